Source: an optimization exercise on an open RTL-to-GDS flow (aim: small area, a short achievable clock period and few clock cycles per item). Production flows keep margins and buffers that such runs may drop. RTL that was checked went through simulation tests only; none was proved equivalent to the original. Runs are listed by start time; runs that overlapped did not see each other's results, and the first one shown may already differ from the original design. Not every run is shown, and edits may drop behaviour that the tests do not exercise. For runs 1 and 2, only the layout was checked, not whether the RTL still works. Power and IR drop assume default switching activity.

File: design.v
module compare #(
	parameter dir       = 1,
	parameter PT_WIDTH  = 4,
	parameter IDX_WIDTH = 9
) (
	input      [PT_WIDTH+IDX_WIDTH-1:0] a, b,
	output reg [PT_WIDTH+IDX_WIDTH-1:0] s0, s1
);
	always @(*) begin
		if ((a[PT_WIDTH-1:0] > b[PT_WIDTH-1:0]) == dir) begin
			s0 = a;
			s1 = b;
		end
		else begin
			s0 = b;
			s1 = a;
		end
	end
endmodule
module bitonic_merge #(
	parameter WIDTH     = 4,
	parameter DIR       = 1,
	parameter PT_WIDTH  = 4,
	parameter IDX_WIDTH = 9
) (
	input  [WIDTH*(PT_WIDTH+IDX_WIDTH)-1:0] m,
	output [WIDTH*(PT_WIDTH+IDX_WIDTH)-1:0] q
);
	localparam MW = PT_WIDTH + IDX_WIDTH;
	localparam k  = WIDTH/2;
	wire [WIDTH*MW-1:0] cmp;
	genvar i;
	generate
		if (WIDTH == 1) begin : leaf
			assign q = m;
		end
		else begin : node
			for (i = 0; i < k; i = i + 1) begin : cmp_g
				compare #(
					.dir(DIR),
					.PT_WIDTH(PT_WIDTH),
					.IDX_WIDTH(IDX_WIDTH)
				) compare_i (
					.a(m[i*MW +: MW]),
					.b(m[(i+k)*MW +: MW]),
					.s0(cmp[i*MW +: MW]),
					.s1(cmp[(i+k)*MW +: MW])
				);
			end
			bitonic_merge #(
				.WIDTH(WIDTH/2),
				.DIR(DIR),
				.PT_WIDTH(PT_WIDTH),
				.IDX_WIDTH(IDX_WIDTH)
			) bitonic_merge_low (
				.m(cmp[0 +: k*MW]),
				.q(q[0 +: k*MW])
			);
			bitonic_merge #(
				.WIDTH(WIDTH/2),
				.DIR(DIR),
				.PT_WIDTH(PT_WIDTH),
				.IDX_WIDTH(IDX_WIDTH)
			) bitonic_merge_high (
				.m(cmp[k*MW +: k*MW]),
				.q(q[k*MW +: k*MW])
			);
		end
	endgenerate
endmodule
module bitonic_sort #(
	parameter WIDTH     = 4,
	parameter DIR       = 1,
	parameter PT_WIDTH  = 4,
	parameter IDX_WIDTH = 9
) (
	input  [WIDTH*(PT_WIDTH+IDX_WIDTH)-1:0] m,
	output [WIDTH*(PT_WIDTH+IDX_WIDTH)-1:0] q
);
	localparam MW = PT_WIDTH + IDX_WIDTH;
	localparam k  = WIDTH/2;
	wire [WIDTH*MW-1:0] sort;
	generate
		if (WIDTH == 1) begin : leaf
			assign q = m;
		end
		else begin : node
			bitonic_sort #(
				.WIDTH(WIDTH/2),
				.DIR(1),
				.PT_WIDTH(PT_WIDTH),
				.IDX_WIDTH(IDX_WIDTH)
			) bitonic_sort_low (
				.m(m[0 +: k*MW]),
				.q(sort[0 +: k*MW])
			);
			bitonic_sort #(
				.WIDTH(WIDTH/2),
				.DIR(0),
				.PT_WIDTH(PT_WIDTH),
				.IDX_WIDTH(IDX_WIDTH)
			) bitonic_sort_high (
				.m(m[k*MW +: k*MW]),
				.q(sort[k*MW +: k*MW])
			);
			bitonic_merge #(
				.WIDTH(WIDTH),
				.DIR(DIR),
				.PT_WIDTH(PT_WIDTH),
				.IDX_WIDTH(IDX_WIDTH)
			) bitonic_merge_i (
				.m(sort),
				.q(q)
			);
		end
	endgenerate
endmodule
module retiming_bitonic #(
	parameter W         = 16,
	parameter DIR       = 1,
	parameter delay     = 0,
	parameter PT_WIDTH  = 4,
	parameter IDX_WIDTH = 9) (
	input clk,
	input  [W*(PT_WIDTH+IDX_WIDTH)-1:0] m,
	output [W*(PT_WIDTH+IDX_WIDTH)-1:0] q);
localparam MW = PT_WIDTH + IDX_WIDTH;
wire [W*MW-1:0] qcomb;
generate
	if (delay == 0) begin : nodelay
		assign q = qcomb;
	end
	else begin : withdelay
		reg [W*MW-1:0] qdelay [1:delay];
		integer i;
		always @(posedge clk) begin
			qdelay[1] <= qcomb;
			for (i = 2; i <= delay; i = i + 1)
				qdelay[i] <= qdelay[i-1];
		end
		assign q = qdelay[delay];
	end
endgenerate
	bitonic_sort #(
		.WIDTH(W),
		.DIR(DIR),
		.PT_WIDTH(PT_WIDTH),
		.IDX_WIDTH(IDX_WIDTH)
	) sorter_inst (
		.m(m),
		.q(qcomb)
	);
endmodule
module bitonic_sorter_top (
	input              clk,
	input              rst,
	input              in_valid,
	input      [415:0] in_data,
	output reg         out_valid,
	output reg [415:0] out_data
);
	localparam CAND_NUM  = 32;
	localparam PT_WIDTH  = 4;
	localparam IDX_WIDTH = 9;    
	reg  [415:0] unsorted_muons;
	reg          unsorted_valid;
	wire [415:0] sorter_out;
	always @(posedge clk) begin
		unsorted_muons <= in_data;
		out_data       <= sorter_out;
	end
	always @(posedge clk) begin
		if (rst) begin
			unsorted_valid <= 1'b0;
			out_valid      <= 1'b0;
		end
		else begin
			unsorted_valid <= in_valid;
			out_valid      <= unsorted_valid;
		end
	end
	retiming_bitonic #(
		.W(CAND_NUM),
		.DIR(1),
		.delay(0),
		.PT_WIDTH(PT_WIDTH),
		.IDX_WIDTH(IDX_WIDTH)
	) dut_inst (
		.clk(clk),
		.m(unsorted_muons),
		.q(sorter_out)
	);
endmodule
File: run.sh
#!/bin/bash
# synth_recipe.tcl (not shown) runs the flow's synth.tcl, then flattens the netlist and writes it again
# the make line also repeats each setting of config.mk as NAME=value (left out here)
make -C /OpenROAD-flow-scripts/flow DESIGN_CONFIG=/design/flow/config.mk WORK_HOME=/design/flow/orfs CLKGATE_MAP_FILE= SYNTH_SCRIPT=/design/flow/synth_recipe.tcl finish
File: config.mk
export PLATFORM = sky130hd
export DESIGN_NAME = bitonic_sorter_top
export DESIGN_NICKNAME = bitonic_sorter_top
export VERILOG_FILES = /design/flow/design.v
export SDC_FILE = /design/flow/constraint.sdc
export NUM_CORES = 4
export LEC_CHECK = 0
export CAP_MARGIN = 20
export CORE_MARGIN = 2
export CORE_UTILIZATION = 40
export SLEW_MARGIN = 20
File: constraint.sdc
create_clock -name core_clock -period 24.0 [get_ports {clk}]
set_input_delay 4.8000 -clock core_clock [delete_from_list [all_inputs] [get_ports {clk}]]
set_output_delay 4.8000 -clock core_clock [all_outputs]
set_load 0.01 [all_outputs]
==> results of run 1 <==
[cell type report]
type                    instances  area [um2]
flip-flops and latches        834       16700
multi-input cells           11600      104000
diodes                         25        62.6
clock buffers                 127        2670
well taps                    3919        4900
fillers                     27300      132000
inverters                     799        3000
clock inverters                37         459
repair buffers               3608       30700
[flip-flops by register name, indices dropped and copies added (netlist names)]
name and flops:
unsorted_valid 1, out_valid 1, unsorted_muons 416, out_data 416
[timing repair]
action,4_1_cts,5_1_grt
pin swaps,38,221
endpoints found under the setup margin,416,416
cloned,2,19
endpoints found under the hold margin,0,0
resized for setup,298,1293
buffers inserted,65,329
[layout by cell type (no fill, tap or decap), types with 510 or more instances in the layout]
cell	Yosys	final
inv_1	796	791
buf_4	32	2595
mux2_2	1559	1536
ha_1	656	584
a21oi_1	716	510
nand2_1	849	814
clkdlybuf4s50_1	0	835
mux2i_1	3364	3001
nor2_1	768	729
dfxtp_1	834	824
[through the flow]
stage	setup WS [ps]	std cells
6_report	558	20900
5_1_grt	-433	20900
4_1_cts	1.50	20500
3_5_place_dp	-1630	20300
3_3_place_gp	-1530	20300
2_1_floorplan	1.44	13900
[cell families (layout without fill, tap and decap cells)]
group	count (synthesis)	count (layout)	synth area share (%)
muxes	4964	4964	43.7
AOI/OAI and AO/OA	3184	3187	18.9
and+or+nand+nor	2672	2672	10.6
buffers and inverters	1511	4571	5.13
DFF	834	834	14.1
adders and majority gates	682	682	7.16
xor gates and xnor gates	45	45	0.333
other	0	25	0
[final timing paths]
| path | to | slack, ps |
|---|---|---|
| max | out_data[10]$_DFF_P_ | 560 |
| max reg2reg | out_data[10]$_DFF_P_ | 560 |
| min reg2reg | out_valid$_SDFF_PP0_ | 440 |
| min | out_valid$_SDFF_PP0_ | 440 |
[layer usage]
layer / track usage [%] / part of all wire [%] / wire (um) / up-vias
li1: - / - / - / 58700
met1: 52.3 / 44 / 273000 / 61900
met2: 59.9 / 43 / 268000 / 4981
met3: 4.46 / 6.8 / 42300 / 963
met4: 18.5 / 5.9 / 36300 / 6
met5: 0 / 0.0082 / 51 / -
==> flow_metrics.env, run 1 <==
export IMPL_dr_pass1_iters=9
export IMPL_startpoint="unsorted_muons[300]$_DFF_P_"
export IMPL_grt_pass1_vias=115000
export IMPL_hold_depth=1
export IMPL_hpwl_mm=529
export IMPL_numCtsBuffers=93
export IMPL_io_buffers=835
export IMPL_grt_max_degree=38
export IMPL_dieHeight_um=548
export IMPL_dpl_instance_area_mm2=0.148
export IMPL_clockRootBuffer="clkbuf_16"
export IMPL_cts_tree="yes"
export IMPL_crit_cells=121
export IMPL_cp_end_kind="register"
export IMPL_synth_most_common_cell="mux2i_1"
export IMPL_htreeDepth=3
export IMPL_drt_iter0_drc=12600
export IMPL_grt_overflow=0
export IMPL_yosys_warnings=3
export IMPL_netlist_area_mm2=0.118
export IMPL_fin_area_mm2=0.162
export IMPL_core_area_mm2=0.294
export IMPL_fin_skew_ps=86.2
export IMPL_drt_antenna_violating_nets=0
export IMPL_cpPeakStageDelay_ps=440
export IMPL_drcViolationCount=0
export IMPL_fin_setup_tns_ps=0
export IMPL_async_reset_ff_share_pct=0
export IMPL_start_kind="register"
export IMPL_crit_fanout=19
export IMPL_path_delay_family="compound AO/OA/AOI/OAI gates"
export IMPL_report_final_hold_viol_count=0
export IMPL_crit_type="reg2reg"
export IMPL_postCtsHoldBufs=0
export IMPL_ys_ff_latch=834
export IMPL_routed_via_count=127000
export IMPL_post_route_util_pct=55.2
export IMPL_holdWs_ps=440
export IMPL_synth_nets=15000
export IMPL_cp_common_cell="buf_4"
export IMPL_synth_distinct_cells=147
export IMPL_grt_usage_pct=38.4
export IMPL_max_freq_mhz=42.7
export IMPL_post_drt_wl_per_cell_um=29.6
export IMPL_antenna_found_initial=41
export IMPL_grt_pass1_wl_mm=838
export IMPL_clk_path_buf_depth=4
export IMPL_critical_path_buf_inv_count=26
export IMPL_synth_edf_count=0
export IMPL_synth_top_area_share_pct=28.4
export IMPL_die_area_mm2=0.300
export IMPL_synthTopCellsByArea="mux2i_1 28%, mux2_2 15%, dfxtp_1 14%"
export IMPL_relSlewSlack_pct=14.9
export IMPL_critPathSlowestCell="or3_4"
export IMPL_synthFlopType="dfxtp_1"
export IMPL_netlist_instances=13900
export IMPL_syn2layout_area_growth_pct=37.2
export IMPL_start_util_pct=40.2
export IMPL_cts_sinks=834
export IMPL_worstRegToRegCells=121
export IMPL_rows=199
export IMPL_yosys_area_top_type="mux2i_1"
export IMPL_tightest_slew_ps=1240
export IMPL_fin_crit_ps=23440
export IMPL_drv_cap=0
export IMPL_routed_wl_mm=619
export IMPL_min_path_type="reg2reg"
export IMPL_nets=18000
export IMPL_crit_arrival_ps=24190
export IMPL_post_route_period_util_pct=97.7
export IMPL_ys_top_cells_by_count="3364 x mux2i_1, 1559 x mux2_2, 849 x nand2_1"
export IMPL_final_max_slew_viol_count=0
export IMPL_crit_required_ps=24750
export IMPL_die_w_um=548
export IMPL_rr_startpoint="unsorted_muons[300]$_DFF_P_"
export IMPL_drive_gt1_share_pct=34.8
export IMPL_path_clk_slew_ps=60
export IMPL_ioPinCount=836
export IMPL_avgSynthCellArea_um2=8.52
export IMPL_hold_start="unsorted_valid$_SDFF_PP0_"
export IMPL_place_gp_congestion=1.11
export IMPL_insertion_delay_ps=880
export IMPL_seq_area_frac_synth_pct=14.1
export IMPL_via_per_inst=6.05
export IMPL_status="timing/DRC/antenna clean"
export IMPL_finalSetupViolations=0
Power of run 1 is not shown: default switching activity piles up to over one toggle a cycle in this logic, so the estimate is an artifact.
==> run 2, diff against run 1 <==
==> design.v (replaced) <==
module compare (
	input  [12:0] a, b,
	output [12:0] s0, s1
);
	wire [3:0] x = a[3:0], y = b[3:0];
	wire swap = (~x[3] & y[3]) | ((~x[3] | y[3]) & ((~x[2] & y[2]) |
	            ((~x[2] | y[2]) & ((~x[1] & y[1]) | ((~x[1] | y[1]) & ~x[0] & y[0])))));
	assign s0 = swap ? b : a;
	assign s1 = swap ? a : b;
endmodule
module bitonic_sorter_top (
	input              clk,
	input              rst,
	input              in_valid,
	input      [415:0] in_data,
	output             out_valid,
	output     [415:0] out_data
);
	localparam MW = 13;
	reg [2:0] vld;
	always @(posedge clk) begin
		if (rst) vld <= 3'd0;
		else     vld <= {vld[1:0], in_valid};
	end
	assign out_valid = vld[2];
	wire [415:0] l1;
	compare ce_1_0_13 (.a(in_data[0*MW +: MW]), .b(in_data[13*MW +: MW]), .s0(l1[0*MW +: MW]), .s1(l1[13*MW +: MW]));
	compare ce_1_1_12 (.a(in_data[1*MW +: MW]), .b(in_data[12*MW +: MW]), .s0(l1[1*MW +: MW]), .s1(l1[12*MW +: MW]));
	compare ce_1_2_15 (.a(in_data[2*MW +: MW]), .b(in_data[15*MW +: MW]), .s0(l1[2*MW +: MW]), .s1(l1[15*MW +: MW]));
	compare ce_1_3_14 (.a(in_data[3*MW +: MW]), .b(in_data[14*MW +: MW]), .s0(l1[3*MW +: MW]), .s1(l1[14*MW +: MW]));
	compare ce_1_4_8 (.a(in_data[4*MW +: MW]), .b(in_data[8*MW +: MW]), .s0(l1[4*MW +: MW]), .s1(l1[8*MW +: MW]));
	compare ce_1_5_6 (.a(in_data[5*MW +: MW]), .b(in_data[6*MW +: MW]), .s0(l1[5*MW +: MW]), .s1(l1[6*MW +: MW]));
	compare ce_1_7_11 (.a(in_data[7*MW +: MW]), .b(in_data[11*MW +: MW]), .s0(l1[7*MW +: MW]), .s1(l1[11*MW +: MW]));
	compare ce_1_9_10 (.a(in_data[9*MW +: MW]), .b(in_data[10*MW +: MW]), .s0(l1[9*MW +: MW]), .s1(l1[10*MW +: MW]));
	compare ce_1_16_29 (.a(in_data[16*MW +: MW]), .b(in_data[29*MW +: MW]), .s0(l1[16*MW +: MW]), .s1(l1[29*MW +: MW]));
	compare ce_1_17_28 (.a(in_data[17*MW +: MW]), .b(in_data[28*MW +: MW]), .s0(l1[17*MW +: MW]), .s1(l1[28*MW +: MW]));
	compare ce_1_18_31 (.a(in_data[18*MW +: MW]), .b(in_data[31*MW +: MW]), .s0(l1[18*MW +: MW]), .s1(l1[31*MW +: MW]));
	compare ce_1_19_30 (.a(in_data[19*MW +: MW]), .b(in_data[30*MW +: MW]), .s0(l1[19*MW +: MW]), .s1(l1[30*MW +: MW]));
	compare ce_1_20_24 (.a(in_data[20*MW +: MW]), .b(in_data[24*MW +: MW]), .s0(l1[20*MW +: MW]), .s1(l1[24*MW +: MW]));
	compare ce_1_21_22 (.a(in_data[21*MW +: MW]), .b(in_data[22*MW +: MW]), .s0(l1[21*MW +: MW]), .s1(l1[22*MW +: MW]));
	compare ce_1_23_27 (.a(in_data[23*MW +: MW]), .b(in_data[27*MW +: MW]), .s0(l1[23*MW +: MW]), .s1(l1[27*MW +: MW]));
	compare ce_1_25_26 (.a(in_data[25*MW +: MW]), .b(in_data[26*MW +: MW]), .s0(l1[25*MW +: MW]), .s1(l1[26*MW +: MW]));
	wire [415:0] l2;
	compare ce_2_0_5 (.a(l1[0*MW +: MW]), .b(l1[5*MW +: MW]), .s0(l2[0*MW +: MW]), .s1(l2[5*MW +: MW]));
	compare ce_2_1_7 (.a(l1[1*MW +: MW]), .b(l1[7*MW +: MW]), .s0(l2[1*MW +: MW]), .s1(l2[7*MW +: MW]));
	compare ce_2_2_9 (.a(l1[2*MW +: MW]), .b(l1[9*MW +: MW]), .s0(l2[2*MW +: MW]), .s1(l2[9*MW +: MW]));
	compare ce_2_3_4 (.a(l1[3*MW +: MW]), .b(l1[4*MW +: MW]), .s0(l2[3*MW +: MW]), .s1(l2[4*MW +: MW]));
	compare ce_2_6_13 (.a(l1[6*MW +: MW]), .b(l1[13*MW +: MW]), .s0(l2[6*MW +: MW]), .s1(l2[13*MW +: MW]));
	compare ce_2_8_14 (.a(l1[8*MW +: MW]), .b(l1[14*MW +: MW]), .s0(l2[8*MW +: MW]), .s1(l2[14*MW +: MW]));
	compare ce_2_10_15 (.a(l1[10*MW +: MW]), .b(l1[15*MW +: MW]), .s0(l2[10*MW +: MW]), .s1(l2[15*MW +: MW]));
	compare ce_2_11_12 (.a(l1[11*MW +: MW]), .b(l1[12*MW +: MW]), .s0(l2[11*MW +: MW]), .s1(l2[12*MW +: MW]));
	compare ce_2_16_21 (.a(l1[16*MW +: MW]), .b(l1[21*MW +: MW]), .s0(l2[16*MW +: MW]), .s1(l2[21*MW +: MW]));
	compare ce_2_17_23 (.a(l1[17*MW +: MW]), .b(l1[23*MW +: MW]), .s0(l2[17*MW +: MW]), .s1(l2[23*MW +: MW]));
	compare ce_2_18_25 (.a(l1[18*MW +: MW]), .b(l1[25*MW +: MW]), .s0(l2[18*MW +: MW]), .s1(l2[25*MW +: MW]));
	compare ce_2_19_20 (.a(l1[19*MW +: MW]), .b(l1[20*MW +: MW]), .s0(l2[19*MW +: MW]), .s1(l2[20*MW +: MW]));
	compare ce_2_22_29 (.a(l1[22*MW +: MW]), .b(l1[29*MW +: MW]), .s0(l2[22*MW +: MW]), .s1(l2[29*MW +: MW]));
	compare ce_2_24_30 (.a(l1[24*MW +: MW]), .b(l1[30*MW +: MW]), .s0(l2[24*MW +: MW]), .s1(l2[30*MW +: MW]));
	compare ce_2_26_31 (.a(l1[26*MW +: MW]), .b(l1[31*MW +: MW]), .s0(l2[26*MW +: MW]), .s1(l2[31*MW +: MW]));
	compare ce_2_27_28 (.a(l1[27*MW +: MW]), .b(l1[28*MW +: MW]), .s0(l2[27*MW +: MW]), .s1(l2[28*MW +: MW]));
	wire [415:0] l3;
	compare ce_3_0_1 (.a(l2[0*MW +: MW]), .b(l2[1*MW +: MW]), .s0(l3[0*MW +: MW]), .s1(l3[1*MW +: MW]));
	compare ce_3_2_3 (.a(l2[2*MW +: MW]), .b(l2[3*MW +: MW]), .s0(l3[2*MW +: MW]), .s1(l3[3*MW +: MW]));
	compare ce_3_4_5 (.a(l2[4*MW +: MW]), .b(l2[5*MW +: MW]), .s0(l3[4*MW +: MW]), .s1(l3[5*MW +: MW]));
	compare ce_3_6_8 (.a(l2[6*MW +: MW]), .b(l2[8*MW +: MW]), .s0(l3[6*MW +: MW]), .s1(l3[8*MW +: MW]));
	compare ce_3_7_9 (.a(l2[7*MW +: MW]), .b(l2[9*MW +: MW]), .s0(l3[7*MW +: MW]), .s1(l3[9*MW +: MW]));
	compare ce_3_10_11 (.a(l2[10*MW +: MW]), .b(l2[11*MW +: MW]), .s0(l3[10*MW +: MW]), .s1(l3[11*MW +: MW]));
	compare ce_3_12_13 (.a(l2[12*MW +: MW]), .b(l2[13*MW +: MW]), .s0(l3[12*MW +: MW]), .s1(l3[13*MW +: MW]));
	compare ce_3_14_15 (.a(l2[14*MW +: MW]), .b(l2[15*MW +: MW]), .s0(l3[14*MW +: MW]), .s1(l3[15*MW +: MW]));
	compare ce_3_16_17 (.a(l2[16*MW +: MW]), .b(l2[17*MW +: MW]), .s0(l3[16*MW +: MW]), .s1(l3[17*MW +: MW]));
	compare ce_3_18_19 (.a(l2[18*MW +: MW]), .b(l2[19*MW +: MW]), .s0(l3[18*MW +: MW]), .s1(l3[19*MW +: MW]));
	compare ce_3_20_21 (.a(l2[20*MW +: MW]), .b(l2[21*MW +: MW]), .s0(l3[20*MW +: MW]), .s1(l3[21*MW +: MW]));
	compare ce_3_22_24 (.a(l2[22*MW +: MW]), .b(l2[24*MW +: MW]), .s0(l3[22*MW +: MW]), .s1(l3[24*MW +: MW]));
	compare ce_3_23_25 (.a(l2[23*MW +: MW]), .b(l2[25*MW +: MW]), .s0(l3[23*MW +: MW]), .s1(l3[25*MW +: MW]));
	compare ce_3_26_27 (.a(l2[26*MW +: MW]), .b(l2[27*MW +: MW]), .s0(l3[26*MW +: MW]), .s1(l3[27*MW +: MW]));
	compare ce_3_28_29 (.a(l2[28*MW +: MW]), .b(l2[29*MW +: MW]), .s0(l3[28*MW +: MW]), .s1(l3[29*MW +: MW]));
	compare ce_3_30_31 (.a(l2[30*MW +: MW]), .b(l2[31*MW +: MW]), .s0(l3[30*MW +: MW]), .s1(l3[31*MW +: MW]));
	reg [415:0] r3;
	always @(posedge clk) r3 <= l3;
	wire [415:0] l4;
	compare ce_4_0_2 (.a(r3[0*MW +: MW]), .b(r3[2*MW +: MW]), .s0(l4[0*MW +: MW]), .s1(l4[2*MW +: MW]));
	compare ce_4_1_3 (.a(r3[1*MW +: MW]), .b(r3[3*MW +: MW]), .s0(l4[1*MW +: MW]), .s1(l4[3*MW +: MW]));
	compare ce_4_4_10 (.a(r3[4*MW +: MW]), .b(r3[10*MW +: MW]), .s0(l4[4*MW +: MW]), .s1(l4[10*MW +: MW]));
	compare ce_4_5_11 (.a(r3[5*MW +: MW]), .b(r3[11*MW +: MW]), .s0(l4[5*MW +: MW]), .s1(l4[11*MW +: MW]));
	compare ce_4_6_7 (.a(r3[6*MW +: MW]), .b(r3[7*MW +: MW]), .s0(l4[6*MW +: MW]), .s1(l4[7*MW +: MW]));
	compare ce_4_8_9 (.a(r3[8*MW +: MW]), .b(r3[9*MW +: MW]), .s0(l4[8*MW +: MW]), .s1(l4[9*MW +: MW]));
	compare ce_4_12_14 (.a(r3[12*MW +: MW]), .b(r3[14*MW +: MW]), .s0(l4[12*MW +: MW]), .s1(l4[14*MW +: MW]));
	compare ce_4_13_15 (.a(r3[13*MW +: MW]), .b(r3[15*MW +: MW]), .s0(l4[13*MW +: MW]), .s1(l4[15*MW +: MW]));
	compare ce_4_16_18 (.a(r3[16*MW +: MW]), .b(r3[18*MW +: MW]), .s0(l4[16*MW +: MW]), .s1(l4[18*MW +: MW]));
	compare ce_4_17_19 (.a(r3[17*MW +: MW]), .b(r3[19*MW +: MW]), .s0(l4[17*MW +: MW]), .s1(l4[19*MW +: MW]));
	compare ce_4_20_26 (.a(r3[20*MW +: MW]), .b(r3[26*MW +: MW]), .s0(l4[20*MW +: MW]), .s1(l4[26*MW +: MW]));
	compare ce_4_21_27 (.a(r3[21*MW +: MW]), .b(r3[27*MW +: MW]), .s0(l4[21*MW +: MW]), .s1(l4[27*MW +: MW]));
	compare ce_4_22_23 (.a(r3[22*MW +: MW]), .b(r3[23*MW +: MW]), .s0(l4[22*MW +: MW]), .s1(l4[23*MW +: MW]));
	compare ce_4_24_25 (.a(r3[24*MW +: MW]), .b(r3[25*MW +: MW]), .s0(l4[24*MW +: MW]), .s1(l4[25*MW +: MW]));
	compare ce_4_28_30 (.a(r3[28*MW +: MW]), .b(r3[30*MW +: MW]), .s0(l4[28*MW +: MW]), .s1(l4[30*MW +: MW]));
	compare ce_4_29_31 (.a(r3[29*MW +: MW]), .b(r3[31*MW +: MW]), .s0(l4[29*MW +: MW]), .s1(l4[31*MW +: MW]));
	wire [415:0] l5;
	compare ce_5_1_2 (.a(l4[1*MW +: MW]), .b(l4[2*MW +: MW]), .s0(l5[1*MW +: MW]), .s1(l5[2*MW +: MW]));
	compare ce_5_3_12 (.a(l4[3*MW +: MW]), .b(l4[12*MW +: MW]), .s0(l5[3*MW +: MW]), .s1(l5[12*MW +: MW]));
	compare ce_5_4_6 (.a(l4[4*MW +: MW]), .b(l4[6*MW +: MW]), .s0(l5[4*MW +: MW]), .s1(l5[6*MW +: MW]));
	compare ce_5_5_7 (.a(l4[5*MW +: MW]), .b(l4[7*MW +: MW]), .s0(l5[5*MW +: MW]), .s1(l5[7*MW +: MW]));
	compare ce_5_8_10 (.a(l4[8*MW +: MW]), .b(l4[10*MW +: MW]), .s0(l5[8*MW +: MW]), .s1(l5[10*MW +: MW]));
	compare ce_5_9_11 (.a(l4[9*MW +: MW]), .b(l4[11*MW +: MW]), .s0(l5[9*MW +: MW]), .s1(l5[11*MW +: MW]));
	compare ce_5_13_14 (.a(l4[13*MW +: MW]), .b(l4[14*MW +: MW]), .s0(l5[13*MW +: MW]), .s1(l5[14*MW +: MW]));
	compare ce_5_17_18 (.a(l4[17*MW +: MW]), .b(l4[18*MW +: MW]), .s0(l5[17*MW +: MW]), .s1(l5[18*MW +: MW]));
	compare ce_5_19_28 (.a(l4[19*MW +: MW]), .b(l4[28*MW +: MW]), .s0(l5[19*MW +: MW]), .s1(l5[28*MW +: MW]));
	compare ce_5_20_22 (.a(l4[20*MW +: MW]), .b(l4[22*MW +: MW]), .s0(l5[20*MW +: MW]), .s1(l5[22*MW +: MW]));
	compare ce_5_21_23 (.a(l4[21*MW +: MW]), .b(l4[23*MW +: MW]), .s0(l5[21*MW +: MW]), .s1(l5[23*MW +: MW]));
	compare ce_5_24_26 (.a(l4[24*MW +: MW]), .b(l4[26*MW +: MW]), .s0(l5[24*MW +: MW]), .s1(l5[26*MW +: MW]));
	compare ce_5_25_27 (.a(l4[25*MW +: MW]), .b(l4[27*MW +: MW]), .s0(l5[25*MW +: MW]), .s1(l5[27*MW +: MW]));
	compare ce_5_29_30 (.a(l4[29*MW +: MW]), .b(l4[30*MW +: MW]), .s0(l5[29*MW +: MW]), .s1(l5[30*MW +: MW]));
	compare ce_5_0_16 (.a(l4[0*MW +: MW]), .b(l4[16*MW +: MW]), .s0(l5[0*MW +: MW]), .s1(l5[16*MW +: MW]));
	compare ce_5_15_31 (.a(l4[15*MW +: MW]), .b(l4[31*MW +: MW]), .s0(l5[15*MW +: MW]), .s1(l5[31*MW +: MW]));
	wire [415:0] l6;
	compare ce_6_1_4 (.a(l5[1*MW +: MW]), .b(l5[4*MW +: MW]), .s0(l6[1*MW +: MW]), .s1(l6[4*MW +: MW]));
	compare ce_6_2_6 (.a(l5[2*MW +: MW]), .b(l5[6*MW +: MW]), .s0(l6[2*MW +: MW]), .s1(l6[6*MW +: MW]));
	compare ce_6_5_8 (.a(l5[5*MW +: MW]), .b(l5[8*MW +: MW]), .s0(l6[5*MW +: MW]), .s1(l6[8*MW +: MW]));
	compare ce_6_7_10 (.a(l5[7*MW +: MW]), .b(l5[10*MW +: MW]), .s0(l6[7*MW +: MW]), .s1(l6[10*MW +: MW]));
	compare ce_6_9_13 (.a(l5[9*MW +: MW]), .b(l5[13*MW +: MW]), .s0(l6[9*MW +: MW]), .s1(l6[13*MW +: MW]));
	compare ce_6_11_14 (.a(l5[11*MW +: MW]), .b(l5[14*MW +: MW]), .s0(l6[11*MW +: MW]), .s1(l6[14*MW +: MW]));
	compare ce_6_17_20 (.a(l5[17*MW +: MW]), .b(l5[20*MW +: MW]), .s0(l6[17*MW +: MW]), .s1(l6[20*MW +: MW]));
	compare ce_6_18_22 (.a(l5[18*MW +: MW]), .b(l5[22*MW +: MW]), .s0(l6[18*MW +: MW]), .s1(l6[22*MW +: MW]));
	compare ce_6_21_24 (.a(l5[21*MW +: MW]), .b(l5[24*MW +: MW]), .s0(l6[21*MW +: MW]), .s1(l6[24*MW +: MW]));
	compare ce_6_23_26 (.a(l5[23*MW +: MW]), .b(l5[26*MW +: MW]), .s0(l6[23*MW +: MW]), .s1(l6[26*MW +: MW]));
	compare ce_6_25_29 (.a(l5[25*MW +: MW]), .b(l5[29*MW +: MW]), .s0(l6[25*MW +: MW]), .s1(l6[29*MW +: MW]));
	compare ce_6_27_30 (.a(l5[27*MW +: MW]), .b(l5[30*MW +: MW]), .s0(l6[27*MW +: MW]), .s1(l6[30*MW +: MW]));
	assign l6[0*MW +: MW] = l5[0*MW +: MW];
	assign l6[3*MW +: MW] = l5[3*MW +: MW];
	assign l6[12*MW +: MW] = l5[12*MW +: MW];
	assign l6[15*MW +: MW] = l5[15*MW +: MW];
	assign l6[16*MW +: MW] = l5[16*MW +: MW];
	assign l6[19*MW +: MW] = l5[19*MW +: MW];
	assign l6[28*MW +: MW] = l5[28*MW +: MW];
	assign l6[31*MW +: MW] = l5[31*MW +: MW];
	wire [415:0] l7;
	compare ce_7_2_4 (.a(l6[2*MW +: MW]), .b(l6[4*MW +: MW]), .s0(l7[2*MW +: MW]), .s1(l7[4*MW +: MW]));
	compare ce_7_3_6 (.a(l6[3*MW +: MW]), .b(l6[6*MW +: MW]), .s0(l7[3*MW +: MW]), .s1(l7[6*MW +: MW]));
	compare ce_7_9_12 (.a(l6[9*MW +: MW]), .b(l6[12*MW +: MW]), .s0(l7[9*MW +: MW]), .s1(l7[12*MW +: MW]));
	compare ce_7_11_13 (.a(l6[11*MW +: MW]), .b(l6[13*MW +: MW]), .s0(l7[11*MW +: MW]), .s1(l7[13*MW +: MW]));
	compare ce_7_18_20 (.a(l6[18*MW +: MW]), .b(l6[20*MW +: MW]), .s0(l7[18*MW +: MW]), .s1(l7[20*MW +: MW]));
	compare ce_7_19_22 (.a(l6[19*MW +: MW]), .b(l6[22*MW +: MW]), .s0(l7[19*MW +: MW]), .s1(l7[22*MW +: MW]));
	compare ce_7_25_28 (.a(l6[25*MW +: MW]), .b(l6[28*MW +: MW]), .s0(l7[25*MW +: MW]), .s1(l7[28*MW +: MW]));
	compare ce_7_27_29 (.a(l6[27*MW +: MW]), .b(l6[29*MW +: MW]), .s0(l7[27*MW +: MW]), .s1(l7[29*MW +: MW]));
	compare ce_7_14_30 (.a(l6[14*MW +: MW]), .b(l6[30*MW +: MW]), .s0(l7[14*MW +: MW]), .s1(l7[30*MW +: MW]));
	compare ce_7_1_17 (.a(l6[1*MW +: MW]), .b(l6[17*MW +: MW]), .s0(l7[1*MW +: MW]), .s1(l7[17*MW +: MW]));
	assign l7[0*MW +: MW] = l6[0*MW +: MW];
	assign l7[5*MW +: MW] = l6[5*MW +: MW];
	assign l7[7*MW +: MW] = l6[7*MW +: MW];
	assign l7[8*MW +: MW] = l6[8*MW +: MW];
	assign l7[10*MW +: MW] = l6[10*MW +: MW];
	assign l7[15*MW +: MW] = l6[15*MW +: MW];
	assign l7[16*MW +: MW] = l6[16*MW +: MW];
	assign l7[21*MW +: MW] = l6[21*MW +: MW];
	assign l7[23*MW +: MW] = l6[23*MW +: MW];
	assign l7[24*MW +: MW] = l6[24*MW +: MW];
	assign l7[26*MW +: MW] = l6[26*MW +: MW];
	assign l7[31*MW +: MW] = l6[31*MW +: MW];
	wire [415:0] l8;
	compare ce_8_3_5 (.a(l7[3*MW +: MW]), .b(l7[5*MW +: MW]), .s0(l8[3*MW +: MW]), .s1(l8[5*MW +: MW]));
	compare ce_8_6_8 (.a(l7[6*MW +: MW]), .b(l7[8*MW +: MW]), .s0(l8[6*MW +: MW]), .s1(l8[8*MW +: MW]));
	compare ce_8_7_9 (.a(l7[7*MW +: MW]), .b(l7[9*MW +: MW]), .s0(l8[7*MW +: MW]), .s1(l8[9*MW +: MW]));
	compare ce_8_10_12 (.a(l7[10*MW +: MW]), .b(l7[12*MW +: MW]), .s0(l8[10*MW +: MW]), .s1(l8[12*MW +: MW]));
	compare ce_8_19_21 (.a(l7[19*MW +: MW]), .b(l7[21*MW +: MW]), .s0(l8[19*MW +: MW]), .s1(l8[21*MW +: MW]));
	compare ce_8_22_24 (.a(l7[22*MW +: MW]), .b(l7[24*MW +: MW]), .s0(l8[22*MW +: MW]), .s1(l8[24*MW +: MW]));
	compare ce_8_23_25 (.a(l7[23*MW +: MW]), .b(l7[25*MW +: MW]), .s0(l8[23*MW +: MW]), .s1(l8[25*MW +: MW]));
	compare ce_8_26_28 (.a(l7[26*MW +: MW]), .b(l7[28*MW +: MW]), .s0(l8[26*MW +: MW]), .s1(l8[28*MW +: MW]));
	compare ce_8_2_18 (.a(l7[2*MW +: MW]), .b(l7[18*MW +: MW]), .s0(l8[2*MW +: MW]), .s1(l8[18*MW +: MW]));
	compare ce_8_13_29 (.a(l7[13*MW +: MW]), .b(l7[29*MW +: MW]), .s0(l8[13*MW +: MW]), .s1(l8[29*MW +: MW]));
	assign l8[0*MW +: MW] = l7[0*MW +: MW];
	assign l8[1*MW +: MW] = l7[1*MW +: MW];
	assign l8[4*MW +: MW] = l7[4*MW +: MW];
	assign l8[11*MW +: MW] = l7[11*MW +: MW];
	assign l8[14*MW +: MW] = l7[14*MW +: MW];
	assign l8[15*MW +: MW] = l7[15*MW +: MW];
	assign l8[16*MW +: MW] = l7[16*MW +: MW];
	assign l8[17*MW +: MW] = l7[17*MW +: MW];
	assign l8[20*MW +: MW] = l7[20*MW +: MW];
	assign l8[27*MW +: MW] = l7[27*MW +: MW];
	assign l8[30*MW +: MW] = l7[30*MW +: MW];
	assign l8[31*MW +: MW] = l7[31*MW +: MW];
	wire [415:0] l9;
	compare ce_9_3_4 (.a(l8[3*MW +: MW]), .b(l8[4*MW +: MW]), .s0(l9[3*MW +: MW]), .s1(l9[4*MW +: MW]));
	compare ce_9_5_6 (.a(l8[5*MW +: MW]), .b(l8[6*MW +: MW]), .s0(l9[5*MW +: MW]), .s1(l9[6*MW +: MW]));
	compare ce_9_7_8 (.a(l8[7*MW +: MW]), .b(l8[8*MW +: MW]), .s0(l9[7*MW +: MW]), .s1(l9[8*MW +: MW]));
	compare ce_9_9_10 (.a(l8[9*MW +: MW]), .b(l8[10*MW +: MW]), .s0(l9[9*MW +: MW]), .s1(l9[10*MW +: MW]));
	compare ce_9_11_12 (.a(l8[11*MW +: MW]), .b(l8[12*MW +: MW]), .s0(l9[11*MW +: MW]), .s1(l9[12*MW +: MW]));
	compare ce_9_19_20 (.a(l8[19*MW +: MW]), .b(l8[20*MW +: MW]), .s0(l9[19*MW +: MW]), .s1(l9[20*MW +: MW]));
	compare ce_9_21_22 (.a(l8[21*MW +: MW]), .b(l8[22*MW +: MW]), .s0(l9[21*MW +: MW]), .s1(l9[22*MW +: MW]));
	compare ce_9_23_24 (.a(l8[23*MW +: MW]), .b(l8[24*MW +: MW]), .s0(l9[23*MW +: MW]), .s1(l9[24*MW +: MW]));
	compare ce_9_25_26 (.a(l8[25*MW +: MW]), .b(l8[26*MW +: MW]), .s0(l9[25*MW +: MW]), .s1(l9[26*MW +: MW]));
	compare ce_9_27_28 (.a(l8[27*MW +: MW]), .b(l8[28*MW +: MW]), .s0(l9[27*MW +: MW]), .s1(l9[28*MW +: MW]));
	assign l9[0*MW +: MW] = l8[0*MW +: MW];
	assign l9[1*MW +: MW] = l8[1*MW +: MW];
	assign l9[2*MW +: MW] = l8[2*MW +: MW];
	assign l9[13*MW +: MW] = l8[13*MW +: MW];
	assign l9[14*MW +: MW] = l8[14*MW +: MW];
	assign l9[15*MW +: MW] = l8[15*MW +: MW];
	assign l9[16*MW +: MW] = l8[16*MW +: MW];
	assign l9[17*MW +: MW] = l8[17*MW +: MW];
	assign l9[18*MW +: MW] = l8[18*MW +: MW];
	assign l9[29*MW +: MW] = l8[29*MW +: MW];
	assign l9[30*MW +: MW] = l8[30*MW +: MW];
	assign l9[31*MW +: MW] = l8[31*MW +: MW];
	reg [415:0] r9;
	always @(posedge clk) r9 <= l9;
	wire [415:0] l10;
	compare ce_10_6_7 (.a(r9[6*MW +: MW]), .b(r9[7*MW +: MW]), .s0(l10[6*MW +: MW]), .s1(l10[7*MW +: MW]));
	compare ce_10_8_9 (.a(r9[8*MW +: MW]), .b(r9[9*MW +: MW]), .s0(l10[8*MW +: MW]), .s1(l10[9*MW +: MW]));
	compare ce_10_22_23 (.a(r9[22*MW +: MW]), .b(r9[23*MW +: MW]), .s0(l10[22*MW +: MW]), .s1(l10[23*MW +: MW]));
	compare ce_10_24_25 (.a(r9[24*MW +: MW]), .b(r9[25*MW +: MW]), .s0(l10[24*MW +: MW]), .s1(l10[25*MW +: MW]));
	compare ce_10_4_20 (.a(r9[4*MW +: MW]), .b(r9[20*MW +: MW]), .s0(l10[4*MW +: MW]), .s1(l10[20*MW +: MW]));
	compare ce_10_12_28 (.a(r9[12*MW +: MW]), .b(r9[28*MW +: MW]), .s0(l10[12*MW +: MW]), .s1(l10[28*MW +: MW]));
	compare ce_10_10_26 (.a(r9[10*MW +: MW]), .b(r9[26*MW +: MW]), .s0(l10[10*MW +: MW]), .s1(l10[26*MW +: MW]));
	compare ce_10_5_21 (.a(r9[5*MW +: MW]), .b(r9[21*MW +: MW]), .s0(l10[5*MW +: MW]), .s1(l10[21*MW +: MW]));
	compare ce_10_3_19 (.a(r9[3*MW +: MW]), .b(r9[19*MW +: MW]), .s0(l10[3*MW +: MW]), .s1(l10[19*MW +: MW]));
	compare ce_10_11_27 (.a(r9[11*MW +: MW]), .b(r9[27*MW +: MW]), .s0(l10[11*MW +: MW]), .s1(l10[27*MW +: MW]));
	assign l10[0*MW +: MW] = r9[0*MW +: MW];
	assign l10[1*MW +: MW] = r9[1*MW +: MW];
	assign l10[2*MW +: MW] = r9[2*MW +: MW];
	assign l10[13*MW +: MW] = r9[13*MW +: MW];
	assign l10[14*MW +: MW] = r9[14*MW +: MW];
	assign l10[15*MW +: MW] = r9[15*MW +: MW];
	assign l10[16*MW +: MW] = r9[16*MW +: MW];
	assign l10[17*MW +: MW] = r9[17*MW +: MW];
	assign l10[18*MW +: MW] = r9[18*MW +: MW];
	assign l10[29*MW +: MW] = r9[29*MW +: MW];
	assign l10[30*MW +: MW] = r9[30*MW +: MW];
	assign l10[31*MW +: MW] = r9[31*MW +: MW];
	wire [415:0] l11;
	compare ce_11_8_24 (.a(l10[8*MW +: MW]), .b(l10[24*MW +: MW]), .s0(l11[8*MW +: MW]), .s1(l11[24*MW +: MW]));
	compare ce_11_12_20 (.a(l10[12*MW +: MW]), .b(l10[20*MW +: MW]), .s0(l11[12*MW +: MW]), .s1(l11[20*MW +: MW]));
	compare ce_11_10_18 (.a(l10[10*MW +: MW]), .b(l10[18*MW +: MW]), .s0(l11[10*MW +: MW]), .s1(l11[18*MW +: MW]));
	compare ce_11_6_22 (.a(l10[6*MW +: MW]), .b(l10[22*MW +: MW]), .s0(l11[6*MW +: MW]), .s1(l11[22*MW +: MW]));
	compare ce_11_9_25 (.a(l10[9*MW +: MW]), .b(l10[25*MW +: MW]), .s0(l11[9*MW +: MW]), .s1(l11[25*MW +: MW]));
	compare ce_11_13_21 (.a(l10[13*MW +: MW]), .b(l10[21*MW +: MW]), .s0(l11[13*MW +: MW]), .s1(l11[21*MW +: MW]));
	compare ce_11_11_19 (.a(l10[11*MW +: MW]), .b(l10[19*MW +: MW]), .s0(l11[11*MW +: MW]), .s1(l11[19*MW +: MW]));
	compare ce_11_7_23 (.a(l10[7*MW +: MW]), .b(l10[23*MW +: MW]), .s0(l11[7*MW +: MW]), .s1(l11[23*MW +: MW]));
	assign l11[0*MW +: MW] = l10[0*MW +: MW];
	assign l11[1*MW +: MW] = l10[1*MW +: MW];
	assign l11[2*MW +: MW] = l10[2*MW +: MW];
	assign l11[3*MW +: MW] = l10[3*MW +: MW];
	assign l11[4*MW +: MW] = l10[4*MW +: MW];
	assign l11[5*MW +: MW] = l10[5*MW +: MW];
	assign l11[14*MW +: MW] = l10[14*MW +: MW];
	assign l11[15*MW +: MW] = l10[15*MW +: MW];
	assign l11[16*MW +: MW] = l10[16*MW +: MW];
	assign l11[17*MW +: MW] = l10[17*MW +: MW];
	assign l11[26*MW +: MW] = l10[26*MW +: MW];
	assign l11[27*MW +: MW] = l10[27*MW +: MW];
	assign l11[28*MW +: MW] = l10[28*MW +: MW];
	assign l11[29*MW +: MW] = l10[29*MW +: MW];
	assign l11[30*MW +: MW] = l10[30*MW +: MW];
	assign l11[31*MW +: MW] = l10[31*MW +: MW];
	wire [415:0] l12;
	compare ce_12_8_16 (.a(l11[8*MW +: MW]), .b(l11[16*MW +: MW]), .s0(l12[8*MW +: MW]), .s1(l12[16*MW +: MW]));
	compare ce_12_20_24 (.a(l11[20*MW +: MW]), .b(l11[24*MW +: MW]), .s0(l12[20*MW +: MW]), .s1(l12[24*MW +: MW]));
	compare ce_12_14_22 (.a(l11[14*MW +: MW]), .b(l11[22*MW +: MW]), .s0(l12[14*MW +: MW]), .s1(l12[22*MW +: MW]));
	compare ce_12_6_10 (.a(l11[6*MW +: MW]), .b(l11[10*MW +: MW]), .s0(l12[6*MW +: MW]), .s1(l12[10*MW +: MW]));
	compare ce_12_9_17 (.a(l11[9*MW +: MW]), .b(l11[17*MW +: MW]), .s0(l12[9*MW +: MW]), .s1(l12[17*MW +: MW]));
	compare ce_12_21_25 (.a(l11[21*MW +: MW]), .b(l11[25*MW +: MW]), .s0(l12[21*MW +: MW]), .s1(l12[25*MW +: MW]));
	compare ce_12_15_23 (.a(l11[15*MW +: MW]), .b(l11[23*MW +: MW]), .s0(l12[15*MW +: MW]), .s1(l12[23*MW +: MW]));
	compare ce_12_7_11 (.a(l11[7*MW +: MW]), .b(l11[11*MW +: MW]), .s0(l12[7*MW +: MW]), .s1(l12[11*MW +: MW]));
	assign l12[0*MW +: MW] = l11[0*MW +: MW];
	assign l12[1*MW +: MW] = l11[1*MW +: MW];
	assign l12[2*MW +: MW] = l11[2*MW +: MW];
	assign l12[3*MW +: MW] = l11[3*MW +: MW];
	assign l12[4*MW +: MW] = l11[4*MW +: MW];
	assign l12[5*MW +: MW] = l11[5*MW +: MW];
	assign l12[12*MW +: MW] = l11[12*MW +: MW];
	assign l12[13*MW +: MW] = l11[13*MW +: MW];
	assign l12[18*MW +: MW] = l11[18*MW +: MW];
	assign l12[19*MW +: MW] = l11[19*MW +: MW];
	assign l12[26*MW +: MW] = l11[26*MW +: MW];
	assign l12[27*MW +: MW] = l11[27*MW +: MW];
	assign l12[28*MW +: MW] = l11[28*MW +: MW];
	assign l12[29*MW +: MW] = l11[29*MW +: MW];
	assign l12[30*MW +: MW] = l11[30*MW +: MW];
	assign l12[31*MW +: MW] = l11[31*MW +: MW];
	wire [415:0] l13;
	compare ce_13_4_8 (.a(l12[4*MW +: MW]), .b(l12[8*MW +: MW]), .s0(l13[4*MW +: MW]), .s1(l13[8*MW +: MW]));
	compare ce_13_12_16 (.a(l12[12*MW +: MW]), .b(l12[16*MW +: MW]), .s0(l13[12*MW +: MW]), .s1(l13[16*MW +: MW]));
	compare ce_13_14_18 (.a(l12[14*MW +: MW]), .b(l12[18*MW +: MW]), .s0(l13[14*MW +: MW]), .s1(l13[18*MW +: MW]));
	compare ce_13_22_26 (.a(l12[22*MW +: MW]), .b(l12[26*MW +: MW]), .s0(l13[22*MW +: MW]), .s1(l13[26*MW +: MW]));
	compare ce_13_5_9 (.a(l12[5*MW +: MW]), .b(l12[9*MW +: MW]), .s0(l13[5*MW +: MW]), .s1(l13[9*MW +: MW]));
	compare ce_13_13_17 (.a(l12[13*MW +: MW]), .b(l12[17*MW +: MW]), .s0(l13[13*MW +: MW]), .s1(l13[17*MW +: MW]));
	compare ce_13_15_19 (.a(l12[15*MW +: MW]), .b(l12[19*MW +: MW]), .s0(l13[15*MW +: MW]), .s1(l13[19*MW +: MW]));
	compare ce_13_23_27 (.a(l12[23*MW +: MW]), .b(l12[27*MW +: MW]), .s0(l13[23*MW +: MW]), .s1(l13[27*MW +: MW]));
	assign l13[0*MW +: MW] = l12[0*MW +: MW];
	assign l13[1*MW +: MW] = l12[1*MW +: MW];
	assign l13[2*MW +: MW] = l12[2*MW +: MW];
	assign l13[3*MW +: MW] = l12[3*MW +: MW];
	assign l13[6*MW +: MW] = l12[6*MW +: MW];
	assign l13[7*MW +: MW] = l12[7*MW +: MW];
	assign l13[10*MW +: MW] = l12[10*MW +: MW];
	assign l13[11*MW +: MW] = l12[11*MW +: MW];
	assign l13[20*MW +: MW] = l12[20*MW +: MW];
	assign l13[21*MW +: MW] = l12[21*MW +: MW];
	assign l13[24*MW +: MW] = l12[24*MW +: MW];
	assign l13[25*MW +: MW] = l12[25*MW +: MW];
	assign l13[28*MW +: MW] = l12[28*MW +: MW];
	assign l13[29*MW +: MW] = l12[29*MW +: MW];
	assign l13[30*MW +: MW] = l12[30*MW +: MW];
	assign l13[31*MW +: MW] = l12[31*MW +: MW];
	wire [415:0] l14;
	compare ce_14_2_4 (.a(l13[2*MW +: MW]), .b(l13[4*MW +: MW]), .s0(l14[2*MW +: MW]), .s1(l14[4*MW +: MW]));
	compare ce_14_6_8 (.a(l13[6*MW +: MW]), .b(l13[8*MW +: MW]), .s0(l14[6*MW +: MW]), .s1(l14[8*MW +: MW]));
	compare ce_14_10_12 (.a(l13[10*MW +: MW]), .b(l13[12*MW +: MW]), .s0(l14[10*MW +: MW]), .s1(l14[12*MW +: MW]));
	compare ce_14_14_16 (.a(l13[14*MW +: MW]), .b(l13[16*MW +: MW]), .s0(l14[14*MW +: MW]), .s1(l14[16*MW +: MW]));
	compare ce_14_18_20 (.a(l13[18*MW +: MW]), .b(l13[20*MW +: MW]), .s0(l14[18*MW +: MW]), .s1(l14[20*MW +: MW]));
	compare ce_14_22_24 (.a(l13[22*MW +: MW]), .b(l13[24*MW +: MW]), .s0(l14[22*MW +: MW]), .s1(l14[24*MW +: MW]));
	compare ce_14_26_28 (.a(l13[26*MW +: MW]), .b(l13[28*MW +: MW]), .s0(l14[26*MW +: MW]), .s1(l14[28*MW +: MW]));
	compare ce_14_3_5 (.a(l13[3*MW +: MW]), .b(l13[5*MW +: MW]), .s0(l14[3*MW +: MW]), .s1(l14[5*MW +: MW]));
	compare ce_14_7_9 (.a(l13[7*MW +: MW]), .b(l13[9*MW +: MW]), .s0(l14[7*MW +: MW]), .s1(l14[9*MW +: MW]));
	compare ce_14_11_13 (.a(l13[11*MW +: MW]), .b(l13[13*MW +: MW]), .s0(l14[11*MW +: MW]), .s1(l14[13*MW +: MW]));
	compare ce_14_15_17 (.a(l13[15*MW +: MW]), .b(l13[17*MW +: MW]), .s0(l14[15*MW +: MW]), .s1(l14[17*MW +: MW]));
	compare ce_14_19_21 (.a(l13[19*MW +: MW]), .b(l13[21*MW +: MW]), .s0(l14[19*MW +: MW]), .s1(l14[21*MW +: MW]));
	compare ce_14_23_25 (.a(l13[23*MW +: MW]), .b(l13[25*MW +: MW]), .s0(l14[23*MW +: MW]), .s1(l14[25*MW +: MW]));
	compare ce_14_27_29 (.a(l13[27*MW +: MW]), .b(l13[29*MW +: MW]), .s0(l14[27*MW +: MW]), .s1(l14[29*MW +: MW]));
	assign l14[0*MW +: MW] = l13[0*MW +: MW];
	assign l14[1*MW +: MW] = l13[1*MW +: MW];
	assign l14[30*MW +: MW] = l13[30*MW +: MW];
	assign l14[31*MW +: MW] = l13[31*MW +: MW];
	wire [415:0] l15;
	compare ce_15_1_2 (.a(l14[1*MW +: MW]), .b(l14[2*MW +: MW]), .s0(l15[1*MW +: MW]), .s1(l15[2*MW +: MW]));
	compare ce_15_3_4 (.a(l14[3*MW +: MW]), .b(l14[4*MW +: MW]), .s0(l15[3*MW +: MW]), .s1(l15[4*MW +: MW]));
	compare ce_15_5_6 (.a(l14[5*MW +: MW]), .b(l14[6*MW +: MW]), .s0(l15[5*MW +: MW]), .s1(l15[6*MW +: MW]));
	compare ce_15_7_8 (.a(l14[7*MW +: MW]), .b(l14[8*MW +: MW]), .s0(l15[7*MW +: MW]), .s1(l15[8*MW +: MW]));
	compare ce_15_9_10 (.a(l14[9*MW +: MW]), .b(l14[10*MW +: MW]), .s0(l15[9*MW +: MW]), .s1(l15[10*MW +: MW]));
	compare ce_15_11_12 (.a(l14[11*MW +: MW]), .b(l14[12*MW +: MW]), .s0(l15[11*MW +: MW]), .s1(l15[12*MW +: MW]));
	compare ce_15_13_14 (.a(l14[13*MW +: MW]), .b(l14[14*MW +: MW]), .s0(l15[13*MW +: MW]), .s1(l15[14*MW +: MW]));
	compare ce_15_15_16 (.a(l14[15*MW +: MW]), .b(l14[16*MW +: MW]), .s0(l15[15*MW +: MW]), .s1(l15[16*MW +: MW]));
	compare ce_15_17_18 (.a(l14[17*MW +: MW]), .b(l14[18*MW +: MW]), .s0(l15[17*MW +: MW]), .s1(l15[18*MW +: MW]));
	compare ce_15_19_20 (.a(l14[19*MW +: MW]), .b(l14[20*MW +: MW]), .s0(l15[19*MW +: MW]), .s1(l15[20*MW +: MW]));
	compare ce_15_21_22 (.a(l14[21*MW +: MW]), .b(l14[22*MW +: MW]), .s0(l15[21*MW +: MW]), .s1(l15[22*MW +: MW]));
	compare ce_15_23_24 (.a(l14[23*MW +: MW]), .b(l14[24*MW +: MW]), .s0(l15[23*MW +: MW]), .s1(l15[24*MW +: MW]));
	compare ce_15_25_26 (.a(l14[25*MW +: MW]), .b(l14[26*MW +: MW]), .s0(l15[25*MW +: MW]), .s1(l15[26*MW +: MW]));
	compare ce_15_27_28 (.a(l14[27*MW +: MW]), .b(l14[28*MW +: MW]), .s0(l15[27*MW +: MW]), .s1(l15[28*MW +: MW]));
	compare ce_15_29_30 (.a(l14[29*MW +: MW]), .b(l14[30*MW +: MW]), .s0(l15[29*MW +: MW]), .s1(l15[30*MW +: MW]));
	assign l15[0*MW +: MW] = l14[0*MW +: MW];
	assign l15[31*MW +: MW] = l14[31*MW +: MW];
	reg [415:0] r15;
	always @(posedge clk) r15 <= l15;
	assign out_data = r15;
endmodule
==> flow_metrics.env, run 2 <==
export IMPL_async_reset_ff_share_pct=0
export IMPL_drv_cap=0
export IMPL_dieHeight_um=487
export IMPL_min_path_type="reg2reg"
export IMPL_start_util_pct=40.2
export IMPL_post_cts_buffers=0
export IMPL_fin_setup_tns_ps=0
export IMPL_rsz0062_at_grt="no"
export IMPL_antenna_found_initial=38
export IMPL_tightest_slew_ps=1340
export IMPL_numCtsBuffers=145
export IMPL_ys_top_cells_by_count="2883 x mux2i_1, 1251 x dfxtp_1, 815 x mux2_2"
export IMPL_fin_crit_ps=10360
export IMPL_htreeDepth=4
export IMPL_layout_common_cells="2878 x mux2i_1, 1251 x dfxtp_1, 835 x clkdlybuf4s50_1"
export IMPL_clk_path_buf_depth=3
export IMPL_path_clk_slew_ps=60
export IMPL_nets=11400
export IMPL_routed_wl_mm=475
export IMPL_clockRootBuffer="clkbuf_16"
export IMPL_drcViolationCount=0
export IMPL_max_freq_mhz=96.5
export IMPL_finalSetupViolations=0
export IMPL_synth_top_family_by_area="multiplexers"
export IMPL_synth_xor_area_share_pct=0
export IMPL_cp_end_kind="register"
export IMPL_die_area_mm2=0.237
export IMPL_io_buffers=835
export IMPL_report_final_hold_viol_count=0
export IMPL_yosys_area_top_type="mux2i_1"
export IMPL_synth_distinct_cells=125
export IMPL_crit_type="in2reg"
export IMPL_grt_max_degree=50
export IMPL_die_w_um=487
export IMPL_core_area_mm2=0.233
export IMPL_crit_fanout=26
export IMPL_seq_area_frac_synth_pct=26.8
export IMPL_start_kind="input port"
export IMPL_cts_sinks=1251
export IMPL_synth_edf_count=0
export IMPL_drive_gt1_share_pct=13.5
export IMPL_synth_compound_area_share_pct=14.6
export IMPL_drt_antenna_violating_nets=0
export IMPL_worstRegToRegCells=23
export IMPL_synthAdderAreaFrac_pct=2.64
export IMPL_hold_depth=0
export IMPL_synth_most_common_cell="mux2i_1"
export IMPL_netlist_area_mm2=0.0934
export IMPL_final_max_slew_viol_count=0
export IMPL_top_regs="r15 x416, r3 x416, r9 x416"
export IMPL_cts_tree="yes"
export IMPL_fin_skew_ps=34.3
export IMPL_synth_nets=10800
export IMPL_netlist_instances=10400
export IMPL_insertion_delay_ps=830
export IMPL_drt_iter0_drc=10400
export IMPL_muxShareOfSynthArea_pct=41.1
export IMPL_post_route_period_util_pct=43.2
export IMPL_place_gp_congestion=1.09
export IMPL_ys_ff_latch=1251
export IMPL_ioPinCount=836
export IMPL_routed_via_count=88400
export IMPL_final_common_cell="mux2i_1"
export IMPL_via_per_inst=6.23
export IMPL_grt_pass1_vias=80500
export IMPL_synthTopCellsByArea="mux2i_1 31%, dfxtp_1 27%, mux2_2 9.8%"
export IMPL_grt_usage_pct=38.0
export IMPL_syn2layout_area_growth_pct=17.8
export IMPL_synth_top_area_share_pct=30.9
export IMPL_grt_pass1_wl_mm=636
export IMPL_postCtsHoldBufs=0
export IMPL_yosys_warnings=1
export IMPL_relSlewSlack_pct=10.1
export IMPL_grt_overflow=0
export IMPL_post_drt_wl_per_cell_um=33.4
export IMPL_status="timing/DRC/antenna clean"
export IMPL_hpwl_mm=409
export IMPL_crit_required_ps=24690
export IMPL_dr_pass1_iters=6
export IMPL_synthSimpleGateAreaFrac_pct=11.1
export IMPL_avgSynthCellArea_um2=8.98
export IMPL_rows=177
export IMPL_synthFlopType="dfxtp_1"
export IMPL_post_cts_resized=0
export IMPL_crit_arrival_ps=11050
[run 2: changes by cell type after synthesis, sizes merged, moves of 103 or more]
cell,before,now
dfxtp,834,1251
o31ai,216,42
inv,798,302
a21oi,729,512
nand3,205,102
mux2,1585,847
mux2i,3379,2883
maj3,26,245
nand2,851,748
ha,656,0
o211ai,203,46
[run 2: final cells by class]
cell class	count	area, um2
clock buffers	184	4010
fillers	22000	122000
well taps	3043	3810
repair buffers	1000	9600
multi-input cells	8314	65400
inverters	302	1130
diodes	17	42.5
flip-flops and latches	1251	25000
clock inverters	81	990
[run 2: path summary, 6_finish.rpt]
path	startpoint	to	slack, ps
hold reg to reg	r9[12]$_DFF_P_	r15[12]$_DFF_P_	320
hold / removal	r9[12]$_DFF_P_	r15[12]$_DFF_P_	320
setup / recovery	in_data[169]	r3[177]$_DFF_P_	13640
setup reg to reg	r3[250]$_DFF_P_	r9[300]$_DFF_P_	14700
[run 2: logic make-up after synthesis]
group	Yosys count
AND/OR/NAND/NOR	2277
flip-flops	1251
AO/OA/AOI/OAI	2062
adder cells (fa/ha/maj)	245
buffers and inverters	846
multiplexers	3730
[run 2: per-stage QoR]
| stage | area, um2 | setup slack (ps) | hold slack [ps] | cells | util, % |
|---|---|---|---|---|---|
| after detailed placement | 105000 | 12740 | 312 | 13900 | 45.1 |
| after CTS | 110000 | 13550 | 325 | 14200 | 47.3 |
| final | 110000 | 13640 | 323 | 14200 | 47.3 |
| after floorplan | 93400 | 14430 | 310 | 10400 | - |
| after global placement | 105000 | 12730 | 314 | 13900 | 45.1 |
| after global routing | 110000 | 13380 | 332 | 14200 | 47.3 |
[run 2: critical path: stages]
cell	delay [ps]
clkdlybuf4s50_1	450
nor2b_1	160
nand2_1	60
nand2_1	50
o21ai_0	80
maj3_1	230
nand2_1	100
a21oi_4	930
mux2i_1	260
nand2b_1	210
maj3_1	330
maj3_1	380
maj3_1	370
buf_4	280
mux2i_1	540
nand2b_1	110
maj3_1	350
maj3_1	360
maj3_1	350
buf_4	260
mux2_2	340
[run 2: per-layer routing]
| layer | GRT usage (%) | share of wire (%) | vias to the layer above |
|---|---|---|---|
| met5 | 0 | 0.0095 | - |
| met3 | 6.84 | 8.0 | 790 |
| met2 | 58.5 | 43 | 4419 |
| met1 | 49.8 | 42 | 43500 |
| met4 | 21.9 | 6.8 | 6 |
| li1 | - | - | 39700 |
Power of run 2 is left out for the same reason.
--- run 3: outline of the changes from run 2 ---
design.v: 343 -> 1260 lines; modules unchanged: 0
  th_dec: new, 11 lines
  th_enc: new, 13 lines
  cmpt: new, 11 lines
  maxmin: new, 13 lines
  sel: new, 10 lines
  bitonic_sorter_top: edited, 333 -> 1202 lines, shown in part
  removed: compare
==> module th_dec as of run 3 <==
module th_dec (
	input  [3:0]  p,
	output [14:0] t
);
	genvar k;
	generate
		for (k = 0; k < 15; k = k + 1) begin : g
			assign t[k] = p > k;
		end
	endgenerate
endmodule
==> module th_enc as of run 3 <==
module th_enc #(
	parameter P = 0
) (
	input  [14:0] t,
	output [3:0]  p
);
	wire [14:0] u = P ? ~t : t;
	assign p[3] = u[7];
	assign p[2] = u[11] | (u[3] & ~u[7]);
	assign p[1] = u[13] | (u[9] & ~u[11]) | (u[5] & ~u[7]) | (u[1] & ~u[3]);
	assign p[0] = u[14] | (u[12] & ~u[13]) | (u[10] & ~u[11]) | (u[8] & ~u[9]) |
	              (u[6] & ~u[7]) | (u[4] & ~u[5]) | (u[2] & ~u[3]) | (u[0] & ~u[1]);
endmodule
==> module cmpt as of run 3 <==
module cmpt #(
	parameter P = 0
) (
	input  [14:0] x, y,
	output        s, sn
);
	wire [14:0] u = P ? ~x : x;
	wire [14:0] v = P ? ~y : y;
	assign s  = |(~u & v);
	assign sn = ~s;
endmodule
==> module maxmin as of run 3 <==
module maxmin #(
	parameter P  = 0,
	parameter Q0 = 1,
	parameter Q1 = 1
) (
	input  [14:0] a, b,
	output [14:0] hi, lo
);
	wire [14:0] u = P ? ~a : a;
	wire [14:0] v = P ? ~b : b;
	assign hi = Q0 ? ~(u | v) : (u | v);
	assign lo = Q1 ? ~(u & v) : (u & v);
endmodule
==> module sel as of run 3 <==
module sel #(
	parameter INV = 0
) (
	input        s, sn,
	input  [8:0] a, b,
	output [8:0] y
);
	wire [8:0] m = ({9{s}} | a) & ({9{sn}} | b);
	assign y = INV ? ~m : m;
endmodule
==> module bitonic_sorter_top, changes in run 3, first 25 of 1513 lines <==
@@ -9,324 +9,1193 @@
 	localparam MW = 13;
-	reg [2:0] vld;
+	localparam TW = 24;   
+	reg [1:0] vld;
 	always @(posedge clk) begin
-		if (rst) vld <= 3'd0;
-		else     vld <= {vld[1:0], in_valid};
+		if (rst) vld <= 2'd0;
+		else     vld <= {vld[0:0], in_valid};
 	end
-	assign out_valid = vld[2];
-	wire [415:0] l1;
-	compare ce_1_0_13 (.a(in_data[0*MW +: MW]), .b(in_data[13*MW +: MW]), .s0(l1[0*MW +: MW]), .s1(l1[13*MW +: MW]));
-	compare ce_1_1_12 (.a(in_data[1*MW +: MW]), .b(in_data[12*MW +: MW]), .s0(l1[1*MW +: MW]), .s1(l1[12*MW +: MW]));
-	compare ce_1_2_15 (.a(in_data[2*MW +: MW]), .b(in_data[15*MW +: MW]), .s0(l1[2*MW +: MW]), .s1(l1[15*MW +: MW]));
-	compare ce_1_3_14 (.a(in_data[3*MW +: MW]), .b(in_data[14*MW +: MW]), .s0(l1[3*MW +: MW]), .s1(l1[14*MW +: MW]));
-	compare ce_1_4_8 (.a(in_data[4*MW +: MW]), .b(in_data[8*MW +: MW]), .s0(l1[4*MW +: MW]), .s1(l1[8*MW +: MW]));
-	compare ce_1_5_6 (.a(in_data[5*MW +: MW]), .b(in_data[6*MW +: MW]), .s0(l1[5*MW +: MW]), .s1(l1[6*MW +: MW]));
-	compare ce_1_7_11 (.a(in_data[7*MW +: MW]), .b(in_data[11*MW +: MW]), .s0(l1[7*MW +: MW]), .s1(l1[11*MW +: MW]));
-	compare ce_1_9_10 (.a(in_data[9*MW +: MW]), .b(in_data[10*MW +: MW]), .s0(l1[9*MW +: MW]), .s1(l1[10*MW +: MW]));
-	compare ce_1_16_29 (.a(in_data[16*MW +: MW]), .b(in_data[29*MW +: MW]), .s0(l1[16*MW +: MW]), .s1(l1[29*MW +: MW]));
-	compare ce_1_17_28 (.a(in_data[17*MW +: MW]), .b(in_data[28*MW +: MW]), .s0(l1[17*MW +: MW]), .s1(l1[28*MW +: MW]));
-	compare ce_1_18_31 (.a(in_data[18*MW +: MW]), .b(in_data[31*MW +: MW]), .s0(l1[18*MW +: MW]), .s1(l1[31*MW +: MW]));
-	compare ce_1_19_30 (.a(in_data[19*MW +: MW]), .b(in_data[30*MW +: MW]), .s0(l1[19*MW +: MW]), .s1(l1[30*MW +: MW]));
--- a/config.mk
+++ b/config.mk
@@ -11 +11,3 @@
 export SLEW_MARGIN = 20
+export SYNTH_HIERARCHICAL = 1
+export SYNTH_MINIMUM_KEEP_SIZE = 0
==> flow_metrics.env, run 3 <==
export IMPL_antenna_found_initial=84
export IMPL_wl_met3_mm=113
export IMPL_met1_length_mm=259
export IMPL_post_drt_wl_per_cell_um=37.9
export IMPL_p_sw_mw=8.51
export IMPL_postCtsHoldBufs=0
export IMPL_dieHeight_um=502
export IMPL_muxShareOfSynthArea_pct=0
export IMPL_post_route_period_util_pct=38.0
export IMPL_seq_area_frac_synth_pct=16.8
export IMPL_grt_pass1_vias=113000
export IMPL_met2_length_mm=284
export IMPL_relSlewSlack_pct=-0.355
export IMPL_place_gp_congestion=1.23
export IMPL_synthFlopType="dfxtp_1"
export IMPL_layout_common_cells="3651 x o22ai_1, 2723 x nand2_1, 2723 x nor2_1"
export IMPL_dr_pass1_iters=13
export IMPL_leakage_nw=48.1
export IMPL_post_cts_buffers=0
export IMPL_routed_top_layer="met5"
export IMPL_pwr_share_comb_pct=75.3
export IMPL_die_w_um=502
export IMPL_start_kind="register"
export IMPL_crit_arrival_ps=9860
export IMPL_grt_usage_pct=57.1
export IMPL_nets=16800
export IMPL_synth_most_common_cell="o22ai_1"
export IMPL_fin_skew_ps=63.5
export IMPL_start_util_pct=40.3
export IMPL_synth_edf_count=0
export IMPL_cp_common_cell="o22ai_1"
export IMPL_max_freq_mhz=110
export IMPL_rsz0062_at_grt="no"
export IMPL_final_max_slew_viol_count=2
export IMPL_dpl_instance_area_mm2=0.106
export IMPL_synth_distinct_cells=30
export IMPL_powerDensity_mw_per_mm2=129
export IMPL_drt_antenna_violating_nets=0
export IMPL_synthAdderAreaFrac_pct=0
export IMPL_fin_area_mm2=0.109
export IMPL_netlist_instances=16200
export IMPL_clk_path_buf_depth=3
export IMPL_htreeDepth=3
export IMPL_fin_crit_ps=9120
export IMPL_cts_tree="yes"
export IMPL_clockRootBuffer="clkbuf_16"
export IMPL_netlist_area_mm2=0.0993
export IMPL_avgSynthCellArea_um2=6.11
export IMPL_synth_nets=16700
export IMPL_grt_pass1_wl_mm=980
export IMPL_insertion_delay_ps=840
export IMPL_routed_wl_mm=755
export IMPL_top_regs="r0 x416, r15 x416, vld x2"
export IMPL_power_frac_clock_pct=10.5
export IMPL_critical_path_buf_inv_count=1
export IMPL_drcViolationCount=0
export IMPL_via_per_inst=6.69
export IMPL_crit_required_ps=24740
export IMPL_synthSimpleGateAreaFrac_pct=36.0
export IMPL_final_common_cell="o22ai_1"
export IMPL_yosys_warnings=7
export IMPL_cpPeakStageDelay_ps=1060
export IMPL_routed_via_count=133000
export IMPL_post_cts_resized=0
export IMPL_rows=182
export IMPL_yosys_area_top_type="o22ai_1"
export IMPL_path_delay_family="compound AO/OA/AOI/OAI gates"
export IMPL_peakVddDrop_mv=0.0819
export IMPL_swShare_pct=60.5
export IMPL_crit_cells=20
export IMPL_synthTopCellsByArea="o22ai_1 23%, dfxtp_1 17%, nor2_1 10%"
export IMPL_failed_checks="capacitance limit, slew limit"
export IMPL_cts_sinks=834
export IMPL_p_int_mw=5.56
export IMPL_grt_overflow=0
export IMPL_fin_setup_tns_ps=0
export IMPL_post_route_util_pct=44.4
export IMPL_synth_compound_area_share_pct=32.1
export IMPL_cp_end_kind="register"
export IMPL_synth_top_area_share_pct=23.2
export IMPL_ys_ff_latch=834
export IMPL_finalSetupViolations=0
export IMPL_crit_type="reg2reg"
export IMPL_core_area_mm2=0.246
export IMPL_syn2layout_area_growth_pct=10.2
export IMPL_worstRegToRegCells=20
export IMPL_crit_chain="nand2_1 > inv_1 > nor2_1 > nor2_1 > nor2_1 > nand2b_1 > o2111ai_1 > nor3_2 > nand4_1 > o22ai_1 > o22ai_1 > o22ai_1 > o22ai_1 > o22ai_1 > o22ai_1 > o22ai_1 > o22ai_1 > o22ai_1 > o22ai_1 > o22ai_1"
export IMPL_ioPinCount=836
export IMPL_hold_depth=1
export IMPL_ys_top_cells_by_count="3678 x o22ai_1, 2738 x nor2_1, 2723 x nand2_1"
export IMPL_drt_iter0_drc=24300
export IMPL_critPathSlowestCell="nand4_1"
export IMPL_holdWs_ps=446
export IMPL_tightest_slew_ps=1510
export IMPL_drive_gt1_share_pct=4.18
export IMPL_path_clk_slew_ps=60
export IMPL_die_area_mm2=0.252
export IMPL_synth_top_family_by_area="simple AND/OR/NAND/NOR gates"
export IMPL_status="finished with violations"
export IMPL_report_final_hold_viol_count=0
export IMPL_grt_max_degree=19
export IMPL_numCtsBuffers=86
export IMPL_min_path_type="reg2reg"
export IMPL_seqPwrFrac_pct=14.2
export IMPL_hpwl_mm=650
export IMPL_synth_xor_area_share_pct=0
export IMPL_drv_cap=1
export IMPL_crit_fanout=18
export IMPL_async_reset_ff_share_pct=0
export IMPL_io_buffers=835
## run 3: cell types whose count changed in the layout (fill, tap and decap cells not counted), moves of 205 or more
cell and delta:
o21ai_0 -405, o22ai_1 +3545, mux2i_1 -2878, dfxtp_1 -417, nand2b_1 +768, nand2_1 +1982
maj3_1 -216, nor2_1 +1968, mux2_2 -815, nand4_1 +205, inv_1 +1753
## run 3: per-layer routing
metal / track usage (%) / vias up
met2: 78.5 / 11700
met3: 26.4 / 3358
li1: - / 57400
met4: 56.6 / 40
met1: 63.3 / 60600
met5: 1.08 / -
## run 3: modules after synthesis (local to each module, per instance), a selection
module / flip-flops and latches / times used / cells inside / cell area [um2]
th_dec: 0 / 32 / 24 / 140
bitonic_sorter_top: 834 / 1 / 908 / 17000
## run 3: worst reg2reg max path: cells and delay by family, from the launching register on
family | cells | cell delay [ps]
flip-flops | 1 | 560
AO/OA/AOI/OAI | 12 | 4820
buffers and inverters | 1 | 120
AND/OR/NAND/NOR | 7 | 3540
## run 3: worst paths after layout
kind | from | end | slack, ps
setup / recovery | r0[172]$_DFF_P_ | r15[191]$_DFF_P_ | 14880
hold / removal | vld[0]$_SDFF_PP0_ | vld[1]$_SDFF_PP0_ | 450
setup reg to reg | r0[172]$_DFF_P_ | r15[191]$_DFF_P_ | 14880
hold reg to reg | vld[0]$_SDFF_PP0_ | vld[1]$_SDFF_PP0_ | 450
## run 3: kinds of logic (layout without fill, tap and decap cells)
| kind of cell | count (synthesis) | count (layout) |
|---|---|---|
| and+or+nand+nor | 7704 | 7704 |
| buffers and inverters | 2950 | 3197 |
| AOI/OAI and AO/OA | 4760 | 4760 |
| other | 0 | 86 |
| DFF | 834 | 834 |
## run 3: area by class of cell
class,instances,area (um2)
Inverter,2050,7690
Fill cell,26600,137000
Tap cell,3312,4140
Timing Repair Buffer,989,9660
Clock inverter,38,618
Clock buffer,120,2480
Antenna cell,86,215
Multi-Input combinational cell,12500,67800
Sequential cell,834,16700
## run 3: per-stage QoR
stage	cells	total power [mW]	setup WS (ps)
after floorplan	16200	7.31	18870
after global placement	19600	11.4	16420
after detailed placement	19600	11.5	16420
after CTS	19800	13.0	16410
after global routing	19800	13.9	15290
final	19900	14.1	14880
## run 3: power by group through the flow
stage | registers, mW | logic (mW) | clock network, mW
3_5_place_dp | 2.02 | 9.46 | 0
3_3_place_gp | 2.02 | 9.42 | 0
4_1_cts | 1.99 | 9.50 | 1.48
6_report | 2.00 | 10.6 | 1.48
5_1_grt | 2.01 | 10.4 | 1.53
2_1_floorplan | 2.07 | 5.24 | 0
Testbench counts for the RTL of run 3, summed over its fixed seeds: cycles 8,016, items 8,000.
==> run 4, diff against run 3 <==
--- a/design.v
+++ b/design.v
@@ -1,2 +1,4 @@
-module th_dec (
+module th_dec #(
+	parameter P = 0
+) (
 	input  [3:0]  p,
@@ -4,2 +6,3 @@
 );
+	wire [3:0] q = P ? ~p : p;
 	genvar k;
@@ -7,3 +10,3 @@
 		for (k = 0; k < 15; k = k + 1) begin : g
-			assign t[k] = p > k;
+			assign t[k] = P ? ~(q > k) : (q > k);
 		end
@@ -11,2 +14,24 @@
 endmodule
+module cmpb #(
+	parameter P = 0
+) (
+	input  [3:0] x, y,
+	output       s, sn
+);
+	wire [3:0] u = P ? y : x;
+	wire [3:0] v = P ? x : y;
+	assign s = (~u[3] & v[3]) | ((~u[3] | v[3]) & ((~u[2] & v[2]) |
+	           ((~u[2] | v[2]) & ((~u[1] & v[1]) | ((~u[1] | v[1]) & ~u[0] & v[0])))));
+	assign sn = ~s;
+endmodule
+module selb #(
+	parameter INV = 0
+) (
+	input         s, sn,
+	input  [12:0] a, b,
+	output [12:0] y
+);
+	wire [12:0] m = ({13{s}} | a) & ({13{sn}} | b);
+	assign y = INV ? ~m : m;
+endmodule
 module th_enc #(
@@ -74,231 +99,215 @@
 	assign out_valid = vld[1];
-	reg [415:0] r0;
-	always @(posedge clk) r0 <= in_data;
-	wire [32*TW-1:0] l0;
-	assign l0[0*TW+15 +: 9] = r0[0*MW+4 +: 9];
-	th_dec dec_l0_0 (.p(r0[0*MW +: 4]), .t(l0[0*TW +: 15]));
-	assign l0[1*TW+15 +: 9] = r0[1*MW+4 +: 9];
-	th_dec dec_l0_1 (.p(r0[1*MW +: 4]), .t(l0[1*TW +: 15]));
-	assign l0[2*TW+15 +: 9] = r0[2*MW+4 +: 9];
-	th_dec dec_l0_2 (.p(r0[2*MW +: 4]), .t(l0[2*TW +: 15]));
-	assign l0[3*TW+15 +: 9] = r0[3*MW+4 +: 9];
-	th_dec dec_l0_3 (.p(r0[3*MW +: 4]), .t(l0[3*TW +: 15]));
-	assign l0[4*TW+15 +: 9] = r0[4*MW+4 +: 9];
-	th_dec dec_l0_4 (.p(r0[4*MW +: 4]), .t(l0[4*TW +: 15]));
-	assign l0[5*TW+15 +: 9] = r0[5*MW+4 +: 9];
-	th_dec dec_l0_5 (.p(r0[5*MW +: 4]), .t(l0[5*TW +: 15]));
-	assign l0[6*TW+15 +: 9] = r0[6*MW+4 +: 9];
-	th_dec dec_l0_6 (.p(r0[6*MW +: 4]), .t(l0[6*TW +: 15]));
-	assign l0[7*TW+15 +: 9] = r0[7*MW+4 +: 9];
-	th_dec dec_l0_7 (.p(r0[7*MW +: 4]), .t(l0[7*TW +: 15]));
-	assign l0[8*TW+15 +: 9] = r0[8*MW+4 +: 9];
-	th_dec dec_l0_8 (.p(r0[8*MW +: 4]), .t(l0[8*TW +: 15]));
-	assign l0[9*TW+15 +: 9] = r0[9*MW+4 +: 9];
-	th_dec dec_l0_9 (.p(r0[9*MW +: 4]), .t(l0[9*TW +: 15]));
-	assign l0[10*TW+15 +: 9] = r0[10*MW+4 +: 9];
-	th_dec dec_l0_10 (.p(r0[10*MW +: 4]), .t(l0[10*TW +: 15]));
-	assign l0[11*TW+15 +: 9] = r0[11*MW+4 +: 9];
-	th_dec dec_l0_11 (.p(r0[11*MW +: 4]), .t(l0[11*TW +: 15]));
-	assign l0[12*TW+15 +: 9] = r0[12*MW+4 +: 9];
-	th_dec dec_l0_12 (.p(r0[12*MW +: 4]), .t(l0[12*TW +: 15]));
-	assign l0[13*TW+15 +: 9] = r0[13*MW+4 +: 9];
-	th_dec dec_l0_13 (.p(r0[13*MW +: 4]), .t(l0[13*TW +: 15]));
-	assign l0[14*TW+15 +: 9] = r0[14*MW+4 +: 9];
-	th_dec dec_l0_14 (.p(r0[14*MW +: 4]), .t(l0[14*TW +: 15]));
-	assign l0[15*TW+15 +: 9] = r0[15*MW+4 +: 9];
-	th_dec dec_l0_15 (.p(r0[15*MW +: 4]), .t(l0[15*TW +: 15]));
-	assign l0[16*TW+15 +: 9] = r0[16*MW+4 +: 9];
-	th_dec dec_l0_16 (.p(r0[16*MW +: 4]), .t(l0[16*TW +: 15]));
-	assign l0[17*TW+15 +: 9] = r0[17*MW+4 +: 9];
-	th_dec dec_l0_17 (.p(r0[17*MW +: 4]), .t(l0[17*TW +: 15]));
-	assign l0[18*TW+15 +: 9] = r0[18*MW+4 +: 9];
-	th_dec dec_l0_18 (.p(r0[18*MW +: 4]), .t(l0[18*TW +: 15]));
-	assign l0[19*TW+15 +: 9] = r0[19*MW+4 +: 9];
-	th_dec dec_l0_19 (.p(r0[19*MW +: 4]), .t(l0[19*TW +: 15]));
-	assign l0[20*TW+15 +: 9] = r0[20*MW+4 +: 9];
-	th_dec dec_l0_20 (.p(r0[20*MW +: 4]), .t(l0[20*TW +: 15]));
-	assign l0[21*TW+15 +: 9] = r0[21*MW+4 +: 9];
-	th_dec dec_l0_21 (.p(r0[21*MW +: 4]), .t(l0[21*TW +: 15]));
-	assign l0[22*TW+15 +: 9] = r0[22*MW+4 +: 9];
-	th_dec dec_l0_22 (.p(r0[22*MW +: 4]), .t(l0[22*TW +: 15]));
-	assign l0[23*TW+15 +: 9] = r0[23*MW+4 +: 9];
-	th_dec dec_l0_23 (.p(r0[23*MW +: 4]), .t(l0[23*TW +: 15]));
-	assign l0[24*TW+15 +: 9] = r0[24*MW+4 +: 9];
-	th_dec dec_l0_24 (.p(r0[24*MW +: 4]), .t(l0[24*TW +: 15]));
-	assign l0[25*TW+15 +: 9] = r0[25*MW+4 +: 9];
-	th_dec dec_l0_25 (.p(r0[25*MW +: 4]), .t(l0[25*TW +: 15]));
-	assign l0[26*TW+15 +: 9] = r0[26*MW+4 +: 9];
-	th_dec dec_l0_26 (.p(r0[26*MW +: 4]), .t(l0[26*TW +: 15]));
-	assign l0[27*TW+15 +: 9] = r0[27*MW+4 +: 9];
-	th_dec dec_l0_27 (.p(r0[27*MW +: 4]), .t(l0[27*TW +: 15]));
-	assign l0[28*TW+15 +: 9] = r0[28*MW+4 +: 9];
-	th_dec dec_l0_28 (.p(r0[28*MW +: 4]), .t(l0[28*TW +: 15]));
-	assign l0[29*TW+15 +: 9] = r0[29*MW+4 +: 9];
-	th_dec dec_l0_29 (.p(r0[29*MW +: 4]), .t(l0[29*TW +: 15]));
-	assign l0[30*TW+15 +: 9] = r0[30*MW+4 +: 9];
-	th_dec dec_l0_30 (.p(r0[30*MW +: 4]), .t(l0[30*TW +: 15]));
-	assign l0[31*TW+15 +: 9] = r0[31*MW+4 +: 9];
-	th_dec dec_l0_31 (.p(r0[31*MW +: 4]), .t(l0[31*TW +: 15]));
-	wire [32*TW-1:0] l1;
-	wire c1_0_s, c1_0_n;
-	cmpt #(.P(0)) c1_0 (.x(l0[0*TW +: 15]), .y(l0[13*TW +: 15]), .s(c1_0_s), .sn(c1_0_n));
-	maxmin #(.P(0), .Q0(1), .Q1(1)) c1_0_m (.a(l0[0*TW +: 15]), .b(l0[13*TW +: 15]), .hi(l1[0*TW +: 15]), .lo(l1[13*TW +: 15]));
-	sel #(.INV(1)) c1_0_0 (.s(c1_0_s), .sn(c1_0_n), .a(l0[0*TW+15 +: 9]), .b(l0[13*TW+15 +: 9]), .y(l1[0*TW+15 +: 9]));
-	sel #(.INV(1)) c1_0_1 (.s(c1_0_s), .sn(c1_0_n), .a(l0[13*TW+15 +: 9]), .b(l0[0*TW+15 +: 9]), .y(l1[13*TW+15 +: 9]));
-	wire c1_1_s, c1_1_n;
-	cmpt #(.P(0)) c1_1 (.x(l0[1*TW +: 15]), .y(l0[12*TW +: 15]), .s(c1_1_s), .sn(c1_1_n));
-	maxmin #(.P(0), .Q0(1), .Q1(1)) c1_1_m (.a(l0[1*TW +: 15]), .b(l0[12*TW +: 15]), .hi(l1[1*TW +: 15]), .lo(l1[12*TW +: 15]));
-	sel #(.INV(1)) c1_1_0 (.s(c1_1_s), .sn(c1_1_n), .a(l0[1*TW+15 +: 9]), .b(l0[12*TW+15 +: 9]), .y(l1[1*TW+15 +: 9]));
-	sel #(.INV(1)) c1_1_1 (.s(c1_1_s), .sn(c1_1_n), .a(l0[12*TW+15 +: 9]), .b(l0[1*TW+15 +: 9]), .y(l1[12*TW+15 +: 9]));
-	wire c1_2_s, c1_2_n;
-	cmpt #(.P(0)) c1_2 (.x(l0[2*TW +: 15]), .y(l0[15*TW +: 15]), .s(c1_2_s), .sn(c1_2_n));
-	maxmin #(.P(0), .Q0(1), .Q1(1)) c1_2_m (.a(l0[2*TW +: 15]), .b(l0[15*TW +: 15]), .hi(l1[2*TW +: 15]), .lo(l1[15*TW +: 15]));
-	sel #(.INV(1)) c1_2_0 (.s(c1_2_s), .sn(c1_2_n), .a(l0[2*TW+15 +: 9]), .b(l0[15*TW+15 +: 9]), .y(l1[2*TW+15 +: 9]));
-	sel #(.INV(1)) c1_2_1 (.s(c1_2_s), .sn(c1_2_n), .a(l0[15*TW+15 +: 9]), .b(l0[2*TW+15 +: 9]), .y(l1[15*TW+15 +: 9]));
-	wire c1_3_s, c1_3_n;
-	cmpt #(.P(0)) c1_3 (.x(l0[3*TW +: 15]), .y(l0[14*TW +: 15]), .s(c1_3_s), .sn(c1_3_n));
-	maxmin #(.P(0), .Q0(1), .Q1(1)) c1_3_m (.a(l0[3*TW +: 15]), .b(l0[14*TW +: 15]), .hi(l1[3*TW +: 15]), .lo(l1[14*TW +: 15]));
-	sel #(.INV(1)) c1_3_0 (.s(c1_3_s), .sn(c1_3_n), .a(l0[3*TW+15 +: 9]), .b(l0[14*TW+15 +: 9]), .y(l1[3*TW+15 +: 9]));
-	sel #(.INV(1)) c1_3_1 (.s(c1_3_s), .sn(c1_3_n), .a(l0[14*TW+15 +: 9]), .b(l0[3*TW+15 +: 9]), .y(l1[14*TW+15 +: 9]));
-	wire c1_4_s, c1_4_n;
-	cmpt #(.P(0)) c1_4 (.x(l0[4*TW +: 15]), .y(l0[8*TW +: 15]), .s(c1_4_s), .sn(c1_4_n));
-	maxmin #(.P(0), .Q0(1), .Q1(1)) c1_4_m (.a(l0[4*TW +: 15]), .b(l0[8*TW +: 15]), .hi(l1[4*TW +: 15]), .lo(l1[8*TW +: 15]));
-	sel #(.INV(1)) c1_4_0 (.s(c1_4_s), .sn(c1_4_n), .a(l0[4*TW+15 +: 9]), .b(l0[8*TW+15 +: 9]), .y(l1[4*TW+15 +: 9]));
-	sel #(.INV(1)) c1_4_1 (.s(c1_4_s), .sn(c1_4_n), .a(l0[8*TW+15 +: 9]), .b(l0[4*TW+15 +: 9]), .y(l1[8*TW+15 +: 9]));
-	wire c1_5_s, c1_5_n;
-	cmpt #(.P(0)) c1_5 (.x(l0[5*TW +: 15]), .y(l0[6*TW +: 15]), .s(c1_5_s), .sn(c1_5_n));
-	maxmin #(.P(0), .Q0(1), .Q1(1)) c1_5_m (.a(l0[5*TW +: 15]), .b(l0[6*TW +: 15]), .hi(l1[5*TW +: 15]), .lo(l1[6*TW +: 15]));
-	sel #(.INV(1)) c1_5_0 (.s(c1_5_s), .sn(c1_5_n), .a(l0[5*TW+15 +: 9]), .b(l0[6*TW+15 +: 9]), .y(l1[5*TW+15 +: 9]));
-	sel #(.INV(1)) c1_5_1 (.s(c1_5_s), .sn(c1_5_n), .a(l0[6*TW+15 +: 9]), .b(l0[5*TW+15 +: 9]), .y(l1[6*TW+15 +: 9]));
-	wire c1_7_s, c1_7_n;
-	cmpt #(.P(0)) c1_7 (.x(l0[7*TW +: 15]), .y(l0[11*TW +: 15]), .s(c1_7_s), .sn(c1_7_n));
-	maxmin #(.P(0), .Q0(1), .Q1(1)) c1_7_m (.a(l0[7*TW +: 15]), .b(l0[11*TW +: 15]), .hi(l1[7*TW +: 15]), .lo(l1[11*TW +: 15]));
-	sel #(.INV(1)) c1_7_0 (.s(c1_7_s), .sn(c1_7_n), .a(l0[7*TW+15 +: 9]), .b(l0[11*TW+15 +: 9]), .y(l1[7*TW+15 +: 9]));
-	sel #(.INV(1)) c1_7_1 (.s(c1_7_s), .sn(c1_7_n), .a(l0[11*TW+15 +: 9]), .b(l0[7*TW+15 +: 9]), .y(l1[11*TW+15 +: 9]));
-	wire c1_9_s, c1_9_n;
-	cmpt #(.P(0)) c1_9 (.x(l0[9*TW +: 15]), .y(l0[10*TW +: 15]), .s(c1_9_s), .sn(c1_9_n));
-	maxmin #(.P(0), .Q0(1), .Q1(1)) c1_9_m (.a(l0[9*TW +: 15]), .b(l0[10*TW +: 15]), .hi(l1[9*TW +: 15]), .lo(l1[10*TW +: 15]));
-	sel #(.INV(1)) c1_9_0 (.s(c1_9_s), .sn(c1_9_n), .a(l0[9*TW+15 +: 9]), .b(l0[10*TW+15 +: 9]), .y(l1[9*TW+15 +: 9]));
-	sel #(.INV(1)) c1_9_1 (.s(c1_9_s), .sn(c1_9_n), .a(l0[10*TW+15 +: 9]), .b(l0[9*TW+15 +: 9]), .y(l1[10*TW+15 +: 9]));
-	wire c1_16_s, c1_16_n;
-	cmpt #(.P(0)) c1_16 (.x(l0[16*TW +: 15]), .y(l0[29*TW +: 15]), .s(c1_16_s), .sn(c1_16_n));
-	maxmin #(.P(0), .Q0(1), .Q1(1)) c1_16_m (.a(l0[16*TW +: 15]), .b(l0[29*TW +: 15]), .hi(l1[16*TW +: 15]), .lo(l1[29*TW +: 15]));
-	sel #(.INV(1)) c1_16_0 (.s(c1_16_s), .sn(c1_16_n), .a(l0[16*TW+15 +: 9]), .b(l0[29*TW+15 +: 9]), .y(l1[16*TW+15 +: 9]));
-	sel #(.INV(1)) c1_16_1 (.s(c1_16_s), .sn(c1_16_n), .a(l0[29*TW+15 +: 9]), .b(l0[16*TW+15 +: 9]), .y(l1[29*TW+15 +: 9]));
-	wire c1_17_s, c1_17_n;
-	cmpt #(.P(0)) c1_17 (.x(l0[17*TW +: 15]), .y(l0[28*TW +: 15]), .s(c1_17_s), .sn(c1_17_n));
-	maxmin #(.P(0), .Q0(1), .Q1(1)) c1_17_m (.a(l0[17*TW +: 15]), .b(l0[28*TW +: 15]), .hi(l1[17*TW +: 15]), .lo(l1[28*TW +: 15]));
-	sel #(.INV(1)) c1_17_0 (.s(c1_17_s), .sn(c1_17_n), .a(l0[17*TW+15 +: 9]), .b(l0[28*TW+15 +: 9]), .y(l1[17*TW+15 +: 9]));
-	sel #(.INV(1)) c1_17_1 (.s(c1_17_s), .sn(c1_17_n), .a(l0[28*TW+15 +: 9]), .b(l0[17*TW+15 +: 9]), .y(l1[28*TW+15 +: 9]));
-	wire c1_18_s, c1_18_n;
-	cmpt #(.P(0)) c1_18 (.x(l0[18*TW +: 15]), .y(l0[31*TW +: 15]), .s(c1_18_s), .sn(c1_18_n));
-	maxmin #(.P(0), .Q0(1), .Q1(1)) c1_18_m (.a(l0[18*TW +: 15]), .b(l0[31*TW +: 15]), .hi(l1[18*TW +: 15]), .lo(l1[31*TW +: 15]));
-	sel #(.INV(1)) c1_18_0 (.s(c1_18_s), .sn(c1_18_n), .a(l0[18*TW+15 +: 9]), .b(l0[31*TW+15 +: 9]), .y(l1[18*TW+15 +: 9]));
-	sel #(.INV(1)) c1_18_1 (.s(c1_18_s), .sn(c1_18_n), .a(l0[31*TW+15 +: 9]), .b(l0[18*TW+15 +: 9]), .y(l1[31*TW+15 +: 9]));
-	wire c1_19_s, c1_19_n;
-	cmpt #(.P(0)) c1_19 (.x(l0[19*TW +: 15]), .y(l0[30*TW +: 15]), .s(c1_19_s), .sn(c1_19_n));
-	maxmin #(.P(0), .Q0(1), .Q1(1)) c1_19_m (.a(l0[19*TW +: 15]), .b(l0[30*TW +: 15]), .hi(l1[19*TW +: 15]), .lo(l1[30*TW +: 15]));
-	sel #(.INV(1)) c1_19_0 (.s(c1_19_s), .sn(c1_19_n), .a(l0[19*TW+15 +: 9]), .b(l0[30*TW+15 +: 9]), .y(l1[19*TW+15 +: 9]));
-	sel #(.INV(1)) c1_19_1 (.s(c1_19_s), .sn(c1_19_n), .a(l0[30*TW+15 +: 9]), .b(l0[19*TW+15 +: 9]), .y(l1[30*TW+15 +: 9]));
-	wire c1_20_s, c1_20_n;
-	cmpt #(.P(0)) c1_20 (.x(l0[20*TW +: 15]), .y(l0[24*TW +: 15]), .s(c1_20_s), .sn(c1_20_n));
-	maxmin #(.P(0), .Q0(1), .Q1(1)) c1_20_m (.a(l0[20*TW +: 15]), .b(l0[24*TW +: 15]), .hi(l1[20*TW +: 15]), .lo(l1[24*TW +: 15]));
-	sel #(.INV(1)) c1_20_0 (.s(c1_20_s), .sn(c1_20_n), .a(l0[20*TW+15 +: 9]), .b(l0[24*TW+15 +: 9]), .y(l1[20*TW+15 +: 9]));
-	sel #(.INV(1)) c1_20_1 (.s(c1_20_s), .sn(c1_20_n), .a(l0[24*TW+15 +: 9]), .b(l0[20*TW+15 +: 9]), .y(l1[24*TW+15 +: 9]));
-	wire c1_21_s, c1_21_n;
-	cmpt #(.P(0)) c1_21 (.x(l0[21*TW +: 15]), .y(l0[22*TW +: 15]), .s(c1_21_s), .sn(c1_21_n));
-	maxmin #(.P(0), .Q0(1), .Q1(1)) c1_21_m (.a(l0[21*TW +: 15]), .b(l0[22*TW +: 15]), .hi(l1[21*TW +: 15]), .lo(l1[22*TW +: 15]));
-	sel #(.INV(1)) c1_21_0 (.s(c1_21_s), .sn(c1_21_n), .a(l0[21*TW+15 +: 9]), .b(l0[22*TW+15 +: 9]), .y(l1[21*TW+15 +: 9]));
-	sel #(.INV(1)) c1_21_1 (.s(c1_21_s), .sn(c1_21_n), .a(l0[22*TW+15 +: 9]), .b(l0[21*TW+15 +: 9]), .y(l1[22*TW+15 +: 9]));
-	wire c1_23_s, c1_23_n;
-	cmpt #(.P(0)) c1_23 (.x(l0[23*TW +: 15]), .y(l0[27*TW +: 15]), .s(c1_23_s), .sn(c1_23_n));
-	maxmin #(.P(0), .Q0(1), .Q1(1)) c1_23_m (.a(l0[23*TW +: 15]), .b(l0[27*TW +: 15]), .hi(l1[23*TW +: 15]), .lo(l1[27*TW +: 15]));
-	sel #(.INV(1)) c1_23_0 (.s(c1_23_s), .sn(c1_23_n), .a(l0[23*TW+15 +: 9]), .b(l0[27*TW+15 +: 9]), .y(l1[23*TW+15 +: 9]));
-	sel #(.INV(1)) c1_23_1 (.s(c1_23_s), .sn(c1_23_n), .a(l0[27*TW+15 +: 9]), .b(l0[23*TW+15 +: 9]), .y(l1[27*TW+15 +: 9]));
-	wire c1_25_s, c1_25_n;
-	cmpt #(.P(0)) c1_25 (.x(l0[25*TW +: 15]), .y(l0[26*TW +: 15]), .s(c1_25_s), .sn(c1_25_n));
-	maxmin #(.P(0), .Q0(1), .Q1(1)) c1_25_m (.a(l0[25*TW +: 15]), .b(l0[26*TW +: 15]), .hi(l1[25*TW +: 15]), .lo(l1[26*TW +: 15]));
-	sel #(.INV(1)) c1_25_0 (.s(c1_25_s), .sn(c1_25_n), .a(l0[25*TW+15 +: 9]), .b(l0[26*TW+15 +: 9]), .y(l1[25*TW+15 +: 9]));
-	sel #(.INV(1)) c1_25_1 (.s(c1_25_s), .sn(c1_25_n), .a(l0[26*TW+15 +: 9]), .b(l0[25*TW+15 +: 9]), .y(l1[26*TW+15 +: 9]));
+	wire [415:0] bl1;
+	wire b1_0_s, b1_0_n;
+	cmpb #(.P(0)) b1_0 (.x(in_data[0*MW +: 4]), .y(in_data[13*MW +: 4]), .s(b1_0_s), .sn(b1_0_n));
+	selb #(.INV(1)) b1_0_0 (.s(b1_0_s), .sn(b1_0_n), .a(in_data[0*MW +: MW]), .b(in_data[13*MW +: MW]), .y(bl1[0*MW +: MW]));
+	selb #(.INV(1)) b1_0_1 (.s(b1_0_s), .sn(b1_0_n), .a(in_data[13*MW +: MW]), .b(in_data[0*MW +: MW]), .y(bl1[13*MW +: MW]));
+	wire b1_1_s, b1_1_n;
+	cmpb #(.P(0)) b1_1 (.x(in_data[1*MW +: 4]), .y(in_data[12*MW +: 4]), .s(b1_1_s), .sn(b1_1_n));
+	selb #(.INV(1)) b1_1_0 (.s(b1_1_s), .sn(b1_1_n), .a(in_data[1*MW +: MW]), .b(in_data[12*MW +: MW]), .y(bl1[1*MW +: MW]));
+	selb #(.INV(1)) b1_1_1 (.s(b1_1_s), .sn(b1_1_n), .a(in_data[12*MW +: MW]), .b(in_data[1*MW +: MW]), .y(bl1[12*MW +: MW]));
+	wire b1_2_s, b1_2_n;
+	cmpb #(.P(0)) b1_2 (.x(in_data[2*MW +: 4]), .y(in_data[15*MW +: 4]), .s(b1_2_s), .sn(b1_2_n));
+	selb #(.INV(1)) b1_2_0 (.s(b1_2_s), .sn(b1_2_n), .a(in_data[2*MW +: MW]), .b(in_data[15*MW +: MW]), .y(bl1[2*MW +: MW]));
+	selb #(.INV(1)) b1_2_1 (.s(b1_2_s), .sn(b1_2_n), .a(in_data[15*MW +: MW]), .b(in_data[2*MW +: MW]), .y(bl1[15*MW +: MW]));
+	wire b1_3_s, b1_3_n;
+	cmpb #(.P(0)) b1_3 (.x(in_data[3*MW +: 4]), .y(in_data[14*MW +: 4]), .s(b1_3_s), .sn(b1_3_n));
+	selb #(.INV(1)) b1_3_0 (.s(b1_3_s), .sn(b1_3_n), .a(in_data[3*MW +: MW]), .b(in_data[14*MW +: MW]), .y(bl1[3*MW +: MW]));
+	selb #(.INV(1)) b1_3_1 (.s(b1_3_s), .sn(b1_3_n), .a(in_data[14*MW +: MW]), .b(in_data[3*MW +: MW]), .y(bl1[14*MW +: MW]));
+	wire b1_4_s, b1_4_n;
+	cmpb #(.P(0)) b1_4 (.x(in_data[4*MW +: 4]), .y(in_data[8*MW +: 4]), .s(b1_4_s), .sn(b1_4_n));
+	selb #(.INV(1)) b1_4_0 (.s(b1_4_s), .sn(b1_4_n), .a(in_data[4*MW +: MW]), .b(in_data[8*MW +: MW]), .y(bl1[4*MW +: MW]));
+	selb #(.INV(1)) b1_4_1 (.s(b1_4_s), .sn(b1_4_n), .a(in_data[8*MW +: MW]), .b(in_data[4*MW +: MW]), .y(bl1[8*MW +: MW]));
+	wire b1_5_s, b1_5_n;
+	cmpb #(.P(0)) b1_5 (.x(in_data[5*MW +: 4]), .y(in_data[6*MW +: 4]), .s(b1_5_s), .sn(b1_5_n));
+	selb #(.INV(1)) b1_5_0 (.s(b1_5_s), .sn(b1_5_n), .a(in_data[5*MW +: MW]), .b(in_data[6*MW +: MW]), .y(bl1[5*MW +: MW]));
+	selb #(.INV(1)) b1_5_1 (.s(b1_5_s), .sn(b1_5_n), .a(in_data[6*MW +: MW]), .b(in_data[5*MW +: MW]), .y(bl1[6*MW +: MW]));
+	wire b1_7_s, b1_7_n;
+	cmpb #(.P(0)) b1_7 (.x(in_data[7*MW +: 4]), .y(in_data[11*MW +: 4]), .s(b1_7_s), .sn(b1_7_n));
+	selb #(.INV(1)) b1_7_0 (.s(b1_7_s), .sn(b1_7_n), .a(in_data[7*MW +: MW]), .b(in_data[11*MW +: MW]), .y(bl1[7*MW +: MW]));
+	selb #(.INV(1)) b1_7_1 (.s(b1_7_s), .sn(b1_7_n), .a(in_data[11*MW +: MW]), .b(in_data[7*MW +: MW]), .y(bl1[11*MW +: MW]));
+	wire b1_9_s, b1_9_n;
+	cmpb #(.P(0)) b1_9 (.x(in_data[9*MW +: 4]), .y(in_data[10*MW +: 4]), .s(b1_9_s), .sn(b1_9_n));
+	selb #(.INV(1)) b1_9_0 (.s(b1_9_s), .sn(b1_9_n), .a(in_data[9*MW +: MW]), .b(in_data[10*MW +: MW]), .y(bl1[9*MW +: MW]));
+	selb #(.INV(1)) b1_9_1 (.s(b1_9_s), .sn(b1_9_n), .a(in_data[10*MW +: MW]), .b(in_data[9*MW +: MW]), .y(bl1[10*MW +: MW]));
+	wire b1_16_s, b1_16_n;
+	cmpb #(.P(0)) b1_16 (.x(in_data[16*MW +: 4]), .y(in_data[29*MW +: 4]), .s(b1_16_s), .sn(b1_16_n));
+	selb #(.INV(1)) b1_16_0 (.s(b1_16_s), .sn(b1_16_n), .a(in_data[16*MW +: MW]), .b(in_data[29*MW +: MW]), .y(bl1[16*MW +: MW]));
+	selb #(.INV(1)) b1_16_1 (.s(b1_16_s), .sn(b1_16_n), .a(in_data[29*MW +: MW]), .b(in_data[16*MW +: MW]), .y(bl1[29*MW +: MW]));
+	wire b1_17_s, b1_17_n;
+	cmpb #(.P(0)) b1_17 (.x(in_data[17*MW +: 4]), .y(in_data[28*MW +: 4]), .s(b1_17_s), .sn(b1_17_n));
+	selb #(.INV(1)) b1_17_0 (.s(b1_17_s), .sn(b1_17_n), .a(in_data[17*MW +: MW]), .b(in_data[28*MW +: MW]), .y(bl1[17*MW +: MW]));
+	selb #(.INV(1)) b1_17_1 (.s(b1_17_s), .sn(b1_17_n), .a(in_data[28*MW +: MW]), .b(in_data[17*MW +: MW]), .y(bl1[28*MW +: MW]));
+	wire b1_18_s, b1_18_n;
+	cmpb #(.P(0)) b1_18 (.x(in_data[18*MW +: 4]), .y(in_data[31*MW +: 4]), .s(b1_18_s), .sn(b1_18_n));
+	selb #(.INV(1)) b1_18_0 (.s(b1_18_s), .sn(b1_18_n), .a(in_data[18*MW +: MW]), .b(in_data[31*MW +: MW]), .y(bl1[18*MW +: MW]));
+	selb #(.INV(1)) b1_18_1 (.s(b1_18_s), .sn(b1_18_n), .a(in_data[31*MW +: MW]), .b(in_data[18*MW +: MW]), .y(bl1[31*MW +: MW]));
+	wire b1_19_s, b1_19_n;
+	cmpb #(.P(0)) b1_19 (.x(in_data[19*MW +: 4]), .y(in_data[30*MW +: 4]), .s(b1_19_s), .sn(b1_19_n));
+	selb #(.INV(1)) b1_19_0 (.s(b1_19_s), .sn(b1_19_n), .a(in_data[19*MW +: MW]), .b(in_data[30*MW +: MW]), .y(bl1[19*MW +: MW]));
+	selb #(.INV(1)) b1_19_1 (.s(b1_19_s), .sn(b1_19_n), .a(in_data[30*MW +: MW]), .b(in_data[19*MW +: MW]), .y(bl1[30*MW +: MW]));
+	wire b1_20_s, b1_20_n;
+	cmpb #(.P(0)) b1_20 (.x(in_data[20*MW +: 4]), .y(in_data[24*MW +: 4]), .s(b1_20_s), .sn(b1_20_n));
+	selb #(.INV(1)) b1_20_0 (.s(b1_20_s), .sn(b1_20_n), .a(in_data[20*MW +: MW]), .b(in_data[24*MW +: MW]), .y(bl1[20*MW +: MW]));
+	selb #(.INV(1)) b1_20_1 (.s(b1_20_s), .sn(b1_20_n), .a(in_data[24*MW +: MW]), .b(in_data[20*MW +: MW]), .y(bl1[24*MW +: MW]));
+	wire b1_21_s, b1_21_n;
+	cmpb #(.P(0)) b1_21 (.x(in_data[21*MW +: 4]), .y(in_data[22*MW +: 4]), .s(b1_21_s), .sn(b1_21_n));
+	selb #(.INV(1)) b1_21_0 (.s(b1_21_s), .sn(b1_21_n), .a(in_data[21*MW +: MW]), .b(in_data[22*MW +: MW]), .y(bl1[21*MW +: MW]));
+	selb #(.INV(1)) b1_21_1 (.s(b1_21_s), .sn(b1_21_n), .a(in_data[22*MW +: MW]), .b(in_data[21*MW +: MW]), .y(bl1[22*MW +: MW]));
+	wire b1_23_s, b1_23_n;
+	cmpb #(.P(0)) b1_23 (.x(in_data[23*MW +: 4]), .y(in_data[27*MW +: 4]), .s(b1_23_s), .sn(b1_23_n));
+	selb #(.INV(1)) b1_23_0 (.s(b1_23_s), .sn(b1_23_n), .a(in_data[23*MW +: MW]), .b(in_data[27*MW +: MW]), .y(bl1[23*MW +: MW]));
+	selb #(.INV(1)) b1_23_1 (.s(b1_23_s), .sn(b1_23_n), .a(in_data[27*MW +: MW]), .b(in_data[23*MW +: MW]), .y(bl1[27*MW +: MW]));
+	wire b1_25_s, b1_25_n;
+	cmpb #(.P(0)) b1_25 (.x(in_data[25*MW +: 4]), .y(in_data[26*MW +: 4]), .s(b1_25_s), .sn(b1_25_n));
+	selb #(.INV(1)) b1_25_0 (.s(b1_25_s), .sn(b1_25_n), .a(in_data[25*MW +: MW]), .b(in_data[26*MW +: MW]), .y(bl1[25*MW +: MW]));
+	selb #(.INV(1)) b1_25_1 (.s(b1_25_s), .sn(b1_25_n), .a(in_data[26*MW +: MW]), .b(in_data[25*MW +: MW]), .y(bl1[26*MW +: MW]));
+	reg [415:0] r1;
+	always @(posedge clk) r1 <= bl1;
+	wire [32*TW-1:0] l1_t;
+	assign l1_t[0*TW+15 +: 9] = r1[0*MW+4 +: 9];
+	th_dec #(.P(1)) dec_l1_t_0 (.p(r1[0*MW +: 4]), .t(l1_t[0*TW +: 15]));
+	assign l1_t[1*TW+15 +: 9] = r1[1*MW+4 +: 9];
+	th_dec #(.P(1)) dec_l1_t_1 (.p(r1[1*MW +: 4]), .t(l1_t[1*TW +: 15]));
+	assign l1_t[2*TW+15 +: 9] = r1[2*MW+4 +: 9];
+	th_dec #(.P(1)) dec_l1_t_2 (.p(r1[2*MW +: 4]), .t(l1_t[2*TW +: 15]));
+	assign l1_t[3*TW+15 +: 9] = r1[3*MW+4 +: 9];
+	th_dec #(.P(1)) dec_l1_t_3 (.p(r1[3*MW +: 4]), .t(l1_t[3*TW +: 15]));
+	assign l1_t[4*TW+15 +: 9] = r1[4*MW+4 +: 9];
+	th_dec #(.P(1)) dec_l1_t_4 (.p(r1[4*MW +: 4]), .t(l1_t[4*TW +: 15]));
+	assign l1_t[5*TW+15 +: 9] = r1[5*MW+4 +: 9];
+	th_dec #(.P(1)) dec_l1_t_5 (.p(r1[5*MW +: 4]), .t(l1_t[5*TW +: 15]));
+	assign l1_t[6*TW+15 +: 9] = r1[6*MW+4 +: 9];
+	th_dec #(.P(1)) dec_l1_t_6 (.p(r1[6*MW +: 4]), .t(l1_t[6*TW +: 15]));
+	assign l1_t[7*TW+15 +: 9] = r1[7*MW+4 +: 9];
+	th_dec #(.P(1)) dec_l1_t_7 (.p(r1[7*MW +: 4]), .t(l1_t[7*TW +: 15]));
+	assign l1_t[8*TW+15 +: 9] = r1[8*MW+4 +: 9];
+	th_dec #(.P(1)) dec_l1_t_8 (.p(r1[8*MW +: 4]), .t(l1_t[8*TW +: 15]));
+	assign l1_t[9*TW+15 +: 9] = r1[9*MW+4 +: 9];
+	th_dec #(.P(1)) dec_l1_t_9 (.p(r1[9*MW +: 4]), .t(l1_t[9*TW +: 15]));
+	assign l1_t[10*TW+15 +: 9] = r1[10*MW+4 +: 9];
+	th_dec #(.P(1)) dec_l1_t_10 (.p(r1[10*MW +: 4]), .t(l1_t[10*TW +: 15]));
+	assign l1_t[11*TW+15 +: 9] = r1[11*MW+4 +: 9];
+	th_dec #(.P(1)) dec_l1_t_11 (.p(r1[11*MW +: 4]), .t(l1_t[11*TW +: 15]));
+	assign l1_t[12*TW+15 +: 9] = r1[12*MW+4 +: 9];
+	th_dec #(.P(1)) dec_l1_t_12 (.p(r1[12*MW +: 4]), .t(l1_t[12*TW +: 15]));
+	assign l1_t[13*TW+15 +: 9] = r1[13*MW+4 +: 9];
+	th_dec #(.P(1)) dec_l1_t_13 (.p(r1[13*MW +: 4]), .t(l1_t[13*TW +: 15]));
+	assign l1_t[14*TW+15 +: 9] = r1[14*MW+4 +: 9];
+	th_dec #(.P(1)) dec_l1_t_14 (.p(r1[14*MW +: 4]), .t(l1_t[14*TW +: 15]));
+	assign l1_t[15*TW+15 +: 9] = r1[15*MW+4 +: 9];
+	th_dec #(.P(1)) dec_l1_t_15 (.p(r1[15*MW +: 4]), .t(l1_t[15*TW +: 15]));
+	assign l1_t[16*TW+15 +: 9] = r1[16*MW+4 +: 9];
+	th_dec #(.P(1)) dec_l1_t_16 (.p(r1[16*MW +: 4]), .t(l1_t[16*TW +: 15]));
+	assign l1_t[17*TW+15 +: 9] = r1[17*MW+4 +: 9];
+	th_dec #(.P(1)) dec_l1_t_17 (.p(r1[17*MW +: 4]), .t(l1_t[17*TW +: 15]));
+	assign l1_t[18*TW+15 +: 9] = r1[18*MW+4 +: 9];
+	th_dec #(.P(1)) dec_l1_t_18 (.p(r1[18*MW +: 4]), .t(l1_t[18*TW +: 15]));
+	assign l1_t[19*TW+15 +: 9] = r1[19*MW+4 +: 9];
+	th_dec #(.P(1)) dec_l1_t_19 (.p(r1[19*MW +: 4]), .t(l1_t[19*TW +: 15]));
+	assign l1_t[20*TW+15 +: 9] = r1[20*MW+4 +: 9];
+	th_dec #(.P(1)) dec_l1_t_20 (.p(r1[20*MW +: 4]), .t(l1_t[20*TW +: 15]));
+	assign l1_t[21*TW+15 +: 9] = r1[21*MW+4 +: 9];
+	th_dec #(.P(1)) dec_l1_t_21 (.p(r1[21*MW +: 4]), .t(l1_t[21*TW +: 15]));
+	assign l1_t[22*TW+15 +: 9] = r1[22*MW+4 +: 9];
+	th_dec #(.P(1)) dec_l1_t_22 (.p(r1[22*MW +: 4]), .t(l1_t[22*TW +: 15]));
+	assign l1_t[23*TW+15 +: 9] = r1[23*MW+4 +: 9];
+	th_dec #(.P(1)) dec_l1_t_23 (.p(r1[23*MW +: 4]), .t(l1_t[23*TW +: 15]));
+	assign l1_t[24*TW+15 +: 9] = r1[24*MW+4 +: 9];
+	th_dec #(.P(1)) dec_l1_t_24 (.p(r1[24*MW +: 4]), .t(l1_t[24*TW +: 15]));
+	assign l1_t[25*TW+15 +: 9] = r1[25*MW+4 +: 9];
+	th_dec #(.P(1)) dec_l1_t_25 (.p(r1[25*MW +: 4]), .t(l1_t[25*TW +: 15]));
+	assign l1_t[26*TW+15 +: 9] = r1[26*MW+4 +: 9];
+	th_dec #(.P(1)) dec_l1_t_26 (.p(r1[26*MW +: 4]), .t(l1_t[26*TW +: 15]));
+	assign l1_t[27*TW+15 +: 9] = r1[27*MW+4 +: 9];
+	th_dec #(.P(1)) dec_l1_t_27 (.p(r1[27*MW +: 4]), .t(l1_t[27*TW +: 15]));
+	assign l1_t[28*TW+15 +: 9] = r1[28*MW+4 +: 9];
+	th_dec #(.P(1)) dec_l1_t_28 (.p(r1[28*MW +: 4]), .t(l1_t[28*TW +: 15]));
+	assign l1_t[29*TW+15 +: 9] = r1[29*MW+4 +: 9];
+	th_dec #(.P(1)) dec_l1_t_29 (.p(r1[29*MW +: 4]), .t(l1_t[29*TW +: 15]));
+	assign l1_t[30*TW+15 +: 9] = r1[30*MW+4 +: 9];
+	th_dec #(.P(1)) dec_l1_t_30 (.p(r1[30*MW +: 4]), .t(l1_t[30*TW +: 15]));
+	assign l1_t[31*TW+15 +: 9] = r1[31*MW+4 +: 9];
+	th_dec #(.P(1)) dec_l1_t_31 (.p(r1[31*MW +: 4]), .t(l1_t[31*TW +: 15]));
 	wire [32*TW-1:0] l2;
 	wire c2_0_s, c2_0_n;
-	cmpt #(.P(1)) c2_0 (.x(l1[0*TW +: 15]), .y(l1[5*TW +: 15]), .s(c2_0_s), .sn(c2_0_n));
-	maxmin #(.P(1), .Q0(0), .Q1(0)) c2_0_m (.a(l1[0*TW +: 15]), .b(l1[5*TW +: 15]), .hi(l2[0*TW +: 15]), .lo(l2[5*TW +: 15]));
-	sel #(.INV(1)) c2_0_0 (.s(c2_0_s), .sn(c2_0_n), .a(l1[0*TW+15 +: 9]), .b(l1[5*TW+15 +: 9]), .y(l2[0*TW+15 +: 9]));
-	sel #(.INV(1)) c2_0_1 (.s(c2_0_s), .sn(c2_0_n), .a(l1[5*TW+15 +: 9]), .b(l1[0*TW+15 +: 9]), .y(l2[5*TW+15 +: 9]));
+	cmpb #(.P(1)) c2_0 (.x(r1[0*MW +: 4]), .y(r1[5*MW +: 4]), .s(c2_0_s), .sn(c2_0_n));
+	maxmin #(.P(1), .Q0(0), .Q1(0)) c2_0_m (.a(l1_t[0*TW +: 15]), .b(l1_t[5*TW +: 15]), .hi(l2[0*TW +: 15]), .lo(l2[5*TW +: 15]));
+	sel #(.INV(1)) c2_0_0 (.s(c2_0_s), .sn(c2_0_n), .a(l1_t[0*TW+15 +: 9]), .b(l1_t[5*TW+15 +: 9]), .y(l2[0*TW+15 +: 9]));
+	sel #(.INV(1)) c2_0_1 (.s(c2_0_s), .sn(c2_0_n), .a(l1_t[5*TW+15 +: 9]), .b(l1_t[0*TW+15 +: 9]), .y(l2[5*TW+15 +: 9]));
 	wire c2_1_s, c2_1_n;
-	cmpt #(.P(1)) c2_1 (.x(l1[1*TW +: 15]), .y(l1[7*TW +: 15]), .s(c2_1_s), .sn(c2_1_n));
-	maxmin #(.P(1), .Q0(0), .Q1(0)) c2_1_m (.a(l1[1*TW +: 15]), .b(l1[7*TW +: 15]), .hi(l2[1*TW +: 15]), .lo(l2[7*TW +: 15]));
-	sel #(.INV(1)) c2_1_0 (.s(c2_1_s), .sn(c2_1_n), .a(l1[1*TW+15 +: 9]), .b(l1[7*TW+15 +: 9]), .y(l2[1*TW+15 +: 9]));
-	sel #(.INV(1)) c2_1_1 (.s(c2_1_s), .sn(c2_1_n), .a(l1[7*TW+15 +: 9]), .b(l1[1*TW+15 +: 9]), .y(l2[7*TW+15 +: 9]));
+	cmpb #(.P(1)) c2_1 (.x(r1[1*MW +: 4]), .y(r1[7*MW +: 4]), .s(c2_1_s), .sn(c2_1_n));
+	maxmin #(.P(1), .Q0(0), .Q1(0)) c2_1_m (.a(l1_t[1*TW +: 15]), .b(l1_t[7*TW +: 15]), .hi(l2[1*TW +: 15]), .lo(l2[7*TW +: 15]));
+	sel #(.INV(1)) c2_1_0 (.s(c2_1_s), .sn(c2_1_n), .a(l1_t[1*TW+15 +: 9]), .b(l1_t[7*TW+15 +: 9]), .y(l2[1*TW+15 +: 9]));
+	sel #(.INV(1)) c2_1_1 (.s(c2_1_s), .sn(c2_1_n), .a(l1_t[7*TW+15 +: 9]), .b(l1_t[1*TW+15 +: 9]), .y(l2[7*TW+15 +: 9]));
 	wire c2_2_s, c2_2_n;
-	cmpt #(.P(1)) c2_2 (.x(l1[2*TW +: 15]), .y(l1[9*TW +: 15]), .s(c2_2_s), .sn(c2_2_n));
-	maxmin #(.P(1), .Q0(0), .Q1(0)) c2_2_m (.a(l1[2*TW +: 15]), .b(l1[9*TW +: 15]), .hi(l2[2*TW +: 15]), .lo(l2[9*TW +: 15]));
-	sel #(.INV(1)) c2_2_0 (.s(c2_2_s), .sn(c2_2_n), .a(l1[2*TW+15 +: 9]), .b(l1[9*TW+15 +: 9]), .y(l2[2*TW+15 +: 9]));
-	sel #(.INV(1)) c2_2_1 (.s(c2_2_s), .sn(c2_2_n), .a(l1[9*TW+15 +: 9]), .b(l1[2*TW+15 +: 9]), .y(l2[9*TW+15 +: 9]));
+	cmpb #(.P(1)) c2_2 (.x(r1[2*MW +: 4]), .y(r1[9*MW +: 4]), .s(c2_2_s), .sn(c2_2_n));
+	maxmin #(.P(1), .Q0(0), .Q1(0)) c2_2_m (.a(l1_t[2*TW +: 15]), .b(l1_t[9*TW +: 15]), .hi(l2[2*TW +: 15]), .lo(l2[9*TW +: 15]));
+	sel #(.INV(1)) c2_2_0 (.s(c2_2_s), .sn(c2_2_n), .a(l1_t[2*TW+15 +: 9]), .b(l1_t[9*TW+15 +: 9]), .y(l2[2*TW+15 +: 9]));
+	sel #(.INV(1)) c2_2_1 (.s(c2_2_s), .sn(c2_2_n), .a(l1_t[9*TW+15 +: 9]), .b(l1_t[2*TW+15 +: 9]), .y(l2[9*TW+15 +: 9]));
 	wire c2_3_s, c2_3_n;
-	cmpt #(.P(1)) c2_3 (.x(l1[3*TW +: 15]), .y(l1[4*TW +: 15]), .s(c2_3_s), .sn(c2_3_n));
-	maxmin #(.P(1), .Q0(0), .Q1(0)) c2_3_m (.a(l1[3*TW +: 15]), .b(l1[4*TW +: 15]), .hi(l2[3*TW +: 15]), .lo(l2[4*TW +: 15]));
-	sel #(.INV(1)) c2_3_0 (.s(c2_3_s), .sn(c2_3_n), .a(l1[3*TW+15 +: 9]), .b(l1[4*TW+15 +: 9]), .y(l2[3*TW+15 +: 9]));
-	sel #(.INV(1)) c2_3_1 (.s(c2_3_s), .sn(c2_3_n), .a(l1[4*TW+15 +: 9]), .b(l1[3*TW+15 +: 9]), .y(l2[4*TW+15 +: 9]));
+	cmpb #(.P(1)) c2_3 (.x(r1[3*MW +: 4]), .y(r1[4*MW +: 4]), .s(c2_3_s), .sn(c2_3_n));
+	maxmin #(.P(1), .Q0(0), .Q1(0)) c2_3_m (.a(l1_t[3*TW +: 15]), .b(l1_t[4*TW +: 15]), .hi(l2[3*TW +: 15]), .lo(l2[4*TW +: 15]));
+	sel #(.INV(1)) c2_3_0 (.s(c2_3_s), .sn(c2_3_n), .a(l1_t[3*TW+15 +: 9]), .b(l1_t[4*TW+15 +: 9]), .y(l2[3*TW+15 +: 9]));
+	sel #(.INV(1)) c2_3_1 (.s(c2_3_s), .sn(c2_3_n), .a(l1_t[4*TW+15 +: 9]), .b(l1_t[3*TW+15 +: 9]), .y(l2[4*TW+15 +: 9]));
 	wire c2_6_s, c2_6_n;
-	cmpt #(.P(1)) c2_6 (.x(l1[6*TW +: 15]), .y(l1[13*TW +: 15]), .s(c2_6_s), .sn(c2_6_n));
-	maxmin #(.P(1), .Q0(0), .Q1(0)) c2_6_m (.a(l1[6*TW +: 15]), .b(l1[13*TW +: 15]), .hi(l2[6*TW +: 15]), .lo(l2[13*TW +: 15]));
-	sel #(.INV(1)) c2_6_0 (.s(c2_6_s), .sn(c2_6_n), .a(l1[6*TW+15 +: 9]), .b(l1[13*TW+15 +: 9]), .y(l2[6*TW+15 +: 9]));
-	sel #(.INV(1)) c2_6_1 (.s(c2_6_s), .sn(c2_6_n), .a(l1[13*TW+15 +: 9]), .b(l1[6*TW+15 +: 9]), .y(l2[13*TW+15 +: 9]));
+	cmpb #(.P(1)) c2_6 (.x(r1[6*MW +: 4]), .y(r1[13*MW +: 4]), .s(c2_6_s), .sn(c2_6_n));
+	maxmin #(.P(1), .Q0(0), .Q1(0)) c2_6_m (.a(l1_t[6*TW +: 15]), .b(l1_t[13*TW +: 15]), .hi(l2[6*TW +: 15]), .lo(l2[13*TW +: 15]));
+	sel #(.INV(1)) c2_6_0 (.s(c2_6_s), .sn(c2_6_n), .a(l1_t[6*TW+15 +: 9]), .b(l1_t[13*TW+15 +: 9]), .y(l2[6*TW+15 +: 9]));
+	sel #(.INV(1)) c2_6_1 (.s(c2_6_s), .sn(c2_6_n), .a(l1_t[13*TW+15 +: 9]), .b(l1_t[6*TW+15 +: 9]), .y(l2[13*TW+15 +: 9]));
 	wire c2_8_s, c2_8_n;
-	cmpt #(.P(1)) c2_8 (.x(l1[8*TW +: 15]), .y(l1[14*TW +: 15]), .s(c2_8_s), .sn(c2_8_n));
-	maxmin #(.P(1), .Q0(0), .Q1(0)) c2_8_m (.a(l1[8*TW +: 15]), .b(l1[14*TW +: 15]), .hi(l2[8*TW +: 15]), .lo(l2[14*TW +: 15]));
-	sel #(.INV(1)) c2_8_0 (.s(c2_8_s), .sn(c2_8_n), .a(l1[8*TW+15 +: 9]), .b(l1[14*TW+15 +: 9]), .y(l2[8*TW+15 +: 9]));
-	sel #(.INV(1)) c2_8_1 (.s(c2_8_s), .sn(c2_8_n), .a(l1[14*TW+15 +: 9]), .b(l1[8*TW+15 +: 9]), .y(l2[14*TW+15 +: 9]));
+	cmpb #(.P(1)) c2_8 (.x(r1[8*MW +: 4]), .y(r1[14*MW +: 4]), .s(c2_8_s), .sn(c2_8_n));
+	maxmin #(.P(1), .Q0(0), .Q1(0)) c2_8_m (.a(l1_t[8*TW +: 15]), .b(l1_t[14*TW +: 15]), .hi(l2[8*TW +: 15]), .lo(l2[14*TW +: 15]));
+	sel #(.INV(1)) c2_8_0 (.s(c2_8_s), .sn(c2_8_n), .a(l1_t[8*TW+15 +: 9]), .b(l1_t[14*TW+15 +: 9]), .y(l2[8*TW+15 +: 9]));
+	sel #(.INV(1)) c2_8_1 (.s(c2_8_s), .sn(c2_8_n), .a(l1_t[14*TW+15 +: 9]), .b(l1_t[8*TW+15 +: 9]), .y(l2[14*TW+15 +: 9]));
 	wire c2_10_s, c2_10_n;
-	cmpt #(.P(1)) c2_10 (.x(l1[10*TW +: 15]), .y(l1[15*TW +: 15]), .s(c2_10_s), .sn(c2_10_n));
-	maxmin #(.P(1), .Q0(0), .Q1(0)) c2_10_m (.a(l1[10*TW +: 15]), .b(l1[15*TW +: 15]), .hi(l2[10*TW +: 15]), .lo(l2[15*TW +: 15]));
-	sel #(.INV(1)) c2_10_0 (.s(c2_10_s), .sn(c2_10_n), .a(l1[10*TW+15 +: 9]), .b(l1[15*TW+15 +: 9]), .y(l2[10*TW+15 +: 9]));
-	sel #(.INV(1)) c2_10_1 (.s(c2_10_s), .sn(c2_10_n), .a(l1[15*TW+15 +: 9]), .b(l1[10*TW+15 +: 9]), .y(l2[15*TW+15 +: 9]));
+	cmpb #(.P(1)) c2_10 (.x(r1[10*MW +: 4]), .y(r1[15*MW +: 4]), .s(c2_10_s), .sn(c2_10_n));
+	maxmin #(.P(1), .Q0(0), .Q1(0)) c2_10_m (.a(l1_t[10*TW +: 15]), .b(l1_t[15*TW +: 15]), .hi(l2[10*TW +: 15]), .lo(l2[15*TW +: 15]));
+	sel #(.INV(1)) c2_10_0 (.s(c2_10_s), .sn(c2_10_n), .a(l1_t[10*TW+15 +: 9]), .b(l1_t[15*TW+15 +: 9]), .y(l2[10*TW+15 +: 9]));
+	sel #(.INV(1)) c2_10_1 (.s(c2_10_s), .sn(c2_10_n), .a(l1_t[15*TW+15 +: 9]), .b(l1_t[10*TW+15 +: 9]), .y(l2[15*TW+15 +: 9]));
 	wire c2_11_s, c2_11_n;
-	cmpt #(.P(1)) c2_11 (.x(l1[11*TW +: 15]), .y(l1[12*TW +: 15]), .s(c2_11_s), .sn(c2_11_n));
-	maxmin #(.P(1), .Q0(0), .Q1(0)) c2_11_m (.a(l1[11*TW +: 15]), .b(l1[12*TW +: 15]), .hi(l2[11*TW +: 15]), .lo(l2[12*TW +: 15]));
-	sel #(.INV(1)) c2_11_0 (.s(c2_11_s), .sn(c2_11_n), .a(l1[11*TW+15 +: 9]), .b(l1[12*TW+15 +: 9]), .y(l2[11*TW+15 +: 9]));
-	sel #(.INV(1)) c2_11_1 (.s(c2_11_s), .sn(c2_11_n), .a(l1[12*TW+15 +: 9]), .b(l1[11*TW+15 +: 9]), .y(l2[12*TW+15 +: 9]));
+	cmpb #(.P(1)) c2_11 (.x(r1[11*MW +: 4]), .y(r1[12*MW +: 4]), .s(c2_11_s), .sn(c2_11_n));
+	maxmin #(.P(1), .Q0(0), .Q1(0)) c2_11_m (.a(l1_t[11*TW +: 15]), .b(l1_t[12*TW +: 15]), .hi(l2[11*TW +: 15]), .lo(l2[12*TW +: 15]));
+	sel #(.INV(1)) c2_11_0 (.s(c2_11_s), .sn(c2_11_n), .a(l1_t[11*TW+15 +: 9]), .b(l1_t[12*TW+15 +: 9]), .y(l2[11*TW+15 +: 9]));
+	sel #(.INV(1)) c2_11_1 (.s(c2_11_s), .sn(c2_11_n), .a(l1_t[12*TW+15 +: 9]), .b(l1_t[11*TW+15 +: 9]), .y(l2[12*TW+15 +: 9]));
 	wire c2_16_s, c2_16_n;
-	cmpt #(.P(1)) c2_16 (.x(l1[16*TW +: 15]), .y(l1[21*TW +: 15]), .s(c2_16_s), .sn(c2_16_n));
-	maxmin #(.P(1), .Q0(0), .Q1(0)) c2_16_m (.a(l1[16*TW +: 15]), .b(l1[21*TW +: 15]), .hi(l2[16*TW +: 15]), .lo(l2[21*TW +: 15]));
-	sel #(.INV(1)) c2_16_0 (.s(c2_16_s), .sn(c2_16_n), .a(l1[16*TW+15 +: 9]), .b(l1[21*TW+15 +: 9]), .y(l2[16*TW+15 +: 9]));
-	sel #(.INV(1)) c2_16_1 (.s(c2_16_s), .sn(c2_16_n), .a(l1[21*TW+15 +: 9]), .b(l1[16*TW+15 +: 9]), .y(l2[21*TW+15 +: 9]));
+	cmpb #(.P(1)) c2_16 (.x(r1[16*MW +: 4]), .y(r1[21*MW +: 4]), .s(c2_16_s), .sn(c2_16_n));
+	maxmin #(.P(1), .Q0(0), .Q1(0)) c2_16_m (.a(l1_t[16*TW +: 15]), .b(l1_t[21*TW +: 15]), .hi(l2[16*TW +: 15]), .lo(l2[21*TW +: 15]));
+	sel #(.INV(1)) c2_16_0 (.s(c2_16_s), .sn(c2_16_n), .a(l1_t[16*TW+15 +: 9]), .b(l1_t[21*TW+15 +: 9]), .y(l2[16*TW+15 +: 9]));
+	sel #(.INV(1)) c2_16_1 (.s(c2_16_s), .sn(c2_16_n), .a(l1_t[21*TW+15 +: 9]), .b(l1_t[16*TW+15 +: 9]), .y(l2[21*TW+15 +: 9]));
 	wire c2_17_s, c2_17_n;
-	cmpt #(.P(1)) c2_17 (.x(l1[17*TW +: 15]), .y(l1[23*TW +: 15]), .s(c2_17_s), .sn(c2_17_n));
-	maxmin #(.P(1), .Q0(0), .Q1(0)) c2_17_m (.a(l1[17*TW +: 15]), .b(l1[23*TW +: 15]), .hi(l2[17*TW +: 15]), .lo(l2[23*TW +: 15]));
-	sel #(.INV(1)) c2_17_0 (.s(c2_17_s), .sn(c2_17_n), .a(l1[17*TW+15 +: 9]), .b(l1[23*TW+15 +: 9]), .y(l2[17*TW+15 +: 9]));
-	sel #(.INV(1)) c2_17_1 (.s(c2_17_s), .sn(c2_17_n), .a(l1[23*TW+15 +: 9]), .b(l1[17*TW+15 +: 9]), .y(l2[23*TW+15 +: 9]));
+	cmpb #(.P(1)) c2_17 (.x(r1[17*MW +: 4]), .y(r1[23*MW +: 4]), .s(c2_17_s), .sn(c2_17_n));
+	maxmin #(.P(1), .Q0(0), .Q1(0)) c2_17_m (.a(l1_t[17*TW +: 15]), .b(l1_t[23*TW +: 15]), .hi(l2[17*TW +: 15]), .lo(l2[23*TW +: 15]));
+	sel #(.INV(1)) c2_17_0 (.s(c2_17_s), .sn(c2_17_n), .a(l1_t[17*TW+15 +: 9]), .b(l1_t[23*TW+15 +: 9]), .y(l2[17*TW+15 +: 9]));
+	sel #(.INV(1)) c2_17_1 (.s(c2_17_s), .sn(c2_17_n), .a(l1_t[23*TW+15 +: 9]), .b(l1_t[17*TW+15 +: 9]), .y(l2[23*TW+15 +: 9]));
 	wire c2_18_s, c2_18_n;
-	cmpt #(.P(1)) c2_18 (.x(l1[18*TW +: 15]), .y(l1[25*TW +: 15]), .s(c2_18_s), .sn(c2_18_n));
-	maxmin #(.P(1), .Q0(0), .Q1(0)) c2_18_m (.a(l1[18*TW +: 15]), .b(l1[25*TW +: 15]), .hi(l2[18*TW +: 15]), .lo(l2[25*TW +: 15]));
-	sel #(.INV(1)) c2_18_0 (.s(c2_18_s), .sn(c2_18_n), .a(l1[18*TW+15 +: 9]), .b(l1[25*TW+15 +: 9]), .y(l2[18*TW+15 +: 9]));
-	sel #(.INV(1)) c2_18_1 (.s(c2_18_s), .sn(c2_18_n), .a(l1[25*TW+15 +: 9]), .b(l1[18*TW+15 +: 9]), .y(l2[25*TW+15 +: 9]));
+	cmpb #(.P(1)) c2_18 (.x(r1[18*MW +: 4]), .y(r1[25*MW +: 4]), .s(c2_18_s), .sn(c2_18_n));
+	maxmin #(.P(1), .Q0(0), .Q1(0)) c2_18_m (.a(l1_t[18*TW +: 15]), .b(l1_t[25*TW +: 15]), .hi(l2[18*TW +: 15]), .lo(l2[25*TW +: 15]));
+	sel #(.INV(1)) c2_18_0 (.s(c2_18_s), .sn(c2_18_n), .a(l1_t[18*TW+15 +: 9]), .b(l1_t[25*TW+15 +: 9]), .y(l2[18*TW+15 +: 9]));
+	sel #(.INV(1)) c2_18_1 (.s(c2_18_s), .sn(c2_18_n), .a(l1_t[25*TW+15 +: 9]), .b(l1_t[18*TW+15 +: 9]), .y(l2[25*TW+15 +: 9]));
 	wire c2_19_s, c2_19_n;
-	cmpt #(.P(1)) c2_19 (.x(l1[19*TW +: 15]), .y(l1[20*TW +: 15]), .s(c2_19_s), .sn(c2_19_n));
-	maxmin #(.P(1), .Q0(0), .Q1(0)) c2_19_m (.a(l1[19*TW +: 15]), .b(l1[20*TW +: 15]), .hi(l2[19*TW +: 15]), .lo(l2[20*TW +: 15]));
-	sel #(.INV(1)) c2_19_0 (.s(c2_19_s), .sn(c2_19_n), .a(l1[19*TW+15 +: 9]), .b(l1[20*TW+15 +: 9]), .y(l2[19*TW+15 +: 9]));
-	sel #(.INV(1)) c2_19_1 (.s(c2_19_s), .sn(c2_19_n), .a(l1[20*TW+15 +: 9]), .b(l1[19*TW+15 +: 9]), .y(l2[20*TW+15 +: 9]));
+	cmpb #(.P(1)) c2_19 (.x(r1[19*MW +: 4]), .y(r1[20*MW +: 4]), .s(c2_19_s), .sn(c2_19_n));
+	maxmin #(.P(1), .Q0(0), .Q1(0)) c2_19_m (.a(l1_t[19*TW +: 15]), .b(l1_t[20*TW +: 15]), .hi(l2[19*TW +: 15]), .lo(l2[20*TW +: 15]));
+	sel #(.INV(1)) c2_19_0 (.s(c2_19_s), .sn(c2_19_n), .a(l1_t[19*TW+15 +: 9]), .b(l1_t[20*TW+15 +: 9]), .y(l2[19*TW+15 +: 9]));
+	sel #(.INV(1)) c2_19_1 (.s(c2_19_s), .sn(c2_19_n), .a(l1_t[20*TW+15 +: 9]), .b(l1_t[19*TW+15 +: 9]), .y(l2[20*TW+15 +: 9]));
 	wire c2_22_s, c2_22_n;
-	cmpt #(.P(1)) c2_22 (.x(l1[22*TW +: 15]), .y(l1[29*TW +: 15]), .s(c2_22_s), .sn(c2_22_n));
-	maxmin #(.P(1), .Q0(0), .Q1(0)) c2_22_m (.a(l1[22*TW +: 15]), .b(l1[29*TW +: 15]), .hi(l2[22*TW +: 15]), .lo(l2[29*TW +: 15]));
-	sel #(.INV(1)) c2_22_0 (.s(c2_22_s), .sn(c2_22_n), .a(l1[22*TW+15 +: 9]), .b(l1[29*TW+15 +: 9]), .y(l2[22*TW+15 +: 9]));
-	sel #(.INV(1)) c2_22_1 (.s(c2_22_s), .sn(c2_22_n), .a(l1[29*TW+15 +: 9]), .b(l1[22*TW+15 +: 9]), .y(l2[29*TW+15 +: 9]));
+	cmpb #(.P(1)) c2_22 (.x(r1[22*MW +: 4]), .y(r1[29*MW +: 4]), .s(c2_22_s), .sn(c2_22_n));
+	maxmin #(.P(1), .Q0(0), .Q1(0)) c2_22_m (.a(l1_t[22*TW +: 15]), .b(l1_t[29*TW +: 15]), .hi(l2[22*TW +: 15]), .lo(l2[29*TW +: 15]));
+	sel #(.INV(1)) c2_22_0 (.s(c2_22_s), .sn(c2_22_n), .a(l1_t[22*TW+15 +: 9]), .b(l1_t[29*TW+15 +: 9]), .y(l2[22*TW+15 +: 9]));
+	sel #(.INV(1)) c2_22_1 (.s(c2_22_s), .sn(c2_22_n), .a(l1_t[29*TW+15 +: 9]), .b(l1_t[22*TW+15 +: 9]), .y(l2[29*TW+15 +: 9]));
 	wire c2_24_s, c2_24_n;
-	cmpt #(.P(1)) c2_24 (.x(l1[24*TW +: 15]), .y(l1[30*TW +: 15]), .s(c2_24_s), .sn(c2_24_n));
-	maxmin #(.P(1), .Q0(0), .Q1(0)) c2_24_m (.a(l1[24*TW +: 15]), .b(l1[30*TW +: 15]), .hi(l2[24*TW +: 15]), .lo(l2[30*TW +: 15]));
-	sel #(.INV(1)) c2_24_0 (.s(c2_24_s), .sn(c2_24_n), .a(l1[24*TW+15 +: 9]), .b(l1[30*TW+15 +: 9]), .y(l2[24*TW+15 +: 9]));
-	sel #(.INV(1)) c2_24_1 (.s(c2_24_s), .sn(c2_24_n), .a(l1[30*TW+15 +: 9]), .b(l1[24*TW+15 +: 9]), .y(l2[30*TW+15 +: 9]));
+	cmpb #(.P(1)) c2_24 (.x(r1[24*MW +: 4]), .y(r1[30*MW +: 4]), .s(c2_24_s), .sn(c2_24_n));
+	maxmin #(.P(1), .Q0(0), .Q1(0)) c2_24_m (.a(l1_t[24*TW +: 15]), .b(l1_t[30*TW +: 15]), .hi(l2[24*TW +: 15]), .lo(l2[30*TW +: 15]));
+	sel #(.INV(1)) c2_24_0 (.s(c2_24_s), .sn(c2_24_n), .a(l1_t[24*TW+15 +: 9]), .b(l1_t[30*TW+15 +: 9]), .y(l2[24*TW+15 +: 9]));
+	sel #(.INV(1)) c2_24_1 (.s(c2_24_s), .sn(c2_24_n), .a(l1_t[30*TW+15 +: 9]), .b(l1_t[24*TW+15 +: 9]), .y(l2[30*TW+15 +: 9]));
 	wire c2_26_s, c2_26_n;
-	cmpt #(.P(1)) c2_26 (.x(l1[26*TW +: 15]), .y(l1[31*TW +: 15]), .s(c2_26_s), .sn(c2_26_n));
-	maxmin #(.P(1), .Q0(0), .Q1(0)) c2_26_m (.a(l1[26*TW +: 15]), .b(l1[31*TW +: 15]), .hi(l2[26*TW +: 15]), .lo(l2[31*TW +: 15]));
-	sel #(.INV(1)) c2_26_0 (.s(c2_26_s), .sn(c2_26_n), .a(l1[26*TW+15 +: 9]), .b(l1[31*TW+15 +: 9]), .y(l2[26*TW+15 +: 9]));
-	sel #(.INV(1)) c2_26_1 (.s(c2_26_s), .sn(c2_26_n), .a(l1[31*TW+15 +: 9]), .b(l1[26*TW+15 +: 9]), .y(l2[31*TW+15 +: 9]));
+	cmpb #(.P(1)) c2_26 (.x(r1[26*MW +: 4]), .y(r1[31*MW +: 4]), .s(c2_26_s), .sn(c2_26_n));
+	maxmin #(.P(1), .Q0(0), .Q1(0)) c2_26_m (.a(l1_t[26*TW +: 15]), .b(l1_t[31*TW +: 15]), .hi(l2[26*TW +: 15]), .lo(l2[31*TW +: 15]));
+	sel #(.INV(1)) c2_26_0 (.s(c2_26_s), .sn(c2_26_n), .a(l1_t[26*TW+15 +: 9]), .b(l1_t[31*TW+15 +: 9]), .y(l2[26*TW+15 +: 9]));
+	sel #(.INV(1)) c2_26_1 (.s(c2_26_s), .sn(c2_26_n), .a(l1_t[31*TW+15 +: 9]), .b(l1_t[26*TW+15 +: 9]), .y(l2[31*TW+15 +: 9]));
 	wire c2_27_s, c2_27_n;
-	cmpt #(.P(1)) c2_27 (.x(l1[27*TW +: 15]), .y(l1[28*TW +: 15]), .s(c2_27_s), .sn(c2_27_n));
-	maxmin #(.P(1), .Q0(0), .Q1(0)) c2_27_m (.a(l1[27*TW +: 15]), .b(l1[28*TW +: 15]), .hi(l2[27*TW +: 15]), .lo(l2[28*TW +: 15]));
-	sel #(.INV(1)) c2_27_0 (.s(c2_27_s), .sn(c2_27_n), .a(l1[27*TW+15 +: 9]), .b(l1[28*TW+15 +: 9]), .y(l2[27*TW+15 +: 9]));
-	sel #(.INV(1)) c2_27_1 (.s(c2_27_s), .sn(c2_27_n), .a(l1[28*TW+15 +: 9]), .b(l1[27*TW+15 +: 9]), .y(l2[28*TW+15 +: 9]));
+	cmpb #(.P(1)) c2_27 (.x(r1[27*MW +: 4]), .y(r1[28*MW +: 4]), .s(c2_27_s), .sn(c2_27_n));
+	maxmin #(.P(1), .Q0(0), .Q1(0)) c2_27_m (.a(l1_t[27*TW +: 15]), .b(l1_t[28*TW +: 15]), .hi(l2[27*TW +: 15]), .lo(l2[28*TW +: 15]));
+	sel #(.INV(1)) c2_27_0 (.s(c2_27_s), .sn(c2_27_n), .a(l1_t[27*TW+15 +: 9]), .b(l1_t[28*TW+15 +: 9]), .y(l2[27*TW+15 +: 9]));
+	sel #(.INV(1)) c2_27_1 (.s(c2_27_s), .sn(c2_27_n), .a(l1_t[28*TW+15 +: 9]), .b(l1_t[27*TW+15 +: 9]), .y(l2[28*TW+15 +: 9]));
 	wire [32*TW-1:0] l3;
@@ -387,4 +396,4 @@
 	cmpt #(.P(1)) c4_0 (.x(l3[0*TW +: 15]), .y(l3[2*TW +: 15]), .s(c4_0_s), .sn(c4_0_n));
-	maxmin #(.P(1), .Q0(0), .Q1(0)) c4_0_m (.a(l3[0*TW +: 15]), .b(l3[2*TW +: 15]), .hi(l4[0*TW +: 15]), .lo(l4[2*TW +: 15]));
-	sel #(.INV(1)) c4_0_0 (.s(c4_0_s), .sn(c4_0_n), .a(l3[0*TW+15 +: 9]), .b(l3[2*TW+15 +: 9]), .y(l4[0*TW+15 +: 9]));
+	maxmin #(.P(1), .Q0(1), .Q1(0)) c4_0_m (.a(l3[0*TW +: 15]), .b(l3[2*TW +: 15]), .hi(l4[0*TW +: 15]), .lo(l4[2*TW +: 15]));
+	sel #(.INV(0)) c4_0_0 (.s(c4_0_s), .sn(c4_0_n), .a(l3[0*TW+15 +: 9]), .b(l3[2*TW+15 +: 9]), .y(l4[0*TW+15 +: 9]));
 	sel #(.INV(1)) c4_0_1 (.s(c4_0_s), .sn(c4_0_n), .a(l3[2*TW+15 +: 9]), .b(l3[0*TW+15 +: 9]), .y(l4[2*TW+15 +: 9]));
@@ -422,9 +431,9 @@
 	cmpt #(.P(1)) c4_13 (.x(l3[13*TW +: 15]), .y(l3[15*TW +: 15]), .s(c4_13_s), .sn(c4_13_n));
-	maxmin #(.P(1), .Q0(0), .Q1(0)) c4_13_m (.a(l3[13*TW +: 15]), .b(l3[15*TW +: 15]), .hi(l4[13*TW +: 15]), .lo(l4[15*TW +: 15]));
+	maxmin #(.P(1), .Q0(0), .Q1(1)) c4_13_m (.a(l3[13*TW +: 15]), .b(l3[15*TW +: 15]), .hi(l4[13*TW +: 15]), .lo(l4[15*TW +: 15]));
 	sel #(.INV(1)) c4_13_0 (.s(c4_13_s), .sn(c4_13_n), .a(l3[13*TW+15 +: 9]), .b(l3[15*TW+15 +: 9]), .y(l4[13*TW+15 +: 9]));
-	sel #(.INV(1)) c4_13_1 (.s(c4_13_s), .sn(c4_13_n), .a(l3[15*TW+15 +: 9]), .b(l3[13*TW+15 +: 9]), .y(l4[15*TW+15 +: 9]));
+	sel #(.INV(0)) c4_13_1 (.s(c4_13_s), .sn(c4_13_n), .a(l3[15*TW+15 +: 9]), .b(l3[13*TW+15 +: 9]), .y(l4[15*TW+15 +: 9]));
 	wire c4_16_s, c4_16_n;
 	cmpt #(.P(1)) c4_16 (.x(l3[16*TW +: 15]), .y(l3[18*TW +: 15]), .s(c4_16_s), .sn(c4_16_n));
-	maxmin #(.P(1), .Q0(0), .Q1(0)) c4_16_m (.a(l3[16*TW +: 15]), .b(l3[18*TW +: 15]), .hi(l4[16*TW +: 15]), .lo(l4[18*TW +: 15]));
-	sel #(.INV(1)) c4_16_0 (.s(c4_16_s), .sn(c4_16_n), .a(l3[16*TW+15 +: 9]), .b(l3[18*TW+15 +: 9]), .y(l4[16*TW+15 +: 9]));
+	maxmin #(.P(1), .Q0(1), .Q1(0)) c4_16_m (.a(l3[16*TW +: 15]), .b(l3[18*TW +: 15]), .hi(l4[16*TW +: 15]), .lo(l4[18*TW +: 15]));
+	sel #(.INV(0)) c4_16_0 (.s(c4_16_s), .sn(c4_16_n), .a(l3[16*TW+15 +: 9]), .b(l3[18*TW+15 +: 9]), .y(l4[16*TW+15 +: 9]));
 	sel #(.INV(1)) c4_16_1 (.s(c4_16_s), .sn(c4_16_n), .a(l3[18*TW+15 +: 9]), .b(l3[16*TW+15 +: 9]), .y(l4[18*TW+15 +: 9]));
@@ -462,5 +471,5 @@
 	cmpt #(.P(1)) c4_29 (.x(l3[29*TW +: 15]), .y(l3[31*TW +: 15]), .s(c4_29_s), .sn(c4_29_n));
-	maxmin #(.P(1), .Q0(0), .Q1(0)) c4_29_m (.a(l3[29*TW +: 15]), .b(l3[31*TW +: 15]), .hi(l4[29*TW +: 15]), .lo(l4[31*TW +: 15]));
+	maxmin #(.P(1), .Q0(0), .Q1(1)) c4_29_m (.a(l3[29*TW +: 15]), .b(l3[31*TW +: 15]), .hi(l4[29*TW +: 15]), .lo(l4[31*TW +: 15]));
 	sel #(.INV(1)) c4_29_0 (.s(c4_29_s), .sn(c4_29_n), .a(l3[29*TW+15 +: 9]), .b(l3[31*TW+15 +: 9]), .y(l4[29*TW+15 +: 9]));
-	sel #(.INV(1)) c4_29_1 (.s(c4_29_s), .sn(c4_29_n), .a(l3[31*TW+15 +: 9]), .b(l3[29*TW+15 +: 9]), .y(l4[31*TW+15 +: 9]));
+	sel #(.INV(0)) c4_29_1 (.s(c4_29_s), .sn(c4_29_n), .a(l3[31*TW+15 +: 9]), .b(l3[29*TW+15 +: 9]), .y(l4[31*TW+15 +: 9]));
 	wire [32*TW-1:0] l5;
@@ -537,4 +546,4 @@
 	wire c5_0_s, c5_0_n;
-	cmpt #(.P(0)) c5_0 (.x(l4[0*TW +: 15]), .y(l4[16*TW +: 15]), .s(c5_0_s), .sn(c5_0_n));
-	maxmin #(.P(0), .Q0(1), .Q1(1)) c5_0_m (.a(l4[0*TW +: 15]), .b(l4[16*TW +: 15]), .hi(l5[0*TW +: 15]), .lo(l5[16*TW +: 15]));
+	cmpt #(.P(1)) c5_0 (.x(l4[0*TW +: 15]), .y(l4[16*TW +: 15]), .s(c5_0_s), .sn(c5_0_n));
+	maxmin #(.P(1), .Q0(0), .Q1(0)) c5_0_m (.a(l4[0*TW +: 15]), .b(l4[16*TW +: 15]), .hi(l5[0*TW +: 15]), .lo(l5[16*TW +: 15]));
 	sel #(.INV(1)) c5_0_0 (.s(c5_0_s), .sn(c5_0_n), .a(l4[0*TW+15 +: 9]), .b(l4[16*TW+15 +: 9]), .y(l5[0*TW+15 +: 9]));
@@ -542,5 +551,5 @@
 	wire c5_15_s, c5_15_n;
-	cmpt #(.P(0)) c5_15 (.x(l4[15*TW +: 15]), .y(l4[31*TW +: 15]), .s(c5_15_s), .sn(c5_15_n));
-	maxmin #(.P(0), .Q0(0), .Q1(1)) c5_15_m (.a(l4[15*TW +: 15]), .b(l4[31*TW +: 15]), .hi(l5[15*TW +: 15]), .lo(l5[31*TW +: 15]));
-	sel #(.INV(0)) c5_15_0 (.s(c5_15_s), .sn(c5_15_n), .a(l4[15*TW+15 +: 9]), .b(l4[31*TW+15 +: 9]), .y(l5[15*TW+15 +: 9]));
+	cmpt #(.P(1)) c5_15 (.x(l4[15*TW +: 15]), .y(l4[31*TW +: 15]), .s(c5_15_s), .sn(c5_15_n));
+	maxmin #(.P(1), .Q0(0), .Q1(0)) c5_15_m (.a(l4[15*TW +: 15]), .b(l4[31*TW +: 15]), .hi(l5[15*TW +: 15]), .lo(l5[31*TW +: 15]));
+	sel #(.INV(1)) c5_15_0 (.s(c5_15_s), .sn(c5_15_n), .a(l4[15*TW+15 +: 9]), .b(l4[31*TW+15 +: 9]), .y(l5[15*TW+15 +: 9]));
 	sel #(.INV(1)) c5_15_1 (.s(c5_15_s), .sn(c5_15_n), .a(l4[31*TW+15 +: 9]), .b(l4[15*TW+15 +: 9]), .y(l5[31*TW+15 +: 9]));
@@ -607,3 +616,3 @@
 	sel #(.INV(1)) c6_27_1 (.s(c6_27_s), .sn(c6_27_n), .a(l5[30*TW+15 +: 9]), .b(l5[27*TW+15 +: 9]), .y(l6[30*TW+15 +: 9]));
-	assign l6[0*TW +: TW] = ~l5[0*TW +: TW];
+	assign l6[0*TW +: TW] = l5[0*TW +: TW];
 	assign l6[3*TW +: TW] = l5[3*TW +: TW];
@@ -618,5 +627,5 @@
 	cmpt #(.P(0)) c7_2 (.x(l6[2*TW +: 15]), .y(l6[4*TW +: 15]), .s(c7_2_s), .sn(c7_2_n));
-	maxmin #(.P(0), .Q0(1), .Q1(0)) c7_2_m (.a(l6[2*TW +: 15]), .b(l6[4*TW +: 15]), .hi(l7[2*TW +: 15]), .lo(l7[4*TW +: 15]));
+	maxmin #(.P(0), .Q0(1), .Q1(1)) c7_2_m (.a(l6[2*TW +: 15]), .b(l6[4*TW +: 15]), .hi(l7[2*TW +: 15]), .lo(l7[4*TW +: 15]));
 	sel #(.INV(1)) c7_2_0 (.s(c7_2_s), .sn(c7_2_n), .a(l6[2*TW+15 +: 9]), .b(l6[4*TW+15 +: 9]), .y(l7[2*TW+15 +: 9]));
-	sel #(.INV(0)) c7_2_1 (.s(c7_2_s), .sn(c7_2_n), .a(l6[4*TW+15 +: 9]), .b(l6[2*TW+15 +: 9]), .y(l7[4*TW+15 +: 9]));
+	sel #(.INV(1)) c7_2_1 (.s(c7_2_s), .sn(c7_2_n), .a(l6[4*TW+15 +: 9]), .b(l6[2*TW+15 +: 9]), .y(l7[4*TW+15 +: 9]));
 	wire c7_3_s, c7_3_n;
@@ -653,4 +662,4 @@
 	cmpt #(.P(0)) c7_27 (.x(l6[27*TW +: 15]), .y(l6[29*TW +: 15]), .s(c7_27_s), .sn(c7_27_n));
-	maxmin #(.P(0), .Q0(0), .Q1(1)) c7_27_m (.a(l6[27*TW +: 15]), .b(l6[29*TW +: 15]), .hi(l7[27*TW +: 15]), .lo(l7[29*TW +: 15]));
-	sel #(.INV(0)) c7_27_0 (.s(c7_27_s), .sn(c7_27_n), .a(l6[27*TW+15 +: 9]), .b(l6[29*TW+15 +: 9]), .y(l7[27*TW+15 +: 9]));
+	maxmin #(.P(0), .Q0(1), .Q1(1)) c7_27_m (.a(l6[27*TW +: 15]), .b(l6[29*TW +: 15]), .hi(l7[27*TW +: 15]), .lo(l7[29*TW +: 15]));
+	sel #(.INV(1)) c7_27_0 (.s(c7_27_s), .sn(c7_27_n), .a(l6[27*TW+15 +: 9]), .b(l6[29*TW+15 +: 9]), .y(l7[27*TW+15 +: 9]));
 	sel #(.INV(1)) c7_27_1 (.s(c7_27_s), .sn(c7_27_n), .a(l6[29*TW+15 +: 9]), .b(l6[27*TW+15 +: 9]), .y(l7[29*TW+15 +: 9]));
@@ -681,4 +690,4 @@
 	cmpt #(.P(0)) c8_3 (.x(l7[3*TW +: 15]), .y(l7[5*TW +: 15]), .s(c8_3_s), .sn(c8_3_n));
-	maxmin #(.P(0), .Q0(0), .Q1(1)) c8_3_m (.a(l7[3*TW +: 15]), .b(l7[5*TW +: 15]), .hi(l8[3*TW +: 15]), .lo(l8[5*TW +: 15]));
-	sel #(.INV(0)) c8_3_0 (.s(c8_3_s), .sn(c8_3_n), .a(l7[3*TW+15 +: 9]), .b(l7[5*TW+15 +: 9]), .y(l8[3*TW+15 +: 9]));
+	maxmin #(.P(0), .Q0(1), .Q1(1)) c8_3_m (.a(l7[3*TW +: 15]), .b(l7[5*TW +: 15]), .hi(l8[3*TW +: 15]), .lo(l8[5*TW +: 15]));
+	sel #(.INV(1)) c8_3_0 (.s(c8_3_s), .sn(c8_3_n), .a(l7[3*TW+15 +: 9]), .b(l7[5*TW+15 +: 9]), .y(l8[3*TW+15 +: 9]));
 	sel #(.INV(1)) c8_3_1 (.s(c8_3_s), .sn(c8_3_n), .a(l7[5*TW+15 +: 9]), .b(l7[3*TW+15 +: 9]), .y(l8[5*TW+15 +: 9]));
@@ -716,5 +725,5 @@
 	cmpt #(.P(0)) c8_26 (.x(l7[26*TW +: 15]), .y(l7[28*TW +: 15]), .s(c8_26_s), .sn(c8_26_n));
-	maxmin #(.P(0), .Q0(1), .Q1(0)) c8_26_m (.a(l7[26*TW +: 15]), .b(l7[28*TW +: 15]), .hi(l8[26*TW +: 15]), .lo(l8[28*TW +: 15]));
+	maxmin #(.P(0), .Q0(1), .Q1(1)) c8_26_m (.a(l7[26*TW +: 15]), .b(l7[28*TW +: 15]), .hi(l8[26*TW +: 15]), .lo(l8[28*TW +: 15]));
 	sel #(.INV(1)) c8_26_0 (.s(c8_26_s), .sn(c8_26_n), .a(l7[26*TW+15 +: 9]), .b(l7[28*TW+15 +: 9]), .y(l8[26*TW+15 +: 9]));
-	sel #(.INV(0)) c8_26_1 (.s(c8_26_s), .sn(c8_26_n), .a(l7[28*TW+15 +: 9]), .b(l7[26*TW+15 +: 9]), .y(l8[28*TW+15 +: 9]));
+	sel #(.INV(1)) c8_26_1 (.s(c8_26_s), .sn(c8_26_n), .a(l7[28*TW+15 +: 9]), .b(l7[26*TW+15 +: 9]), .y(l8[28*TW+15 +: 9]));
 	wire c8_2_s, c8_2_n;
@@ -743,6 +752,6 @@
 	wire c9_3_s, c9_3_n;
-	cmpt #(.P(0)) c9_3 (.x(l8[3*TW +: 15]), .y(l8[4*TW +: 15]), .s(c9_3_s), .sn(c9_3_n));
-	maxmin #(.P(0), .Q0(1), .Q1(0)) c9_3_m (.a(l8[3*TW +: 15]), .b(l8[4*TW +: 15]), .hi(l9[3*TW +: 15]), .lo(l9[4*TW +: 15]));
+	cmpt #(.P(1)) c9_3 (.x(l8[3*TW +: 15]), .y(l8[4*TW +: 15]), .s(c9_3_s), .sn(c9_3_n));
+	maxmin #(.P(1), .Q0(0), .Q1(0)) c9_3_m (.a(l8[3*TW +: 15]), .b(l8[4*TW +: 15]), .hi(l9[3*TW +: 15]), .lo(l9[4*TW +: 15]));
 	sel #(.INV(1)) c9_3_0 (.s(c9_3_s), .sn(c9_3_n), .a(l8[3*TW+15 +: 9]), .b(l8[4*TW+15 +: 9]), .y(l9[3*TW+15 +: 9]));
-	sel #(.INV(0)) c9_3_1 (.s(c9_3_s), .sn(c9_3_n), .a(l8[4*TW+15 +: 9]), .b(l8[3*TW+15 +: 9]), .y(l9[4*TW+15 +: 9]));
+	sel #(.INV(1)) c9_3_1 (.s(c9_3_s), .sn(c9_3_n), .a(l8[4*TW+15 +: 9]), .b(l8[3*TW+15 +: 9]), .y(l9[4*TW+15 +: 9]));
 	wire c9_5_s, c9_5_n;
@@ -764,4 +773,4 @@
 	cmpt #(.P(0)) c9_11 (.x(l8[11*TW +: 15]), .y(l8[12*TW +: 15]), .s(c9_11_s), .sn(c9_11_n));
-	maxmin #(.P(0), .Q0(1), .Q1(1)) c9_11_m (.a(l8[11*TW +: 15]), .b(l8[12*TW +: 15]), .hi(l9[11*TW +: 15]), .lo(l9[12*TW +: 15]));
-	sel #(.INV(1)) c9_11_0 (.s(c9_11_s), .sn(c9_11_n), .a(l8[11*TW+15 +: 9]), .b(l8[12*TW+15 +: 9]), .y(l9[11*TW+15 +: 9]));
+	maxmin #(.P(0), .Q0(0), .Q1(1)) c9_11_m (.a(l8[11*TW +: 15]), .b(l8[12*TW +: 15]), .hi(l9[11*TW +: 15]), .lo(l9[12*TW +: 15]));
+	sel #(.INV(0)) c9_11_0 (.s(c9_11_s), .sn(c9_11_n), .a(l8[11*TW+15 +: 9]), .b(l8[12*TW+15 +: 9]), .y(l9[11*TW+15 +: 9]));
 	sel #(.INV(1)) c9_11_1 (.s(c9_11_s), .sn(c9_11_n), .a(l8[12*TW+15 +: 9]), .b(l8[11*TW+15 +: 9]), .y(l9[12*TW+15 +: 9]));
@@ -769,4 +778,4 @@
 	cmpt #(.P(1)) c9_19 (.x(l8[19*TW +: 15]), .y(l8[20*TW +: 15]), .s(c9_19_s), .sn(c9_19_n));
-	maxmin #(.P(1), .Q0(1), .Q1(0)) c9_19_m (.a(l8[19*TW +: 15]), .b(l8[20*TW +: 15]), .hi(l9[19*TW +: 15]), .lo(l9[20*TW +: 15]));
-	sel #(.INV(0)) c9_19_0 (.s(c9_19_s), .sn(c9_19_n), .a(l8[19*TW+15 +: 9]), .b(l8[20*TW+15 +: 9]), .y(l9[19*TW+15 +: 9]));
+	maxmin #(.P(1), .Q0(0), .Q1(0)) c9_19_m (.a(l8[19*TW +: 15]), .b(l8[20*TW +: 15]), .hi(l9[19*TW +: 15]), .lo(l9[20*TW +: 15]));
+	sel #(.INV(1)) c9_19_0 (.s(c9_19_s), .sn(c9_19_n), .a(l8[19*TW+15 +: 9]), .b(l8[20*TW+15 +: 9]), .y(l9[19*TW+15 +: 9]));
 	sel #(.INV(1)) c9_19_1 (.s(c9_19_s), .sn(c9_19_n), .a(l8[20*TW+15 +: 9]), .b(l8[19*TW+15 +: 9]), .y(l9[20*TW+15 +: 9]));
@@ -788,6 +797,6 @@
 	wire c9_27_s, c9_27_n;
-	cmpt #(.P(0)) c9_27 (.x(l8[27*TW +: 15]), .y(l8[28*TW +: 15]), .s(c9_27_s), .sn(c9_27_n));
-	maxmin #(.P(0), .Q0(1), .Q1(1)) c9_27_m (.a(l8[27*TW +: 15]), .b(l8[28*TW +: 15]), .hi(l9[27*TW +: 15]), .lo(l9[28*TW +: 15]));
+	cmpt #(.P(1)) c9_27 (.x(l8[27*TW +: 15]), .y(l8[28*TW +: 15]), .s(c9_27_s), .sn(c9_27_n));
+	maxmin #(.P(1), .Q0(0), .Q1(1)) c9_27_m (.a(l8[27*TW +: 15]), .b(l8[28*TW +: 15]), .hi(l9[27*TW +: 15]), .lo(l9[28*TW +: 15]));
 	sel #(.INV(1)) c9_27_0 (.s(c9_27_s), .sn(c9_27_n), .a(l8[27*TW+15 +: 9]), .b(l8[28*TW+15 +: 9]), .y(l9[27*TW+15 +: 9]));
-	sel #(.INV(1)) c9_27_1 (.s(c9_27_s), .sn(c9_27_n), .a(l8[28*TW+15 +: 9]), .b(l8[27*TW+15 +: 9]), .y(l9[28*TW+15 +: 9]));
+	sel #(.INV(0)) c9_27_1 (.s(c9_27_s), .sn(c9_27_n), .a(l8[28*TW+15 +: 9]), .b(l8[27*TW+15 +: 9]), .y(l9[28*TW+15 +: 9]));
 	assign l9[0*TW +: TW] = l8[0*TW +: TW];
@@ -803,3 +812,3 @@
 	assign l9[30*TW +: TW] = l8[30*TW +: TW];
-	assign l9[31*TW +: TW] = ~l8[31*TW +: TW];
+	assign l9[31*TW +: TW] = l8[31*TW +: TW];
 	wire [32*TW-1:0] l10;
@@ -846,11 +855,11 @@
 	wire c10_3_s, c10_3_n;
-	cmpt #(.P(1)) c10_3 (.x(l9[3*TW +: 15]), .y(l9[19*TW +: 15]), .s(c10_3_s), .sn(c10_3_n));
-	maxmin #(.P(1), .Q0(0), .Q1(0)) c10_3_m (.a(l9[3*TW +: 15]), .b(l9[19*TW +: 15]), .hi(l10[3*TW +: 15]), .lo(l10[19*TW +: 15]));
-	sel #(.INV(1)) c10_3_0 (.s(c10_3_s), .sn(c10_3_n), .a(l9[3*TW+15 +: 9]), .b(l9[19*TW+15 +: 9]), .y(l10[3*TW+15 +: 9]));
+	cmpt #(.P(0)) c10_3 (.x(l9[3*TW +: 15]), .y(l9[19*TW +: 15]), .s(c10_3_s), .sn(c10_3_n));
+	maxmin #(.P(0), .Q0(0), .Q1(1)) c10_3_m (.a(l9[3*TW +: 15]), .b(l9[19*TW +: 15]), .hi(l10[3*TW +: 15]), .lo(l10[19*TW +: 15]));
+	sel #(.INV(0)) c10_3_0 (.s(c10_3_s), .sn(c10_3_n), .a(l9[3*TW+15 +: 9]), .b(l9[19*TW+15 +: 9]), .y(l10[3*TW+15 +: 9]));
 	sel #(.INV(1)) c10_3_1 (.s(c10_3_s), .sn(c10_3_n), .a(l9[19*TW+15 +: 9]), .b(l9[3*TW+15 +: 9]), .y(l10[19*TW+15 +: 9]));
 	wire c10_11_s, c10_11_n;
-	cmpt #(.P(1)) c10_11 (.x(l9[11*TW +: 15]), .y(l9[27*TW +: 15]), .s(c10_11_s), .sn(c10_11_n));
-	maxmin #(.P(1), .Q0(0), .Q1(1)) c10_11_m (.a(l9[11*TW +: 15]), .b(l9[27*TW +: 15]), .hi(l10[11*TW +: 15]), .lo(l10[27*TW +: 15]));
+	cmpt #(.P(0)) c10_11 (.x(l9[11*TW +: 15]), .y(l9[27*TW +: 15]), .s(c10_11_s), .sn(c10_11_n));
+	maxmin #(.P(0), .Q0(1), .Q1(1)) c10_11_m (.a(l9[11*TW +: 15]), .b(l9[27*TW +: 15]), .hi(l10[11*TW +: 15]), .lo(l10[27*TW +: 15]));
 	sel #(.INV(1)) c10_11_0 (.s(c10_11_s), .sn(c10_11_n), .a(l9[11*TW+15 +: 9]), .b(l9[27*TW+15 +: 9]), .y(l10[11*TW+15 +: 9]));
-	sel #(.INV(0)) c10_11_1 (.s(c10_11_s), .sn(c10_11_n), .a(l9[27*TW+15 +: 9]), .b(l9[11*TW+15 +: 9]), .y(l10[27*TW+15 +: 9]));
+	sel #(.INV(1)) c10_11_1 (.s(c10_11_s), .sn(c10_11_n), .a(l9[27*TW+15 +: 9]), .b(l9[11*TW+15 +: 9]), .y(l10[27*TW+15 +: 9]));
 	assign l10[0*TW +: TW] = l9[0*TW +: TW];
@@ -899,6 +908,6 @@
 	wire c11_11_s, c11_11_n;
-	cmpt #(.P(0)) c11_11 (.x(l10[11*TW +: 15]), .y(l10[19*TW +: 15]), .s(c11_11_s), .sn(c11_11_n));
-	maxmin #(.P(0), .Q0(1), .Q1(1)) c11_11_m (.a(l10[11*TW +: 15]), .b(l10[19*TW +: 15]), .hi(l11[11*TW +: 15]), .lo(l11[19*TW +: 15]));
-	sel #(.INV(1)) c11_11_0 (.s(c11_11_s), .sn(c11_11_n), .a(l10[11*TW+15 +: 9]), .b(l10[19*TW+15 +: 9]), .y(l11[11*TW+15 +: 9]));
-	sel #(.INV(1)) c11_11_1 (.s(c11_11_s), .sn(c11_11_n), .a(l10[19*TW+15 +: 9]), .b(l10[11*TW+15 +: 9]), .y(l11[19*TW+15 +: 9]));
+	cmpt #(.P(1)) c11_11 (.x(l10[11*TW +: 15]), .y(l10[19*TW +: 15]), .s(c11_11_s), .sn(c11_11_n));
+	maxmin #(.P(1), .Q0(1), .Q1(1)) c11_11_m (.a(l10[11*TW +: 15]), .b(l10[19*TW +: 15]), .hi(l11[11*TW +: 15]), .lo(l11[19*TW +: 15]));
+	sel #(.INV(0)) c11_11_0 (.s(c11_11_s), .sn(c11_11_n), .a(l10[11*TW+15 +: 9]), .b(l10[19*TW+15 +: 9]), .y(l11[11*TW+15 +: 9]));
+	sel #(.INV(0)) c11_11_1 (.s(c11_11_s), .sn(c11_11_n), .a(l10[19*TW+15 +: 9]), .b(l10[11*TW+15 +: 9]), .y(l11[19*TW+15 +: 9]));
 	wire c11_7_s, c11_7_n;
@@ -916,3 +925,3 @@
 	assign l11[15*TW +: TW] = l10[15*TW +: TW];
-	assign l11[16*TW +: TW] = ~l10[16*TW +: TW];
+	assign l11[16*TW +: TW] = l10[16*TW +: TW];
 	assign l11[17*TW +: TW] = l10[17*TW +: TW];
==> flow/run.sh (new file) <==
#!/bin/bash
# Own layout flow: the standard flow (standard.sh, unchanged synthesis and
# steps), except that the input and output ports are buffered with buf_2 cells
# instead of the default clkdlybuf4s50_1. make's full output goes to
# standard.log here; ORFS keeps each step's log under orfs/logs/.
set -euo pipefail
bash standard.sh "BUFFER_PORTS_ARGS=-buffer_cell sky130_fd_sc_hd__buf_2" finish > standard.log 2>&1
==> standard.sh (new file) <==
#!/bin/bash
# synth_recipe.tcl (not shown) runs the flow's synth.tcl, then flattens the netlist and writes it again
# the make line also repeats each setting of config.mk as NAME=value (left out here)
make -C /OpenROAD-flow-scripts/flow DESIGN_CONFIG=/design/flow/config.mk WORK_HOME=/design/flow/orfs CLKGATE_MAP_FILE= SYNTH_SCRIPT=/design/flow/synth_recipe.tcl "${@:-finish}"
--- a/config.mk
+++ b/config.mk
@@ -9,3 +9,3 @@
 export CORE_MARGIN = 2
-export CORE_UTILIZATION = 40
+export CORE_UTILIZATION = 70
 export SLEW_MARGIN = 20
removed: run.sh
==> flow_metrics.env, run 4 <==
export IMPL_cts_sinks=834
export IMPL_synth_top_area_share_pct=24.0
export IMPL_lastStage="global routing (5_1_grt)"
export IMPL_yosys_warnings=7
export IMPL_synthTopCellsByArea="o22ai_1 24%, dfxtp_1 17%, nand2_1 9.7%"
export IMPL_synth_edf_count=0
export IMPL_dieHeight_um=375
export IMPL_avgSynthCellArea_um2=6.25
export IMPL_grt_max_degree=27
export IMPL_io_buffers=835
export IMPL_synth_nets=15800
export IMPL_netlist_area_mm2=0.0963
export IMPL_netlist_instances=15400
export IMPL_synth_most_common_cell="o22ai_1"
export IMPL_rows=136
export IMPL_synth_distinct_cells=34
export IMPL_postCtsHoldBufs=0
export IMPL_grt_pass1_vias=128000
export IMPL_ys_top_cells_by_count="3701 x o22ai_1, 2498 x nand2_1, 2468 x nor2_1"
export IMPL_grt_overflow=2535
export IMPL_clockRootBuffer="clkbuf_16"
export IMPL_ys_ff_latch=834
export IMPL_grt_usage_pct=85.3
export IMPL_place_gp_congestion=1.62
export IMPL_grt_pass1_wl_mm=908
export IMPL_seq_area_frac_synth_pct=17.3
export IMPL_synthFlopType="dfxtp_1"
export IMPL_start_util_pct=70.3
export IMPL_post_cts_resized=0
export IMPL_firstError="[ERROR GRT-0116] Global routing finished with congestion. Check the congestion regions in the DRC Viewer."
export IMPL_htreeDepth=3
export IMPL_status="did not finish"
export IMPL_async_reset_ff_share_pct=0
export IMPL_die_w_um=375
export IMPL_post_cts_buffers=0
export IMPL_clk_path_buf_depth=3
export IMPL_ioPinCount=836
export IMPL_yosys_area_top_type="o22ai_1"
export IMPL_hpwl_mm=465
export IMPL_numCtsBuffers=80
-- run 4: cells by family after synthesis --
group,synth area share (%)
buf+inv,14.3
simple gates,34.3
fa+ha+maj,1.08
flops,17.3
compound gates,33.0
-- run 4: how the worst min path moves through the flow --
stage,from,endpoint,slack [ps],cells after the start
floorplan,vld[0]$_SDFF_PP0_,vld[1]$_SDFF_PP0_,410,1
global placement,vld[0]$_SDFF_PP0_,vld[1]$_SDFF_PP0_,450,1
detailed placement,vld[0]$_SDFF_PP0_,vld[1]$_SDFF_PP0_,450,1
CTS,vld[0]$_SDFF_PP0_,vld[1]$_SDFF_PP0_,470,1
-- run 4: per-stage QoR --
| stage | instance area, um2 | setup WS, ps | cells |
|---|---|---|---|
| 2_1_floorplan | 96300 | 17890 | 15400 |
| 3_5_place_dp | 95700 | 17190 | 17200 |
| 4_1_cts | 98500 | 17390 | 17300 |
| 3_3_place_gp | 95700 | 17240 | 17200 |
-- run 4: routing by layer --
layer / GRT usage [%] / overflow
met5: 50.1 / 26
met4: 84.2 / 553
met3: 72.4 / 193
met2: 100 / 1546
met1: 84.3 / 217
Testbench counts for the RTL of run 4, summed over its fixed seeds: cycles 8,016, items 8,000.
--- run 5: outline of the changes from run 4 ---
design.v: 1269 -> 1221 lines; modules unchanged: 3
  dec2: new, 10 lines
  enc2: new, 9 lines
  cx2: new, 21 lines
  bitonic_sorter_top: edited, 1186 -> 1149 lines, shown in part
  removed: th_dec, th_enc, cmpt, maxmin
==> module dec2 as of run 5 <==
module dec2 #(
	parameter P = 0
) (
	input  [3:0] p,
	output [5:0] t
);
	wire [3:0] q = P ? ~p : p;
	wire [5:0] c = {q[3] & q[2], q[3], q[3] | q[2], q[1] & q[0], q[1], q[1] | q[0]};
	assign t = P ? ~c : c;
endmodule
==> module enc2 as of run 5 <==
module enc2 #(
	parameter P = 0
) (
	input  [5:0] t,
	output [3:0] p
);
	wire [5:0] u = P ? ~t : t;
	assign p = {u[4], u[5] | (u[3] & ~u[4]), u[1], u[2] | (u[0] & ~u[1])};
endmodule
==> module cx2 as of run 5 <==
module cx2 #(
	parameter P  = 0,
	parameter Q0 = 1,
	parameter Q1 = 1
) (
	input  [5:0] a, b,
	output [5:0] hi, lo,
	output       s, sn
);
	wire [5:0] u = P ? ~a : a;
	wire [5:0] v = P ? ~b : b;
	wire [2:0] ha = u[5:3], la = u[2:0], hb = v[5:3], lb = v[2:0];
	wire ga = |(ha & ~hb);    
	wire gb = |(hb & ~ha);    
	wire [5:0] mx = {ha | hb, (la & {3{~gb}}) | (lb & {3{~ga}})};
	wire [5:0] mn = {ha & hb, (la | {3{ga}}) & (lb | {3{gb}})};
	assign hi = Q0 ? ~mx : mx;
	assign lo = Q1 ? ~mn : mn;
	assign s  = gb | (~ga & |(lb & ~la));
	assign sn = ~s;
endmodule
==> module bitonic_sorter_top, changes in run 5, first 29 of 1950 lines <==
@@ -9,526 +9,450 @@
 	localparam MW = 13;
-	localparam TW = 24;   
-	reg [1:0] vld;
+	localparam TW = 15;   
+	reg [2:0] vld;
 	always @(posedge clk) begin
-		if (rst) vld <= 2'd0;
-		else     vld <= {vld[0:0], in_valid};
+		if (rst) vld <= 3'd0;
+		else     vld <= {vld[1:0], in_valid};
 	end
-	assign out_valid = vld[1];
-	wire [415:0] bl1;
-	wire b1_0_s, b1_0_n;
-	cmpb #(.P(0)) b1_0 (.x(in_data[0*MW +: 4]), .y(in_data[13*MW +: 4]), .s(b1_0_s), .sn(b1_0_n));
-	selb #(.INV(1)) b1_0_0 (.s(b1_0_s), .sn(b1_0_n), .a(in_data[0*MW +: MW]), .b(in_data[13*MW +: MW]), .y(bl1[0*MW +: MW]));
-	selb #(.INV(1)) b1_0_1 (.s(b1_0_s), .sn(b1_0_n), .a(in_data[13*MW +: MW]), .b(in_data[0*MW +: MW]), .y(bl1[13*MW +: MW]));
-	wire b1_1_s, b1_1_n;
-	cmpb #(.P(0)) b1_1 (.x(in_data[1*MW +: 4]), .y(in_data[12*MW +: 4]), .s(b1_1_s), .sn(b1_1_n));
-	selb #(.INV(1)) b1_1_0 (.s(b1_1_s), .sn(b1_1_n), .a(in_data[1*MW +: MW]), .b(in_data[12*MW +: MW]), .y(bl1[1*MW +: MW]));
-	selb #(.INV(1)) b1_1_1 (.s(b1_1_s), .sn(b1_1_n), .a(in_data[12*MW +: MW]), .b(in_data[1*MW +: MW]), .y(bl1[12*MW +: MW]));
-	wire b1_2_s, b1_2_n;
-	cmpb #(.P(0)) b1_2 (.x(in_data[2*MW +: 4]), .y(in_data[15*MW +: 4]), .s(b1_2_s), .sn(b1_2_n));
-	selb #(.INV(1)) b1_2_0 (.s(b1_2_s), .sn(b1_2_n), .a(in_data[2*MW +: MW]), .b(in_data[15*MW +: MW]), .y(bl1[2*MW +: MW]));
-	selb #(.INV(1)) b1_2_1 (.s(b1_2_s), .sn(b1_2_n), .a(in_data[15*MW +: MW]), .b(in_data[2*MW +: MW]), .y(bl1[15*MW +: MW]));
-	wire b1_3_s, b1_3_n;
-	cmpb #(.P(0)) b1_3 (.x(in_data[3*MW +: 4]), .y(in_data[14*MW +: 4]), .s(b1_3_s), .sn(b1_3_n));
-	selb #(.INV(1)) b1_3_0 (.s(b1_3_s), .sn(b1_3_n), .a(in_data[3*MW +: MW]), .b(in_data[14*MW +: MW]), .y(bl1[3*MW +: MW]));
--- a/config.mk
+++ b/config.mk
@@ -10,3 +10,3 @@
 export CORE_UTILIZATION = 70
-export SLEW_MARGIN = 20
+export SLEW_MARGIN = 50
 export SYNTH_HIERARCHICAL = 1
==> flow_metrics.env, run 5 <==
export IMPL_finalSetupViolations=0
export IMPL_async_reset_ff_share_pct=0
export IMPL_final_max_slew_viol_count=6
export IMPL_synthTopCellsByArea="dfxtp_1 27%, o22ai_1 24%, o221a_4 5.1%"
export IMPL_final_common_cell="o22ai_1"
export IMPL_seq_area_frac_synth_pct=26.9
export IMPL_synth_distinct_cells=30
export IMPL_fin_crit_ps=6820
export IMPL_timing_rr_end="r15[199]$_DFF_P_"
export IMPL_ys_ff_latch=1251
export IMPL_insertion_delay_ps=890
export IMPL_cts_sinks=1251
export IMPL_cpPeakStageDelay_ps=1490
export IMPL_netlist_area_mm2=0.0932
export IMPL_synth_top_area_share_pct=26.9
export IMPL_dr_pass1_iters=23
export IMPL_avgSynthCellArea_um2=8.21
export IMPL_fin_skew_ps=92.7
export IMPL_ys_top_cells_by_count="3554 x o22ai_1, 1251 x dfxtp_1, 1250 x inv_1"
export IMPL_status="finished with violations"
export IMPL_drcViolationCount=0
export IMPL_relSlewSlack_pct=-31.4
export IMPL_hold_depth=0
export IMPL_startpoint="r8[94]$_DFF_P_"
export IMPL_synth_top_family_by_area="compound AO/OA/AOI/OAI gates"
export IMPL_post_cts_buffers=0
export IMPL_netlist_instances=11400
export IMPL_synth_edf_count=0
export IMPL_numCtsBuffers=115
export IMPL_rr_startpoint="r8[94]$_DFF_P_"
export IMPL_top_regs="r0 x416, r15 x416, r8 x416"
export IMPL_yosys_warnings=7
export IMPL_place_gp_congestion=1.31
export IMPL_synth_xor_area_share_pct=0
export IMPL_report_final_hold_viol_count=0
export IMPL_layout_common_cells="3464 x o22ai_1, 1251 x dfxtp_1, 1250 x inv_1"
export IMPL_hold_start="r8[6]$_DFF_P_"
export IMPL_dieHeight_um=369
export IMPL_drv_cap=2
export IMPL_drive_gt1_share_pct=21.8
export IMPL_routed_wl_mm=467
export IMPL_die_w_um=369
export IMPL_grt_pass1_vias=96700
export IMPL_grt_usage_pct=64.1
export IMPL_regToRegSetupSlack_ps=17180
export IMPL_rows=133
export IMPL_routed_via_count=112000
export IMPL_crit_chain="or2_1 > nor2_1 > nand2_1 > a222oi_1 > buf_1 > buf_1 > a2bb2oi_4 > a222oi_1 > o21a_1 > o22ai_1 > o22ai_1 > o22ai_1 > o22ai_2"
export IMPL_io_buffers=835
export IMPL_synth_nets=11800
export IMPL_grt_pass1_wl_mm=647
export IMPL_worstRegToRegCells=13
export IMPL_path_clk_slew_ps=70
export IMPL_die_area_mm2=0.136
export IMPL_syn2layout_area_growth_pct=5.95
export IMPL_critPathSlowestCell="o22ai_1"
export IMPL_synth_compound_area_share_pct=49.4
export IMPL_failed_checks="capacitance limit, slew limit"
export IMPL_crit_cells=13
export IMPL_fin_setup_tns_ps=0
export IMPL_htreeDepth=3
export IMPL_grt_max_degree=19
export IMPL_start_util_pct=70.7
export IMPL_post_route_period_util_pct=28.4
export IMPL_cp_endpoint="r15[199]$_DFF_P_"
export IMPL_post_drt_wl_per_cell_um=34.8
export IMPL_min_path_type="reg2reg"
export IMPL_drt_iter0_drc=29600
export IMPL_antenna_found_initial=48
export IMPL_max_freq_mhz=147
export IMPL_postCtsHoldBufs=0
export IMPL_critical_path_buf_inv_count=2
export IMPL_crit_fanout=18
export IMPL_synthAdderAreaFrac_pct=0
export IMPL_synthSimpleGateAreaFrac_pct=9.05
export IMPL_nets=12000
export IMPL_crit_type="reg2reg"
export IMPL_start_kind="register"
export IMPL_hpwl_mm=359
export IMPL_drt_antenna_violating_nets=0
export IMPL_path_delay_family="compound AO/OA/AOI/OAI gates"
export IMPL_cp_common_cell="o22ai_1"
export IMPL_nFillCells=9284
export IMPL_core_area_mm2=0.132
export IMPL_via_per_inst=8.30
export IMPL_synthFlopType="dfxtp_1"
export IMPL_cp_end_kind="register"
export IMPL_cts_tree="yes"
export IMPL_grt_overflow=0
export IMPL_clk_path_buf_depth=3
export IMPL_muxShareOfSynthArea_pct=0
export IMPL_tightest_slew_ps=1970
export IMPL_synth_most_common_cell="o22ai_1"
export IMPL_crit_arrival_ps=7510
export IMPL_post_cts_resized=0
export IMPL_clockRootBuffer="clkbuf_16"
export IMPL_yosys_area_top_type="dfxtp_1"
export IMPL_rsz0062_at_grt="no"
export IMPL_ioPinCount=836
export IMPL_crit_required_ps=24690
run 5: metrics by stage:
stage,instances,hold WS [ps],util (%),instance area [um2],worst slack [ps]
after floorplan,11400,310,-,93200,18870
after global placement,13100,333,70.4,92700,18780
after detailed placement,13100,313,70.7,93100,18730
after CTS,13300,349,73.9,97400,17880
after global routing,13400,353,74.9,98700,17270
final,13400,348,74.9,98800,17180
run 5: area by class of cell:
class	instances	area, um2	share of cell area [%]
multi-input cells	7602	55700	56.4
well taps	1755	2200	2.22
clock inverters	62	986	0.998
repair buffers	1052	5780	5.86
diodes	58	145	0.147
clock buffers	152	3250	3.29
flip-flops and latches	1251	25000	25.4
inverters	1512	5680	5.75
run 5: how the worst min path moves through the flow:
stage | to
finish | r15[6]$_DFF_P_
floorplan | r15[10]$_DFF_P_
global placement | r15[413]$_DFF_P_
global route | r15[4]$_DFF_P_
detailed placement | r15[4]$_DFF_P_
CTS | r15[4]$_DFF_P_
run 5: cells by family after synthesis:
family | after synthesis
AOI/OAI and AO/OA | 5863
buffers and inverters | 2508
and+or+nand+nor | 1739
DFF | 1251
run 5: worst reg2reg max path, stage by stage, from the launching register on:
cell and delay, ps:
dfxtp_1 480, or2_1 390, nor2_1 370, nand2_1 270, a222oi_1 580, buf_1 200
buf_1 220, a2bb2oi_4 230, a222oi_1 420, o21a_1 580, o22ai_1 280, o22ai_1 1490
o22ai_1 470, o22ai_2 680
run 5: metal layers:
metal | share of wire [%] | track usage [%] | vias up
met2 | 37 | 86.2 | 12100
met5 | 0.33 | 8.16 | -
met3 | 19 | 38.8 | 4499
li1 | - | - | 45100
met4 | 14 | 62.5 | 58
met1 | 30 | 66.9 | 49900
Testbench counts for the RTL of run 5, summed over its fixed seeds: cycles 8,024, items 8,000.
Power of run 5 is not shown: the default activity estimate is doubtful for this run.
==> run 6, diff against run 5 <==
--- a/config.mk
+++ b/config.mk
@@ -7,5 +7,5 @@
 export LEC_CHECK = 0
-export CAP_MARGIN = 20
+export CAP_MARGIN = 30
 export CORE_MARGIN = 2
-export CORE_UTILIZATION = 70
+export CORE_UTILIZATION = 62
 export SLEW_MARGIN = 50
==> flow_metrics.env, run 6 <==
export IMPL_post_drt_wl_per_cell_um=35.1
export IMPL_async_reset_ff_share_pct=0
export IMPL_worstRegToRegCells=14
export IMPL_synth_most_common_cell="o22ai_1"
export IMPL_relSlewSlack_pct=39.6
export IMPL_avgSynthCellArea_um2=8.21
export IMPL_cpPeakStageDelay_ps=560
export IMPL_top_regs="r0 x416, r15 x416, r8 x416"
export IMPL_grt_max_degree=19
export IMPL_critical_path_buf_inv_count=1
export IMPL_post_route_period_util_pct=26.6
export IMPL_place_gp_congestion=1.21
export IMPL_routed_via_count=109000
export IMPL_crit_cells=1
export IMPL_synthFlopType="dfxtp_1"
export IMPL_rr_startpoint="r0[120]$_DFF_P_"
export IMPL_start_util_pct=62.3
export IMPL_die_w_um=392
export IMPL_postCtsHoldBufs=0
export IMPL_fin_skew_ps=62.6
export IMPL_post_cts_buffers=0
export IMPL_ioPinCount=836
export IMPL_path_clk_slew_ps=70
export IMPL_crit_arrival_ps=1600
export IMPL_drv_cap=0
export IMPL_dp_cells=13400
export IMPL_critPathSlowestCell="dfxtp_1"
export IMPL_crit_required_ps=19200
export IMPL_crit_fanout=1
export IMPL_syn2layout_area_growth_pct=5.73
export IMPL_path_delay_family="flip-flops"
export IMPL_min_path_type="reg2reg"
export IMPL_fin_crit_ps=6400
export IMPL_synth_distinct_cells=30
export IMPL_drive_gt1_share_pct=21.6
export IMPL_layout_common_cells="3494 x o22ai_1, 1251 x dfxtp_1, 1250 x inv_1"
export IMPL_ys_top_cells_by_count="3554 x o22ai_1, 1251 x dfxtp_1, 1250 x inv_1"
export IMPL_final_cells=13700
export IMPL_crit_chain="buf_2"
export IMPL_clockRootBuffer="clkbuf_16"
export IMPL_place_ws_ps=18560
export IMPL_dieHeight_um=392
export IMPL_tightest_slew_ps=905
export IMPL_crit_type="reg2out"
export IMPL_ys_ff_latch=1251
export IMPL_seq_area_frac_synth_pct=26.9
export IMPL_start_kind="register"
export IMPL_rows=142
export IMPL_routed_wl_mm=480
export IMPL_grt_pass1_vias=95400
export IMPL_post_route_util_pct=65.9
export IMPL_grt_usage_pct=58.4
export IMPL_grt_pass1_wl_mm=656
export IMPL_final_common_cell="o22ai_1"
export IMPL_cp_endpoint="out_data[205]"
export IMPL_nets=12000
export IMPL_cp_end_kind="output port"
export IMPL_netlist_instances=11400
export IMPL_drt_iter0_drc=22600
export IMPL_drt_antenna_violating_nets=0
export IMPL_report_final_hold_viol_count=0
export IMPL_finalSetupViolations=0
export IMPL_synthTopCellsByArea="dfxtp_1 27%, o22ai_1 24%, o221a_4 5.1%"
export IMPL_startpoint="r15[205]$_DFF_P_"
export IMPL_rsz0062_at_grt="no"
export IMPL_synth_nets=11800
export IMPL_clk_path_buf_depth=3
export IMPL_via_per_inst=7.98
export IMPL_grt_overflow=0
export IMPL_timing_rr_end="r8[34]$_DFF_P_"
export IMPL_insertion_delay_ps=840
export IMPL_numCtsBuffers=115
export IMPL_dr_pass1_iters=17
export IMPL_cts_tree="yes"
export IMPL_htreeDepth=3
export IMPL_yosys_warnings=7
export IMPL_antenna_found_initial=56
export IMPL_synth_top_area_share_pct=26.9
export IMPL_status="timing/DRC/antenna clean"
export IMPL_regToRegSetupSlack_ps=17950
export IMPL_synth_edf_count=0
export IMPL_post_cts_resized=0
export IMPL_die_area_mm2=0.153
export IMPL_drcViolationCount=0
export IMPL_io_buffers=835
export IMPL_yosys_area_top_type="dfxtp_1"
export IMPL_cts_sinks=1251
export IMPL_final_max_slew_viol_count=0
export IMPL_max_freq_mhz=156
export IMPL_hpwl_mm=389
export IMPL_netlist_area_mm2=0.0932
export IMPL_fin_setup_tns_ps=0
export IMPL_fin_ws_ps=17600
export IMPL_core_area_mm2=0.150
## run 6: cell types whose count changed in the layout (fill, tap and decap cells not counted), sizes merged
cell          previous run  this run
bufinv                  17        12
buf                   1023      1026
dlymetal6s2s            11        10
diode                   58        43
clkinv                  28        29
inv                   1517      1519
clkinvlp                12         9
clkbuf                 170       172
## run 6: cell families after synthesis
| kind of cell | count (synthesis) | share of synthesized area [%] |
|---|---|---|
| AO/OA/AOI/OAI | 5863 | 49.4 |
| buffers and inverters | 2508 | 14.7 |
| flip-flops | 1251 | 26.9 |
| AND/OR/NAND/NOR | 1739 | 9.05 |
## run 6: per-layer routing
metal / GRT usage, % / part of all wire, % / up-vias
met5: 0.893 / 0.10 / -
met3: 25.7 / 16 / 3653
met4: 58.9 / 13 / 36
met2: 82.7 / 38 / 10900
li1: - / - / 45000
met1: 63.6 / 32 / 49600
## run 6: per-stage QoR
step	hold slack, ps	instance area, um2
2_1_floorplan	310	93200
3_3_place_gp	337	93200
3_5_place_dp	326	93700
4_1_cts	347	97700
5_1_grt	350	98500
6_report	351	98600
## run 6: final cells by class
class	count	area (um2)
timing repair buffer	1050	5780
clock buffer	158	3250
inverter	1512	5680
clock inverter	57	790
fill	11900	51000
sequential	1251	25000
tap	2016	2520
antenna	43	108
multi-input combinational	7602	55400
## run 6: worst min path at each step
stage / from / endpoint / slack, ps / cells past startpoint
floorplan: r8[10]$_DFF_P_ / r15[10]$_DFF_P_ / 310 / 0
global placement: r8[9]$_DFF_P_ / r15[9]$_DFF_P_ / 340 / 0
detailed placement: r8[9]$_DFF_P_ / r15[9]$_DFF_P_ / 330 / 0
CTS: r8[410]$_DFF_P_ / r15[410]$_DFF_P_ / 350 / 0
global route: r8[410]$_DFF_P_ / r15[410]$_DFF_P_ / 350 / 0
finish: r8[410]$_DFF_P_ / r15[410]$_DFF_P_ / 350 / 0
Power of run 6 is not shown: the default activity estimate is doubtful for this run.
==> run 7, diff against run 6 <==
--- a/config.mk
+++ b/config.mk
@@ -9,3 +9,3 @@
 export CORE_MARGIN = 2
-export CORE_UTILIZATION = 62
+export CORE_UTILIZATION = 66
 export SLEW_MARGIN = 50
==> flow_metrics.env, run 7 <==
export IMPL_status="finished with violations"
export IMPL_failed_checks="capacitance limit, slew limit"
export IMPL_cts_sinks=1251
export IMPL_synthTopCellsByArea="dfxtp_1 27%, o22ai_1 24%, o221a_4 5.1%"
export IMPL_io_buffers=835
export IMPL_final_common_cell="o22ai_1"
export IMPL_antenna_found_initial=53
export IMPL_netlist_area_mm2=0.0932
export IMPL_dpl_instance_area_mm2=0.0933
export IMPL_start_util_pct=66.6
export IMPL_max_freq_mhz=157
export IMPL_crit_arrival_ps=1570
export IMPL_finalSetupViolations=0
export IMPL_relSlewSlack_pct=-4.04
export IMPL_synth_top_area_share_pct=26.9
export IMPL_fin_skew_ps=53.6
export IMPL_post_cts_resized=0
export IMPL_ys_ff_latch=1251
export IMPL_synthFlopType="dfxtp_1"
export IMPL_core_area_mm2=0.140
export IMPL_htreeDepth=3
export IMPL_layout_common_cells="3484 x o22ai_1, 1251 x dfxtp_1, 1250 x inv_1"
export IMPL_drt_antenna_violating_nets=0
export IMPL_numCtsBuffers=116
export IMPL_avgSynthCellArea_um2=8.21
export IMPL_final_cells=13500
export IMPL_nFillCells=10600
export IMPL_nets=11900
export IMPL_cp_end_kind="output port"
export IMPL_report_final_hold_viol_count=0
export IMPL_yosys_area_top_type="dfxtp_1"
export IMPL_die_area_mm2=0.144
export IMPL_path_delay_family="flip-flops"
export IMPL_die_w_um=380
export IMPL_crit_fanout=1
export IMPL_start_kind="register"
export IMPL_post_drt_wl_per_cell_um=34.8
export IMPL_drcViolationCount=0
export IMPL_grt_overflow=0
export IMPL_tightest_slew_ps=1560
export IMPL_rsz0062_at_grt="no"
export IMPL_ioPinCount=836
export IMPL_async_reset_ff_share_pct=0
export IMPL_synth_edf_count=0
export IMPL_drt_iter0_drc=24400
export IMPL_dp_cells=13200
export IMPL_path_clk_slew_ps=70
export IMPL_place_gp_congestion=1.28
export IMPL_dieHeight_um=380
export IMPL_critical_path_buf_inv_count=1
export IMPL_synth_distinct_cells=30
export IMPL_fin_crit_ps=6370
export IMPL_fin_area_mm2=0.0986
export IMPL_via_per_inst=8.13
export IMPL_top_regs="r0 x416, r15 x416, r8 x416"
export IMPL_critPathSlowestCell="dfxtp_1"
export IMPL_routed_via_count=110000
export IMPL_clockRootBuffer="clkbuf_16"
export IMPL_grt_usage_pct=60.6
export IMPL_final_max_slew_viol_count=3
export IMPL_fin_setup_tns_ps=0
export IMPL_syn2layout_area_growth_pct=5.73
export IMPL_yosys_warnings=7
export IMPL_cpPeakStageDelay_ps=540
export IMPL_seq_area_frac_synth_pct=26.9
export IMPL_synth_nets=11800
export IMPL_crit_type="reg2out"
export IMPL_drive_gt1_share_pct=21.6
export IMPL_cts_tree="yes"
export IMPL_min_path_type="reg2reg"
export IMPL_post_route_period_util_pct=26.6
export IMPL_clk_path_buf_depth=3
export IMPL_drv_cap=1
export IMPL_crit_required_ps=19200
export IMPL_rows=137
export IMPL_crit_chain="buf_2"
export IMPL_grt_max_degree=19
export IMPL_insertion_delay_ps=820
export IMPL_hpwl_mm=372
export IMPL_synth_most_common_cell="o22ai_1"
export IMPL_grt_pass1_wl_mm=650
export IMPL_netlist_instances=11400
export IMPL_grt_pass1_vias=95800
export IMPL_ys_top_cells_by_count="3554 x o22ai_1, 1251 x dfxtp_1, 1250 x inv_1"
export IMPL_postCtsHoldBufs=0
export IMPL_routed_wl_mm=472
export IMPL_dr_pass1_iters=29
export IMPL_post_cts_buffers=0
run 7: changes by cell type in the layout (fill, tap and decap cells not counted), sizes merged:
cell / change
clkinv: -4
buf: -7
inv: -2
bufinv: +5
clkbuf: +3
diode: +1
dlymetal6s2s: -4
run 7: cell families after synthesis:
group	synth area share, %
simple gates	9.05
flops	26.9
buf+inv	14.7
compound gates	49.4
run 7: through the flow:
stage | utilization, % | setup slack [ps] | hold WS [ps]
after global routing | 70.4 | 17690 | 352
after global placement | 66.4 | 18680 | 336
after floorplan | - | 18870 | 310
final | 70.5 | 17630 | 337
after CTS | 69.7 | 17850 | 338
after detailed placement | 66.7 | 18630 | 316
run 7: routing by layer:
layer | track usage [%] | part of all wire (%) | up-vias
met2 | 84.2 | 38 | 11600
met4 | 61.0 | 14 | 28
met3 | 28.6 | 17 | 4019
met1 | 65.9 | 31 | 49500
met5 | 1.72 | 0.070 | -
li1 | - | - | 45000
run 7: area by class of cell:
type / instances / area [um2] / share of cell area (%)
flip-flops and latches: 1251 / 25000 / 25.4
clock inverters: 56 / 886 / 0.899
repair buffers: 1046 / 5720 / 5.81
clock buffers: 154 / 3250 / 3.30
multi-input cells: 7602 / 55500 / 56.3
inverters: 1512 / 5680 / 5.76
well taps: 1876 / 2350 / 2.38
diodes: 44 / 110 / 0.112
run 7: path summary, 6_finish.rpt:
kind                            cells past startpoint        startpoint         endpoint  slack (ps)
worst max-delay path                                1  r15[212]$_DFF_P_    out_data[212]       17630
worst min-delay path                                0     r8[7]$_DFF_P_   r15[7]$_DFF_P_         340
worst max register to register                     15    r0[94]$_DFF_P_  r8[243]$_DFF_P_       18000
worst min register to register                      0     r8[7]$_DFF_P_   r15[7]$_DFF_P_         340
run 7: worst reg2reg max path, cell delays in order, from the launching register on:
cell and delay, ps:
dfxtp_1 350, or2_1 300, nor2_1 410, nand2_1 290, nor2_1 620, inv_1 190, a222oi_1 720, clkbuf_1 210
a22oi_1 160, a222oi_1 440, o21ai_0 130, buf_4 220, o22ai_1 550, o22ai_1 250, o22ai_1 750, o22ai_1 260
Power of run 7 is not shown: the default activity estimate is doubtful for this run.

## port drivers added, routing unchanged
In the flow no input, the clock included, has a driving cell. The finished layouts below were timed again as built, in two steps.
Step 1 sets driving cells, clkbuf_16 on the clock port and buf_2 on the other inputs (assumed; they add their load-dependent delay and slew).
Step 2, shift: input delay + t, output delay - t, t = (earliest + latest rising clock arrival at the registers) / 2. This alone moves slack from input paths to output paths.
Three values: ideal ports, drivers, drivers and shift; two values: the first two.
run | shift t [ns] | setup slack, ns | worst setup path at the end
run 1 | 0.939 | 0.558 / 0.558 / 0.558 | register to register
run 2 | 0.915 | 13.636 / 13.720 / 12.805 | input to register
run 3 | 0.917 | 14.877 / 14.877 / 14.877 | register to register
run 5 | 0.945 | 17.176 / 17.176 / 17.176 | register to register
run 6 | 0.903 | 17.605 / 17.509 / 17.947 | register to register
run 7 | 0.884 | 17.625 / 17.531 / 18.003 | register to register
For run 2, which loses most, drivers alone change the setup slack by +0.084 ns; drivers and shift together by -0.831 ns.
